Source: an optimization exercise on an open RTL-to-GDS flow (aim: a short achievable clock period and few clock cycles). Production flows keep margins and buffers that such runs may drop. RTL that was checked went through simulation tests only; none was proved equivalent to the original. The runs stand in the order in which they began. Some may have run side by side, so a run need not build on the results above it, and the first need not be the original design. The series may have gaps, and a smaller design here may also do less where the tests do not look. No functional check of the RTL was part of runs 1, 5, 6, 8 and 10 to 14. No activity file was given, so power comes from the tool's default toggle rates.

File: flow/run.sh
#!/bin/bash
# synth_recipe.tcl (not shown) runs the flow's synth.tcl, then flattens the netlist and writes it again
# the make line also repeats each setting of config.mk as NAME=value (left out here)
make -C /OpenROAD-flow-scripts/flow DESIGN_CONFIG=/design/flow/config.mk WORK_HOME=/design/flow/orfs CLKGATE_MAP_FILE= SYNTH_SCRIPT=/design/flow/synth_recipe.tcl finish
File: flow/config.mk
export PLATFORM = sky130hd
export DESIGN_NAME = cpu
export DESIGN_NICKNAME = cpu
export VERILOG_FILES = /design/flow/design.v
export SDC_FILE = /design/flow/constraint.sdc
export NUM_CORES = 4
export LEC_CHECK = 0
export CAP_MARGIN = 20
export CORE_MARGIN = 2
export CORE_UTILIZATION = 40
export PLACE_DENSITY = 0.6
export SLEW_MARGIN = 20
File: flow/constraint.sdc
create_clock -name core_clock -period 6.0 [get_ports {clk}]
set_input_delay 1.2000 -clock core_clock [delete_from_list [all_inputs] [get_ports {clk}]]
set_output_delay 1.2000 -clock core_clock [all_outputs]
set_load 0.01 [all_outputs]
File: flow/design.v
module ALU(clk,reset,in_A,in_B,flag_n,flag_z,ALU_op,ALU_out);
	input [15:0] in_A, in_B;
	input clk, reset;
	input ALU_op;  
	output flag_n, flag_z;
	output reg [15:0] ALU_out;
	always_comb begin
		case (ALU_op)
			0: ALU_out = in_A + in_B;
			1: ALU_out = in_A - in_B;
		endcase
	end
	assign flag_z = (ALU_out == 0);
	assign flag_n = ALU_out[15];
endmodule  
module cpu_rf(clk,reset,rf_write,reg_A,reg_B,reg_w,reg_A_data,reg_B_data,data_w);
	input clk,reset;
	input rf_write;  
	input [2:0] reg_A, reg_B;  
	input [2:0] reg_w;  
	input [15:0] data_w;  
	output logic [15:0] reg_A_data,reg_B_data;  
	logic [15:0] R0,R1,R2,R3,R4,R5,R6,R7;
	always_comb begin
		case(reg_A)
			0: reg_A_data = R0;
			1: reg_A_data = R1;
			2: reg_A_data = R2;
			3: reg_A_data = R3;
			4: reg_A_data = R4;
			5: reg_A_data = R5;
			6: reg_A_data = R6;
			7: reg_A_data = R7;
		endcase  
		case(reg_B)
			0: reg_B_data = R0;
			1: reg_B_data = R1;
			2: reg_B_data = R2;
			3: reg_B_data = R3;
			4: reg_B_data = R4;
			5: reg_B_data = R5;
			6: reg_B_data = R6;
			7: reg_B_data = R7;
		endcase  
	end
	always_ff @(posedge clk or posedge reset) begin
		if(reset) begin
			R0 <= 0;
			R1 <= 0;
			R2 <= 0;
			R3 <= 0;
			R4 <= 0;
			R5 <= 0;
			R6 <= 0;
			R7 <= 0;
		end 
		else if(rf_write) begin
			case (reg_w)
				0: R0 <= data_w;
				1: R1 <= data_w;
				2: R2 <= data_w;
				3: R3 <= data_w;
				4: R4 <= data_w;
				5: R5 <= data_w;
				6: R6 <= data_w;
				7: R7 <= data_w;
			endcase
		end
	end
endmodule  
module Reg_in_sel(reg_in, ALU_out, mdr, opB, ir, opA, pc, reg_in_data);
	input  [2:0]  reg_in;
	input  [15:0] ALU_out, mdr, ir, opA, opB, pc;
	output logic [15:0] reg_in_data;
	always_comb begin
		case(reg_in)
			0: reg_in_data = ALU_out;
			1: reg_in_data = mdr;
			2: reg_in_data = opB;
			3: reg_in_data = {ir[15]?8'b11111111:8'd0, ir[15:8]};  
			4: reg_in_data = {ir[15:8], opA[7:0]};  
			5: reg_in_data = pc;
			default: reg_in_data = 0;
		endcase  
	end
endmodule
module Alu_1_sel(alu_1, pc, opA, alu_in_A);
	input  alu_1;
	input  [15:0] pc, opA;
	output logic [15:0] alu_in_A;
	always_comb begin
		case(alu_1)
			0: alu_in_A = pc;
			1: alu_in_A = opA;
		endcase  
	end
endmodule
module Alu_2_sel(alu_2,opB,ir,alu_in_B);
	input  [1:0]  alu_2;
	input  [15:0] opB,ir;
	output logic [15:0] alu_in_B;
	always_comb begin
		case(alu_2)
			0: alu_in_B = 2;
			1: alu_in_B = opB;
			2: alu_in_B = ({ir[15]?4'b1111:4'd0, ir[15:5]} << 1);  
			3: alu_in_B = {ir[15]?8'b11111111:8'd0, ir[15:8]};  
		endcase  
	end
endmodule
module Addr_sel(addr_sel,pc,opB,mem_addr);
	input  addr_sel;
	input  [15:0] pc, opB;
	output logic [15:0] mem_addr;
	always_comb begin
		case(addr_sel)
			0: mem_addr = pc;
			1: mem_addr = opB;
		endcase  
	end
endmodule
module Pc_sel(pc_sel,ALU_out_wire,opA,pc_wire);
	input  pc_sel;
	input  [15:0] ALU_out_wire, opA;
	output logic [15:0] pc_wire;
	always_comb begin
		case(pc_sel)
			0:  pc_wire = ALU_out_wire;  
			1:  pc_wire = opA;  
		endcase  
	end
endmodule
module Reg_w_sel(reg_w_sel,ir,reg_w);
	input  reg_w_sel;
	input  [15:0] ir;
	output logic [2:0] reg_w;
	always_comb begin
		case(reg_w_sel)
			0:  reg_w = ir[7:5]; 
			1:  reg_w = 3'b111;  
		endcase  
	end
endmodule
module cpu_datapath(
	clk, reset, alu_1, alu_2, ALU_op, reg_in, addr_sel,
	opA_wr, opB_wr, alu_out_wr,pc_sel, reg_w_sel,
	PC_wr, MDR_wr, ir_wr, flag_wr, RF_wr, data_in,
	mem_addr, data_out, instr, flag_n, flag_z
	);
	input clk, reset;
	input alu_1, ALU_op, addr_sel;
	input [1:0]alu_2;
	input [2:0]reg_in;
	input pc_sel, reg_w_sel;
	input opA_wr, opB_wr, alu_out_wr;
	input PC_wr, MDR_wr, ir_wr, flag_wr;
	input RF_wr;
	input [15:0] data_in;
	output logic [15:0] mem_addr;
	output logic [15:0] data_out;
	output logic [4:0] instr;
	output logic flag_n, flag_z;
	logic [15:0] pc, mdr, ir; 
	logic [15:0] opA, opB, ALU_out;
	logic n_wire, z_wire;
	logic [15:0] reg_in_data, pc_wire;
	logic [15:0] in_A, in_B, alu_in_A, alu_in_B;
	logic [15:0] ALU_out_wire;
	logic [2:0] reg_w;
	assign instr = ir[4:0];
	assign data_out = opA;
	ALU alu_inst(
		.clk(clk), .reset(reset), .in_A(alu_in_A), .in_B(alu_in_B),
		.ALU_op(ALU_op),
		.flag_n(n_wire), .flag_z(z_wire),.ALU_out(ALU_out_wire)
	);
	cpu_rf RF_inst(
		.clk(clk), .reset(reset), .rf_write(RF_wr),
		.reg_A(ir[7:5]), .reg_B(ir[10:8]),
		.reg_w(reg_w),
		.data_w(reg_in_data),
		.reg_A_data(in_A), .reg_B_data(in_B)
	);
	always_ff @(posedge clk or posedge reset) begin
		if(reset) begin
			pc 		<= 0;
			mdr 	<= 0;
			ir 		<= 0; 
			opA 	<= 0;
			opB 	<= 0;
			ALU_out <= 0;
			flag_z  <= 0;
			flag_n  <= 0;
		end 
		else begin
			if(opA_wr) opA <= in_A;
			if(opB_wr) opB <= in_B;
			if(alu_out_wr) ALU_out <= ALU_out_wire;
			if(PC_wr) pc <= pc_wire;
			if(MDR_wr) mdr <= data_in;
			if(ir_wr) ir <= data_in;
			if(flag_wr) begin
				flag_z <= z_wire;
				flag_n <= n_wire;
			end
		end
	end
	Reg_in_sel reg_in_inst(.reg_in(reg_in), .ALU_out(ALU_out), 
						   .mdr(mdr), .opB(opB), .ir(ir), .opA(opA), 
						   .pc(pc), .reg_in_data(reg_in_data));
	Alu_1_sel alu_1_sel_inst(.alu_1(alu_1), .pc(pc), .opA(opA), .alu_in_A(alu_in_A));
	Alu_2_sel alu_2_sel_ins(.alu_2(alu_2), .opB(opB), .ir(ir), .alu_in_B(alu_in_B));
	Addr_sel addr_sel_inst(.addr_sel(addr_sel), .pc(pc), .opB(opB), .mem_addr(mem_addr));
	Pc_sel pc_sel_inst(.pc_sel(pc_sel), .ALU_out_wire(ALU_out_wire), .opA(opA), .pc_wire(pc_wire));
	Reg_w_sel reg_w_inst(.reg_w_sel(reg_w_sel), .ir(ir), .reg_w(reg_w));
endmodule  
module cpu_control(
	clk, reset,
	instr, flag_n, flag_z,
	alu_1, ALU_op, addr_sel, 
	alu_2,reg_in, pc_sel, reg_w_sel,
	mem_wait, mem_rddatavalid,
	mem_read, mem_wr,
	opA_wr, opB_wr, alu_out_wr, PC_wr, MDR_wr, ir_wr, flag_wr, RF_wr
);
	input clk, reset;
	input [4:0] instr;
	input flag_n, flag_z;
	input mem_wait, mem_rddatavalid;
	output logic alu_1, ALU_op, addr_sel;
	output logic [1:0] alu_2;
	output logic [2:0] reg_in;
	output logic pc_sel, reg_w_sel;
	output logic mem_read,mem_wr;
	output logic opA_wr, opB_wr, alu_out_wr;
	output logic PC_wr, MDR_wr, ir_wr, flag_wr;
	output logic RF_wr;
	enum int unsigned
	{	
		s_reset, c0,
		c1, c2, c3_mv, c3_asc, c4_as,
		c3_st, c3_ld, c4_ld, c5_ld, c3_mvi, 
		c3_asci, c4_asi, c3_mvhi, 
		c3_jr, c3_jznr, c3_callr, c4_callr,
		c3_j, c3_jzn, c3_call, c4_call
	} state, nextstate;
	always_ff @ (posedge clk or posedge reset) begin
		if (reset) state <= s_reset; 
		else state <= nextstate;
	end
	always_comb begin
		nextstate = state;
		alu_1      = 0;
		ALU_op     = 0;
		addr_sel   = 0;
		alu_2      = 0;
		reg_in     = 0;
		pc_sel     = 0;
		reg_w_sel  = 0;
		opA_wr     = 0;
		opB_wr     = 0;
		alu_out_wr = 0;
		PC_wr      = 0;
		MDR_wr     = 0;
		ir_wr      = 0;
		flag_wr    = 0;
		RF_wr      = 0;
		mem_read   = 0;
		mem_wr     = 0;
		case(state)
			s_reset: begin
				nextstate = c0;
			end
			c0: begin  
				if(mem_wait == 1) nextstate = c0;  
				else nextstate = c1;
				mem_read   = 1;
			end
			c1: begin  
				if(mem_rddatavalid == 0) nextstate = c1;  
				else begin  
					nextstate = c2;
					alu_1      = 0;  
					ALU_op     = 0;  
					addr_sel   = 0;  
					alu_2      = 0;  
					pc_sel     = 0;  
					PC_wr      = 1;
					ir_wr      = 1;  
				end
			end
			c2: begin  
				if(instr == 5'b00000) nextstate = c3_mv;
				else if(instr == 5'b00001 || instr == 5'b00010 || instr == 5'b00011) nextstate = c3_asc;
				else if(instr == 5'b00100) nextstate = c3_ld;
				else if(instr == 5'b00101) nextstate = c3_st;
				else if(instr == 5'b10000) nextstate = c3_mvi;
				else if(instr == 5'b10001 || instr == 5'b10010 || instr == 5'b10011) nextstate = c3_asci;
				else if(instr == 5'b10110) nextstate = c3_mvhi;
				else if(instr == 5'b01000) nextstate = c3_jr;
				else if(instr == 5'b01001 || instr == 5'b01010) nextstate = c3_jznr;
				else if(instr == 5'b01100) nextstate = c3_callr;
				else if(instr == 5'b11000) nextstate = c3_j;
				else if(instr == 5'b11001 || instr == 5'b11010) nextstate = c3_jzn;
				else if(instr == 5'b11100) nextstate = c3_call;
				reg_w_sel  = 0;  
				opA_wr     = 1; 
				opB_wr     = 1;
			end
			c3_mv: begin  
				nextstate = c0;
				reg_in     = 2;  
				reg_w_sel  = 0;  
				RF_wr      = 1;
			end
			c3_asc: begin  
				if(instr == 5'b00001) begin  
					nextstate = c4_as;
					ALU_op    = 0;  
				end
				else if(instr == 5'b00010) begin  
					nextstate = c4_as;
					ALU_op    = 1;  
				end
				else begin  
					nextstate = c0;
					ALU_op    = 1;  
				end
				alu_1      = 1;  
				alu_2      = 1;  
				alu_out_wr = 1;  
				flag_wr    = 1;  
			end
			c4_as: begin
				nextstate = c0;
				reg_in     = 0;  
				reg_w_sel  = 0;  
				RF_wr      = 1;
			end
			c3_st: begin  
				if(mem_wait == 1) nextstate = c3_st;  
				else nextstate = c0;
				addr_sel   = 1;  
				mem_wr     = 1;  
			end
			c3_ld: begin  
				if(mem_wait == 1) nextstate = c3_ld;  
				else nextstate = c4_ld;
				addr_sel   = 1;  
				mem_read   = 1;
			end
			c4_ld: begin 
				if(mem_rddatavalid == 0) nextstate = c4_ld;  
				else begin
					nextstate = c5_ld;
					MDR_wr     = 1;  
				end
			end
			c5_ld: begin  
				nextstate = c0;
				reg_in     = 1;  
				reg_w_sel  = 0;  
				RF_wr      = 1;
			end
			c3_mvi: begin  
				nextstate = c0;
				reg_in     = 3;  
				reg_w_sel  = 0;  
				RF_wr      = 1; 
			end
			c3_asci: begin  
				if(instr == 5'b10001) begin  
					nextstate = c4_asi;
					ALU_op    = 0;  
				end
				else if(instr == 5'b10010) begin  
					nextstate = c4_asi;
					ALU_op    = 1;  
				end
				else begin  
					nextstate = c0;
					ALU_op    = 1;  
				end				
				alu_1      = 1;  
				alu_2      = 3;  
				alu_out_wr = 1;  
				flag_wr    = 1;  
			end
			c4_asi: begin  
				nextstate = c0;
				reg_in     = 0;  
				reg_w_sel  = 0;  
				RF_wr      = 1;
			end
			c3_mvhi: begin  
				nextstate = c0;
				reg_in     = 4;  
				reg_w_sel  = 0;  
				RF_wr      = 1; 
			end
			c3_jr: begin  
				nextstate = c0;
				pc_sel     = 1;  
				PC_wr      = 1; 
			end
			c3_jznr: begin  
				nextstate = c0;
				if(instr == 5'b01001 && flag_z == 1) begin  
					pc_sel     = 1;  
					PC_wr      = 1; 
				end
				else if(instr == 5'b01010 && flag_n == 1) begin  
					pc_sel     = 1;  
					PC_wr      = 1; 
				end
			end
			c3_callr: begin  
				nextstate = c4_callr;
				reg_in     = 5;  
				reg_w_sel  = 1;  
				RF_wr      = 1;
			end
			c4_callr: begin  
				nextstate = c0;
				pc_sel     = 1;  
				PC_wr      = 1; 
			end
			c3_j: begin  
				nextstate = c0;
				alu_1      = 0;  
				ALU_op     = 0;  
				addr_sel   = 0;  
				alu_2      = 2;  
				pc_sel     = 0;  
				PC_wr      = 1; 
			end
			c3_jzn: begin  
				nextstate = c0;
				if(instr == 5'b11001 && flag_z == 1) begin  
					alu_1      = 0;  
					ALU_op     = 0;  
					addr_sel   = 0;  
					alu_2      = 2;  
					pc_sel     = 0;  
					PC_wr      = 1; 
				end
				else if(instr == 5'b11010 && flag_n == 1) begin  
					alu_1      = 0;  
					ALU_op     = 0;  
					addr_sel   = 0;  
					alu_2      = 2;  
					pc_sel     = 0;  
					PC_wr      = 1; 
				end			
			end
			c3_call: begin  
				nextstate = c4_call;
				reg_in     = 5;  
				reg_w_sel  = 1;  
				RF_wr      = 1;
			end 
			c4_call: begin  
				nextstate = c0;
				alu_1      = 0;  
				ALU_op     = 0;  
				addr_sel   = 0;  
				alu_2      = 2;  
				pc_sel     = 0;  
				PC_wr      = 1; 
			end
		endcase  
	end
endmodule  
module cpu(clk,reset,o_mem_addr,o_mem_rd,i_mem_rddata,
		   o_mem_wr,o_mem_wrdata, i_mem_wait,i_mem_rddatavalid);
	input clk;
	input reset;
	input [15:0] i_mem_rddata;
	input i_mem_wait, i_mem_rddatavalid;
	output [15:0] o_mem_addr;
	output [15:0] o_mem_wrdata;
	output o_mem_wr;
	output o_mem_rd;
	logic [4:0] instr;
	logic flag_n, flag_z;
	logic alu_1, ALU_op, addr_sel;
	logic [1:0] alu_2;
	logic [2:0] reg_in;
	logic pc_sel, reg_w_sel;
	logic opA_wr, opB_wr, alu_out_wr;
	logic PC_wr, MDR_wr, ir_wr, flag_wr;
	logic RF_wr;
	cpu_datapath dp_inst(.clk(clk), .reset(reset), .alu_1(alu_1), .alu_2(alu_2), .ALU_op(ALU_op), 
		.reg_in(reg_in), .addr_sel(addr_sel),
		.opA_wr(opA_wr), .opB_wr(opB_wr), .alu_out_wr(alu_out_wr),
		.PC_wr(PC_wr), .MDR_wr(MDR_wr), .ir_wr(ir_wr), .flag_wr(flag_wr), .RF_wr(RF_wr), .data_in(i_mem_rddata),
		.mem_addr(o_mem_addr), .data_out(o_mem_wrdata), .instr(instr), .flag_n(flag_n), .flag_z(flag_z),
		.pc_sel(pc_sel), .reg_w_sel(reg_w_sel));
	cpu_control ctl_inst( .clk(clk), .reset(reset),
		.instr(instr), .flag_n(flag_n), .flag_z(flag_z),
		.alu_1(alu_1), .ALU_op(ALU_op), .addr_sel(addr_sel), 
		.alu_2(alu_2), .reg_in(reg_in), .pc_sel(pc_sel), .reg_w_sel(reg_w_sel),
		.mem_wait(i_mem_wait), .mem_rddatavalid(i_mem_rddatavalid),
		.mem_read(o_mem_rd), .mem_wr(o_mem_wr),
		.opA_wr(opA_wr), .opB_wr(opB_wr), .alu_out_wr(alu_out_wr), .PC_wr(PC_wr), .MDR_wr(MDR_wr), 
		.ir_wr(ir_wr), .flag_wr(flag_wr), .RF_wr(RF_wr)
	);
endmodule  
==> metrics.cfg, run 1 <==
[floorplanning]
die-width_um=187
core_mm2=0.0334
initial_utilization_pct=40.3
die_h_um=187
num_io_pins=54
die-area_mm2=0.0351
num_rows=67

[detailed_routing]
avgViaCountPerCell=5.89
dr.pass1.iters=7
drtIter0Drc=1133
drcViolationCount=0
postRouteAntennaNets=0
routedWlPerCell_um=22.2
vias=11700
routed_wl_um=43900

[layout]
stdcell_area_mm2=0.0155
area.growth.synth_to_final_pct=15.2
nets=1549
final_core_util_pct=46.5
drive_gt1_share_pct=14.4
antennaDiodeCount=0
fin_cells=1982

[sta]
whs_ns=0.484
hold_violations=0
tns_ns=0
fin_crit_sh_pct=87.8
slew_headroom_pct=25.7
finalCriticalPeriod_ns=5.27
rsz0062_at_grt=no
setup_viol=0
max_freq_ghz=0.190
final_max_slew_viol_count=0
clock_skew_ns=0.0128
tightest_slew_ns=1.11

[placement]
dp_hpwl_um=30000
routabilityCongestion=0.923
postPlaceCellArea_mm2=0.0145
port-buffer-count=53
place_inst=1927

[cts]
clock_latency_ns=0.56
cts_buffer_depth=3
cts-resized-gates=0
cts.htree.levels=1
post_cts_buffers=0
clock-root-buffer=clkbuf_16
numCtsBuffers=28
ctsHoldBuffers=0
cts.sinks=230
clkSlewWorstSetupHoldPaths_ns=0.06
tritoncts=built

[synthesis]
yosys_warnings=10
yosysSeqAreaShare_pct=42.8
avgSynthCellArea_um2=9.02
synthesis.nets=1529
netlist_area_mm2=0.0135
synth_edf_count=0
yosys_most_used_dff=dfrtp_1
synth_cell_types=74
ys_ff_latch=230
async_flop_share_pct=100
synthCells=1492

[power]
p_leak_nw=6.63
p_comb_share_pct=51.2
p_int_mw=5.29
p_per_area_mw_per_mm2=628
power_frac_seq_pct=30.4
power_frac_clock_pct=18.4
power.switching_mw=4.44
peakVddDrop_v=0.000283
p_sw_share_pct=45.6

[worst_setup_path]
r2r_slack_ns=0.73
crit_fanout=14
rr_worst_depth=15
crit_type=reg -> reg
worstReg2RegEnd=dp_inst.flag_n
startpoint=ctl_inst.state[3]
reg2reg_from=ctl_inst.state[3]
cp-end-kind=flop
worstPathRequired_ns=6.45
cp-start-kind=flop
worstPathArrival_ns=5.72

[worst_hold_path]
hp-start=dp_inst.RF_inst.R4[7]
min_path_cells=2
min_path_type=reg -> reg
hold-path-endpoint=dp_inst.RF_inst.R4[7]

[outcome]
outcome=timing/DRC/antenna clean

[grt]
grt_max_degree=176
gr-usage-all-layers_pct=25.0
globalRouteOverflowTotal=0
grt_pass1_vias=11200
antenna_found_initial=0
grt_pass1_wl_um=68400

[flow_run]
maxCapViolations=0

==> stage by stage <==
stage,setup WS [ns],power [mW]
6_report,0.729,9.74
5_1_grt,0.376,10.4
4_1_cts,0.806,9.66
3_5_place_dp,0.865,7.85
3_3_place_gp,0.938,7.77
2_1_floorplan,1.48,6.16
==> synth_stat cells (all sizes together) (16+ instances only) <==
| library cell | n | area [um^2] |
|---|---|---|
| dfrtp | 230 | 5760 |
| nand2 | 238 | 893 |
| nor3 | 27 | 140 |
| o21ai | 183 | 920 |
| mux4 | 19 | 428 |
| clkbuf | 79 | 297 |
| a21oi | 107 | 536 |
| o31ai | 16 | 125 |
| mux2 | 82 | 923 |
| buf | 28 | 138 |
| a221oi | 21 | 184 |
| mux2i | 55 | 551 |
| nor2 | 108 | 408 |
| nand3 | 20 | 100 |
| ha | 16 | 200 |
| xnor2 | 17 | 149 |
| a22oi | 29 | 218 |
| inv | 47 | 176 |
==> how the worst max path moves through the flow <==
stage	cells after the start	end	slack [ns]
final	15	dp_inst.flag_n	0.73
after floorplan	19	dp_inst.flag_z	1.48
after global placement	16	dp_inst.flag_n	0.94
after CTS	15	dp_inst.flag_n	0.81
after global routing	17	dp_inst.flag_z	0.38
after detailed placement	15	dp_inst.flag_n	0.86
==> kinds of logic (layout without fill, tap and decap cells) <==
kind of cell,Yosys count,count (layout),share of synthesized area (%)
and+or+nand+nor,452,452,14.4
buffers and inverters,155,197,4.57
adders and majority gates,17,17,1.64
DFF,230,230,42.8
AOI/OAI and AO/OA,454,454,20.6
muxes,156,156,14.1
xor gates and xnor gates,28,28,1.82
==> sequential cells by signal (all words and copies together) (netlist names) <==
name                cells
dp_inst.flag_z          1
dp_inst.RF_inst.R6     16
dp_inst.RF_inst.R0     16
dp_inst.flag_n          1
dp_inst.pc             16
dp_inst.RF_inst.R4     16
dp_inst.RF_inst.R1     16
dp_inst.RF_inst.R2     16
dp_inst.mdr            16
dp_inst.opB            16
dp_inst.RF_inst.R7     16
dp_inst.RF_inst.R3     16
dp_inst.RF_inst.R5     16
dp_inst.opA            16
dp_inst.ir             16
ctl_inst.state          5
dp_inst.ALU_out        15
==> cell usage in the layout (no fill, tap or decap), types with 17 or more instances in the layout <==
cell type          n
a21oi_1          107
a221oi_1          21
a22oi_1           29
buf_4             38
clkbuf_16         28
clkdlybuf4s50_1   53
dfrtp_1          226
inv_1             45
mux2_2            81
mux2i_1           55
mux4_2            19
nand2_1          237
nand3_1           20
nor2_1           106
nor3_1            23
o21ai_0          182
xnor2_1           17
==> critical path, cell delays in order, from the launching register on <==
cell and delay, ns:
dfrtp_1 0.53, buf_4 0.24, or3b_2 0.50, nor2_1 0.56, a21oi_1 0.19, a31oi_2 0.48
a31oi_1 0.11, o32a_1 0.34, ha_1 0.25, or3_1 0.40, o211ai_1 0.25, a21oi_1 0.14
o41ai_1 0.44, o21ai_0 0.21, xnor2_1 0.20, mux2_1 0.29
==> layer usage <==
| layer | track usage [%] | part of all wire (%) |
|---|---|---|
| met1 | 34.9 | 44 |
| met4 | 9.36 | 3.9 |
| met5 | 0 | 0 |
| met2 | 39.7 | 45 |
| met3 | 3.36 | 6.9 |
==> area by class of cell <==
type	count	area [um^2]
inverter	48	184
clock buffer	44	871
tap	448	561
fill	3232	17900
sequential	230	5760
timing repair buffer	97	861
multi-input combinational	1107	7140
clock inverter	8	128
==> power by group through the flow <==
stage	clock network, mW	logic [mW]	registers [mW]
floorplan	0	3.56	2.59
global placement	0	4.84	2.94
detailed placement	0	4.90	2.95
CTS	1.81	4.92	2.93
global route	1.88	5.46	3.03
finish	1.79	4.99	2.96
==> run 2: changes to the inputs <==
==> flow/design.v (replaced) <==
module cpu(clk,reset,o_mem_addr,o_mem_rd,i_mem_rddata,
		   o_mem_wr,o_mem_wrdata, i_mem_wait,i_mem_rddatavalid);
	input clk;
	input reset;
	input [15:0] i_mem_rddata;
	input i_mem_wait, i_mem_rddatavalid;
	output logic [15:0] o_mem_addr;
	output logic [15:0] o_mem_wrdata;
	output logic o_mem_wr;
	output logic o_mem_rd;
	localparam logic [1:0] S_FETCH = 2'd0;  
	localparam logic [1:0] S_IWAIT = 2'd1;  
	localparam logic [1:0] S_LWAIT = 2'd2;  
	localparam logic [1:0] S_RETRY = 2'd3;  
	logic [1:0] state;
	logic [15:0] areg;    
	logic [15:0] pcn;     
	logic [15:0] sdata;   
	logic [15:0] fres;    
	logic [2:0] dest;     
	logic rkind;          
	logic [7:0][15:0] rf;
	wire [15:0] ins = i_mem_rddata;
	wire exec = (state == S_IWAIT) & i_mem_rddatavalid;
	wire [4:0] op = ins[4:0];
	wire [2:0] rx = ins[7:5];
	wire [2:0] ry = ins[10:8];
	wire [15:0] ra = rf[rx];
	wire [15:0] rb = rf[ry];
	wire [15:0] imm8s = {{8{ins[15]}}, ins[15:8]};
	wire [15:0] boff = {{4{ins[15]}}, ins[15:5], 1'b0};
	wire fz = (fres == 16'd0);
	wire fn = fres[15];
	wire is_br = op[3];
	wire is_ldst = ~op[3] & ~op[4] & op[2];
	wire taken = is_br & (op[2] | (op[1:0] == 2'b00) | (op[0] & fz) | (op[1] & fn));
	wire [15:0] tgt = pcn + boff;
	wire [15:0] nxt = taken ? (op[4] ? tgt : ra) : pcn;
	wire sub = op[1];
	wire [15:0] opb = op[4] ? imm8s : rb;
	wire [15:0] alu = sub ? ra - opb : ra + opb;
	always_comb begin
		o_mem_rd = 1'b0;
		o_mem_wr = 1'b0;
		o_mem_addr = areg;
		o_mem_wrdata = (state == S_RETRY) ? sdata : ra;
		case (state)
			S_FETCH: o_mem_rd = 1'b1;
			S_IWAIT: if (i_mem_rddatavalid) begin
				if (is_ldst) begin
					o_mem_addr = rb;
					o_mem_rd = ~op[0];
					o_mem_wr = op[0];
				end else begin
					o_mem_addr = nxt;
					o_mem_rd = 1'b1;
				end
			end
			S_LWAIT: o_mem_rd = i_mem_rddatavalid;
			S_RETRY: begin
				o_mem_rd = rkind;
				o_mem_wr = ~rkind;
			end
		endcase
		if (reset) begin
			o_mem_rd = 1'b0;
			o_mem_wr = 1'b0;
		end
	end
	always_ff @(posedge clk or posedge reset) begin
		if (reset) begin
			state <= S_FETCH;
			areg <= 16'd0;
			pcn <= 16'd2;
			sdata <= 16'd0;
			fres <= 16'd1;  
			dest <= 3'd0;
			rkind <= 1'b0;
			rf <= '0;
		end else begin
			case (state)
				S_FETCH: if (!i_mem_wait) state <= S_IWAIT;
				S_IWAIT: if (i_mem_rddatavalid) begin
					if (is_ldst) begin
						dest <= rx;
						if (!i_mem_wait) begin
							areg <= pcn;
							pcn <= pcn + 16'd2;
							state <= op[0] ? S_FETCH : S_LWAIT;
						end else begin
							areg <= rb;
							sdata <= ra;
							rkind <= ~op[0];
							state <= S_RETRY;
						end
					end else begin
						areg <= nxt;
						pcn <= nxt + 16'd2;
						state <= i_mem_wait ? S_FETCH : S_IWAIT;
						if (!op[3]) begin
							if (op[4] & op[2]) rf[rx] <= {ins[15:8], ra[7:0]};      
							else if (op[1:0] == 2'b00) rf[rx] <= op[4] ? imm8s : rb;  
							else begin
								if (op[1:0] != 2'b11) rf[rx] <= alu;                  
								fres <= alu;                                           
							end
						end else if (op[2]) rf[7] <= pcn;                           
					end
				end
				S_LWAIT: if (i_mem_rddatavalid) begin
					rf[dest] <= i_mem_rddata;
					state <= i_mem_wait ? S_FETCH : S_IWAIT;
				end
				S_RETRY: if (!i_mem_wait) begin
					areg <= pcn;
					pcn <= pcn + 16'd2;
					state <= rkind ? S_LWAIT : S_FETCH;
				end
			endcase
		end
	end
endmodule
==> run 2 against run 1 <==
Still clean. Flip-flop and latch count fell by 32. Die area is 30% higher. Sequential share of layout area decreased by 13 points. Design area grew 33%. Total power is 20% higher. Sequential power is about 10% lower. Register-to-register slack improved by 0.33 ns. Core utilization up 1.1 points. Worst setup slack worse by 0.59 ns. Clock power fell by 24%. Routed wire length up 91%. Critical path depth down 1.
==> metrics.cfg, run 2 <==
[outcome]
outcome=timing/DRC/antenna clean

[layout]
n_fill_cell=4246
drive_gt1_share_pct=17.7
largest-register=rf
largest_reg_flops=128
final_cell_mix=nor2_1 (284), nand2_1 (254), buf_4 (221)
area.growth.synth_to_final_pct=17.1
mostFrequentLayoutCell=nor2_1
nets=2394
stdcell_area_mm2=0.0205

[floorplanning]
die-area_mm2=0.0456
die-width_um=213
num_io_pins=54
num_rows=76
core_mm2=0.0432
initial_utilization_pct=40.7
die_h_um=213

[worst_setup_path]
cp-end-kind=output pin
worstPathRequired_ns=4.80
crit_buf_inv=3
cp-start-kind=input port
cpPeakStageDelay_ns=0.60
crit_fanout=2
crit_type=in -> out
crit_slowest_cell=clkdlybuf4s50_1
crit_family=compound AO/OA/AOI/OAI gates
cp_cell_sequence=clkdlybuf4s50_1 -> ha_1 -> a211oi_2 -> o21ai_1 -> a221oi_2 -> o21a_1 -> o21ai_0 -> xnor2_1 -> mux2i_1 -> a21oi_1 -> buf_4 -> mux2i_1 -> o21ai_0 -> clkdlybuf4s50_1
worstPathArrival_ns=4.66

[sta]
tns_ns=0
max_freq_ghz=0.171
rsz0062_at_grt=yes
slew_headroom_pct=17.6
final_max_slew_viol_count=0
fin_crit_sh_pct=97.7
finalCriticalPeriod_ns=5.86
tightest_slew_ns=1.23
setup_viol=0
hold_violations=0
clock_skew_ns=0.0185

[cts]
clock-root-buffer=clkbuf_16
post_cts_buffers=0
tritoncts=built
cts.htree.levels=4
clock_latency_ns=0.52
cts_buffer_depth=2
clkSlewWorstSetupHoldPaths_ns=0.07
numCtsBuffers=17
ctsHoldBuffers=0
cts.sinks=198

[power]
p_int_mw=5.71
p_comb_share_pct=65.7
p_leak_nw=8.19
peakVddDrop_v=0.000329
total_power_mw=11.7
power_frac_clock_pct=11.6
power.switching_mw=6.02
p_per_area_mw_per_mm2=571
p_sw_share_pct=51.3
power_frac_seq_pct=22.7

[grt]
antenna_found_initial=2
grt_pass1_wl_um=122000
grt_max_degree=156
globalRouteOverflowTotal=0
grt_pass1_vias=18700
use_met2_pct=55.3
gr-usage-all-layers_pct=37.0
top_usage_layer=met2
met1_usage_pct=48.2
grt_use_met3_pct=9.31

[synthesis]
synthCells=2196
yosys_most_used_dff=dfrtp_1
synth_area_leaders=dfrtp_1 (28%), mux4_2 (6.3%), o21ai_0 (6.3%)
synth_top_area_share_pct=27.9
synth_fa_ha_area_share_pct=3.72
synthXorXnorAreaFrac_pct=2.15
async_flop_share_pct=100
synth-compound-area-share_pct=30.2
avgSynthCellArea_um2=7.99
yosys_warnings=1
synth-simple-area-share_pct=18.7
synth_cell_types=83
yosysSeqAreaShare_pct=28.2
synth_largest_area_cell=dfrtp_1
synth_edf_count=0
synthMuxAreaShare_pct=11.6
netlist_top_cells_count=nor2_1 (284), nand2_1 (254), o21ai_0 (220)
netlist_area_mm2=0.0176
synthesis.nets=2267
yosysMostFrequentCell=nor2_1
ys_ff_latch=198
synth_top_family_by_area=compound AO/OA/AOI/OAI gates

[detailed_routing]
routed_wl_um=83900
avgViaCountPerCell=6.80
drtIter0Drc=3179
vias=19800
dr.pass1.iters=6
drcViolationCount=0
routedWlPerCell_um=28.7
postRouteAntennaNets=0

[placement]
routabilityCongestion=1.05
port-buffer-count=53
dp_hpwl_um=60200
postPlaceCellArea_mm2=0.0199

[flow_run]
maxCapViolations=0

[worst_hold_path]
min_path_type=reg -> reg

==> run 2: cell types whose count changed in the layout (fill, tap and decap cells not counted), sizes merged, moves of 34 or more <==
cell | previous run | this run
buf | 41 | 231
dfrtp | 230 | 196
a22oi | 29 | 73
a211oi | 5 | 42
a21oi | 107 | 165
o21ai | 183 | 225
a221oi | 21 | 82
nor2 | 108 | 284
o22ai | 9 | 54
==> run 2: per-layer routing <==
layer | wire [um] | vias to the layer above
li1 | - | 8490
met5 | 0 | -
met3 | 9750 | 322
met4 | 5690 | 0
met2 | 35800 | 1397
met1 | 32700 | 9635
==> run 2: worst min-delay path: stages, from the launching register on <==
cell and delay (ns):
dfrtp_1 0.35, nand2_1 0.05, nand2_1 0.05
==> run 2: path summary, 6_finish.rpt <==
kind | startpoint | endpoint | slack [ns] | cells after the start
setup / recovery | i_mem_rddata[7] | o_mem_addr[15] | 0.14 | 14
hold / removal | fres[2] | fres[2] | 0.48 | 2
setup reg to reg | rf[81] | rf[93] | 1.06 | 16
hold reg to reg | fres[2] | fres[2] | 0.48 | 2
max in group asynchronous | reset | rf[24] | 3.86 | 3
min in group asynchronous | reset | rkind | 1.30 | 3
==> run 2: kinds of logic after synthesis <==
logic type      count (synthesis)
simple gates                  742
compound gates                808
xor+xnor                       43
mux                           133
fa+ha+maj                      51
flops                         198
buf+inv                       221
==> run 2: power groups by stage <==
stage / sequential [mW] / combinational [mW] / clock (mW)
2_1_floorplan: 2.34 / 4.38 / 0
3_3_place_gp: 2.60 / 7.36 / 0
3_5_place_dp: 2.63 / 7.41 / 0
4_1_cts: 2.60 / 7.45 / 1.37
5_1_grt: 2.71 / 8.15 / 1.42
6_report: 2.66 / 7.71 / 1.36
==> run 2: cell type report <==
class | instances | area (um^2) | share of cell area, %
sequential | 198 | 4960 | 24.1
timing repair buffer | 280 | 2290 | 11.1
antenna | 2 | 5.00 | 0.0244
clock inverter | 10 | 193 | 0.938
clock buffer | 19 | 443 | 2.16
inverter | 49 | 188 | 0.914
tap | 585 | 732 | 3.56
multi-input combinational | 1777 | 11700 | 57.1
==> run 2: repair_timing <==
| item | 4_1_cts | 5_1_grt |
|---|---|---|
| resized for setup | 1 | 12 |
| hold endpoints to repair | 0 | 0 |
| endpoints found under the setup margin | 1 | 22 |
==> run 2: through the flow <==
step | util [%] | setup slack, ns | hold slack (ns) | instances
after floorplan | - | 0.638 | 0.444 | 2196
after global placement | 46.0 | -0.291 | 0.456 | 2889
after detailed placement | 46.0 | -0.235 | 0.465 | 2889
after CTS | 47.5 | 0.00900 | 0.482 | 2918
after global routing | 47.6 | -0.0160 | 0.506 | 2919
final | 47.6 | 0.140 | 0.479 | 2920
Testbench counts for the RTL of run 2, summed over its fixed seeds: cycles 29,402.
==> run 3: changes to the inputs <==
--- a/flow/design.v
+++ b/flow/design.v
@@ -16,29 +16,37 @@
 	logic [15:0] areg;    
 	logic [15:0] pcn;     
 	logic [15:0] sdata;   
-	logic [15:0] fres;    
 	logic [2:0] dest;     
 	logic rkind;          
 	logic [7:0][15:0] rf;
+	logic pv;
+	logic [2:0] pd;
+	logic [15:0] pa, pb;
+	logic pci;
+	wire [15:0] psum = pa + pb + {15'd0, pci};
+	logic [15:0] fa, fb;
+	logic fci;
+	wire [15:0] fsum = fa + fb + {15'd0, fci};
+	wire fz = &((fa ^ fb) ~^ {fa[14:0] | fb[14:0], fci});
+	wire fn = fsum[15];
 	wire [15:0] ins = i_mem_rddata;
 	wire exec = (state == S_IWAIT) & i_mem_rddatavalid;
 	wire [4:0] op = ins[4:0];
 	wire [2:0] rx = ins[7:5];
 	wire [2:0] ry = ins[10:8];
-	wire [15:0] ra = rf[rx];
-	wire [15:0] rb = rf[ry];
+	wire [15:0] ra = (pv && pd == rx) ? psum : rf[rx];
+	wire [15:0] rb = (pv && pd == ry) ? psum : rf[ry];
 	wire [15:0] imm8s = {{8{ins[15]}}, ins[15:8]};
 	wire [15:0] boff = {{4{ins[15]}}, ins[15:5], 1'b0};
-	wire fz = (fres == 16'd0);
-	wire fn = fres[15];
 	wire is_br = op[3];
 	wire is_ldst = ~op[3] & ~op[4] & op[2];
+	wire is_mvhi = ~op[3] & op[4] & op[2];
+	wire is_arith = ~op[3] & ~op[2] & (op[1:0] != 2'b00);
 	wire taken = is_br & (op[2] | (op[1:0] == 2'b00) | (op[0] & fz) | (op[1] & fn));
 	wire [15:0] tgt = pcn + boff;
 	wire [15:0] nxt = taken ? (op[4] ? tgt : ra) : pcn;
-	wire sub = op[1];
 	wire [15:0] opb = op[4] ? imm8s : rb;
-	wire [15:0] alu = sub ? ra - opb : ra + opb;
+	wire [15:0] opb_x = op[1] ? ~opb : opb;
 	always_comb begin
 		o_mem_rd = 1'b0;
 		o_mem_wr = 1'b0;
@@ -46,15 +54,10 @@
 		o_mem_wrdata = (state == S_RETRY) ? sdata : ra;
 		case (state)
 			S_FETCH: o_mem_rd = 1'b1;
-			S_IWAIT: if (i_mem_rddatavalid) begin
-				if (is_ldst) begin
-					o_mem_addr = rb;
-					o_mem_rd = ~op[0];
-					o_mem_wr = op[0];
-				end else begin
-					o_mem_addr = nxt;
-					o_mem_rd = 1'b1;
-				end
+			S_IWAIT: begin
+				o_mem_addr = is_ldst ? rb : nxt;
+				o_mem_rd = i_mem_rddatavalid & ~(is_ldst & op[0]);
+				o_mem_wr = i_mem_rddatavalid & is_ldst & op[0];
 			end
 			S_LWAIT: o_mem_rd = i_mem_rddatavalid;
 			S_RETRY: begin
@@ -73,11 +76,20 @@
 			areg <= 16'd0;
 			pcn <= 16'd2;
 			sdata <= 16'd0;
-			fres <= 16'd1;  
 			dest <= 3'd0;
 			rkind <= 1'b0;
 			rf <= '0;
+			pv <= 1'b0;
+			pd <= 3'd0;
+			pa <= 16'd0;
+			pb <= 16'd0;
+			pci <= 1'b0;
+			fa <= 16'd1;  
+			fb <= 16'd0;
+			fci <= 1'b0;
 		end else begin
+			if (pv) rf[pd] <= psum;
+			pv <= 1'b0;
 			case (state)
 				S_FETCH: if (!i_mem_wait) state <= S_IWAIT;
 				S_IWAIT: if (i_mem_rddatavalid) begin
@@ -97,18 +109,36 @@
 						areg <= nxt;
 						pcn <= nxt + 16'd2;
 						state <= i_mem_wait ? S_FETCH : S_IWAIT;
-						if (!op[3]) begin
-							if (op[4] & op[2]) rf[rx] <= {ins[15:8], ra[7:0]};      
-							else if (op[1:0] == 2'b00) rf[rx] <= op[4] ? imm8s : rb;  
-							else begin
-								if (op[1:0] != 2'b11) rf[rx] <= alu;                  
-								fres <= alu;                                           
-							end
-						end else if (op[2]) rf[7] <= pcn;                           
+						pd <= rx;
+						pb <= 16'd0;
+						pci <= 1'b0;
+						if (is_br) begin
+							pa <= pcn;                      
+							pd <= 3'd7;
+							pv <= op[2];
+						end else if (is_mvhi) begin
+							pa <= {ins[15:8], ra[7:0]};
+							pv <= 1'b1;
+						end else if (!is_arith) begin
+							pa <= op[4] ? imm8s : rb;       
+							pv <= 1'b1;
+						end else begin
+							pa <= ra;                       
+							pb <= opb_x;
+							pci <= op[1];
+							pv <= (op[1:0] != 2'b11);
+							fa <= ra;
+							fb <= opb_x;
+							fci <= op[1];
+						end
 					end
 				end
 				S_LWAIT: if (i_mem_rddatavalid) begin
-					rf[dest] <= i_mem_rddata;
+					pv <= 1'b1;
+					pd <= dest;
+					pa <= i_mem_rddata;
+					pb <= 16'd0;
+					pci <= 1'b0;
 					state <= i_mem_wait ? S_FETCH : S_IWAIT;
 				end
 				S_RETRY: if (!i_mem_wait) begin
--- a/flow/config.mk
+++ b/flow/config.mk
@@ -5,8 +5,10 @@
 export SDC_FILE = /design/flow/constraint.sdc
 export NUM_CORES = 4
 export LEC_CHECK = 0
+export ABC_CLOCK_PERIOD_IN_PS = 4000
 export CAP_MARGIN = 20
 export CORE_MARGIN = 2
 export CORE_UTILIZATION = 40
 export PLACE_DENSITY = 0.6
+export SETUP_SLACK_MARGIN = 2.0
 export SLEW_MARGIN = 20
==> run 3 against run 2 <==
Combinational power decreased by 23%. Synthesized cell count down 16%. Routed wire length shrank 23%. Clock power rose by 38%. Clock skew increased by 0.010 ns. Total power is 9.9% lower. Synthesized area shrank 2.7%. First-iteration DRC count shrank 42%. Flip-flop and latch count up 54. Critical path type is now reg -> out. Largest cell class unchanged.
==> metrics.cfg, run 3 <==
[worst_setup_path]
rr_worst_depth=18
path_common_cell=a21oi_2
cp-end-kind=output pin
worstReg2RegEnd=pcn[15]
cp_cell_sequence=fa_2 -> inv_2 -> fa_2 -> nor2b_2 -> o31a_1 -> o21a_1 -> or3_4 -> a31o_4 -> mux2_4 -> nand2_2 -> a21oi_2 -> a21oi_2 -> a21oi_2 -> clkdlybuf4s15_2
worstPathRequired_ns=4.80
path_depth=14
crit_slowest_cell=fa_2
crit_fanout=5
crit_family=compound AO/OA/AOI/OAI gates
cpPeakStageDelay_ns=0.45
crit_buf_inv=2
r2r_slack_ns=2.10
startpoint=pa[0]
reg2reg_from=fa[0]
crit_type=reg -> out
cp-start-kind=flop
worstPathArrival_ns=3.78

[synthesis]
synth_largest_area_cell=dfrtp_1
yosys_warnings=1
async_flop_share_pct=100
yosysSeqAreaShare_pct=37.0
netlist_top_cells_count=nand2_1 (294), dfrtp_1 (250), o21ai_0 (225)
synth_top_area_share_pct=36.6
netlist_area_mm2=0.0171
synthesis.nets=1938
synth_area_leaders=dfrtp_1 (37%), mux4_2 (8.3%), o21ai_0 (6.6%)
synth_cell_types=103
yosysMostFrequentCell=nand2_1
ys_ff_latch=252
avgSynthCellArea_um2=9.26
yosys_most_used_dff=dfrtp_1
synthCells=1844
synth_edf_count=0

[cts]
clock-root-buffer=clkbuf_16
clkSlewWorstSetupHoldPaths_ns=0.06
tritoncts=built
cts.sinks=252
numCtsBuffers=29
cts.htree.levels=1
cts_buffer_depth=3
clock_latency_ns=0.60

[sta]
whs_ns=0.481
clock_skew_ns=0.0289
tns_ns=0
setup_viol=0
final_max_slew_viol_count=0
hold_violations=0
fin_crit_sh_pct=83.0
rsz0062_at_grt=yes
finalCriticalPeriod_ns=4.98
tightest_slew_ns=1.08
max_freq_ghz=0.201
slew_headroom_pct=27.4

[flow_run]
maxCapViolations=0

[layout]
largest-register=rf
drive_gt1_share_pct=27.0
n_fill_cell=3888
mostFrequentLayoutCell=nand2_1
area.growth.synth_to_final_pct=26.0
fin_cells=2558
largest_reg_flops=128
area.sequential_mm2=0.00631
final_cell_mix=nand2_1 (282), dfrtp_1 (250), o21ai_0 (192)
final_core_util_pct=51.2
multi_input_area_mm2=0.0111
nets=2088

[detailed_routing]
vias=15800
drcViolationCount=0
avgViaCountPerCell=6.18
dr.pass1.iters=6
routed_wl_um=65000
postRouteAntennaNets=0
drtIter0Drc=1839
routedWlPerCell_um=25.4

[floorplanning]
num_rows=75
num_io_pins=54
core_mm2=0.0420
die-area_mm2=0.0443
die-width_um=211
initial_utilization_pct=40.6
die_h_um=211

[grt]
grt_pass1_vias=15500
grt_max_degree=132
globalRouteOverflowTotal=0
gr-usage-all-layers_pct=29.4
grt_pass1_wl_um=98300
antenna_found_initial=3

[power]
p_leak_nw=9.17
peakVddDrop_v=0.000282
p_per_area_mw_per_mm2=491

[placement]
port-buffer-count=53
place_inst=2401
routabilityCongestion=0.972
dp_hpwl_um=45600

[worst_hold_path]
min_path_cells=2
hold-path-endpoint=sdata[2]
hp-start=sdata[2]
min_path_type=reg -> reg

[outcome]
outcome=timing/DRC/antenna clean

-- run 3: worst max-delay path by stage --
stage | endpoint | slack, ns
after global placement | o_mem_addr[15] | 0.38
after detailed placement | o_mem_addr[13] | 0.30
final | o_mem_addr[6] | 1.02
after floorplan | areg[0] | 1.49
after global routing | o_mem_addr[5] | 0.92
after CTS | o_mem_addr[9] | 0.91
-- run 3: worst register-to-register path: stages (launching register included) --
cell,delay [ns]
dfstp_2,0.54
inv_2,0.04
fa_2,0.31
nand3b_1,0.15
a21o_1,0.21
a2111oi_4,0.28
buf_4,0.19
nor4b_4,0.05
buf_6,0.15
a211o_4,0.34
buf_6,0.14
buf_6,0.11
a31oi_4,0.21
buf_6,0.13
buf_4,0.14
o211ai_4,0.13
nor4_4,0.39
mux2i_1,0.23
nand2_1,0.07
-- run 3: area by class of cell --
class / count / area share (%)
clock inverter: 8 / 0.616
inverter: 60 / 1.09
clock buffer: 46 / 4.04
timing repair buffer: 232 / 10.0
tap: 539 / 3.13
sequential: 252 / 29.3
multi-input combinational: 1419 / 51.8
antenna: 2 / 0.0233
-- run 3: cells by family (layout without fill, tap and decap cells) --
family | after synthesis | in the layout | synth area share (%)
multiplexers | 126 | 126 | 12.3
adder cells (fa/ha/maj) | 74 | 74 | 5.60
flip-flops | 252 | 252 | 37.0
AND/OR/NAND/NOR | 565 | 565 | 15.0
buffers and inverters | 174 | 346 | 4.27
other | 0 | 2 | 0
AO/OA/AOI/OAI | 585 | 586 | 22.1
XOR/XNOR | 68 | 68 | 3.75
-- run 3: power breakdown --
part	internal (mW)	switching, mW	total, mW
registers	2.24	0.518	2.76
logic	2.51	3.41	5.92
clock network	1.12	0.755	1.88
-- run 3: through the flow --
stage | power, mW | worst slack, ns | cell area [um^2]
2_1_floorplan | 5.93 | 1.49 | 17500
3_3_place_gp | 7.66 | 0.383 | 18700
3_5_place_dp | 7.71 | 0.303 | 18700
4_1_cts | 10.3 | 0.909 | 21100
5_1_grt | 11.1 | 0.920 | 21500
6_report | 10.6 | 1.02 | 21500
-- run 3: timing repair --
item,in CTS,in global routing
gates cloned,5,0
resized for setup,320,76
endpoints found under the setup margin,35,39
pin swaps,58,56
hold buffers,0,0
setup buffers,68,28
-- run 3: metal layers --
| metal | GRT usage, % | share of wire, % |
|---|---|---|
| met1 | 41.1 | 43 |
| met2 | 44.9 | 44 |
| met3 | 5.30 | 8.1 |
| met4 | 12.8 | 5.0 |
| met5 | 0 | 0.052 |
Testbench counts for the RTL of run 3, summed over its fixed seeds: cycles 29,402.
==> run 4: changes to the inputs <==
==> flow/design.v (replaced) <==
module cpu(clk,reset,o_mem_addr,o_mem_rd,i_mem_rddata,
		   o_mem_wr,o_mem_wrdata, i_mem_wait,i_mem_rddatavalid);
	input clk;
	input reset;
	input [15:0] i_mem_rddata;
	input i_mem_wait, i_mem_rddatavalid;
	output logic [15:0] o_mem_addr;
	output logic [15:0] o_mem_wrdata;
	output logic o_mem_wr;
	output logic o_mem_rd;
	integer k;
	logic [7:0][15:0] rf;
	logic [15:0] areg;      
	logic mq_v, mq_ld;
	logic [2:0] mq_dst;
	logic [15:0] mq_addr, mq_data;
	logic [1:0] qn;
	logic [2:0] q_ld, q_kill, q_pt;
	logic [2:0][2:0] q_dst;
	logic [2:0][15:0] q_pc, q_pr;
	logic [1:0] ibn;
	logic [2:0] ib_pt, ib_w7, ib_fs;
	logic [2:0][15:0] ib_ins, ib_pc, ib_pcn, ib_tgt, ib_pr;
	logic [7:0] btb_v;
	logic [7:0][15:0] btb_tag;
	logic [7:0][15:0] btb_tgt;
	logic [2:0] btb_ptr;
	logic pv;
	logic [2:0] pd;
	logic [15:0] pa, pb;
	logic pci;
	wire [15:0] psum = pa + pb + {15'd0, pci};
	logic [15:0] fa, fb;
	logic fci;
	wire [15:0] fsum = fa + fb + {15'd0, fci};
	wire fz = &((fa ^ fb) ~^ {fa[14:0] | fb[14:0], fci});
	wire fn = fsum[15];
	logic fok;    
	logic mok;    
	logic [1:0] nfr;  
	logic [7:0] bm;
	logic [15:0] btgt;
	always_comb begin
		btgt = 16'd0;
		for (k = 0; k < 8; k++) begin
			bm[k] = btb_v[k] & (btb_tag[k] == areg);
			btgt = btgt | ({16{bm[k]}} & btb_tgt[k]);
		end
	end
	wire bhit = |bm;
	wire [15:0] aseq = areg + 16'd2;
	wire [15:0] npred = bhit ? btgt : aseq;
	logic [7:0] xm;
	logic [2:0] xi;
	always_comb begin
		xi = btb_ptr;
		for (k = 0; k < 8; k++) begin
			xm[k] = btb_v[k] & (btb_tag[k] == ib_pc[0]);
			if (xm[k]) xi = k[2:0];
		end
	end
	wire xhit = |xm;
	always_comb begin
		o_mem_addr = mq_v ? mq_addr : areg;
		o_mem_wrdata = mq_data;
		o_mem_rd = ~reset & (mq_v ? mq_ld & mok : fok);
		o_mem_wr = ~reset & mq_v & ~mq_ld;
	end
	wire acc = ~i_mem_wait;
	wire issue_m = mq_v & acc & (~mq_ld | mok);
	wire issue_f = ~mq_v & fok & acc;
	wire [15:0] ins = ib_ins[0];
	wire [15:0] pcn = ib_pcn[0];
	wire [4:0] op = ins[4:0];
	wire [2:0] rx = ins[7:5];
	wire [2:0] ry = ins[10:8];
	wire [15:0] ra = (pv && pd == rx) ? psum : rf[rx];
	wire [15:0] rb = (pv && pd == ry) ? psum : rf[ry];
	wire [15:0] imm8s = {{8{ins[15]}}, ins[15:8]};
	wire is_br = op[3];
	wire is_ldst = ~op[3] & ~op[4] & op[2];
	wire is_mvhi = ~op[3] & op[4] & op[2];
	wire is_arith = ~op[3] & ~op[2] & (op[1:0] != 2'b00);
	wire taken = is_br & (op[2] | (op[1:0] == 2'b00) | (op[0] & fz) | (op[1] & fn));
	wire use_rx = ~(op[4] & op[3]);
	wire use_ry = ~op[4] & ~op[3];
	wire use_r7 = op[3] & op[2];
	logic hazard;
	always_comb begin
		hazard = mq_v & (is_ldst | (mq_ld & ((use_rx & mq_dst == rx) | (use_ry & mq_dst == ry) | (use_r7 & mq_dst == 3'd7))));
		for (k = 0; k < 3; k++)
			if (k < qn && q_ld[k] &&
			    ((use_rx && q_dst[k] == rx) || (use_ry && q_dst[k] == ry) || (use_r7 && q_dst[k] == 3'd7)))
				hazard = 1'b1;
	end
	wire go = (ibn != 2'd0) & ~hazard;
	wire [15:0] ex_nk = ~ib_pr[0];
	wire [15:0] ex_s = pa ^ pb ^ ex_nk;
	wire [15:0] ex_t = {((pa & pb) | (pa & ex_nk) | (pb & ex_nk)), pci};
	wire ex_eq = &((ex_s ^ ex_t) ~^ {ex_s[14:0] | ex_t[14:0], 1'b1});
	logic [7:0] eqr;
	always_comb
		for (k = 0; k < 8; k++) eqr[k] = (rf[k] == ib_pr[0]);
	wire eq_ra = (pv && pd == rx) ? ex_eq : eqr[rx];
	wire pt = ib_pt[0];
	wire [15:0] pr = ib_pr[0];
	wire [15:0] tgt = ib_tgt[0];
	wire [15:0] bt = op[4] ? tgt : ra;            
	wire pred_ok = taken ? (pt & (op[4] ? (pr == tgt) : eq_ra)) : ~pt;
	wire redirect = go & ~pred_ok;
	wire [15:0] actual = taken ? bt : pcn;
	wire [15:0] opb = op[4] ? imm8s : rb;
	wire [15:0] opb_x = op[1] ? ~opb : opb;
	wire rv = i_mem_rddatavalid & (qn != 2'd0);
	wire r_raw = rv & ~q_ld[0];
	wire r_ins = r_raw & ~q_kill[0] & ~redirect;
	wire [4:0] r_op = i_mem_rddata[4:0];
	wire [2:0] r_rx = i_mem_rddata[7:5];
	wire r_jdir = r_op[4] & r_op[3] & (r_op[2] | (r_op[1:0] == 2'b00));
	wire r_jr7 = ~r_op[4] & r_op[3] & (r_op[2] | (r_op[1:0] == 2'b00)) & (r_rx == 3'd7);
	wire [15:0] r7v = (pv && pd == 3'd7) ? psum : rf[7];
	logic r7_busy;
	always_comb begin
		r7_busy = mq_v & mq_ld & (mq_dst == 3'd7);
		for (k = 0; k < 3; k++) begin
			if (k < ibn && ib_w7[k]) r7_busy = 1'b1;
			if (k < qn && q_ld[k] && q_dst[k] == 3'd7) r7_busy = 1'b1;
		end
	end
	wire [15:0] d_nk = ~q_pr[0];
	wire [15:0] d_s = pa ^ pb ^ d_nk;
	wire [15:0] d_t = {((pa & pb) | (pa & d_nk) | (pb & d_nk)), pci};
	wire d_eq = &((d_s ^ d_t) ~^ {d_s[14:0] | d_t[14:0], 1'b1});
	wire r7_pred_ok = q_pt[0] & ((pv && pd == 3'd7) ? d_eq : (rf[7] == q_pr[0]));
	logic fl_busy;
	always_comb begin
		fl_busy = 1'b0;
		for (k = 0; k < 3; k++)
			if (k < ibn && ib_fs[k]) fl_busy = 1'b1;
	end
	wire r_cond = r_op[4] & r_op[3] & ~r_op[2] & (r_op[1] ^ r_op[0]);
	wire r_taken = (r_op[0] & fz) | (r_op[1] & fn);
	wire dd_cond = r_cond & ~fl_busy & (r_taken ^ q_pt[0]);
	wire r_fs = ~r_op[3] & ~(~r_op[4] & r_op[2]) & ~(r_op[4] & r_op[2]) & (r_op[1:0] != 2'b00);
	wire dd_dir = r_jdir & ~q_pt[0];
	wire dd_r7 = r_jr7 & ~r7_busy & ~r7_pred_ok;
	wire d_dir = r_ins & dd_dir;
	wire d_r7 = r_ins & dd_r7;
	wire d_cond = r_ins & dd_cond;
	wire d_redirect = d_dir | d_r7 | d_cond;
	wire [15:0] d_tgt = dd_r7 ? r7v : (dd_dir | r_taken) ? r_tgt : r_pcn;
	wire r_w7 = (r_op[3] & r_op[2]) |
	            (~r_op[3] & (r_rx == 3'd7) & (r_op[1:0] != 2'b11 | r_op[2]) & ~(~r_op[4] & r_op[2] & r_op[0]));
	wire [15:0] r_boff = {{4{i_mem_rddata[15]}}, i_mem_rddata[15:5], 1'b0};
	wire [15:0] r_pcn = q_pc[0] + 16'd2;
	wire [15:0] r_tgt = r_pcn + r_boff;
	logic [1:0] qn_t, ibn_t, nfr_t;
	logic mq_v_t, le2;
	always_ff @(posedge clk or posedge reset) begin
		if (reset) begin
			rf <= '0;
			areg <= 16'd0;
			mq_v <= 1'b0;
			fok <= 1'b1;
			mok <= 1'b1;
			nfr <= 2'd0;
			mq_ld <= 1'b0;
			mq_dst <= 3'd0;
			mq_addr <= 16'd0;
			mq_data <= 16'd0;
			qn <= 2'd0;
			q_ld <= '0;
			q_kill <= '0;
			q_pt <= '0;
			q_dst <= '0;
			q_pc <= '0;
			q_pr <= '0;
			ibn <= 2'd0;
			ib_pt <= '0;
			ib_w7 <= '0;
			ib_fs <= '0;
			ib_ins <= '0;
			ib_pc <= '0;
			ib_pcn <= '0;
			ib_tgt <= '0;
			ib_pr <= '0;
			btb_v <= '0;
			btb_ptr <= 3'd0;
			pv <= 1'b0;
			pd <= 3'd0;
			pa <= 16'd0;
			pb <= 16'd0;
			pci <= 1'b0;
			fa <= 16'd1;  
			fb <= 16'd0;
			fci <= 1'b0;
		end else begin
			if (pv) rf[pd] <= psum;
			if (rv & q_ld[0]) rf[q_dst[0]] <= i_mem_rddata;
			pv <= 1'b0;
			qn_t = qn;
			if (rv) begin
				for (k = 0; k < 2; k++) begin
					q_ld[k] <= q_ld[k+1];
					q_kill[k] <= q_kill[k+1];
					q_pt[k] <= q_pt[k+1];
					q_dst[k] <= q_dst[k+1];
					q_pc[k] <= q_pc[k+1];
					q_pr[k] <= q_pr[k+1];
				end
				qn_t = qn - 2'd1;
			end
			if (issue_m & mq_ld) begin
				q_ld[qn_t] <= 1'b1;
				q_dst[qn_t] <= mq_dst;
				qn_t = qn_t + 2'd1;
			end else if (issue_f) begin
				q_ld[qn_t] <= 1'b0;
				q_kill[qn_t] <= 1'b0;
				q_pc[qn_t] <= areg;
				q_pr[qn_t] <= npred;
				q_pt[qn_t] <= bhit;
				qn_t = qn_t + 2'd1;
			end
			qn <= qn_t;
			if (redirect | d_redirect) q_kill <= '1;
			if (issue_m) mq_v <= 1'b0;
			if (issue_f) areg <= npred;
			ibn_t = ibn;
			if (go) begin
				for (k = 0; k < 2; k++) begin
					ib_ins[k] <= ib_ins[k+1];
					ib_pt[k] <= ib_pt[k+1];
					ib_w7[k] <= ib_w7[k+1];
					ib_fs[k] <= ib_fs[k+1];
					ib_pc[k] <= ib_pc[k+1];
					ib_pcn[k] <= ib_pcn[k+1];
					ib_tgt[k] <= ib_tgt[k+1];
					ib_pr[k] <= ib_pr[k+1];
				end
				ibn_t = ibn - 2'd1;
			end
			if (r_raw) begin
				ib_ins[ibn_t] <= i_mem_rddata;
				ib_pc[ibn_t] <= q_pc[0];
				ib_pcn[ibn_t] <= r_pcn;
				ib_tgt[ibn_t] <= r_tgt;
				ib_pr[ibn_t] <= (dd_dir | dd_r7 | dd_cond) ? d_tgt : q_pr[0];
				ib_pt[ibn_t] <= dd_cond ? r_taken : (q_pt[0] | dd_dir | dd_r7);
				ib_fs[ibn_t] <= r_fs;
				ib_w7[ibn_t] <= r_w7;
			end
			if (r_raw & ~q_kill[0]) ibn_t = ibn_t + 2'd1;
			ibn <= redirect ? 2'd0 : ibn_t;
			nfr_t = nfr + {1'b0, issue_f} - {1'b0, r_raw};
			nfr <= nfr_t;
			mq_v_t = (mq_v & ~issue_m) | (go & is_ldst);
			case ({nfr_t, ibn_t})
				4'b00_00, 4'b00_01, 4'b00_10, 4'b01_00, 4'b01_01, 4'b10_00: le2 = 1'b1;
				default: le2 = 1'b0;
			endcase
			fok <= ~mq_v_t & (qn_t != 2'd3) & (redirect ? (nfr_t != 2'd3) : le2);
			mok <= (qn_t != 2'd3);
			if (d_redirect) areg <= d_tgt;
			if (go) begin
				if (redirect) begin
					areg <= actual;
				end
				if (is_br) begin
					if (taken | xhit) begin
						btb_v[xi] <= taken;
						btb_tag[xi] <= ib_pc[0];
						btb_tgt[xi] <= bt;
					end
					if (taken & ~xhit) btb_ptr <= btb_ptr + 3'd1;
				end
				if (is_ldst) begin
					mq_v <= 1'b1;
					mq_ld <= ~op[0];
					mq_dst <= rx;
					mq_addr <= rb;
					mq_data <= ra;
				end
				pd <= rx;
				pb <= 16'd0;
				pci <= 1'b0;
				if (is_br) begin
					pa <= pcn;                      
					pd <= 3'd7;
					pv <= op[2];
				end else if (is_ldst) begin
					pa <= pcn;
				end else if (is_mvhi) begin
					pa <= {ins[15:8], ra[7:0]};
					pv <= 1'b1;
				end else if (!is_arith) begin
					pa <= op[4] ? imm8s : rb;       
					pv <= 1'b1;
				end else begin
					pa <= ra;                       
					pb <= opb_x;
					pci <= op[1];
					pv <= (op[1:0] != 2'b11);
					fa <= ra;
					fb <= opb_x;
					fci <= op[1];
				end
			end
		end
	end
endmodule
==> flow/flow/run.sh (new file) <==
#!/bin/bash
set -euo pipefail
bash standard.sh MATCH_CELL_FOOTPRINT=0 finish > flow_make.log 2>&1
==> flow/standard.sh (new file) <==
#!/bin/bash
# synth_recipe.tcl (not shown) runs the flow's synth.tcl, then flattens the netlist and writes it again
# the make line also repeats each setting of config.mk as NAME=value (left out here)
make -C /OpenROAD-flow-scripts/flow DESIGN_CONFIG=/design/flow/config.mk WORK_HOME=/design/flow/orfs CLKGATE_MAP_FILE= SYNTH_SCRIPT=/design/flow/synth_recipe.tcl "${@:-finish}"
==> flow/config.mk (replaced) <==
export PLATFORM = sky130hd
export DESIGN_NAME = cpu
export DESIGN_NICKNAME = cpu
export VERILOG_FILES = /design/flow/design.v
export SDC_FILE = /design/flow/constraint.sdc
export NUM_CORES = 4
export LEC_CHECK = 0
export ABC_CLOCK_PERIOD_IN_PS = 3000
export CAP_MARGIN = 20
export CORE_MARGIN = 2
export CORE_UTILIZATION = 40
export PLACE_DENSITY = 0.6
export SETUP_SLACK_MARGIN = 2.4
export SLEW_MARGIN = 20
export TNS_END_PERCENT = 10
removed: flow/run.sh
==> run 4 against run 3 <==
Highest routed layer unchanged. Largest cell class unchanged. Still clean on timing, DRC and antenna. Via count rose to 3.2 times the previous value. Sequential power grew to 4.2 times the previous value. Design area grew to 3.0 times the previous value. Largest power group unchanged. Critical endpoint is now ib_pr[8].
==> metrics.cfg, run 4 <==
[detailed_routing]
routed_wl_um=258000
routedWlPerCell_um=35.0
dr.pass1.iters=10
avgViaCountPerCell=6.78
postRouteAntennaNets=0
drtIter0Drc=8364
drcViolationCount=0
vias=49900

[floorplanning]
core_mm2=0.134
die-width_um=371
num_io_pins=54
die_h_um=371
num_rows=134
die-area_mm2=0.138
initial_utilization_pct=40.4

[synthesis]
synth_cell_types=88
yosys_warnings=1
synthXorXnorAreaFrac_pct=9.32
yosysSeqAreaShare_pct=43.6
synth_top_family_by_area=compound AO/OA/AOI/OAI gates
ys_ff_latch=889
synthCells=5255
avgSynthCellArea_um2=10.3
yosysMostFrequentCell=dfrtp_1
netlist_area_mm2=0.0539
yosys_most_used_dff=dfrtp_1
synthMuxAreaShare_pct=9.02
synth-simple-area-share_pct=10.9
synth_fa_ha_area_share_pct=4.14
netlist_top_cells_count=dfrtp_1 (630), nand2_1 (425), xnor2_1 (372)
synth_top_area_share_pct=29.2
synthesis.nets=5433
synth_largest_area_cell=dfrtp_1
synth-compound-area-share_pct=18.4
async_flop_share_pct=71.2
synth_edf_count=256
synth_area_leaders=dfrtp_1 (29%), edfxtp_1 (14%), xnor2_1 (6.0%)

[worst_setup_path]
cp_cell_sequence=xor2_1 -> nor4_1 -> nand3_1 -> nor4_2 -> or2_4 -> buf_12 -> buf_6 -> o31ai_2 -> o211ai_1 -> o21ai_2 -> o22ai_1
crit_fanout=7
crit_type=reg -> reg
worstPathArrival_ns=4.69
worstPathRequired_ns=6.64
cp-end-kind=flop
r2r_slack_ns=1.95
crit_slowest_cell=nor4_2
cp-start-kind=flop
crit_family=simple AND/OR/NAND/NOR gates
crit_buf_inv=2
cpPeakStageDelay_ns=1.05

[layout]
stdcell_area_mm2=0.0656
area.sequential_mm2=0.0237
final_core_util_pct=49.1
multi_input_area_mm2=0.0303
nets=5668
drive_gt1_share_pct=22.2
n_fill_cell=12000
final_cell_mix=dfrtp_1 (557), nand2_1 (408), buf_4 (372)
fin_cells=7354
mostFrequentLayoutCell=dfrtp_1
area.growth.synth_to_final_pct=21.7
largestRegisters=btb_tag x128, btb_tgt x128, rf x128

[power]
p_per_area_mw_per_mm2=705
power.switching_mw=23.5
total_power_mw=46.3
p_int_mw=22.8
p_comb_share_pct=61.1
p_leak_nw=26.5
power_frac_clock_pct=13.8
p_sw_share_pct=50.7
power_frac_seq_pct=25.2
peakVddDrop_v=0.000655

[sta]
hold_violations=0
setup_viol=0
tightest_slew_ns=1.32
finalCriticalPeriod_ns=4.05
fin_crit_sh_pct=67.5
slew_headroom_pct=11.7
final_max_slew_viol_count=0
worst_slack_ns=1.95
max_freq_ghz=0.247
tns_ns=0
whs_ns=0.478
clock_skew_ns=0.0475
rsz0062_at_grt=yes

[worst_hold_path]
min_path_type=reg -> reg

[outcome]
outcome=timing/DRC/antenna clean

[placement]
postPlaceCellArea_mm2=0.0573
pre_cts_slack_ns=0.566
routabilityCongestion=1.07
dp_hpwl_um=178000
port-buffer-count=53
place_inst=6913

[cts]
clock_latency_ns=0.76
clkSlewWorstSetupHoldPaths_ns=0.06
tritoncts=built
clock-root-buffer=clkbuf_16
cts_buffer_depth=3
cts.sinks=889
cts.htree.levels=3
numCtsBuffers=101

[grt]
grt_pass1_wl_um=353000
gr-usage-all-layers_pct=35.9
globalRouteOverflowTotal=0
grt_pass1_vias=45800
grt_max_degree=98
antenna_found_initial=23

[flow_run]
maxCapViolations=0

-- run 4: changes by cell type after synthesis, moves of 187 or more --
cell,change
clkbuf_1,+187
dfrtp_1,+380
edfxtp_1,+256
mux2i_1,+238
o22ai_1,+256
xnor2_1,+338
-- run 4: cell type report --
cell class	count	share of cell area, %
multi-input combinational	3753	46.3
timing repair buffer	544	8.02
tap	1768	3.37
clock inverter	39	0.666
antenna	18	0.0687
sequential	889	36.1
clock buffer	142	4.36
inverter	201	1.19
-- run 4: power by group through the flow --
stage	sequential [mW]	combinational (mW)	clock, mW
floorplan	10.0	14.8	0
global placement	11.5	23.0	0
detailed placement	11.5	23.2	0
CTS	11.5	24.8	6.37
global route	11.7	29.1	6.62
finish	11.6	28.3	6.37
-- run 4: kinds of logic after synthesis --
group                    count (synthesis)
flip-flops                             889
multiplexers                           399
buffers and inverters                  620
AND/OR/NAND/NOR                       1191
AO/OA/AOI/OAI                         1424
XOR/XNOR                               574
adder cells (fa/ha/maj)                158
-- run 4: repair_timing --
item / CTS / global route
setup endpoints to repair: 1032 / 1005
pin swaps: 95 / 110
hold buffers: 0 / 0
endpoints found under the hold margin: 0 / 0
cloned: 14 / 11
resized for setup: 289 / 391
setup buffers: 76 / 139
-- run 4: layer usage --
| layer | part of all wire [%] | track usage [%] |
|---|---|---|
| met5 | 0.13 | 0 |
| met1 | 38 | 48.7 |
| met2 | 40 | 49.0 |
| met4 | 6.0 | 17.3 |
| met3 | 15 | 14.8 |
-- run 4: final timing paths --
kind                            depth (start not counted)         end  startpoint
worst max-delay path                                   11    ib_pr[8]     rf[121]
worst min-delay path                                    2  ib_pcn[39]  ib_pcn[39]
worst max register to register                         11    ib_pr[8]     rf[121]
worst min register to register                          2  ib_pcn[39]  ib_pcn[39]
max in group asynchronous                               4    ib_pc[3]       reset
min in group asynchronous                               2    areg[11]       reset
-- run 4: worst min-delay path: stages (launching register included) --
cell and delay [ns]:
dfrtp_1 0.34, nand2_1 0.04, o21ai_0 0.06
Testbench counts for the RTL of run 4, summed over its fixed seeds: cycles 32,975.
==> run 5: changes to the inputs <==
--- a/flow/design.v
+++ b/flow/design.v
@@ -17,10 +17,18 @@
 	logic [1:0] qn;
 	logic [2:0] q_ld, q_kill, q_pt;
 	logic [2:0][2:0] q_dst;
-	logic [2:0][15:0] q_pc, q_pr;
-	logic [1:0] ibn;
-	logic [2:0] ib_pt, ib_w7, ib_fs;
-	logic [2:0][15:0] ib_ins, ib_pc, ib_pcn, ib_tgt, ib_pr;
+	logic [2:0][15:0] q_pc, q_pcn, q_pr;
+	wire [2:0] q_val = {qn == 2'd3, qn >= 2'd2, qn != 2'd0};
+	wire h_ld = q_ld[0];
+	wire h_kill = q_kill[0];
+	wire h_pt = q_pt[0];
+	wire [2:0] h_dst = q_dst[0];
+	wire [15:0] h_pc = q_pc[0];
+	wire [15:0] h_pcn = q_pcn[0];
+	wire [15:0] h_pr = q_pr[0];
+	logic [2:0] ibn;
+	logic [3:0] ib_pt, ib_w7, ib_fs;
+	logic [3:0][15:0] ib_ins, ib_pc, ib_pcn, ib_tgt, ib_pr;
 	logic [7:0] btb_v;
 	logic [7:0][15:0] btb_tag;
 	logic [7:0][15:0] btb_tgt;
@@ -50,16 +58,14 @@
 	wire bhit = |bm;
 	wire [15:0] aseq = areg + 16'd2;
 	wire [15:0] npred = bhit ? btgt : aseq;
-	logic [7:0] xm;
-	logic [2:0] xi;
-	always_comb begin
-		xi = btb_ptr;
-		for (k = 0; k < 8; k++) begin
+	logic [7:0] xm, xw;
+	always_comb
+		for (k = 0; k < 8; k++)
 			xm[k] = btb_v[k] & (btb_tag[k] == ib_pc[0]);
-			if (xm[k]) xi = k[2:0];
-		end
-	end
 	wire xhit = |xm;
+	always_comb
+		for (k = 0; k < 8; k++)
+			xw[k] = xhit ? xm[k] : (btb_ptr == k[2:0]);
 	always_comb begin
 		o_mem_addr = mq_v ? mq_addr : areg;
 		o_mem_wrdata = mq_data;
@@ -74,8 +80,9 @@
 	wire [4:0] op = ins[4:0];
 	wire [2:0] rx = ins[7:5];
 	wire [2:0] ry = ins[10:8];
-	wire [15:0] ra = (pv && pd == rx) ? psum : rf[rx];
-	wire [15:0] rb = (pv && pd == ry) ? psum : rf[ry];
+	logic fw_rx, fw_ry;   
+	wire [15:0] ra = fw_rx ? psum : rf[rx];
+	wire [15:0] rb = fw_ry ? psum : rf[ry];
 	wire [15:0] imm8s = {{8{ins[15]}}, ins[15:8]};
 	wire is_br = op[3];
 	wire is_ldst = ~op[3] & ~op[4] & op[2];
@@ -89,11 +96,11 @@
 	always_comb begin
 		hazard = mq_v & (is_ldst | (mq_ld & ((use_rx & mq_dst == rx) | (use_ry & mq_dst == ry) | (use_r7 & mq_dst == 3'd7))));
 		for (k = 0; k < 3; k++)
-			if (k < qn && q_ld[k] &&
+			if (q_val[k] && q_ld[k] &&
 			    ((use_rx && q_dst[k] == rx) || (use_ry && q_dst[k] == ry) || (use_r7 && q_dst[k] == 3'd7)))
 				hazard = 1'b1;
 	end
-	wire go = (ibn != 2'd0) & ~hazard;
+	wire go = (ibn != 3'd0) & ~hazard;
 	wire [15:0] ex_nk = ~ib_pr[0];
 	wire [15:0] ex_s = pa ^ pb ^ ex_nk;
 	wire [15:0] ex_t = {((pa & pb) | (pa & ex_nk) | (pb & ex_nk)), pci};
@@ -101,7 +108,7 @@
 	logic [7:0] eqr;
 	always_comb
 		for (k = 0; k < 8; k++) eqr[k] = (rf[k] == ib_pr[0]);
-	wire eq_ra = (pv && pd == rx) ? ex_eq : eqr[rx];
+	wire eq_ra = fw_rx ? ex_eq : eqr[rx];
 	wire pt = ib_pt[0];
 	wire [15:0] pr = ib_pr[0];
 	wire [15:0] tgt = ib_tgt[0];
@@ -112,8 +119,8 @@
 	wire [15:0] opb = op[4] ? imm8s : rb;
 	wire [15:0] opb_x = op[1] ? ~opb : opb;
 	wire rv = i_mem_rddatavalid & (qn != 2'd0);
-	wire r_raw = rv & ~q_ld[0];
-	wire r_ins = r_raw & ~q_kill[0] & ~redirect;
+	wire r_raw = rv & ~h_ld;
+	wire r_ins = r_raw & ~h_kill & ~redirect;
 	wire [4:0] r_op = i_mem_rddata[4:0];
 	wire [2:0] r_rx = i_mem_rddata[7:5];
 	wire r_jdir = r_op[4] & r_op[3] & (r_op[2] | (r_op[1:0] == 2'b00));
@@ -122,27 +129,27 @@
 	logic r7_busy;
 	always_comb begin
 		r7_busy = mq_v & mq_ld & (mq_dst == 3'd7);
-		for (k = 0; k < 3; k++) begin
+		for (k = 0; k < 4; k++)
 			if (k < ibn && ib_w7[k]) r7_busy = 1'b1;
-			if (k < qn && q_ld[k] && q_dst[k] == 3'd7) r7_busy = 1'b1;
-		end
+		for (k = 0; k < 3; k++)
+			if (q_val[k] && q_ld[k] && q_dst[k] == 3'd7) r7_busy = 1'b1;
 	end
-	wire [15:0] d_nk = ~q_pr[0];
+	wire [15:0] d_nk = ~h_pr;
 	wire [15:0] d_s = pa ^ pb ^ d_nk;
 	wire [15:0] d_t = {((pa & pb) | (pa & d_nk) | (pb & d_nk)), pci};
 	wire d_eq = &((d_s ^ d_t) ~^ {d_s[14:0] | d_t[14:0], 1'b1});
-	wire r7_pred_ok = q_pt[0] & ((pv && pd == 3'd7) ? d_eq : (rf[7] == q_pr[0]));
+	wire r7_pred_ok = h_pt & ((pv && pd == 3'd7) ? d_eq : (rf[7] == h_pr));
 	logic fl_busy;
 	always_comb begin
 		fl_busy = 1'b0;
-		for (k = 0; k < 3; k++)
+		for (k = 0; k < 4; k++)
 			if (k < ibn && ib_fs[k]) fl_busy = 1'b1;
 	end
 	wire r_cond = r_op[4] & r_op[3] & ~r_op[2] & (r_op[1] ^ r_op[0]);
 	wire r_taken = (r_op[0] & fz) | (r_op[1] & fn);
-	wire dd_cond = r_cond & ~fl_busy & (r_taken ^ q_pt[0]);
+	wire dd_cond = r_cond & ~fl_busy & (r_taken ^ h_pt);
 	wire r_fs = ~r_op[3] & ~(~r_op[4] & r_op[2]) & ~(r_op[4] & r_op[2]) & (r_op[1:0] != 2'b00);
-	wire dd_dir = r_jdir & ~q_pt[0];
+	wire dd_dir = r_jdir & ~h_pt;
 	wire dd_r7 = r_jr7 & ~r7_busy & ~r7_pred_ok;
 	wire d_dir = r_ins & dd_dir;
 	wire d_r7 = r_ins & dd_r7;
@@ -152,10 +159,19 @@
 	wire r_w7 = (r_op[3] & r_op[2]) |
 	            (~r_op[3] & (r_rx == 3'd7) & (r_op[1:0] != 2'b11 | r_op[2]) & ~(~r_op[4] & r_op[2] & r_op[0]));
 	wire [15:0] r_boff = {{4{i_mem_rddata[15]}}, i_mem_rddata[15:5], 1'b0};
-	wire [15:0] r_pcn = q_pc[0] + 16'd2;
+	wire [15:0] r_pcn = h_pcn;
 	wire [15:0] r_tgt = r_pcn + r_boff;
-	logic [1:0] qn_t, ibn_t, nfr_t;
-	logic mq_v_t, le2;
+	logic [2:0] ibn_t;
+	wire x_pw = is_br ? op[2] : (is_mvhi | (~is_ldst & (op[1:0] != 2'b11)));
+	wire [2:0] x_pd = is_br ? 3'd7 : rx;
+	wire [15:0] nx_ins = (ibn >= 3'd2) ? ib_ins[1] : i_mem_rddata;
+	logic mq_v_t;
+	wire push = issue_f | (issue_m & mq_ld);
+	wire [2:0] s0 = {1'b0, nfr} + ibn - {2'b0, go};
+	wire r_kill = r_raw & h_kill;
+	wire le_ok = issue_f ? (r_kill ? (s0 <= 3'd3) : (s0 <= 3'd2)) : (r_kill ? (s0 <= 3'd4) : (s0 <= 3'd3));
+	wire nf_ok = issue_f ? (r_raw ? (nfr <= 2'd2) : (nfr <= 2'd1)) : (r_raw | (nfr <= 2'd2));
+	wire q_ok = push ? (rv ? (qn <= 2'd2) : (qn <= 2'd1)) : (rv | (qn <= 2'd2));
 	always_ff @(posedge clk or posedge reset) begin
 		if (reset) begin
 			rf <= '0;
@@ -174,8 +190,9 @@
 			q_pt <= '0;
 			q_dst <= '0;
 			q_pc <= '0;
+			q_pcn <= '0;
 			q_pr <= '0;
-			ibn <= 2'd0;
+			ibn <= 3'd0;
 			ib_pt <= '0;
 			ib_w7 <= '0;
 			ib_fs <= '0;
@@ -187,6 +204,8 @@
 			btb_v <= '0;
 			btb_ptr <= 3'd0;
 			pv <= 1'b0;
+			fw_rx <= 1'b0;
+			fw_ry <= 1'b0;
 			pd <= 3'd0;
 			pa <= 16'd0;
 			pb <= 16'd0;
@@ -196,39 +215,36 @@
 			fci <= 1'b0;
 		end else begin
 			if (pv) rf[pd] <= psum;
-			if (rv & q_ld[0]) rf[q_dst[0]] <= i_mem_rddata;
+			if (rv & h_ld) rf[h_dst] <= i_mem_rddata;
 			pv <= 1'b0;
-			qn_t = qn;
-			if (rv) begin
-				for (k = 0; k < 2; k++) begin
+			fw_rx <= go & x_pw & (x_pd == nx_ins[7:5]);
+			fw_ry <= go & x_pw & (x_pd == nx_ins[10:8]);
+			for (k = 0; k < 3; k++) begin
+				if (push & (rv ? (qn == k[1:0] + 2'd1) : (qn == k[1:0]))) begin
+					q_ld[k] <= ~issue_f;
+					q_kill[k] <= 1'b0;
+					q_dst[k] <= mq_dst;
+					q_pc[k] <= areg;
+					q_pcn[k] <= aseq;
+					q_pr[k] <= npred;
+					q_pt[k] <= bhit;
+				end else if (rv && k < 2) begin
 					q_ld[k] <= q_ld[k+1];
 					q_kill[k] <= q_kill[k+1];
-					q_pt[k] <= q_pt[k+1];
 					q_dst[k] <= q_dst[k+1];
 					q_pc[k] <= q_pc[k+1];
+					q_pcn[k] <= q_pcn[k+1];
 					q_pr[k] <= q_pr[k+1];
+					q_pt[k] <= q_pt[k+1];
 				end
-				qn_t = qn - 2'd1;
-			end
-			if (issue_m & mq_ld) begin
-				q_ld[qn_t] <= 1'b1;
-				q_dst[qn_t] <= mq_dst;
-				qn_t = qn_t + 2'd1;
-			end else if (issue_f) begin
-				q_ld[qn_t] <= 1'b0;
-				q_kill[qn_t] <= 1'b0;
-				q_pc[qn_t] <= areg;
-				q_pr[qn_t] <= npred;
-				q_pt[qn_t] <= bhit;
-				qn_t = qn_t + 2'd1;
 			end
-			qn <= qn_t;
+			qn <= qn + {1'b0, push} - {1'b0, rv};
 			if (redirect | d_redirect) q_kill <= '1;
 			if (issue_m) mq_v <= 1'b0;
 			if (issue_f) areg <= npred;
 			ibn_t = ibn;
 			if (go) begin
-				for (k = 0; k < 2; k++) begin
+				for (k = 0; k < 3; k++) begin
 					ib_ins[k] <= ib_ins[k+1];
 					ib_pt[k] <= ib_pt[k+1];
 					ib_w7[k] <= ib_w7[k+1];
@@ -238,40 +254,36 @@
 					ib_tgt[k] <= ib_tgt[k+1];
 					ib_pr[k] <= ib_pr[k+1];
 				end
-				ibn_t = ibn - 2'd1;
+				ibn_t = ibn - 3'd1;
 			end
 			if (r_raw) begin
 				ib_ins[ibn_t] <= i_mem_rddata;
-				ib_pc[ibn_t] <= q_pc[0];
+				ib_pc[ibn_t] <= h_pc;
 				ib_pcn[ibn_t] <= r_pcn;
 				ib_tgt[ibn_t] <= r_tgt;
-				ib_pr[ibn_t] <= (dd_dir | dd_r7 | dd_cond) ? d_tgt : q_pr[0];
-				ib_pt[ibn_t] <= dd_cond ? r_taken : (q_pt[0] | dd_dir | dd_r7);
+				ib_pr[ibn_t] <= (dd_dir | dd_r7 | dd_cond) ? d_tgt : h_pr;
+				ib_pt[ibn_t] <= dd_cond ? r_taken : (h_pt | dd_dir | dd_r7);
 				ib_fs[ibn_t] <= r_fs;
 				ib_w7[ibn_t] <= r_w7;
 			end
-			if (r_raw & ~q_kill[0]) ibn_t = ibn_t + 2'd1;
-			ibn <= redirect ? 2'd0 : ibn_t;
-			nfr_t = nfr + {1'b0, issue_f} - {1'b0, r_raw};
-			nfr <= nfr_t;
+			if (r_raw & ~h_kill) ibn_t = ibn_t + 3'd1;
+			ibn <= redirect ? 3'd0 : ibn_t;
+			nfr <= nfr + {1'b0, issue_f} - {1'b0, r_raw};
 			mq_v_t = (mq_v & ~issue_m) | (go & is_ldst);
-			case ({nfr_t, ibn_t})
-				4'b00_00, 4'b00_01, 4'b00_10, 4'b01_00, 4'b01_01, 4'b10_00: le2 = 1'b1;
-				default: le2 = 1'b0;
-			endcase
-			fok <= ~mq_v_t & (qn_t != 2'd3) & (redirect ? (nfr_t != 2'd3) : le2);
-			mok <= (qn_t != 2'd3);
+			fok <= ~mq_v_t & q_ok & (redirect ? nf_ok : le_ok);
+			mok <= q_ok;
 			if (d_redirect) areg <= d_tgt;
 			if (go) begin
 				if (redirect) begin
 					areg <= actual;
 				end
 				if (is_br) begin
-					if (taken | xhit) begin
-						btb_v[xi] <= taken;
-						btb_tag[xi] <= ib_pc[0];
-						btb_tgt[xi] <= bt;
-					end
+					for (k = 0; k < 8; k++)
+						if (xw[k] & (taken | xhit)) begin
+							btb_v[k] <= taken;
+							btb_tag[k] <= ib_pc[0];
+							btb_tgt[k] <= bt;
+						end
 					if (taken & ~xhit) btb_ptr <= btb_ptr + 3'd1;
 				end
 				if (is_ldst) begin
==> flow/flow/run.sh (replaced) <==
#!/bin/bash
set -euo pipefail
bash standard.sh MATCH_CELL_FOOTPRINT=0 "BUFFER_PORTS_ARGS=-buffer_cell sky130_fd_sc_hd__buf_4" finish > flow_make.log 2>&1
--- a/flow/config.mk
+++ b/flow/config.mk
@@ -10,6 +10,6 @@
 export CORE_MARGIN = 2
 export CORE_UTILIZATION = 40
 export PLACE_DENSITY = 0.6
-export SETUP_SLACK_MARGIN = 2.4
+export SETUP_SLACK_MARGIN = 3.0
 export SLEW_MARGIN = 20
-export TNS_END_PERCENT = 10
+export TNS_END_PERCENT = 30
==> run 5 against run 4 <==
Via count fell by 0.42%. Sequential share of layout area rose by 1.1 points. Global-route usage shrank 3.8 points. Maximum frequency grew 0.34%. Design area up 10%. Largest cell class unchanged. Largest power group unchanged.
==> metrics.cfg, run 5 <==
[outcome]
outcome=timing/DRC/antenna clean

[sta]
max_freq_ghz=0.248
clock_skew_ns=0.0754
setup_viol=0
whs_ns=0.474
fin_crit_sh_pct=67.3
hold_violations=0
tns_ns=0
tightest_slew_ns=1.21
rsz0062_at_grt=yes
slew_headroom_pct=19.0
worst_slack_ns=1.96
finalCriticalPeriod_ns=4.04
final_max_slew_viol_count=0

[layout]
drive_gt1_share_pct=26.8
final_core_util_pct=51.2
final_cell_mix=dfrtp_1 (688), nand2_1 (542), buf_4 (388)
mostFrequentLayoutCell=dfrtp_1
n_fill_cell=12400
multi_input_area_mm2=0.0317
area.growth.synth_to_final_pct=26.8
nets=5940
largestRegisters=btb_tag x128, btb_tgt x128, rf x128
stdcell_area_mm2=0.0724
area.sequential_mm2=0.0269

[grt]
globalRouteOverflowTotal=0
antenna_found_initial=5
grt_pass1_vias=46100
grt_use_met3_pct=7.89
gr-usage-all-layers_pct=32.1
top_usage_layer=met2
grt_max_degree=152
met1_usage_pct=44.1
use_met2_pct=46.7
grt_pass1_wl_um=341000

[floorplanning]
core_mm2=0.142
die-width_um=382
num_rows=138
die-area_mm2=0.146
initial_utilization_pct=40.3
num_io_pins=54
die_h_um=382

[worst_setup_path]
endpoint=ib_pr[26]
r2r_slack_ns=1.96
startpoint=q_pr[13]
cp-start-kind=flop
worstPathRequired_ns=6.66
crit_type=reg -> reg
worstReg2RegEnd=ib_pr[26]
cp-end-kind=flop
rr_worst_depth=14
reg2reg_from=q_pr[13]
crit_fanout=5
worstPathArrival_ns=4.70

[power]
p_per_area_mw_per_mm2=707
p_int_mw=26.5
p_leak_nw=29.8
power_frac_seq_pct=25.5
p_sw_share_pct=48.2
p_comb_share_pct=60.1
power.switching_mw=24.6
peakVddDrop_v=0.000522
power_frac_clock_pct=14.3

[cts]
cts.htree.levels=3
numCtsBuffers=112
ctsHoldBuffers=0
cts_buffer_depth=3
tritoncts=built
clkSlewWorstSetupHoldPaths_ns=0.07
cts.sinks=1020
clock-root-buffer=clkbuf_16
clock_latency_ns=0.81

[synthesis]
synth_area_leaders=dfrtp_1 (33%), edfxtp_1 (13%), mux2i_1 (6.3%)
synthCells=5421
avgSynthCellArea_um2=10.5
synth_cell_types=101
async_flop_share_pct=74.9
synthesis.nets=5599
yosys_warnings=8
netlist_top_cells_count=dfrtp_1 (761), nand2_1 (577), mux2i_1 (357)
synth_top_area_share_pct=33.4
ys_ff_latch=1020
synth_largest_area_cell=dfrtp_1
netlist_area_mm2=0.0571
yosysSeqAreaShare_pct=47.0
yosys_most_used_dff=dfrtp_1
yosysMostFrequentCell=dfrtp_1
synth_edf_count=256

[detailed_routing]
avgViaCountPerCell=6.41
drtIter0Drc=6775
routed_wl_um=250000
postRouteAntennaNets=0
drcViolationCount=0
routedWlPerCell_um=32.3
dr.pass1.iters=8
vias=49700

[placement]
postPlaceCellArea_mm2=0.0598
dp_hpwl_um=159000
port-buffer-count=53
pre_cts_slack_ns=0.977
routabilityCongestion=0.994

[worst_hold_path]
min_path_type=reg -> reg

[flow_run]
maxCapViolations=0

## run 5: cell types whose count changed after synthesis, sizes merged, moves of 46 or more
cell / before / now
a21oi: 103 / 203
a22o: 226 / 72
xor2: 202 / 303
xnor2: 372 / 255
nand2: 425 / 578
o22ai: 267 / 220
dfrtp: 630 / 761
o21ai: 332 / 378
mux2i: 278 / 357
a22oi: 141 / 88
## run 5: final cells by class
cell class | count | area share, %
inverter | 166 | 0.916
antenna | 4 | 0.0138
tap | 1890 | 3.27
clock inverter | 44 | 0.727
multi-input combinational | 3854 | 43.8
timing repair buffer | 608 | 9.48
clock buffer | 166 | 4.61
sequential | 1020 | 37.2
## run 5: worst min path at each step
stage	startpoint	to	slack [ns]	cells after the start
2_1_floorplan	ib_pt[3]	ib_pt[3]	0.44	2
3_3_place_gp	q_pc[46]	q_pc[46]	0.46	2
3_5_place_dp	q_pc[42]	q_pc[42]	0.46	2
4_1_cts	q_pcn[34]	q_pcn[34]	0.48	2
5_1_grt	q_pr[35]	q_pr[35]	0.49	2
6_report	q_pcn[34]	q_pcn[34]	0.47	2
## run 5: metrics by stage
| step | power [mW] | cells |
|---|---|---|
| final | 51.2 | 7752 |
| after global routing | 52.7 | 7748 |
| after global placement | 35.1 | 7147 |
| after CTS | 45.7 | 7529 |
| after floorplan | 26.5 | 5421 |
| after detailed placement | 35.3 | 7147 |
## run 5: routing by layer
layer,share of wire (%),vias to the layer above
met5,0.023,-
met4,6.9,8
met3,12,810
met2,42,3448
met1,39,24900
li1,-,20500
## run 5: power by group through the flow
stage / Clock (mW) / Combinational (mW) / Sequential [mW]
after global placement: 0 / 22.1 / 12.9
after detailed placement: 0 / 22.4 / 13.0
after CTS: 7.37 / 25.4 / 12.9
final: 7.34 / 30.8 / 13.1
after floorplan: 0 / 15.2 / 11.3
after global routing: 7.67 / 31.9 / 13.1
## run 5: logic make-up after synthesis
family	after synthesis	share of synthesized area, %
fa+ha+maj	159	3.94
compound gates	1328	15.4
simple gates	1324	11.0
xor+xnor	558	8.57
mux	472	9.79
buf+inv	560	4.31
flops	1020	47.0
## run 5: repair_timing
| item | in CTS | in global routing |
|---|---|---|
| resized for setup | 423 | 596 |
| endpoints found under the setup margin | 1147 | 1146 |
| pin swaps | 75 | 179 |
| buffers inserted | 125 | 181 |
| gates cloned | 47 | 38 |
## run 5: critical path: stages (launching register included)
cell and delay, ns:
dfrtp_1 0.42, inv_2 0.09, fa_1 0.56, inv_1 0.05, ha_1 0.30, xnor2_1 0.26, nor4_2 0.08, nand4_1 0.23
o22ai_4 0.13, buf_4 0.16, or2_4 0.28, a211oi_1 0.59, a31oi_1 0.25, a21oi_1 0.36, o22ai_1 0.14
==> run 6: changes to the inputs <==
--- a/flow/design.v
+++ b/flow/design.v
@@ -101,10 +101,8 @@
 				hazard = 1'b1;
 	end
 	wire go = (ibn != 3'd0) & ~hazard;
-	wire [15:0] ex_nk = ~ib_pr[0];
-	wire [15:0] ex_s = pa ^ pb ^ ex_nk;
-	wire [15:0] ex_t = {((pa & pb) | (pa & ex_nk) | (pb & ex_nk)), pci};
-	wire ex_eq = &((ex_s ^ ex_t) ~^ {ex_s[14:0] | ex_t[14:0], 1'b1});
+	logic pz;   
+	wire ex_eq = pz & (pa == ib_pr[0]);
 	logic [7:0] eqr;
 	always_comb
 		for (k = 0; k < 8; k++) eqr[k] = (rf[k] == ib_pr[0]);
@@ -125,7 +123,8 @@
 	wire [2:0] r_rx = i_mem_rddata[7:5];
 	wire r_jdir = r_op[4] & r_op[3] & (r_op[2] | (r_op[1:0] == 2'b00));
 	wire r_jr7 = ~r_op[4] & r_op[3] & (r_op[2] | (r_op[1:0] == 2'b00)) & (r_rx == 3'd7);
-	wire [15:0] r7v = (pv && pd == 3'd7) ? psum : rf[7];
+	wire [15:0] r7v = rf[7];
+	wire r7_pend = pv & (pd == 3'd7);
 	logic r7_busy;
 	always_comb begin
 		r7_busy = mq_v & mq_ld & (mq_dst == 3'd7);
@@ -134,11 +133,7 @@
 		for (k = 0; k < 3; k++)
 			if (q_val[k] && q_ld[k] && q_dst[k] == 3'd7) r7_busy = 1'b1;
 	end
-	wire [15:0] d_nk = ~h_pr;
-	wire [15:0] d_s = pa ^ pb ^ d_nk;
-	wire [15:0] d_t = {((pa & pb) | (pa & d_nk) | (pb & d_nk)), pci};
-	wire d_eq = &((d_s ^ d_t) ~^ {d_s[14:0] | d_t[14:0], 1'b1});
-	wire r7_pred_ok = h_pt & ((pv && pd == 3'd7) ? d_eq : (rf[7] == h_pr));
+	wire r7_pred_ok = h_pt & (rf[7] == h_pr);
 	logic fl_busy;
 	always_comb begin
 		fl_busy = 1'b0;
@@ -150,7 +145,7 @@
 	wire dd_cond = r_cond & ~fl_busy & (r_taken ^ h_pt);
 	wire r_fs = ~r_op[3] & ~(~r_op[4] & r_op[2]) & ~(r_op[4] & r_op[2]) & (r_op[1:0] != 2'b00);
 	wire dd_dir = r_jdir & ~h_pt;
-	wire dd_r7 = r_jr7 & ~r7_busy & ~r7_pred_ok;
+	wire dd_r7 = r_jr7 & ~r7_busy & ~r7_pend & ~r7_pred_ok;
 	wire d_dir = r_ins & dd_dir;
 	wire d_r7 = r_ins & dd_r7;
 	wire d_cond = r_ins & dd_cond;
@@ -167,9 +162,12 @@
 	wire [15:0] nx_ins = (ibn >= 3'd2) ? ib_ins[1] : i_mem_rddata;
 	logic mq_v_t;
 	wire push = issue_f | (issue_m & mq_ld);
-	wire [2:0] s0 = {1'b0, nfr} + ibn - {2'b0, go};
+	wire [2:0] s1 = {1'b0, nfr} + ibn;    
+	wire [2:0] s0 = {1'b0, nfr} + ibn - 3'd1;
 	wire r_kill = r_raw & h_kill;
-	wire le_ok = issue_f ? (r_kill ? (s0 <= 3'd3) : (s0 <= 3'd2)) : (r_kill ? (s0 <= 3'd4) : (s0 <= 3'd3));
+	wire le_ok0 = issue_f ? (r_kill ? (s1 <= 3'd3) : (s1 <= 3'd2)) : (r_kill ? (s1 <= 3'd4) : (s1 <= 3'd3));
+	wire le_ok1 = issue_f ? (r_kill ? (s0 <= 3'd3) : (s0 <= 3'd2)) : (r_kill ? (s0 <= 3'd4) : (s0 <= 3'd3));
+	wire le_ok = go ? le_ok1 : le_ok0;
 	wire nf_ok = issue_f ? (r_raw ? (nfr <= 2'd2) : (nfr <= 2'd1)) : (r_raw | (nfr <= 2'd2));
 	wire q_ok = push ? (rv ? (qn <= 2'd2) : (qn <= 2'd1)) : (rv | (qn <= 2'd2));
 	always_ff @(posedge clk or posedge reset) begin
@@ -204,6 +202,7 @@
 			btb_v <= '0;
 			btb_ptr <= 3'd0;
 			pv <= 1'b0;
+			pz <= 1'b1;
 			fw_rx <= 1'b0;
 			fw_ry <= 1'b0;
 			pd <= 3'd0;
@@ -256,16 +255,17 @@
 				end
 				ibn_t = ibn - 3'd1;
 			end
-			if (r_raw) begin
-				ib_ins[ibn_t] <= i_mem_rddata;
-				ib_pc[ibn_t] <= h_pc;
-				ib_pcn[ibn_t] <= r_pcn;
-				ib_tgt[ibn_t] <= r_tgt;
-				ib_pr[ibn_t] <= (dd_dir | dd_r7 | dd_cond) ? d_tgt : h_pr;
-				ib_pt[ibn_t] <= dd_cond ? r_taken : (h_pt | dd_dir | dd_r7);
-				ib_fs[ibn_t] <= r_fs;
-				ib_w7[ibn_t] <= r_w7;
-			end
+			for (k = 0; k < 4; k++)
+				if (r_raw & (go ? (ibn == k[2:0] + 3'd1) : (ibn == k[2:0]))) begin
+					ib_ins[k] <= i_mem_rddata;
+					ib_pc[k] <= h_pc;
+					ib_pcn[k] <= r_pcn;
+					ib_tgt[k] <= r_tgt;
+					ib_pr[k] <= (dd_dir | dd_r7 | dd_cond) ? d_tgt : h_pr;
+					ib_pt[k] <= dd_cond ? r_taken : (h_pt | dd_dir | dd_r7);
+					ib_fs[k] <= r_fs;
+					ib_w7[k] <= r_w7;
+				end
 			if (r_raw & ~h_kill) ibn_t = ibn_t + 3'd1;
 			ibn <= redirect ? 3'd0 : ibn_t;
 			nfr <= nfr + {1'b0, issue_f} - {1'b0, r_raw};
@@ -296,6 +296,7 @@
 				pd <= rx;
 				pb <= 16'd0;
 				pci <= 1'b0;
+				pz <= ~is_arith | is_br | is_ldst | is_mvhi;
 				if (is_br) begin
 					pa <= pcn;                      
 					pd <= 3'd7;
==> run 6 against run 5 <==
Via count shrank 1.8%. Non-clock buffer count down 99. Highest routed layer unchanged. Clock-buffer cell count shrank 2. Clock skew fell by 0.0034 ns. Worst hold slack worse by 0.0015 ns. Sequential share of layout area rose by 2.3 points. First-iteration DRC count is 0.69% higher. Final cell count rose by 0.44%. Flip-flop and latch count fell by 7. Combinational power shrank 16%.
==> metrics.cfg, run 6 <==
[outcome]
outcome=timing/DRC/antenna clean

[grt]
grt_max_degree=178
grt_pass1_vias=45900
antenna_found_initial=4
globalRouteOverflowTotal=0
gr-usage-all-layers_pct=31.8
grt_pass1_wl_um=330000

[synthesis]
synth_cell_types=95
netlist_area_mm2=0.0554
netlist_top_cells_count=nand2_1 (1110), dfrtp_1 (753), o21ai_0 (374)
synth_largest_area_cell=dfrtp_1
synthesis.nets=5824
yosysSeqAreaShare_pct=48.1
synth_top_area_share_pct=34.0
synth_area_leaders=dfrtp_1 (34%), edfxtp_1 (14%), nand2_1 (7.5%)
synthCells=5707
async_flop_share_pct=74.7
synth_edf_count=256
avgSynthCellArea_um2=9.71
yosysMostFrequentCell=nand2_1
yosys_most_used_dff=dfrtp_1
yosys_warnings=8
ys_ff_latch=1013

[placement]
pre_cts_slack_ns=1.29
port-buffer-count=53
postPlaceCellArea_mm2=0.0578
routabilityCongestion=0.977
dp_hpwl_um=145000

[sta]
setup_viol=0
slew_headroom_pct=20.4
max_freq_ghz=0.285
worst_slack_ns=2.49
whs_ns=0.473
clock_skew_ns=0.0720
final_max_slew_viol_count=0
tightest_slew_ns=1.19
rsz0062_at_grt=yes
fin_crit_sh_pct=58.5
hold_violations=0
finalCriticalPeriod_ns=3.51

[power]
power_frac_seq_pct=28.9
power.switching_mw=22.6
p_leak_nw=27.9
p_comb_share_pct=55.6
p_per_area_mw_per_mm2=688
power_frac_clock_pct=15.5
p_int_mw=24.0
peakVddDrop_v=0.000517
p_sw_share_pct=48.6

[cts]
cts.htree.levels=3
clkSlewWorstSetupHoldPaths_ns=0.07
clock-root-buffer=clkbuf_16
cts_buffer_depth=3
clock_latency_ns=0.80
numCtsBuffers=111
cts.sinks=1013
tritoncts=built

[flow_run]
maxCapViolations=0

[detailed_routing]
avgViaCountPerCell=6.27
routed_wl_um=232000
postRouteAntennaNets=0
drcViolationCount=0
dr.pass1.iters=8
routedWlPerCell_um=29.8
drtIter0Drc=6822
vias=48800

[floorplanning]
die-width_um=376
initial_utilization_pct=40.3
num_io_pins=54
die-area_mm2=0.142
core_mm2=0.137
die_h_um=376
num_rows=136

[layout]
mostFrequentLayoutCell=nand2_1
final_core_util_pct=49.3
nets=6010
stdcell_area_mm2=0.0677
final_cell_mix=nand2_1 (1094), dfrtp_1 (689), buf_4 (356)
largestRegisters=btb_tag x128, btb_tgt x128, rf x128
drive_gt1_share_pct=21.4
area.growth.synth_to_final_pct=22.2

[worst_setup_path]
crit_type=reg -> reg
cp-start-kind=flop
worstPathRequired_ns=6.68
crit_fanout=10
cp-end-kind=flop
worstPathArrival_ns=4.19

[worst_hold_path]
min_path_type=reg -> reg

==> run 6: cell count changes after synthesis, sizes merged, moves of 42 or more <==
| cell | change |
|---|---|
| a22oi | +42 |
| a31oi | +106 |
| o2bb2ai | -42 |
| o32ai | -45 |
| inv | -74 |
| nand2 | +532 |
| a22o | -66 |
| clkbuf | +49 |
| a21oi | -47 |
| nor2 | +96 |
| mux2i | -144 |
| o22ai | -47 |
==> run 6: power groups by stage <==
stage	sequential, mW	combinational [mW]	clock (mW)
after floorplan	11.4	14.0	0
after global placement	13.4	20.0	0
after detailed placement	13.5	20.3	0
after CTS	13.3	23.6	7.27
after global routing	13.6	27.3	7.55
final	13.5	25.9	7.22
==> run 6: repair_timing <==
item	CTS	global route
cloned	31	7
setup buffers	170	89
pin swaps	80	95
endpoints found under the setup margin	1115	993
resized for setup	530	252
hold buffers	0	0
==> run 6: critical path: stages (launching register included) <==
cell	delay, ns
dfrtp_4	0.61
buf_12	0.21
xnor2_1	0.13
nand3_1	0.12
or3_1	0.43
o22ai_1	0.22
nor4_2	0.74
o22ai_1	0.20
a211o_1	0.33
a22oi_2	0.29
a21oi_2	0.10
==> run 6: routing by layer <==
metal	wire length [um]	global-route usage (%)
met2	95100	44.5
met1	92600	43.9
met5	218	0.274
met3	31300	11.2
met4	12500	14.5
==> run 6: stage by stage <==
stage | setup TNS, ns | power [mW] | std cells
after floorplan | -6594.04 | 25.3 | 5707
after global placement | 0 | 33.5 | 7276
after detailed placement | 0 | 33.8 | 7277
after CTS | 0 | 44.2 | 7689
after global routing | 0 | 48.4 | 7785
final | 0 | 46.6 | 7786
==> run 6: layout make-up <==
class | count | area (um^2)
Antenna cell | 1 | 2.50
Clock buffer | 164 | 3240
Clock inverter | 47 | 574
Fill cell | 12400 | 69800
Inverter | 92 | 363
Multi-Input combinational cell | 4166 | 29300
Sequential cell | 1013 | 26800
Tap cell | 1794 | 2240
Timing Repair Buffer | 509 | 5280
==> run 6: cell families after synthesis <==
family          share of synthesized area, %
flops                                   48.1
simple gates                            16.1
compound gates                          13.3
mux                                     7.53
buf+inv                                 4.07
xor+xnor                                8.63
fa+ha+maj                               2.28
==> run 6: path summary, 6_finish.rpt <==
check	startpoint	end	slack [ns]	cells after the start
worst min-delay path	ib_pc[51]	ib_pc[51]	0.47	2
worst min register to register	ib_pc[51]	ib_pc[51]	0.47	2
max in group asynchronous	reset	ib_ins[3]	3.49	4
worst max-delay path	areg[9]	areg[3]	2.49	10
min in group asynchronous	reset	btb_ptr[2]	0.70	3
worst max register to register	areg[9]	areg[3]	2.49	10
==> run 7: changes to the inputs <==
--- a/flow/design.v
+++ b/flow/design.v
@@ -37,11 +37,14 @@
 	logic [2:0] pd;
 	logic [15:0] pa, pb;
 	logic pci;
-	wire [15:0] psum = pa + pb + {15'd0, pci};
+	wire [16:0] psum17 = {pa, 1'b1} + {pb, pci};    
+	wire [15:0] psum = psum17[16:1];
 	logic [15:0] fa, fb;
 	logic fci;
-	wire [15:0] fsum = fa + fb + {15'd0, fci};
-	wire fz = &((fa ^ fb) ~^ {fa[14:0] | fb[14:0], fci});
+	logic [15:0] ft, fu;    
+	wire [16:0] fsum17 = {fa, 1'b1} + {fb, fci};
+	wire [15:0] fsum = fsum17[16:1];
+	wire fz = &(ft ~^ {fu[14:0], fci});
 	wire fn = fsum[15];
 	logic fok;    
 	logic mok;    
@@ -58,10 +61,12 @@
 	wire bhit = |bm;
 	wire [15:0] aseq = areg + 16'd2;
 	wire [15:0] npred = bhit ? btgt : aseq;
+	logic u_v, u_taken;
+	logic [15:0] u_pc, u_bt;
 	logic [7:0] xm, xw;
 	always_comb
 		for (k = 0; k < 8; k++)
-			xm[k] = btb_v[k] & (btb_tag[k] == ib_pc[0]);
+			xm[k] = btb_v[k] & (btb_tag[k] == u_pc);
 	wire xhit = |xm;
 	always_comb
 		for (k = 0; k < 8; k++)
@@ -140,17 +145,19 @@
 		for (k = 0; k < 4; k++)
 			if (k < ibn && ib_fs[k]) fl_busy = 1'b1;
 	end
-	wire r_cond = r_op[4] & r_op[3] & ~r_op[2] & (r_op[1] ^ r_op[0]);
-	wire r_taken = (r_op[0] & fz) | (r_op[1] & fn);
+	wire r_cond = r_op[4] & r_op[3] & ~r_op[2] & ~r_op[1] & r_op[0];
+	wire r_taken = fz;
 	wire dd_cond = r_cond & ~fl_busy & (r_taken ^ h_pt);
+	wire dd_back = r_op[4] & r_op[3] & ~r_op[2] & (r_op[1] ^ r_op[0]) & (fl_busy | r_op[1]) & i_mem_rddata[15] & ~h_pt;
 	wire r_fs = ~r_op[3] & ~(~r_op[4] & r_op[2]) & ~(r_op[4] & r_op[2]) & (r_op[1:0] != 2'b00);
 	wire dd_dir = r_jdir & ~h_pt;
 	wire dd_r7 = r_jr7 & ~r7_busy & ~r7_pend & ~r7_pred_ok;
 	wire d_dir = r_ins & dd_dir;
 	wire d_r7 = r_ins & dd_r7;
 	wire d_cond = r_ins & dd_cond;
-	wire d_redirect = d_dir | d_r7 | d_cond;
-	wire [15:0] d_tgt = dd_r7 ? r7v : (dd_dir | r_taken) ? r_tgt : r_pcn;
+	wire d_back = r_ins & dd_back;
+	wire d_redirect = d_dir | d_r7 | d_cond | d_back;
+	wire [15:0] d_tgt = dd_r7 ? r7v : (dd_dir | dd_back | r_taken) ? r_tgt : r_pcn;
 	wire r_w7 = (r_op[3] & r_op[2]) |
 	            (~r_op[3] & (r_rx == 3'd7) & (r_op[1:0] != 2'b11 | r_op[2]) & ~(~r_op[4] & r_op[2] & r_op[0]));
 	wire [15:0] r_boff = {{4{i_mem_rddata[15]}}, i_mem_rddata[15:5], 1'b0};
@@ -201,6 +208,10 @@
 			ib_pr <= '0;
 			btb_v <= '0;
 			btb_ptr <= 3'd0;
+			u_v <= 1'b0;
+			u_taken <= 1'b0;
+			u_pc <= 16'd0;
+			u_bt <= 16'd0;
 			pv <= 1'b0;
 			pz <= 1'b1;
 			fw_rx <= 1'b0;
@@ -211,6 +222,8 @@
 			pci <= 1'b0;
 			fa <= 16'd1;  
 			fb <= 16'd0;
+			ft <= 16'd1;
+			fu <= 16'd1;
 			fci <= 1'b0;
 		end else begin
 			if (pv) rf[pd] <= psum;
@@ -261,8 +274,8 @@
 					ib_pc[k] <= h_pc;
 					ib_pcn[k] <= r_pcn;
 					ib_tgt[k] <= r_tgt;
-					ib_pr[k] <= (dd_dir | dd_r7 | dd_cond) ? d_tgt : h_pr;
-					ib_pt[k] <= dd_cond ? r_taken : (h_pt | dd_dir | dd_r7);
+					ib_pr[k] <= (dd_dir | dd_r7 | dd_cond | dd_back) ? d_tgt : h_pr;
+					ib_pt[k] <= dd_cond ? r_taken : (h_pt | dd_dir | dd_r7 | dd_back);
 					ib_fs[k] <= r_fs;
 					ib_w7[k] <= r_w7;
 				end
@@ -273,19 +286,23 @@
 			fok <= ~mq_v_t & q_ok & (redirect ? nf_ok : le_ok);
 			mok <= q_ok;
 			if (d_redirect) areg <= d_tgt;
+			u_v <= go & is_br;
+			u_taken <= taken;
+			u_pc <= ib_pc[0];
+			u_bt <= bt;
+			if (u_v) begin
+				for (k = 0; k < 8; k++)
+					if (xw[k] & (u_taken | xhit)) begin
+						btb_v[k] <= u_taken;
+						btb_tag[k] <= u_pc;
+						btb_tgt[k] <= u_bt;
+					end
+				if (u_taken & ~xhit) btb_ptr <= btb_ptr + 3'd1;
+			end
 			if (go) begin
 				if (redirect) begin
 					areg <= actual;
 				end
-				if (is_br) begin
-					for (k = 0; k < 8; k++)
-						if (xw[k] & (taken | xhit)) begin
-							btb_v[k] <= taken;
-							btb_tag[k] <= ib_pc[0];
-							btb_tgt[k] <= bt;
-						end
-					if (taken & ~xhit) btb_ptr <= btb_ptr + 3'd1;
-				end
 				if (is_ldst) begin
 					mq_v <= 1'b1;
 					mq_ld <= ~op[0];
@@ -316,6 +333,8 @@
 					pv <= (op[1:0] != 2'b11);
 					fa <= ra;
 					fb <= opb_x;
+					ft <= ra ^ opb_x;
+					fu <= ra | opb_x;
 					fci <= op[1];
 				end
 			end
==> run 7 against run 6 <==
Core utilization is 1.2 points higher. Clock skew is 0.015 ns higher. Clock power is 4.0% higher. Combinational power is 8.5% higher. First-iteration DRC count is 8.5% higher. Synthesized area is 2.2% higher. Non-clock buffer count is 99 higher. Clock-buffer cell count is 4 higher. Flip-flop and latch count is 65 higher.
==> metrics.cfg, run 7 <==
[floorplanning]
die-width_um=380
core_mm2=0.141
die_h_um=380
num_rows=138
initial_utilization_pct=40.2
num_io_pins=54
die-area_mm2=0.145

[sta]
slew_headroom_pct=25.8
clock_skew_ns=0.0871
rsz0062_at_grt=yes
fin_crit_sh_pct=55.1
tightest_slew_ns=1.11
tns_ns=0
finalCriticalPeriod_ns=3.31
hold_violations=0
final_max_slew_viol_count=0
max_freq_ghz=0.302
setup_viol=0

[synthesis]
avgSynthCellArea_um2=10.2
synth_top_area_share_pct=36.0
yosys_warnings=8
synthCells=5570
netlist_top_cells_count=nand2_1 (972), dfrtp_1 (816), xnor2_1 (363)
synth_largest_area_cell=dfrtp_1
synth_area_leaders=dfrtp_1 (36%), edfxtp_1 (14%), nand2_1 (6.4%)
yosysMostFrequentCell=nand2_1
async_flop_share_pct=76.3
synth_cell_types=93
synth_edf_count=256
synthesis.nets=5684
ys_ff_latch=1078
yosysSeqAreaShare_pct=49.9
netlist_area_mm2=0.0566
yosys_most_used_dff=dfrtp_1

[detailed_routing]
drcViolationCount=0
routed_wl_um=236000
dr.pass1.iters=10
avgViaCountPerCell=6.22
routedWlPerCell_um=29.9
drtIter0Drc=7401
postRouteAntennaNets=0
vias=49100

[worst_setup_path]
crit_fanout=13
cp-end-kind=flop
crit_type=reg -> reg
cp-start-kind=flop
worstPathRequired_ns=6.62
worstPathArrival_ns=3.93

[placement]
routabilityCongestion=0.968
dp_hpwl_um=142000
port-buffer-count=53

[cts]
clkSlewWorstSetupHoldPaths_ns=0.06
numCtsBuffers=117
clock-root-buffer=clkbuf_16
cts.htree.levels=3
cts_buffer_depth=3
clock_latency_ns=0.81
cts.sinks=1078
tritoncts=built

[layout]
nets=6014
mostFrequentLayoutCell=nand2_1
area.growth.synth_to_final_pct=25.8
final_cell_mix=nand2_1 (951), dfrtp_1 (733), buf_4 (413)
area.sequential_mm2=0.0285
multi_input_area_mm2=0.0293
n_fill_cell=12400
largestRegisters=btb_tag x128, btb_tgt x128, rf x128
drive_gt1_share_pct=25.0

[flow_run]
maxCapViolations=0

[grt]
gr-usage-all-layers_pct=30.0
grt_pass1_vias=44800
antenna_found_initial=15
grt_max_degree=187
globalRouteOverflowTotal=0
grt_pass1_wl_um=321000

[outcome]
outcome=timing/DRC/antenna clean

[worst_hold_path]
min_path_type=reg -> reg

[power]
total_power_mw=49.7
p_per_area_mw_per_mm2=697
peakVddDrop_v=0.000647
p_leak_nw=29.5

run 7: cell types whose count changed after synthesis, sizes merged, moves of 41 or more:
cell | previous run | this run
xor2 | 321 | 174
nand3 | 85 | 126
nor2 | 287 | 362
dfrtp | 753 | 816
xnor2 | 224 | 363
o22ai | 173 | 95
o21ai | 381 | 298
a31oi | 131 | 221
nand2 | 1110 | 973
mux2 | 53 | 169
run 7: repair_timing:
item / 4_1_cts / 5_1_grt
endpoints found under the hold margin: 0 / 0
resized for setup: 463 / 437
hold buffers: 0 / 0
cloned: 28 / 40
pin swaps: 85 / 92
setup endpoints to repair: 1019 / 911
setup buffers: 191 / 155
run 7: worst paths after layout:
path | from | end | slack, ns | cells after the start
hold / removal | ib_pc[2] | u_pc[2] | 0.37 | 0
setup / recovery | ib_ins[3] | ib_ins[39] | 2.69 | 12
hold reg to reg | ib_pc[2] | u_pc[2] | 0.37 | 0
max in group asynchronous | reset | u_pc[6] | 3.69 | 4
min in group asynchronous | reset | u_bt[6] | 0.71 | 3
setup reg to reg | ib_ins[3] | ib_ins[39] | 2.69 | 12
run 7: critical path, cell delays in order (launching register included):
cell	delay (ns)
dfrtp_2	0.58
buf_8	0.24
inv_1	0.15
and3_2	0.30
nand2_2	0.25
nand3_4	0.16
buf_12	0.18
xnor2_4	0.16
or4_4	0.55
buf_12	0.23
clkbuf_16	0.18
nor2_1	0.08
a31oi_1	0.05
run 7: area by class of cell:
cell class | instances | area share [%]
diodes | 4 | 0.0140
clock buffers | 168 | 4.64
clock inverters | 53 | 0.943
inverters | 63 | 0.378
multi-input cells | 4032 | 41.2
flip-flops and latches | 1078 | 39.9
well taps | 1890 | 3.32
repair buffers | 608 | 9.60
run 7: cells by family after synthesis:
| logic type | synth area share [%] |
|---|---|
| buffers and inverters | 3.67 |
| muxes | 9.00 |
| adders and majority gates | 2.13 |
| and+or+nand+nor | 14.5 |
| xor gates and xnor gates | 8.30 |
| AOI/OAI and AO/OA | 12.5 |
| DFF | 49.9 |
run 7: power breakdown:
group	total (mW)	internal [mW]	switching (mW)	leakage (nW)
combinational	28.1	11.5	16.6	15.0
sequential	14.1	10.4	3.65	12.5
clock	7.51	4.25	3.26	1.92
total	49.7	26.2	23.5	29.5
run 7: stage by stage:
step	hold slack [ns]	setup WS (ns)	instance area [um^2]	std cells	util [%]
3_5_place_dp	0.361	1.36	59100	7257	41.9
2_1_floorplan	0.354	-9.84	56700	5570	-
6_report	0.370	2.69	71300	7896	50.5
3_3_place_gp	0.360	1.37	59100	7255	41.9
4_1_cts	0.376	2.74	67100	7697	47.6
5_1_grt	0.385	2.68	71200	7893	50.5
run 7: per-layer routing:
metal | track usage [%] | routed length, um | vias to the layer above
li1 | - | - | 20500
met4 | 13.9 | 14100 | 24
met2 | 42.2 | 96500 | 3309
met1 | 41.6 | 91800 | 24500
met5 | 0.827 | 926 | -
met3 | 10.1 | 32600 | 772
Testbench counts for the RTL of run 7, summed over its fixed seeds: cycles 32,654.
==> run 8: changes to the inputs <==
--- a/flow/design.v
+++ b/flow/design.v
@@ -27,6 +27,7 @@
 	wire [15:0] h_pcn = q_pcn[0];
 	wire [15:0] h_pr = q_pr[0];
 	logic [2:0] ibn;
+	logic [3:0] ib_v;    
 	logic [3:0] ib_pt, ib_w7, ib_fs;
 	logic [3:0][15:0] ib_ins, ib_pc, ib_pcn, ib_tgt, ib_pr;
 	logic [7:0] btb_v;
@@ -47,6 +48,8 @@
 	wire fz = &(ft ~^ {fu[14:0], fci});
 	wire fn = fsum[15];
 	logic fok;    
+	logic [15:0] oa;   
+	logic ord, owr;    
 	logic mok;    
 	logic [1:0] nfr;  
 	logic [7:0] bm;
@@ -72,10 +75,10 @@
 		for (k = 0; k < 8; k++)
 			xw[k] = xhit ? xm[k] : (btb_ptr == k[2:0]);
 	always_comb begin
-		o_mem_addr = mq_v ? mq_addr : areg;
+		o_mem_addr = oa;
 		o_mem_wrdata = mq_data;
-		o_mem_rd = ~reset & (mq_v ? mq_ld & mok : fok);
-		o_mem_wr = ~reset & mq_v & ~mq_ld;
+		o_mem_rd = ~reset & ord;
+		o_mem_wr = ~reset & owr;
 	end
 	wire acc = ~i_mem_wait;
 	wire issue_m = mq_v & acc & (~mq_ld | mok);
@@ -97,15 +100,9 @@
 	wire use_rx = ~(op[4] & op[3]);
 	wire use_ry = ~op[4] & ~op[3];
 	wire use_r7 = op[3] & op[2];
-	logic hazard;
-	always_comb begin
-		hazard = mq_v & (is_ldst | (mq_ld & ((use_rx & mq_dst == rx) | (use_ry & mq_dst == ry) | (use_r7 & mq_dst == 3'd7))));
-		for (k = 0; k < 3; k++)
-			if (q_val[k] && q_ld[k] &&
-			    ((use_rx && q_dst[k] == rx) || (use_ry && q_dst[k] == ry) || (use_r7 && q_dst[k] == 3'd7)))
-				hazard = 1'b1;
-	end
-	wire go = (ibn != 3'd0) & ~hazard;
+	logic [7:0] lp;
+	wire hazard = (mq_v & is_ldst) | (use_rx & lp[rx]) | (use_ry & lp[ry]) | (use_r7 & lp[7]);
+	wire go = ib_v[0] & ~hazard;
 	logic pz;   
 	wire ex_eq = pz & (pa == ib_pr[0]);
 	logic [7:0] eqr;
@@ -132,18 +129,16 @@
 	wire r7_pend = pv & (pd == 3'd7);
 	logic r7_busy;
 	always_comb begin
-		r7_busy = mq_v & mq_ld & (mq_dst == 3'd7);
+		r7_busy = lp[7];
 		for (k = 0; k < 4; k++)
-			if (k < ibn && ib_w7[k]) r7_busy = 1'b1;
-		for (k = 0; k < 3; k++)
-			if (q_val[k] && q_ld[k] && q_dst[k] == 3'd7) r7_busy = 1'b1;
+			if (ib_v[k] && ib_w7[k]) r7_busy = 1'b1;
 	end
 	wire r7_pred_ok = h_pt & (rf[7] == h_pr);
 	logic fl_busy;
 	always_comb begin
 		fl_busy = 1'b0;
 		for (k = 0; k < 4; k++)
-			if (k < ibn && ib_fs[k]) fl_busy = 1'b1;
+			if (ib_v[k] && ib_fs[k]) fl_busy = 1'b1;
 	end
 	wire r_cond = r_op[4] & r_op[3] & ~r_op[2] & ~r_op[1] & r_op[0];
 	wire r_taken = fz;
@@ -164,10 +159,16 @@
 	wire [15:0] r_pcn = h_pcn;
 	wire [15:0] r_tgt = r_pcn + r_boff;
 	logic [2:0] ibn_t;
+	logic [3:0] ib_vt;
 	wire x_pw = is_br ? op[2] : (is_mvhi | (~is_ldst & (op[1:0] != 2'b11)));
 	wire [2:0] x_pd = is_br ? 3'd7 : rx;
-	wire [15:0] nx_ins = (ibn >= 3'd2) ? ib_ins[1] : i_mem_rddata;
+	wire [15:0] nx_ins = ib_v[1] ? ib_ins[1] : i_mem_rddata;
 	logic mq_v_t;
+	wire [15:0] areg_n = redirect ? actual : d_redirect ? d_tgt : issue_f ? npred : areg;
+	wire mqv_n = (mq_v & ~issue_m) | (go & is_ldst);
+	wire mqld_n = (go & is_ldst) ? ~op[0] : mq_ld;
+	wire [15:0] mqa_n = (go & is_ldst) ? rb : mq_addr;
+	wire fok_n = ~mqv_n & q_ok & (redirect ? nf_ok : le_ok);
 	wire push = issue_f | (issue_m & mq_ld);
 	wire [2:0] s1 = {1'b0, nfr} + ibn;    
 	wire [2:0] s0 = {1'b0, nfr} + ibn - 3'd1;
@@ -183,6 +184,10 @@
 			areg <= 16'd0;
 			mq_v <= 1'b0;
 			fok <= 1'b1;
+			oa <= 16'd0;
+			lp <= 8'd0;
+			ord <= 1'b1;
+			owr <= 1'b0;
 			mok <= 1'b1;
 			nfr <= 2'd0;
 			mq_ld <= 1'b0;
@@ -198,6 +203,7 @@
 			q_pcn <= '0;
 			q_pr <= '0;
 			ibn <= 3'd0;
+			ib_v <= 4'd0;
 			ib_pt <= '0;
 			ib_w7 <= '0;
 			ib_fs <= '0;
@@ -228,6 +234,9 @@
 		end else begin
 			if (pv) rf[pd] <= psum;
 			if (rv & h_ld) rf[h_dst] <= i_mem_rddata;
+			for (k = 0; k < 8; k++)
+				if (go & is_ldst & ~op[0] & (rx == k[2:0])) lp[k] <= 1'b1;
+				else if (rv & h_ld & (h_dst == k[2:0])) lp[k] <= 1'b0;
 			pv <= 1'b0;
 			fw_rx <= go & x_pw & (x_pd == nx_ins[7:5]);
 			fw_ry <= go & x_pw & (x_pd == nx_ins[10:8]);
@@ -269,7 +278,7 @@
 				ibn_t = ibn - 3'd1;
 			end
 			for (k = 0; k < 4; k++)
-				if (r_raw & (go ? (ibn == k[2:0] + 3'd1) : (ibn == k[2:0]))) begin
+				if (r_raw & (go ? (ib_v[k] & (k == 3 || !ib_v[(k+1)%4])) : (~ib_v[k] & (k == 0 || ib_v[(k+3)%4])))) begin
 					ib_ins[k] <= i_mem_rddata;
 					ib_pc[k] <= h_pc;
 					ib_pcn[k] <= r_pcn;
@@ -281,9 +290,15 @@
 				end
 			if (r_raw & ~h_kill) ibn_t = ibn_t + 3'd1;
 			ibn <= redirect ? 3'd0 : ibn_t;
+			ib_vt = go ? {1'b0, ib_v[3:1]} : ib_v;
+			if (r_raw & ~h_kill) ib_vt = {ib_vt[2:0], 1'b1};
+			ib_v <= redirect ? 4'd0 : ib_vt;
 			nfr <= nfr + {1'b0, issue_f} - {1'b0, r_raw};
 			mq_v_t = (mq_v & ~issue_m) | (go & is_ldst);
 			fok <= ~mq_v_t & q_ok & (redirect ? nf_ok : le_ok);
+			oa <= mqv_n ? mqa_n : areg_n;
+			ord <= mqv_n ? (mqld_n & q_ok) : fok_n;
+			owr <= mqv_n & ~mqld_n;
 			mok <= q_ok;
 			if (d_redirect) areg <= d_tgt;
 			u_v <= go & is_br;
==> run 8 against run 7 <==
Register-to-register slack improved by 0.08 ns. First-iteration DRC count fell by 9.5%. Synthesized area rose by 1.1%. Worst hold slack got worse by 0.042 ns. Final cell count fell by 1.6%. Via count fell by 0.56%. Worst setup slack improved by 0.077 ns. Non-clock buffer count fell by 134. Maximum frequency rose by 2.4%. Die area rose by 1.1%. Critical path type unchanged. Largest cell class unchanged.
==> metrics.cfg, run 8 <==
[outcome]
outcome=timing/DRC/antenna clean

[synthesis]
netlist_area_mm2=0.0573
synthesis.nets=5703
yosys_most_used_dff=dfrtp_1
synth-compound-area-share_pct=13.9
synth_area_leaders=dfrtp_1 (37%), edfxtp_1 (13%), nand2_1 (6.4%)
synth-simple-area-share_pct=14.6
avgSynthCellArea_um2=10.3
async_flop_share_pct=76.9
synth_edf_count=256
synth_fa_ha_area_share_pct=2.11
yosysSeqAreaShare_pct=50.7
synthXorXnorAreaFrac_pct=8.00
netlist_top_cells_count=nand2_1 (978), dfrtp_1 (845), xnor2_1 (416)
synthMuxAreaShare_pct=7.34
synth_top_family_by_area=simple AND/OR/NAND/NOR gates
synthCells=5588
ys_ff_latch=1108
yosysMostFrequentCell=nand2_1
yosys_warnings=8
synth_top_area_share_pct=36.9
synth_largest_area_cell=dfrtp_1
synth_cell_types=93

[sta]
tightest_slew_ns=1.16
slew_headroom_pct=22.1
worst_slack_ns=2.77
fin_crit_sh_pct=53.9
tns_ns=0
rsz0062_at_grt=yes
final_max_slew_viol_count=0
setup_viol=0
finalCriticalPeriod_ns=3.23
max_freq_ghz=0.309
hold_violations=0
clock_skew_ns=0.0554

[cts]
ctsHoldBuffers=0
clock_latency_ns=0.80
tritoncts=built
numCtsBuffers=117
cts_buffer_depth=3
cts.htree.levels=3
cts.sinks=1108
clkSlewWorstSetupHoldPaths_ns=0.06
clock-root-buffer=clkbuf_16

[worst_setup_path]
worstPathRequired_ns=6.68
endpoint=ord
rr_worst_depth=10
worstPathArrival_ns=3.91
cp-start-kind=flop
r2r_slack_ns=2.77
reg2reg_from=ib_tgt[9]
crit_type=reg -> reg
worstReg2RegEnd=ord
crit_fanout=4
startpoint=ib_tgt[9]
cp-end-kind=flop

[placement]
pre_cts_slack_ns=1.39
dp_hpwl_um=143000
port-buffer-count=53
routabilityCongestion=1.04
place_inst=7253

[power]
p_per_area_mw_per_mm2=615
p_leak_nw=28.8
peakVddDrop_v=0.000332

[layout]
drive_gt1_share_pct=22.8
mostFrequentLayoutCell=nand2_1
fin_cells=7772
area.growth.synth_to_final_pct=22.6
n_fill_cell=12500
largestRegisters=btb_tag x128, btb_tgt x128, rf x128
final_cell_mix=nand2_1 (962), dfrtp_1 (761), xnor2_1 (373)
nets=5889

[grt]
grt_pass1_wl_um=326000
antenna_found_initial=4
grt_max_degree=164
globalRouteOverflowTotal=0
grt_pass1_vias=45300
gr-usage-all-layers_pct=30.3

[floorplanning]
die-width_um=382
die-area_mm2=0.146
num_io_pins=54
initial_utilization_pct=40.4
core_mm2=0.142
die_h_um=382
num_rows=138

[detailed_routing]
routedWlPerCell_um=30.0
postRouteAntennaNets=0
avgViaCountPerCell=6.28
dr.pass1.iters=8
routed_wl_um=233000
drcViolationCount=0
vias=48800
drtIter0Drc=6699

[flow_run]
maxCapViolations=0

[worst_hold_path]
min_path_type=reg -> reg

==> run 8: changes by cell type after synthesis, moves of 31 or more <==
cell,before,now
a31oi_1,221,95
nor2_1,362,246
o21ai_0,269,375
a221o_1,3,89
o211ai_1,11,82
and3_1,53,122
xor2_1,174,105
mux2_1,63,0
o22ai_1,95,40
xnor2_1,363,416
nand3_1,126,169
clkbuf_1,252,283
o31ai_1,11,42
==> run 8: final cells by class <==
type	instances	area, um^2	share of cell area, %
Clock buffer	165	3450	4.92
Clock inverter	59	850	1.21
Antenna cell	3	7.51	0.0107
Tap cell	1890	2360	3.37
Timing Repair Buffer	474	4840	6.89
Multi-Input combinational cell	4015	29300	41.7
Sequential cell	1108	29200	41.5
Inverter	58	249	0.354
==> run 8: logic make-up after synthesis <==
logic type                 count (synthesis)
DFF                                     1108
buffers and inverters                    479
muxes                                    324
xor gates and xnor gates                 522
adders and majority gates                 95
AOI/OAI and AO/OA                       1213
and+or+nand+nor                         1847
==> run 8: per-stage QoR <==
stage	area, um^2	util [%]	hold WS, ns	total power [mW]
3_5_place_dp	59700	42.1	0.363	29.8
4_1_cts	67900	47.9	0.319	40.7
2_1_floorplan	57300	-	0.354	22.9
6_report	70200	49.5	0.328	43.2
5_1_grt	70200	49.5	0.344	44.5
3_3_place_gp	59700	42.1	0.360	29.5
==> run 8: worst min-delay path by stage <==
stage,from,cells past startpoint,end
after floorplan,ib_pc[10],0,u_pc[10]
after global placement,ib_pc[14],0,u_pc[14]
after detailed placement,ib_pc[14],0,u_pc[14]
after CTS,ib_pc[7],0,u_pc[7]
after global routing,ib_pc[9],0,u_pc[9]
final,ib_pc[7],0,u_pc[7]
==> run 8: what timing repair did <==
item                                    4_1_cts  5_1_grt
resized for setup                           503      283
cloned                                       29       19
pin swaps                                    84      118
endpoints found under the setup margin      965      850
setup buffers                               157       86
==> run 8: worst max-delay path, cell delays in order, from the launching register on <==
cell and delay [ns]:
dfrtp_1 0.51, xnor2_1 0.34, nand4_1 0.23, o41ai_4 0.49
nand2_2 0.17, a311oi_4 0.38, buf_4 0.20, o21ai_4 0.09
nand2_4 0.12, mux2_4 0.31, o31a_1 0.28
==> run 8: routing by layer <==
layer	GRT usage (%)	vias to the layer above	part of all wire, %
met1	41.4	24300	39
met3	9.49	757	13
met2	43.8	3253	42
met4	14.1	14	6.0
li1	-	20500	-
met5	0.893	-	0.13
==> run 8: power breakdown <==
group	leakage [nW]	switching [mW]	internal (mW)
sequential	12.7	3.84	10.5
clock	2.09	3.34	4.73
combinational	14.0	12.5	8.34
==> run 9: changes to the inputs <==
--- a/flow/design.v
+++ b/flow/design.v
@@ -27,7 +27,6 @@
 	wire [15:0] h_pcn = q_pcn[0];
 	wire [15:0] h_pr = q_pr[0];
 	logic [2:0] ibn;
-	logic [3:0] ib_v;    
 	logic [3:0] ib_pt, ib_w7, ib_fs;
 	logic [3:0][15:0] ib_ins, ib_pc, ib_pcn, ib_tgt, ib_pr;
 	logic [7:0] btb_v;
@@ -100,9 +99,15 @@
 	wire use_rx = ~(op[4] & op[3]);
 	wire use_ry = ~op[4] & ~op[3];
 	wire use_r7 = op[3] & op[2];
-	logic [7:0] lp;
-	wire hazard = (mq_v & is_ldst) | (use_rx & lp[rx]) | (use_ry & lp[ry]) | (use_r7 & lp[7]);
-	wire go = ib_v[0] & ~hazard;
+	logic hazard;
+	always_comb begin
+		hazard = mq_v & (is_ldst | (mq_ld & ((use_rx & mq_dst == rx) | (use_ry & mq_dst == ry) | (use_r7 & mq_dst == 3'd7))));
+		for (k = 0; k < 3; k++)
+			if (q_val[k] && q_ld[k] &&
+			    ((use_rx && q_dst[k] == rx) || (use_ry && q_dst[k] == ry) || (use_r7 && q_dst[k] == 3'd7)))
+				hazard = 1'b1;
+	end
+	wire go = (ibn != 3'd0) & ~hazard;
 	logic pz;   
 	wire ex_eq = pz & (pa == ib_pr[0]);
 	logic [7:0] eqr;
@@ -129,16 +134,18 @@
 	wire r7_pend = pv & (pd == 3'd7);
 	logic r7_busy;
 	always_comb begin
-		r7_busy = lp[7];
+		r7_busy = mq_v & mq_ld & (mq_dst == 3'd7);
 		for (k = 0; k < 4; k++)
-			if (ib_v[k] && ib_w7[k]) r7_busy = 1'b1;
+			if (k < ibn && ib_w7[k]) r7_busy = 1'b1;
+		for (k = 0; k < 3; k++)
+			if (q_val[k] && q_ld[k] && q_dst[k] == 3'd7) r7_busy = 1'b1;
 	end
 	wire r7_pred_ok = h_pt & (rf[7] == h_pr);
 	logic fl_busy;
 	always_comb begin
 		fl_busy = 1'b0;
 		for (k = 0; k < 4; k++)
-			if (ib_v[k] && ib_fs[k]) fl_busy = 1'b1;
+			if (k < ibn && ib_fs[k]) fl_busy = 1'b1;
 	end
 	wire r_cond = r_op[4] & r_op[3] & ~r_op[2] & ~r_op[1] & r_op[0];
 	wire r_taken = fz;
@@ -159,10 +166,9 @@
 	wire [15:0] r_pcn = h_pcn;
 	wire [15:0] r_tgt = r_pcn + r_boff;
 	logic [2:0] ibn_t;
-	logic [3:0] ib_vt;
 	wire x_pw = is_br ? op[2] : (is_mvhi | (~is_ldst & (op[1:0] != 2'b11)));
 	wire [2:0] x_pd = is_br ? 3'd7 : rx;
-	wire [15:0] nx_ins = ib_v[1] ? ib_ins[1] : i_mem_rddata;
+	wire [15:0] nx_ins = (ibn >= 3'd2) ? ib_ins[1] : i_mem_rddata;
 	logic mq_v_t;
 	wire [15:0] areg_n = redirect ? actual : d_redirect ? d_tgt : issue_f ? npred : areg;
 	wire mqv_n = (mq_v & ~issue_m) | (go & is_ldst);
@@ -185,7 +191,6 @@
 			mq_v <= 1'b0;
 			fok <= 1'b1;
 			oa <= 16'd0;
-			lp <= 8'd0;
 			ord <= 1'b1;
 			owr <= 1'b0;
 			mok <= 1'b1;
@@ -203,7 +208,6 @@
 			q_pcn <= '0;
 			q_pr <= '0;
 			ibn <= 3'd0;
-			ib_v <= 4'd0;
 			ib_pt <= '0;
 			ib_w7 <= '0;
 			ib_fs <= '0;
@@ -234,9 +238,6 @@
 		end else begin
 			if (pv) rf[pd] <= psum;
 			if (rv & h_ld) rf[h_dst] <= i_mem_rddata;
-			for (k = 0; k < 8; k++)
-				if (go & is_ldst & ~op[0] & (rx == k[2:0])) lp[k] <= 1'b1;
-				else if (rv & h_ld & (h_dst == k[2:0])) lp[k] <= 1'b0;
 			pv <= 1'b0;
 			fw_rx <= go & x_pw & (x_pd == nx_ins[7:5]);
 			fw_ry <= go & x_pw & (x_pd == nx_ins[10:8]);
@@ -278,7 +279,7 @@
 				ibn_t = ibn - 3'd1;
 			end
 			for (k = 0; k < 4; k++)
-				if (r_raw & (go ? (ib_v[k] & (k == 3 || !ib_v[(k+1)%4])) : (~ib_v[k] & (k == 0 || ib_v[(k+3)%4])))) begin
+				if (r_raw & (go ? (ibn == k[2:0] + 3'd1) : (ibn == k[2:0]))) begin
 					ib_ins[k] <= i_mem_rddata;
 					ib_pc[k] <= h_pc;
 					ib_pcn[k] <= r_pcn;
@@ -290,9 +291,6 @@
 				end
 			if (r_raw & ~h_kill) ibn_t = ibn_t + 3'd1;
 			ibn <= redirect ? 3'd0 : ibn_t;
-			ib_vt = go ? {1'b0, ib_v[3:1]} : ib_v;
-			if (r_raw & ~h_kill) ib_vt = {ib_vt[2:0], 1'b1};
-			ib_v <= redirect ? 4'd0 : ib_vt;
 			nfr <= nfr + {1'b0, issue_f} - {1'b0, r_raw};
 			mq_v_t = (mq_v & ~issue_m) | (go & is_ldst);
 			fok <= ~mq_v_t & q_ok & (redirect ? nf_ok : le_ok);
==> run 9 against run 8 <==
Sequential power about the same. Final cell count decreased by 1.3%. Synthesized area rose by 0.85%. Flip-flop and latch count shrank 12. Largest power group unchanged.
==> metrics.cfg, run 9 <==
[synthesis]
synth_edf_count=256
synth_area_leaders=dfrtp_1 (36%), edfxtp_1 (13%), mux2i_1 (5.8%)
yosysSeqAreaShare_pct=49.7
yosys_most_used_dff=dfrtp_1
synth_cell_types=97
netlist_area_mm2=0.0578
synthCells=5417
netlist_top_cells_count=dfrtp_1 (833), nand2_1 (616), o21ai_0 (448)
synthesis.nets=5534
ys_ff_latch=1096
synth_largest_area_cell=dfrtp_1
synth_top_area_share_pct=36.1
yosysMostFrequentCell=dfrtp_1
avgSynthCellArea_um2=10.7
async_flop_share_pct=76.6
yosys_warnings=8

[floorplanning]
core_mm2=0.143
die_h_um=384
initial_utilization_pct=40.3
num_rows=139
die-area_mm2=0.147
num_io_pins=54
die-width_um=384

[worst_setup_path]
worstPathRequired_ns=6.70
crit_family=compound AO/OA/AOI/OAI gates
worstPathArrival_ns=3.90
crit_fanout=2
cp_cell_sequence=buf_12 -> ha_4 -> inv_2 -> fa_2 -> nor2b_2 -> o31a_1 -> o2111ai_2 -> a2111o_1 -> o211a_1 -> or3_4 -> a31oi_4 -> nor2_2 -> o32ai_1
cp-end-kind=flop
crit_type=in -> reg
crit_slowest_cell=a2111o_1
r2r_slack_ns=2.81
worstReg2RegEnd=oa[12]
cp-start-kind=input port
reg2reg_from=fb[10]
rr_worst_depth=11
cpPeakStageDelay_ns=0.42
crit_buf_inv=2

[detailed_routing]
dr.pass1.iters=8
drtIter0Drc=6191
routedWlPerCell_um=29.4
avgViaCountPerCell=6.13
postRouteAntennaNets=0
vias=47000
drcViolationCount=0
routed_wl_um=226000

[layout]
area.growth.synth_to_final_pct=23.4
largestRegisters=btb_tag x128, btb_tgt x128, rf x128
drive_gt1_share_pct=25.6
final_core_util_pct=49.7
final_cell_mix=dfrtp_1 (765), nand2_1 (598), o21ai_0 (381)
stdcell_area_mm2=0.0713
nets=5772
mostFrequentLayoutCell=dfrtp_1
fin_cells=7668

[cts]
numCtsBuffers=120
clock_latency_ns=0.80
tritoncts=built
cts.htree.levels=3
clock-root-buffer=clkbuf_16
cts_buffer_depth=3
cts.sinks=1096
ctsHoldBuffers=0
clkSlewWorstSetupHoldPaths_ns=0.06

[sta]
clock_skew_ns=0.0456
fin_crit_sh_pct=53.5
max_freq_ghz=0.312
hold_violations=0
setup_viol=0
worst_slack_ns=2.79
tns_ns=0
rsz0062_at_grt=yes
finalCriticalPeriod_ns=3.21
final_max_slew_viol_count=0
slew_headroom_pct=24.8
whs_ns=0.364
tightest_slew_ns=1.13

[grt]
grt_max_degree=204
grt_pass1_vias=44500
antenna_found_initial=8
gr-usage-all-layers_pct=29.3
grt_pass1_wl_um=318000
globalRouteOverflowTotal=0

[worst_hold_path]
hold-path-endpoint=u_pc[15]
hp-start=ib_pc[15]
min_path_type=reg -> reg
min_path_cells=0

[placement]
place_inst=7118
routabilityCongestion=1.01
dp_hpwl_um=139000
pre_cts_slack_ns=1.39
postPlaceCellArea_mm2=0.0600
port-buffer-count=53

[power]
p_leak_nw=29.6
peakVddDrop_v=0.000381
total_power_mw=49.0
p_per_area_mw_per_mm2=687

[flow_run]
maxCapViolations=0

[outcome]
outcome=timing/DRC/antenna clean

## run 9: cell families (layout without fill, tap and decap cells)
family                     after synthesis  count (layout)  share of synthesized area (%)
muxes                                  581             581                           11.9
xor gates and xnor gates               553             553                           8.41
other                                    0               5                              0
and+or+nand+nor                       1407            1412                           11.2
buffers and inverters                  471             809                           3.67
DFF                                   1096            1096                           49.7
adders and majority gates               99              99                           2.18
AOI/OAI and AO/OA                     1210            1210                           12.9
## run 9: layout make-up
cell class / instances / area [um^2]
fill: 12600 / 72200
multi-input combinational: 3855 / 29700
sequential: 1096 / 28900
timing repair buffer: 506 / 5600
clock buffer: 154 / 3330
tap: 1903 / 2380
clock inverter: 73 / 1050
inverter: 76 / 294
antenna: 5 / 12.5
## run 9: what timing repair did
action                                  CTS  global route
pin swaps                               115            83
buffers inserted                        206            61
resized for setup                       657           238
endpoints found under the setup margin  975           974
cloned                                   33            17
endpoints found under the hold margin     0             0
## run 9: worst reg2reg max path: stages (launching register included)
cell and delay [ns]:
dfrtp_1 0.41, ha_4 0.29, nand4_1 0.22, nor3b_4 0.24, o2111ai_2 0.15, a211o_1 0.36, o211ai_4 0.16, nand4b_1 0.25
o22ai_4 0.41, buf_6 0.18, nor2_4 0.07, a221o_1 0.36
## run 9: worst max-delay path by stage
stage          cells past startpoint       startpoint  slack (ns)      endpoint
2_1_floorplan                      2            reset       -9.52  btb_tag[100]
3_3_place_gp                       9  i_mem_rddata[7]        1.44     ib_pr[60]
3_5_place_dp                       9        ib_ins[2]        1.39    ib_pcn[36]
4_1_cts                            7            pd[1]        2.68       rf[122]
5_1_grt                           11           fb[10]        2.72        oa[12]
6_report                          13  i_mem_rddata[5]        2.79      areg[15]
## run 9: where the power goes
group	internal, mW	leakage, nW	switching [mW]
Combinational	11.4	14.7	15.2
Sequential	10.6	12.7	3.64
Clock	4.85	2.14	3.38
## run 9: layer usage
layer | vias to the layer above | part of all wire, % | wire (um) | global-route usage [%]
met5 | - | 0.010 | 23 | 0
met4 | 4 | 5.2 | 11800 | 12.8
met1 | 23700 | 40 | 91100 | 40.6
met3 | 598 | 11 | 25000 | 7.18
met2 | 2712 | 43 | 97600 | 43.7
li1 | 20000 | - | - | -
Testbench counts for the RTL of run 9, summed over its fixed seeds: cycles 32,654.
==> run 10: changes to the inputs <==
--- a/flow/design.v
+++ b/flow/design.v
@@ -27,6 +27,7 @@
 	wire [15:0] h_pcn = q_pcn[0];
 	wire [15:0] h_pr = q_pr[0];
 	logic [2:0] ibn;
+	logic [3:0] ib_v;    
 	logic [3:0] ib_pt, ib_w7, ib_fs;
 	logic [3:0][15:0] ib_ins, ib_pc, ib_pcn, ib_tgt, ib_pr;
 	logic [7:0] btb_v;
@@ -99,15 +100,9 @@
 	wire use_rx = ~(op[4] & op[3]);
 	wire use_ry = ~op[4] & ~op[3];
 	wire use_r7 = op[3] & op[2];
-	logic hazard;
-	always_comb begin
-		hazard = mq_v & (is_ldst | (mq_ld & ((use_rx & mq_dst == rx) | (use_ry & mq_dst == ry) | (use_r7 & mq_dst == 3'd7))));
-		for (k = 0; k < 3; k++)
-			if (q_val[k] && q_ld[k] &&
-			    ((use_rx && q_dst[k] == rx) || (use_ry && q_dst[k] == ry) || (use_r7 && q_dst[k] == 3'd7)))
-				hazard = 1'b1;
-	end
-	wire go = (ibn != 3'd0) & ~hazard;
+	logic [7:0] lp;
+	wire hazard = (mq_v & is_ldst) | (use_rx & lp[rx]) | (use_ry & lp[ry]) | (use_r7 & lp[7]);
+	wire go = ib_v[0] & ~hazard;
 	logic pz;   
 	wire ex_eq = pz & (pa == ib_pr[0]);
 	logic [7:0] eqr;
@@ -134,18 +129,16 @@
 	wire r7_pend = pv & (pd == 3'd7);
 	logic r7_busy;
 	always_comb begin
-		r7_busy = mq_v & mq_ld & (mq_dst == 3'd7);
+		r7_busy = lp[7];
 		for (k = 0; k < 4; k++)
-			if (k < ibn && ib_w7[k]) r7_busy = 1'b1;
-		for (k = 0; k < 3; k++)
-			if (q_val[k] && q_ld[k] && q_dst[k] == 3'd7) r7_busy = 1'b1;
+			if (ib_v[k] && ib_w7[k]) r7_busy = 1'b1;
 	end
 	wire r7_pred_ok = h_pt & (rf[7] == h_pr);
 	logic fl_busy;
 	always_comb begin
 		fl_busy = 1'b0;
 		for (k = 0; k < 4; k++)
-			if (k < ibn && ib_fs[k]) fl_busy = 1'b1;
+			if (ib_v[k] && ib_fs[k]) fl_busy = 1'b1;
 	end
 	wire r_cond = r_op[4] & r_op[3] & ~r_op[2] & ~r_op[1] & r_op[0];
 	wire r_taken = fz;
@@ -164,11 +157,18 @@
 	            (~r_op[3] & (r_rx == 3'd7) & (r_op[1:0] != 2'b11 | r_op[2]) & ~(~r_op[4] & r_op[2] & r_op[0]));
 	wire [15:0] r_boff = {{4{i_mem_rddata[15]}}, i_mem_rddata[15:5], 1'b0};
 	wire [15:0] r_pcn = h_pcn;
-	wire [15:0] r_tgt = r_pcn + r_boff;
+	wire [12:0] r_lo = {1'b0, r_pcn[11:0]} + {1'b0, r_boff[11:0]};
+	wire [3:0] r_hi0 = r_pcn[15:12];
+	wire [3:0] r_hip = r_pcn[15:12] + 4'd1;
+	wire [3:0] r_him = r_pcn[15:12] - 4'd1;
+	wire r_sg = i_mem_rddata[15];
+	wire [3:0] r_hi = (r_lo[12] & ~r_sg) ? r_hip : (~r_lo[12] & r_sg) ? r_him : r_hi0;
+	wire [15:0] r_tgt = {r_hi, r_lo[11:0]};
 	logic [2:0] ibn_t;
+	logic [3:0] ib_vt;
 	wire x_pw = is_br ? op[2] : (is_mvhi | (~is_ldst & (op[1:0] != 2'b11)));
 	wire [2:0] x_pd = is_br ? 3'd7 : rx;
-	wire [15:0] nx_ins = (ibn >= 3'd2) ? ib_ins[1] : i_mem_rddata;
+	wire [15:0] nx_ins = ib_v[1] ? ib_ins[1] : i_mem_rddata;
 	logic mq_v_t;
 	wire [15:0] areg_n = redirect ? actual : d_redirect ? d_tgt : issue_f ? npred : areg;
 	wire mqv_n = (mq_v & ~issue_m) | (go & is_ldst);
@@ -191,6 +191,7 @@
 			mq_v <= 1'b0;
 			fok <= 1'b1;
 			oa <= 16'd0;
+			lp <= 8'd0;
 			ord <= 1'b1;
 			owr <= 1'b0;
 			mok <= 1'b1;
@@ -208,6 +209,7 @@
 			q_pcn <= '0;
 			q_pr <= '0;
 			ibn <= 3'd0;
+			ib_v <= 4'd0;
 			ib_pt <= '0;
 			ib_w7 <= '0;
 			ib_fs <= '0;
@@ -238,6 +240,9 @@
 		end else begin
 			if (pv) rf[pd] <= psum;
 			if (rv & h_ld) rf[h_dst] <= i_mem_rddata;
+			for (k = 0; k < 8; k++)
+				if (go & is_ldst & ~op[0] & (rx == k[2:0])) lp[k] <= 1'b1;
+				else if (rv & h_ld & (h_dst == k[2:0])) lp[k] <= 1'b0;
 			pv <= 1'b0;
 			fw_rx <= go & x_pw & (x_pd == nx_ins[7:5]);
 			fw_ry <= go & x_pw & (x_pd == nx_ins[10:8]);
@@ -279,7 +284,7 @@
 				ibn_t = ibn - 3'd1;
 			end
 			for (k = 0; k < 4; k++)
-				if (r_raw & (go ? (ibn == k[2:0] + 3'd1) : (ibn == k[2:0]))) begin
+				if (r_raw & (go ? (ib_v[k] & (k == 3 || !ib_v[(k+1)%4])) : (~ib_v[k] & (k == 0 || ib_v[(k+3)%4])))) begin
 					ib_ins[k] <= i_mem_rddata;
 					ib_pc[k] <= h_pc;
 					ib_pcn[k] <= r_pcn;
@@ -291,6 +296,9 @@
 				end
 			if (r_raw & ~h_kill) ibn_t = ibn_t + 3'd1;
 			ibn <= redirect ? 3'd0 : ibn_t;
+			ib_vt = go ? {1'b0, ib_v[3:1]} : ib_v;
+			if (r_raw & ~h_kill) ib_vt = {ib_vt[2:0], 1'b1};
+			ib_v <= redirect ? 4'd0 : ib_vt;
 			nfr <= nfr + {1'b0, issue_f} - {1'b0, r_raw};
 			mq_v_t = (mq_v & ~issue_m) | (go & is_ldst);
 			fok <= ~mq_v_t & q_ok & (redirect ? nf_ok : le_ok);
==> run 10 against run 9 <==
Clock skew up 0.0064 ns. Routed wire length grew 4.9%. Combinational power down 18%. Worst setup slack worse by 0.042 ns. Register-to-register slack got worse by 0.06 ns.
==> metrics.cfg, run 10 <==
[worst_setup_path]
rr_worst_depth=10
worstPathRequired_ns=6.63
cp-start-kind=flop
reg2reg_from=ib_pr[13]
cp-end-kind=flop
crit_type=reg -> reg
worstPathArrival_ns=3.88
r2r_slack_ns=2.75
crit_fanout=8
worstReg2RegEnd=oa[0]

[grt]
top_usage_layer=met2
met1_usage_pct=43.2
grt_pass1_vias=45600
grt_use_met3_pct=8.92
grt_pass1_wl_um=333000
antenna_found_initial=9
globalRouteOverflowTotal=0
use_met2_pct=45.0
grt_max_degree=178
gr-usage-all-layers_pct=31.1

[power]
p_per_area_mw_per_mm2=610
peakVddDrop_v=0.000391
total_power_mw=43.7
p_leak_nw=29.6

[synthesis]
synth_area_leaders=dfrtp_1 (37%), edfxtp_1 (13%), nand2_1 (6.3%)
synth-simple-area-share_pct=14.8
synth_edf_count=256
synth_top_area_share_pct=36.9
yosys_warnings=8
ys_ff_latch=1108
synthCells=5583
netlist_top_cells_count=nand2_1 (956), dfrtp_1 (845), o21ai_0 (390)
synthXorXnorAreaFrac_pct=8.03
synth-compound-area-share_pct=13.8
yosys_most_used_dff=dfrtp_1
yosysMostFrequentCell=nand2_1
synthesis.nets=5697
synth_largest_area_cell=dfrtp_1
netlist_area_mm2=0.0573
synth_cell_types=94
synth_fa_ha_area_share_pct=2.11
async_flop_share_pct=76.9
yosysSeqAreaShare_pct=50.6
synthMuxAreaShare_pct=7.03
synth_top_family_by_area=simple AND/OR/NAND/NOR gates
avgSynthCellArea_um2=10.3

[sta]
hold_violations=0
rsz0062_at_grt=yes
finalCriticalPeriod_ns=3.25
worst_slack_ns=2.75
whs_ns=0.374
tightest_slew_ns=1.10
max_freq_ghz=0.308
setup_viol=0
slew_headroom_pct=26.1
tns_ns=0
fin_crit_sh_pct=54.2
final_max_slew_viol_count=0
clock_skew_ns=0.0521

[placement]
dp_hpwl_um=149000
port-buffer-count=53
place_inst=7256
routabilityCongestion=1.05
pre_cts_slack_ns=1.16
postPlaceCellArea_mm2=0.0598

[cts]
clock_latency_ns=0.77
ctsHoldBuffers=0
numCtsBuffers=120
clkSlewWorstSetupHoldPaths_ns=0.07
cts.sinks=1108
cts_buffer_depth=3
tritoncts=built
cts.htree.levels=3
clock-root-buffer=clkbuf_16

[floorplanning]
num_rows=138
num_io_pins=54
core_mm2=0.142
die-area_mm2=0.146
initial_utilization_pct=40.4
die_h_um=382
die-width_um=382

[layout]
drive_gt1_share_pct=24.9
stdcell_area_mm2=0.0717
final_core_util_pct=50.5
mostFrequentLayoutCell=nand2_1
fin_cells=7872
area.growth.synth_to_final_pct=25.1
final_cell_mix=nand2_1 (945), dfrtp_1 (765), buf_4 (440)
largestRegisters=btb_tag x128, btb_tgt x128, rf x128
nets=5989
n_fill_cell=12600

[detailed_routing]
drcViolationCount=0
routedWlPerCell_um=30.1
postRouteAntennaNets=0
routed_wl_um=237000
vias=49000
dr.pass1.iters=7
drtIter0Drc=6692
avgViaCountPerCell=6.22

[worst_hold_path]
min_path_cells=0
hp-start=ib_pc[9]
hold-path-endpoint=u_pc[9]
min_path_type=reg -> reg

[flow_run]
maxCapViolations=0

[outcome]
outcome=timing/DRC/antenna clean

-- run 10: kinds of logic after synthesis --
family,Yosys count
AO/OA/AOI/OAI,1193
XOR/XNOR,525
adder cells (fa/ha/maj),95
buffers and inverters,495
flip-flops,1108
multiplexers,307
AND/OR/NAND/NOR,1860
-- run 10: how the worst max path moves through the flow --
stage | from | depth (start not counted) | to | slack, ns
detailed placement | i_mem_rddata[11] | 11 | oa[10] | 1.16
floorplan | reset | 3 | btb_tag[112] | -10.0
global placement | i_mem_rddata[11] | 11 | oa[10] | 1.14
CTS | pd[0] | 13 | rf[110] | 2.80
finish | ib_pr[13] | 10 | oa[0] | 2.75
global route | ib_pr[0] | 10 | oa[0] | 2.75
-- run 10: area by class of cell --
cell class,count,area (um^2),area share (%)
Multi-Input combinational cell,3994,29800,41.5
Sequential cell,1108,29200,40.7
Timing Repair Buffer,583,5860,8.17
Clock buffer,177,3520,4.91
Tap cell,1890,2360,3.30
Clock inverter,48,681,0.950
Inverter,68,293,0.409
Antenna cell,4,10.0,0.0140
-- run 10: power breakdown --
group / switching [mW] / leakage (nW) / internal [mW]
Clock: 3.31 / 2.06 / 4.63
Combinational: 12.8 / 14.8 / 8.78
Sequential: 3.63 / 12.7 / 10.5
Total: 19.7 / 29.6 / 23.9
-- run 10: layer usage --
layer / vias up / share of wire [%]
li1: 20600 / -
met1: 24700 / 40
met2: 3071 / 42
met3: 611 / 12
met4: 4 / 5.3
met5: - / 0.011
-- run 10: timing repair --
item	4_1_cts	5_1_grt
buffers inserted	212	134
setup endpoints to repair	971	842
hold endpoints to repair	0	0
gates resized for setup	591	278
gates cloned	25	15
pin swaps	100	126
-- run 10: worst max-delay path: stages, from the launching register on --
cell and delay, ns:
dfrtp_2 0.53, xor2_1 0.23, nor4_1 0.41, nand4_1 0.17
a221oi_2 0.36, o21ai_2 0.17, a21o_4 0.28, o21a_4 0.25
buf_4 0.15, mux2_4 0.30, mux2_4 0.25
==> run 11: changes to the inputs <==
--- a/flow/config.mk
+++ b/flow/config.mk
@@ -8,8 +8,8 @@
 export ABC_CLOCK_PERIOD_IN_PS = 3000
 export CAP_MARGIN = 20
 export CORE_MARGIN = 2
-export CORE_UTILIZATION = 40
-export PLACE_DENSITY = 0.6
+export CORE_UTILIZATION = 50
+export PLACE_DENSITY = 0.7
 export SETUP_SLACK_MARGIN = 3.0
 export SLEW_MARGIN = 20
 export TNS_END_PERCENT = 30
==> run 11 against run 10 <==
Sequential share of layout area shrank 0.071 points. Still clean. Die area shrank 20%. Critical endpoint is now oa[13]. Combinational power grew 3%. Register-to-register slack lost 0.09 ns. Critical path type unchanged. Total power grew 0.43%. Core utilization grew 12 points. Synthesized area is the same. Global-route usage grew 6.2 points. Critical path depth is the same.
==> metrics.cfg, run 11 <==
[synthesis]
synth_largest_area_cell=dfrtp_1
synthCells=5583
synth_top_area_share_pct=36.9
synth_cell_types=94
ys_ff_latch=1108
yosysSeqAreaShare_pct=50.6
yosysMostFrequentCell=nand2_1
synth_edf_count=256
netlist_top_cells_count=nand2_1 (956), dfrtp_1 (845), o21ai_0 (390)
synthesis.nets=5697
yosys_warnings=8
avgSynthCellArea_um2=10.3
async_flop_share_pct=76.9
synth_area_leaders=dfrtp_1 (37%), edfxtp_1 (13%), nand2_1 (6.3%)
netlist_area_mm2=0.0573
yosys_most_used_dff=dfrtp_1

[floorplanning]
num_rows=124
num_io_pins=54
die_h_um=342
core_mm2=0.114
die-area_mm2=0.117
initial_utilization_pct=50.2
die-width_um=342

[worst_setup_path]
cp-start-kind=flop
cp-end-kind=flop
rr_worst_depth=10
worstPathArrival_ns=4.01
worstReg2RegEnd=oa[13]
r2r_slack_ns=2.66
reg2reg_from=areg[3]
crit_type=reg -> reg
crit_fanout=8
worstPathRequired_ns=6.67

[cts]
cts_buffer_depth=3
tritoncts=built
cts.htree.levels=3
clkSlewWorstSetupHoldPaths_ns=0.07
numCtsBuffers=115
ctsHoldBuffers=0
clock-root-buffer=clkbuf_16
cts.sinks=1108
clock_latency_ns=0.77

[grt]
globalRouteOverflowTotal=0
grt_max_degree=169
grt_pass1_wl_um=322000
antenna_found_initial=9
gr-usage-all-layers_pct=37.3
grt_pass1_vias=47000

[placement]
routabilityCongestion=1.05
port-buffer-count=53
dp_hpwl_um=137000

[outcome]
outcome=timing/DRC/antenna clean

[detailed_routing]
wl_met3_um=37600
drtIter0Drc=8716
avgViaCountPerCell=6.82
routedWlPerCell_um=31.4
routed_wl_um=238000
vias=51700
highest_layer=met5
dr_wl_met2_um=98300
drcViolationCount=0
wl_met1_um=83200
postRouteAntennaNets=0
dr.pass1.iters=10

[power]
peakVddDrop_v=0.000356
p_per_area_mw_per_mm2=611
p_leak_nw=30.0

[sta]
whs_ns=0.375
clock_skew_ns=0.0618
slew_headroom_pct=21.3
final_max_slew_viol_count=0
max_freq_ghz=0.299
finalCriticalPeriod_ns=3.34
fin_crit_sh_pct=55.7
tightest_slew_ns=1.18
hold_violations=0
setup_viol=0
rsz0062_at_grt=yes

[layout]
largestRegisters=btb_tag x128, btb_tgt x128, rf x128
area.growth.synth_to_final_pct=25.3
mostFrequentLayoutCell=nand2_1
final_core_util_pct=63.0
nets=6075
final_cell_mix=nand2_1 (947), dfrtp_1 (774), buf_4 (482)
drive_gt1_share_pct=25.8

[worst_hold_path]
min_path_type=reg -> reg
min_path_cells=0
hold-path-endpoint=u_pc[13]
hp-start=ib_pc[13]

[flow_run]
maxCapViolations=0

## run 11: changes by cell type in the layout (fill, tap and decap cells not counted), sizes merged, moves of 4 or more
cell and change:
inv +5, bufinv -4, clkbuf -15, buf +84
clkinv +6
## run 11: worst max-delay path by stage
stage | depth (start not counted) | to | slack [ns] | startpoint
floorplan | 3 | btb_tag[112] | -10.0 | reset
global placement | 12 | oa[5] | 1.22 | i_mem_rddata[0]
detailed placement | 12 | oa[5] | 1.13 | i_mem_rddata[0]
CTS | 13 | ft[12] | 2.85 | pb[7]
global route | 13 | oa[7] | 2.59 | areg[14]
finish | 10 | oa[13] | 2.66 | areg[3]
## run 11: worst max-delay path, cell delays in order, from the launching register on
cell and delay [ns]:
dfrtp_2 0.46, buf_4 0.25, xnor2_1 0.40, nand3_1 0.26, nor3_4 0.37, and2_1 0.30
a22oi_1 0.15, and4b_1 0.30, nor3_1 0.29, o22ai_2 0.19, a211oi_1 0.26
## run 11: what timing repair did
action	CTS	global route
resized for setup	557	336
pin swaps	114	143
hold endpoints to repair	0	0
endpoints found under the setup margin	969	836
cloned	29	28
buffers inserted	241	190
## run 11: cell type report
cell class | count | area, um^2
Multi-Input combinational cell | 3997 | 29700
Clock inverter | 57 | 651
Antenna cell | 6 | 15.0
Fill cell | 8557 | 42200
Inverter | 68 | 283
Timing Repair Buffer | 671 | 6820
Clock buffer | 158 | 3250
Tap cell | 1512 | 1890
Sequential cell | 1108 | 29200
## run 11: stage by stage
stage	area, um^2	setup TNS, ns	power, mW	worst slack, ns	std cells
2_1_floorplan	57300	-6650.97	22.8	-10.0	5583
3_3_place_gp	59200	0	29.2	1.22	6866
3_5_place_dp	59200	0	29.7	1.13	6868
4_1_cts	68100	0	40.0	2.85	7353
5_1_grt	71800	0	44.9	2.59	7572
6_report	71800	0	43.9	2.66	7577
## run 11: cells by family after synthesis
kind of cell	after synthesis	share of synthesized area, %
flops	1108	50.6
fa+ha+maj	95	2.11
xor+xnor	525	8.03
buf+inv	495	3.64
compound gates	1193	13.8
simple gates	1860	14.8
mux	307	7.03
## run 11: metal layers
| layer | up-vias | track usage [%] |
|---|---|---|
| met3 | 1208 | 13.7 |
| met4 | 10 | 20.3 |
| met1 | 25200 | 49.5 |
| met5 | - | 0.0408 |
| li1 | 20800 | - |
| met2 | 4445 | 53.1 |
## run 11: power breakdown
group	switching [mW]	internal, mW	leakage [nW]
clock network	3.32	4.20	1.92
logic	13.3	9.01	15.4
registers	3.47	10.5	12.7
total	20.1	23.7	30.0
==> run 12: changes to the inputs <==
--- a/flow/design.v
+++ b/flow/design.v
@@ -28,7 +28,7 @@
 	wire [15:0] h_pr = q_pr[0];
 	logic [2:0] ibn;
 	logic [3:0] ib_v;    
-	logic [3:0] ib_pt, ib_w7, ib_fs;
+	logic [3:0] ib_pt, ib_w7, ib_fs, ib_pit;   
 	logic [3:0][15:0] ib_ins, ib_pc, ib_pcn, ib_tgt, ib_pr;
 	logic [7:0] btb_v;
 	logic [7:0][15:0] btb_tag;
@@ -113,7 +113,7 @@
 	wire [15:0] pr = ib_pr[0];
 	wire [15:0] tgt = ib_tgt[0];
 	wire [15:0] bt = op[4] ? tgt : ra;            
-	wire pred_ok = taken ? (pt & (op[4] ? (pr == tgt) : eq_ra)) : ~pt;
+	wire pred_ok = taken ? (pt & (op[4] ? ib_pit[0] : eq_ra)) : ~pt;
 	wire redirect = go & ~pred_ok;
 	wire [15:0] actual = taken ? bt : pcn;
 	wire [15:0] opb = op[4] ? imm8s : rb;
@@ -213,6 +213,7 @@
 			ib_pt <= '0;
 			ib_w7 <= '0;
 			ib_fs <= '0;
+			ib_pit <= '0;
 			ib_ins <= '0;
 			ib_pc <= '0;
 			ib_pcn <= '0;
@@ -276,6 +277,7 @@
 					ib_pt[k] <= ib_pt[k+1];
 					ib_w7[k] <= ib_w7[k+1];
 					ib_fs[k] <= ib_fs[k+1];
+					ib_pit[k] <= ib_pit[k+1];
 					ib_pc[k] <= ib_pc[k+1];
 					ib_pcn[k] <= ib_pcn[k+1];
 					ib_tgt[k] <= ib_tgt[k+1];
@@ -292,6 +294,8 @@
 					ib_pr[k] <= (dd_dir | dd_r7 | dd_cond | dd_back) ? d_tgt : h_pr;
 					ib_pt[k] <= dd_cond ? r_taken : (h_pt | dd_dir | dd_r7 | dd_back);
 					ib_fs[k] <= r_fs;
+					ib_pit[k] <= (dd_dir | dd_back) ? 1'b1 :
+					             dd_cond ? (r_taken | (i_mem_rddata[15:5] == 11'd0)) : (h_pr == r_tgt);
 					ib_w7[k] <= r_w7;
 				end
 			if (r_raw & ~h_kill) ibn_t = ibn_t + 3'd1;
--- a/flow/config.mk
+++ b/flow/config.mk
@@ -8,8 +8,8 @@
 export ABC_CLOCK_PERIOD_IN_PS = 3000
 export CAP_MARGIN = 20
 export CORE_MARGIN = 2
-export CORE_UTILIZATION = 50
-export PLACE_DENSITY = 0.7
+export CORE_UTILIZATION = 40
+export PLACE_DENSITY = 0.6
 export SETUP_SLACK_MARGIN = 3.0
 export SLEW_MARGIN = 20
 export TNS_END_PERCENT = 30
==> run 12 against run 11 <==
Via count shrank 2.8%. Largest cell class unchanged. Non-clock buffer count shrank 138. Worst setup slack lost 0.071 ns. Final cell count grew 5.8%. Core utilization shrank 13 points.
==> metrics.cfg, run 12 <==
[synthesis]
netlist_top_cells_count=nand2_1 (1078), dfrtp_1 (849), xnor2_1 (433)
yosysSeqAreaShare_pct=50.1
yosysMostFrequentCell=nand2_1
synthesis.nets=5867
synthCells=5753
netlist_area_mm2=0.0581
async_flop_share_pct=77.0
yosys_most_used_dff=dfrtp_1
synth_largest_area_cell=dfrtp_1
yosys_warnings=8
avgSynthCellArea_um2=10.1
synth_edf_count=256
ys_ff_latch=1112
synth_area_leaders=dfrtp_1 (37%), edfxtp_1 (13%), nand2_1 (7.0%)
synth_top_area_share_pct=36.6
synth_cell_types=94

[floorplanning]
die-area_mm2=0.148
die_h_um=385
num_io_pins=54
core_mm2=0.144
initial_utilization_pct=40.4
num_rows=139
die-width_um=385

[detailed_routing]
routedWlPerCell_um=29.7
drtIter0Drc=6768
vias=50200
routed_wl_um=238000
avgViaCountPerCell=6.26
postRouteAntennaNets=0
drcViolationCount=0
dr.pass1.iters=7

[worst_setup_path]
cp-start-kind=flop
crit_type=reg -> reg
crit_buf_inv=2
worstPathRequired_ns=6.68
path_depth=11
reg2reg_from=ib_ins[6]
crit_family=multiplexers
crit_slowest_cell=mux2i_1
worstReg2RegEnd=oa[5]
rr_worst_depth=11
r2r_slack_ns=2.59
worstPathArrival_ns=4.10
crit_fanout=31
cpPeakStageDelay_ns=0.49
cp_cell_sequence=buf_4 -> buf_6 -> mux4_2 -> mux2i_1 -> nor2_1 -> a21oi_2 -> o21ai_0 -> mux2i_1 -> nand2_1 -> o22ai_4 -> a21oi_2
cp-end-kind=flop

[sta]
fin_crit_sh_pct=56.9
tns_ns=0
tightest_slew_ns=1.29
finalCriticalPeriod_ns=3.41
rsz0062_at_grt=yes
slew_headroom_pct=13.7
whs_ns=0.370
hold_violations=0
clock_skew_ns=0.101
setup_viol=0
final_max_slew_viol_count=0
max_freq_ghz=0.293

[grt]
grt_max_degree=140
use_met2_pct=44.5
grt_use_met3_pct=9.85
gr-usage-all-layers_pct=31.3
antenna_found_initial=9
globalRouteOverflowTotal=0
grt_pass1_wl_um=339000
top_usage_layer=met2
grt_pass1_vias=46800
met1_usage_pct=44.4

[placement]
dp_hpwl_um=153000
routabilityCongestion=1.04
port-buffer-count=53

[cts]
clkSlewWorstSetupHoldPaths_ns=0.06
cts_buffer_depth=3
numCtsBuffers=120
cts.sinks=1112
clock-root-buffer=clkbuf_16
ctsHoldBuffers=0
cts.htree.levels=3
tritoncts=built
clock_latency_ns=0.81

[worst_hold_path]
min_path_type=reg -> reg
hold-path-endpoint=u_pc[7]
hp-start=ib_pc[7]
min_path_cells=0

[layout]
area.growth.synth_to_final_pct=24.8
mostFrequentLayoutCell=nand2_1
largestRegisters=btb_tag x128, btb_tgt x128, rf x128
nets=6117
final_cell_mix=nand2_1 (1068), dfrtp_1 (770), buf_4 (387)
drive_gt1_share_pct=24.5

[flow_run]
maxCapViolations=0

[power]
peakVddDrop_v=0.000461
p_sw_share_pct=46.2
power.switching_mw=21.1
power_frac_seq_pct=32.1
power_frac_clock_pct=17.1
p_int_mw=24.5
p_leak_nw=29.8
p_per_area_mw_per_mm2=629
p_comb_share_pct=50.7

[outcome]
outcome=timing/DRC/antenna clean

[run 12: cell types whose count changed in the layout (fill, tap and decap cells not counted), moves of 49 or more]
| cell | change |
|---|---|
| xor2_1 | -138 |
| and3_1 | -49 |
| xnor2_1 | +105 |
| buf_4 | -95 |
| nand4_1 | +56 |
| nand2_1 | +121 |
[run 12: through the flow]
| step | setup WS, ns | instance area (um^2) | std cells | util [%] | power, mW |
|---|---|---|---|---|---|
| after floorplan | -9.78 | 58100 | 5753 | - | 24.2 |
| after global placement | 1.19 | 60500 | 7431 | 42.1 | 31.5 |
| after detailed placement | 1.18 | 60600 | 7433 | 42.1 | 31.8 |
| after global routing | 2.56 | 72500 | 8017 | 50.4 | 47.4 |
| after CTS | 2.81 | 70100 | 7908 | 48.8 | 43.2 |
| final | 2.59 | 72500 | 8018 | 50.4 | 45.6 |
[run 12: what timing repair did]
action,4_1_cts,5_1_grt
setup buffers,209,95
setup endpoints to repair,977,882
resized for setup,698,279
pin swaps,158,89
gates cloned,37,9
[run 12: how the worst max path moves through the flow]
stage,to,startpoint
floorplan,btb_tag[100],reset
global placement,ib_pit[2],i_mem_rddata[5]
detailed placement,ib_pit[2],i_mem_rddata[5]
CTS,ib_v[3],fb[7]
global route,ft[13],pb[0]
finish,oa[5],ib_ins[6]
[run 12: layout make-up]
class | instances | area, um^2
Fill cell | 12700 | 71300
Timing Repair Buffer | 533 | 5540
Sequential cell | 1112 | 29300
Tap cell | 1903 | 2380
Multi-Input combinational cell | 4177 | 30900
Antenna cell | 5 | 12.5
Clock buffer | 162 | 3420
Inverter | 59 | 238
Clock inverter | 67 | 772
[run 12: metal layers]
| metal | vias up | share of wire (%) |
|---|---|---|
| li1 | 21200 | - |
| met1 | 25200 | 41 |
| met3 | 587 | 13 |
| met5 | - | 0.029 |
| met4 | 10 | 4.4 |
| met2 | 3191 | 42 |
[run 12: cell families (layout without fill, tap and decap cells)]
logic type | count (synthesis) | after routing | share of synthesized area (%)
AO/OA/AOI/OAI | 1240 | 1244 | 14.2
adder cells (fa/ha/maj) | 95 | 95 | 2.08
AND/OR/NAND/NOR | 2012 | 2029 | 15.7
XOR/XNOR | 517 | 517 | 7.84
flip-flops | 1112 | 1112 | 50.1
other | 0 | 5 | 0
multiplexers | 292 | 292 | 6.62
buffers and inverters | 485 | 821 | 3.45
[run 12: power by group through the flow]
| stage | sequential (mW) | combinational (mW) | clock (mW) |
|---|---|---|---|
| after floorplan | 12.1 | 12.1 | 0 |
| after global placement | 14.5 | 17.0 | 0 |
| after detailed placement | 14.6 | 17.2 | 0 |
| after CTS | 14.4 | 20.9 | 7.87 |
| after global routing | 14.8 | 24.4 | 8.20 |
| final | 14.7 | 23.1 | 7.82 |
==> run 13: changes to the inputs <==
--- a/flow/design.v
+++ b/flow/design.v
@@ -28,7 +28,7 @@
 	wire [15:0] h_pr = q_pr[0];
 	logic [2:0] ibn;
 	logic [3:0] ib_v;    
-	logic [3:0] ib_pt, ib_w7, ib_fs, ib_pit;   
+	logic [3:0] ib_pt, ib_w7, ib_fs;
 	logic [3:0][15:0] ib_ins, ib_pc, ib_pcn, ib_tgt, ib_pr;
 	logic [7:0] btb_v;
 	logic [7:0][15:0] btb_tag;
@@ -113,7 +113,7 @@
 	wire [15:0] pr = ib_pr[0];
 	wire [15:0] tgt = ib_tgt[0];
 	wire [15:0] bt = op[4] ? tgt : ra;            
-	wire pred_ok = taken ? (pt & (op[4] ? ib_pit[0] : eq_ra)) : ~pt;
+	wire pred_ok = taken ? (pt & (op[4] ? (pr == tgt) : eq_ra)) : ~pt;
 	wire redirect = go & ~pred_ok;
 	wire [15:0] actual = taken ? bt : pcn;
 	wire [15:0] opb = op[4] ? imm8s : rb;
@@ -213,7 +213,6 @@
 			ib_pt <= '0;
 			ib_w7 <= '0;
 			ib_fs <= '0;
-			ib_pit <= '0;
 			ib_ins <= '0;
 			ib_pc <= '0;
 			ib_pcn <= '0;
@@ -277,7 +276,6 @@
 					ib_pt[k] <= ib_pt[k+1];
 					ib_w7[k] <= ib_w7[k+1];
 					ib_fs[k] <= ib_fs[k+1];
-					ib_pit[k] <= ib_pit[k+1];
 					ib_pc[k] <= ib_pc[k+1];
 					ib_pcn[k] <= ib_pcn[k+1];
 					ib_tgt[k] <= ib_tgt[k+1];
@@ -294,8 +292,6 @@
 					ib_pr[k] <= (dd_dir | dd_r7 | dd_cond | dd_back) ? d_tgt : h_pr;
 					ib_pt[k] <= dd_cond ? r_taken : (h_pt | dd_dir | dd_r7 | dd_back);
 					ib_fs[k] <= r_fs;
-					ib_pit[k] <= (dd_dir | dd_back) ? 1'b1 :
-					             dd_cond ? (r_taken | (i_mem_rddata[15:5] == 11'd0)) : (h_pr == r_tgt);
 					ib_w7[k] <= r_w7;
 				end
 			if (r_raw & ~h_kill) ibn_t = ibn_t + 3'd1;
--- a/flow/config.mk
+++ b/flow/config.mk
@@ -10,6 +10,6 @@
 export CORE_MARGIN = 2
 export CORE_UTILIZATION = 40
 export PLACE_DENSITY = 0.6
-export SETUP_SLACK_MARGIN = 3.0
+export SETUP_SLACK_MARGIN = 3.2
 export SLEW_MARGIN = 20
-export TNS_END_PERCENT = 30
+export TNS_END_PERCENT = 100
==> run 13 against run 12 <==
Register-to-register slack improved by 0.03 ns. Total power rose by 9.3%. Clock skew fell by 0.0094 ns. Combinational power rose by 18%. Routed wire length rose by 16%. First-iteration DRC count rose by 20%. Core utilization rose by 6.5 points. Largest power group unchanged.
==> metrics.cfg, run 13 <==
[cts]
tritoncts=built
cts.htree.levels=3
clkSlewWorstSetupHoldPaths_ns=0.07
ctsHoldBuffers=0
cts_buffer_depth=3
clock_latency_ns=0.84
numCtsBuffers=120
cts.sinks=1108
clock-root-buffer=clkbuf_16

[synthesis]
synth_top_area_share_pct=36.9
synth_edf_count=256
async_flop_share_pct=76.9
yosys_most_used_dff=dfrtp_1
ys_ff_latch=1108
synthCells=5583
synth_cell_types=94
yosysSeqAreaShare_pct=50.6
netlist_area_mm2=0.0573
netlist_top_cells_count=nand2_1 (956), dfrtp_1 (845), o21ai_0 (390)
yosys_warnings=8
avgSynthCellArea_um2=10.3
synth_area_leaders=dfrtp_1 (37%), edfxtp_1 (13%), nand2_1 (6.3%)
synth_largest_area_cell=dfrtp_1
yosysMostFrequentCell=nand2_1
synthesis.nets=5697

[floorplanning]
die-area_mm2=0.146
num_rows=138
die_h_um=382
num_io_pins=54
core_mm2=0.142
initial_utilization_pct=40.4
die-width_um=382

[detailed_routing]
avgViaCountPerCell=6.52
routedWlPerCell_um=33.7
routed_wl_um=276000
drcViolationCount=0
drtIter0Drc=8133
vias=53500
postRouteAntennaNets=0
dr.pass1.iters=6

[worst_hold_path]
min_path_type=reg -> reg

[sta]
max_freq_ghz=0.296
final_max_slew_viol_count=0
rsz0062_at_grt=yes
tns_ns=0
whs_ns=0.378
tightest_slew_ns=1.09
setup_viol=0
slew_headroom_pct=27.0
fin_crit_sh_pct=56.3
hold_violations=0
finalCriticalPeriod_ns=3.38
clock_skew_ns=0.0912

[power]
p_comb_share_pct=54.7
p_int_mw=26.9
p_leak_nw=33.0
power.switching_mw=22.9
power_frac_clock_pct=16.1
power_frac_seq_pct=29.2
peakVddDrop_v=0.000353
p_sw_share_pct=46.0
p_per_area_mw_per_mm2=617

[layout]
stdcell_area_mm2=0.0808
largestRegisters=btb_tag x128, btb_tgt x128, rf x128
n_fill_cell=11300
area.sequential_mm2=0.0292
area.growth.synth_to_final_pct=41.0
drive_gt1_share_pct=37.8
final_cell_mix=nand2_1 (772), dfrtp_1 (756), buf_4 (437)
nets=6317
multi_input_area_mm2=0.0334
mostFrequentLayoutCell=nand2_1

[worst_setup_path]
crit_type=reg -> reg
worstPathRequired_ns=6.71
worstPathArrival_ns=4.09
crit_fanout=9
cp-start-kind=flop
cp-end-kind=flop
r2r_slack_ns=2.62

[placement]
dp_hpwl_um=149000
port-buffer-count=53
postPlaceCellArea_mm2=0.0598
routabilityCongestion=1.05

[grt]
grt_pass1_vias=49300
grt_max_degree=178
grt_pass1_wl_um=366000
antenna_found_initial=16
globalRouteOverflowTotal=0
gr-usage-all-layers_pct=34.5

[outcome]
outcome=timing/DRC/antenna clean

[flow_run]
maxCapViolations=0

-- run 13: through the flow --
step           total power, mW  setup WS, ns  utilization, %  std cells
3_3_place_gp              29.8          1.14            42.1       7256
2_1_floorplan             22.8         -10.0               -       5583
6_report                  49.8          2.62            56.9       8204
4_1_cts                   44.2          2.82            52.9       7974
5_1_grt                   50.9          2.69            56.9       8201
3_5_place_dp              30.0          1.16            42.1       7256
-- run 13: timing repair --
| item | 4_1_cts | 5_1_grt |
|---|---|---|
| gates resized for setup | 1352 | 770 |
| pin swaps | 374 | 406 |
| cloned | 126 | 43 |
| setup buffers | 367 | 179 |
| setup endpoints to repair | 982 | 920 |
| hold endpoints to repair | 0 | 0 |
-- run 13: power groups by stage --
stage	Combinational, mW	Clock [mW]	Sequential (mW)
2_1_floorplan	10.7	0	12.1
3_3_place_gp	15.7	0	14.1
3_5_place_dp	15.9	0	14.2
4_1_cts	22.2	7.99	14.0
5_1_grt	28.0	8.35	14.6
6_report	27.3	8.02	14.6
-- run 13: logic make-up after synthesis --
logic type                 after synthesis  synth area share, %
buffers and inverters                  495                 3.64
AOI/OAI and AO/OA                     1193                 13.8
xor gates and xnor gates               525                 8.03
and+or+nand+nor                       1860                 14.8
adders and majority gates               95                 2.11
muxes                                  307                 7.03
DFF                                   1108                 50.6
-- run 13: path summary, 6_finish.rpt --
| check | startpoint | end | cells after the start |
|---|---|---|---|
| hold reg to reg | ib_pc[12] | u_pc[12] | 0 |
| setup / recovery | ib_pr[7] | oa[6] | 11 |
| min in group asynchronous | reset | btb_v[6] | 3 |
| max in group asynchronous | reset | areg[4] | 4 |
| setup reg to reg | ib_pr[7] | oa[6] | 11 |
| hold / removal | ib_pc[12] | u_pc[12] | 0 |
-- run 13: area by class of cell --
class                      instances  area share [%]
antenna                            8          0.0248
clock buffer                     177            4.36
clock inverter                    48           0.843
inverter                          68           0.373
multi-input combinational       4010            41.4
sequential                      1108            36.1
tap                             1890            2.93
timing repair buffer             893            13.9
timing repair inverter             2          0.0201
-- run 13: worst max-delay path: stages (launching register included) --
cell,delay (ns)
dfrtp_4,0.58
buf_4,0.21
xnor2_1,0.32
nand4_1,0.19
nor4_1,0.33
o21ai_0,0.26
a21o_1,0.34
o21a_4,0.29
buf_12,0.16
buf_6,0.11
a211o_4,0.29
a41oi_2,0.14
-- run 13: layer usage --
layer	share of wire (%)	vias up	track usage [%]
li1	-	21400	-
met1	36	26700	45.6
met2	41	4289	49.6
met3	14	1155	11.8
met4	7.7	22	18.8
met5	0.11	-	0
==> run 14: changes to the inputs <==
==> flow/config.mk (replaced) <==
export PLATFORM = sky130hd
export DESIGN_NAME = cpu
export DESIGN_NICKNAME = cpu
export VERILOG_FILES = /design/flow/design.v
export SDC_FILE = /design/flow/constraint.sdc
export NUM_CORES = 4
export LEC_CHECK = 0
export ABC_CLOCK_PERIOD_IN_PS = 2000
export CAP_MARGIN = 20
export CORE_MARGIN = 2
export CORE_UTILIZATION = 40
export PLACE_DENSITY = 0.6
export SETUP_SLACK_MARGIN = 3.0
export SLEW_MARGIN = 20
export TNS_END_PERCENT = 30
==> run 14 against run 13 <==
Still clean. Critical path depth decreased by 1. Worst setup slack improved by 0.13 ns. Final cell count decreased by 4.0%. Synthesized area unchanged. First-iteration DRC count decreased by 18%. Total power decreased by 12%. Flip-flop and latch count unchanged. Sequential share of layout area increased by 4.5 points. Clock-buffer cell count unchanged. Maximum frequency increased by 4.0%. Core utilization decreased by 6.4 points. Largest cell class unchanged.
==> metrics.cfg, run 14 <==
[cts]
clock_latency_ns=0.77
cts_buffer_depth=3
numCtsBuffers=120
cts.sinks=1108
ctsHoldBuffers=0
tritoncts=built
clkSlewWorstSetupHoldPaths_ns=0.07
clock-root-buffer=clkbuf_16
cts.htree.levels=3

[layout]
n_fill_cell=12600
multi_input_area_mm2=0.0298
area.sequential_mm2=0.0292
drive_gt1_share_pct=24.9
mostFrequentLayoutCell=nand2_1
stdcell_area_mm2=0.0717
area.growth.synth_to_final_pct=25.1
fin_cells=7872
largestRegisters=btb_tag x128, btb_tgt x128, rf x128
final_cell_mix=nand2_1 (945), dfrtp_1 (765), buf_4 (440)
nets=5989

[worst_setup_path]
path_common_cell=mux2_4
cpPeakStageDelay_ns=0.53
crit_type=reg -> reg
worstPathArrival_ns=3.88
cp-end-kind=flop
crit_fanout=8
worstPathRequired_ns=6.63
cp_cell_sequence=xor2_1 -> nor4_1 -> nand4_1 -> a221oi_2 -> o21ai_2 -> a21o_4 -> o21a_4 -> buf_4 -> mux2_4 -> mux2_4
crit_buf_inv=1
crit_family=compound AO/OA/AOI/OAI gates
crit_slowest_cell=dfrtp_2
cp-start-kind=flop

[synthesis]
yosys_warnings=8
synthCells=5583
yosysSeqAreaShare_pct=50.6
netlist_area_mm2=0.0573
synth_largest_area_cell=dfrtp_1
synth_cell_types=94
async_flop_share_pct=76.9
synthesis.nets=5697
yosys_most_used_dff=dfrtp_1
yosysMostFrequentCell=nand2_1
synth_area_leaders=dfrtp_1 (37%), edfxtp_1 (13%), nand2_1 (6.3%)
avgSynthCellArea_um2=10.3
netlist_top_cells_count=nand2_1 (956), dfrtp_1 (845), o21ai_0 (390)
ys_ff_latch=1108
synth_edf_count=256
synth_top_area_share_pct=36.9

[sta]
final_max_slew_viol_count=0
hold_violations=0
finalCriticalPeriod_ns=3.25
clock_skew_ns=0.0521
tightest_slew_ns=1.10
rsz0062_at_grt=yes
slew_headroom_pct=26.1
max_freq_ghz=0.308
fin_crit_sh_pct=54.2
setup_viol=0
whs_ns=0.374

[detailed_routing]
avgViaCountPerCell=6.22
drcViolationCount=0
routedWlPerCell_um=30.1
postRouteAntennaNets=0
routed_wl_um=237000
drtIter0Drc=6692
vias=49000
dr.pass1.iters=7

[worst_hold_path]
min_path_type=reg -> reg

[power]
power_frac_seq_pct=32.4
power.switching_mw=19.7
p_comb_share_pct=49.4
total_power_mw=43.7
peakVddDrop_v=0.000391
power_frac_clock_pct=18.2
p_int_mw=23.9
p_leak_nw=29.6
p_sw_share_pct=45.2
p_per_area_mw_per_mm2=610

[placement]
postPlaceCellArea_mm2=0.0598
routabilityCongestion=1.05
place_inst=7256
dp_hpwl_um=149000
port-buffer-count=53

[grt]
globalRouteOverflowTotal=0
gr-usage-all-layers_pct=31.1
grt_max_degree=178
antenna_found_initial=9
grt_pass1_vias=45600
grt_pass1_wl_um=333000

[flow_run]
maxCapViolations=0

[floorplanning]
core_mm2=0.142
die-area_mm2=0.146
num_io_pins=54
die_h_um=382
num_rows=138
initial_utilization_pct=40.4
die-width_um=382

[outcome]
outcome=timing/DRC/antenna clean

run 14: worst paths after layout:
kind / slack [ns] / startpoint / end / cells after the start
worst max-delay path: 2.75 / ib_pr[13] / oa[0] / 10
max in group asynchronous: 3.46 / reset / areg[11] / 4
worst max register to register: 2.75 / ib_pr[13] / oa[0] / 10
min in group asynchronous: 0.78 / reset / btb_v[6] / 3
worst min register to register: 0.37 / ib_pc[9] / u_pc[9] / 0
worst min-delay path: 0.37 / ib_pc[9] / u_pc[9] / 0
run 14: worst register-to-register path: stages, from the launching register on:
cell      delay [ns]
dfrtp_2         0.53
xor2_1          0.24
nor4_1          0.41
nand4_1         0.17
a221oi_2        0.36
o21ai_2         0.17
a21o_4          0.28
o21a_4          0.25
buf_4           0.15
mux2_4          0.30
mux2_4          0.25
run 14: final cells by class:
class,instances,share of cell area (%)
repair buffers,583,8.17
flip-flops and latches,1108,40.7
multi-input cells,3994,41.5
clock buffers,177,4.91
diodes,4,0.0140
clock inverters,48,0.950
well taps,1890,3.30
inverters,68,0.409
run 14: cells by family (layout without fill, tap and decap cells):
kind of cell / after synthesis / in the layout / synth area share (%)
xor+xnor: 525 / 525 / 8.03
mux: 307 / 307 / 7.03
simple gates: 1860 / 1871 / 14.8
flops: 1108 / 1108 / 50.6
fa+ha+maj: 95 / 95 / 2.11
other cells: 0 / 4 / 0
buf+inv: 495 / 876 / 3.64
compound gates: 1193 / 1196 / 13.8
run 14: timing repair:
| action | CTS | global route |
|---|---|---|
| gates cloned | 25 | 15 |
| endpoints found under the setup margin | 971 | 842 |
| buffers inserted | 212 | 134 |
| resized for setup | 591 | 278 |
| pin swaps | 100 | 126 |
run 14: power by group through the flow:
| stage | combinational (mW) | sequential, mW | clock, mW |
|---|---|---|---|
| floorplan | 10.7 | 12.1 | 0 |
| global placement | 15.7 | 14.1 | 0 |
| detailed placement | 15.9 | 14.2 | 0 |
| CTS | 19.0 | 13.9 | 7.99 |
| global route | 22.6 | 14.3 | 8.32 |
| finish | 21.6 | 14.2 | 7.93 |
run 14: stage by stage:
step                      worst slack (ns)  util, %  setup TNS (ns)
after floorplan                      -10.0        -        -6650.97
after global placement                1.14     42.1               0
after detailed placement              1.16     42.1               0
after CTS                             2.80     48.5               0
after global routing                  2.75     50.5               0
final                                 2.75     50.5               0
run 14: layer usage:
| metal | up-vias | routed length [um] | global-route usage, % |
|---|---|---|---|
| met3 | 611 | 29000 | 8.92 |
| met5 | - | 26 | 0 |
| li1 | 20600 | - | - |
| met1 | 24700 | 94800 | 43.2 |
| met4 | 4 | 12500 | 13.8 |
| met2 | 3071 | 100000 | 45.0 |

[separate check: timing with driven ports]
Ports are ideal in the flow. The routed layouts listed here were re-timed in OpenROAD. Step 1 assumes that a clkbuf_16 drives the clock port and a buf_2 every other input. Step 2, shift: input delay + t, output delay - t, t = (earliest + latest rising clock arrival at the registers) / 2. This alone moves slack from input paths to output paths. Three values: ideal, step 1, step 2; two values: the first two.
| run | t (ns) | setup WS [ns] | hold WS [ns] | worst setup path at the end | worst slew at a driven data input, ns |
|---|---|---|---|---|---|
| run 1 | 0.610 | 0.729 / 0.729 / 0.729 | 0.484 / 0.484 / 0.484 | register to register | 0.04 |
| run 2 | 0.566 | 0.140 / 0.112 / -0.299 | 0.479 / 0.479 / 0.479 | input to register | 0.07 |
| run 3 | 0.637 | 1.019 / 0.966 / 1.045 | 0.481 / 0.481 / 0.481 | input to output | 0.07 |
| run 4 | 0.825 | 1.950 / 1.950 / 1.237 | 0.478 / 0.478 / 0.478 | input to register | 0.22 |
| run 5 | 0.845 | 1.964 / 1.964 / 1.332 | 0.474 / 0.474 / 0.474 | input to register | 0.08 |
| run 6 | 0.841 | 2.491 / 2.491 / 1.824 | 0.473 / 0.473 / 0.473 | input to register | 0.11 |
| run 7 | 0.854 | 2.691 / 2.684 / 1.902 | 0.370 / 0.370 / 0.370 | input to register | 0.11 |
| run 8 | 0.849 | 2.768 / 2.768 / 1.951 | 0.328 / 0.328 / 0.328 | input to register | 0.20 |
| run 9 | 0.866 | 2.792 / 2.809 / 1.950 | 0.364 / 0.364 / 0.364 | input to register | 0.10 |
| run 10 | 0.821 | 2.750 / 2.718 / 1.898 | 0.374 / 0.374 / 0.374 | input to register | 0.20 |
| run 11 | 0.831 | 2.658 / 2.634 / 1.803 | 0.375 / 0.375 / 0.375 | input to register | 0.26 |
| run 12 | 0.847 | 2.587 / 2.587 / 1.953 | 0.370 / 0.370 / 0.370 | input to register | 0.08 |
| run 13 | 0.885 | 2.621 / 2.621 / 1.829 | 0.378 / 0.378 / 0.378 | input to register | 0.20 |
| run 14 | 0.821 | 2.750 / 2.718 / 1.898 | 0.374 / 0.374 / 0.374 | input to register | 0.20 |
Met with ideal ports but missed after step 2: setup timing in run 2. For run 11, which loses most, drivers alone change the setup slack by -0.024 ns; drivers and shift together by -0.855 ns.
